From an optimization exercise on the open Yosys and OpenROAD flow, aimed at a short achievable clock period and few clock cycles; shortcuts taken in it are not production practice.
RTL that was checked went through simulation tests only; none was proved equivalent to the original.
The runs stand in the order in which they began. Some may have run side by side, so a run need not build on the results above it, and the first need not be the original design.
Some runs may be left out. An edit can pass the tests and still lose a function that they never use.
For runs 8 and 10, only the layout was checked, not whether the RTL still works.
Power is estimated from default activity; no workload was simulated.

`design.v`:
```
module encryption_engine (
    input wire sysclk,
    input wire arduino_execute,
    output reg arduino_isfinished,
    input wire arduino_reset,
    input wire [7:0] mem_src_dout,
    output reg mem_src_clk,
    output wire mem_src_oce,
    output reg mem_src_ce,
    output reg mem_src_wre,
    output reg [13:0] mem_src_ad,
    output reg [7:0] mem_src_din,
    input wire [7:0] mem_key_dout,
    output reg mem_key_clk,
    output wire mem_key_oce,
    output reg mem_key_ce,
    output reg mem_key_wre,
    output reg [13:0] mem_key_ad,
    output reg [7:0] mem_key_din,
    input wire [7:0] mem_cmd_dout,
    output reg mem_cmd_clk,
    output wire mem_cmd_oce,
    output reg mem_cmd_ce,
    output reg mem_cmd_wre,
    output reg [13:0] mem_cmd_ad,
    output reg [7:0] mem_cmd_din,
    input wire [7:0] mem_dst_dout,
    output reg mem_dst_clk,
    output wire mem_dst_oce,
    output reg mem_dst_ce,
    output reg mem_dst_wre,
    output reg [13:0] mem_dst_ad,
    output reg [7:0] mem_dst_din,
    input wire [7:0] mem_ram_dout,
    output reg mem_ram_clk,
    output wire mem_ram_oce,
    output reg mem_ram_ce,
    output reg mem_ram_wre,
    output reg [13:0] mem_ram_ad,
    output reg [7:0] mem_ram_din
);
    assign mem_src_oce = 1'b0;
    assign mem_key_oce = 1'b0;
    assign mem_cmd_oce = 1'b0;
    assign mem_dst_oce = 1'b0;
    assign mem_ram_oce = 1'b0;
    localparam S_IDLE  = 3'd0;    
    localparam S_RD    = 3'd1;    
    localparam S_DEC   = 3'd2;    
    localparam S_BULK  = 3'd3;    
    localparam S_WR    = 3'd4;    
    localparam S_DONE  = 3'd5;    
    reg        ph;                
    reg        exe_r;
    reg [2:0]  state;
    reg [13:0] pc;
    reg [7:0]  opc;               
    reg [1:0]  nopr;              
    reg [7:0]  reg_bank_select;
    reg [15:0] lfsr;
    reg [7:0]  imm;               
    reg [7:0] r_src, r_key, r_cmd, r_dst, r_ram;
    reg [13:0] ar;                
    reg [13:0] a1;                
    reg        rv;                
    reg        p1;                
    reg [4:0]  sel_a, sel_b;      
    reg [4:0]  wr;                
    reg        is35, is22;
    wire [15:0] l8 = {lfsr[7:0],
                      lfsr[14]^lfsr[12]^lfsr[11]^lfsr[9],
                      lfsr[13]^lfsr[11]^lfsr[10]^lfsr[8],
                      lfsr[12]^lfsr[10]^lfsr[9]^lfsr[7],
                      lfsr[11]^lfsr[9]^lfsr[8]^lfsr[6],
                      lfsr[10]^lfsr[8]^lfsr[7]^lfsr[5],
                      lfsr[9]^lfsr[7]^lfsr[6]^lfsr[4],
                      lfsr[8]^lfsr[6]^lfsr[5]^lfsr[3],
                      lfsr[7]^lfsr[5]^lfsr[4]^lfsr[2]};
    wire [7:0] key = {l8[0], l8[1], l8[2], l8[3], l8[4], l8[5], l8[6], l8[7]};
    function [7:0] pick;
        input [4:0] s;
        input [7:0] d0, d1, d2, d3, d4;
        pick = ({8{s[0]}} & d0) | ({8{s[1]}} & d1) | ({8{s[2]}} & d2) |
               ({8{s[3]}} & d3) | ({8{s[4]}} & d4);
    endfunction
    wire [7:0] va = pick(sel_a, r_src, r_key, r_cmd, r_dst, r_ram);
    wire [7:0] vb = pick(sel_b, r_src, r_key, r_cmd, r_dst, r_ram);
    wire [7:0] wdata = va ^ vb ^ (is35 ? key : 8'd0) ^ (is22 ? imm : 8'd0);
    function [4:0] onehot4;
        input [1:0] b;
        onehot4 = {1'b0, b == 2'd3, b == 2'd2, b == 2'd1, b == 2'd0};
    endfunction
    wire [4:0] bank_a = onehot4(reg_bank_select[7:6]);
    wire [4:0] bank_b = onehot4(reg_bank_select[5:4]);
    wire [4:0] bank_c = onehot4(reg_bank_select[3:2]);
    wire [13:0] pc1 = pc + 14'd1;
    wire [13:0] an = ar + 14'd1;
    always @(posedge sysclk) begin
        r_src <= mem_src_dout;
        r_key <= mem_key_dout;
        r_cmd <= mem_cmd_dout;
        r_dst <= mem_dst_dout;
        r_ram <= mem_ram_dout;
    end
    always @(posedge sysclk) begin
        if (arduino_reset) begin
            ph <= 1'b0;
            mem_src_clk <= 1'b0;
            mem_key_clk <= 1'b0;
            mem_cmd_clk <= 1'b0;
            mem_dst_clk <= 1'b0;
            mem_ram_clk <= 1'b0;
            exe_r <= 1'b0;
        end else begin
            ph <= ~ph;
            mem_src_clk <= ~ph;
            mem_key_clk <= ~ph;
            mem_cmd_clk <= ~ph;
            mem_dst_clk <= ~ph;
            mem_ram_clk <= ~ph;
            exe_r <= arduino_execute;
        end
    end
    always @(posedge sysclk) begin
        if (arduino_reset) begin
            arduino_isfinished <= 1'b0;
            state <= S_IDLE;
            pc <= 14'd0;
            opc <= 8'd0;
            nopr <= 2'd0;
            reg_bank_select <= 8'd0;
            lfsr <= 16'd0;
            imm <= 8'd0;
            ar <= 14'd0;
            a1 <= 14'd0;
            rv <= 1'b0;
            p1 <= 1'b0;
            sel_a <= 5'd0;
            sel_b <= 5'd0;
            wr <= 5'd0;
            is35 <= 1'b0;
            is22 <= 1'b0;
            mem_src_ce <= 1'b0; mem_src_wre <= 1'b0; mem_src_ad <= 14'd0; mem_src_din <= 8'd0;
            mem_key_ce <= 1'b0; mem_key_wre <= 1'b0; mem_key_ad <= 14'd0; mem_key_din <= 8'd0;
            mem_cmd_ce <= 1'b0; mem_cmd_wre <= 1'b0; mem_cmd_ad <= 14'd0; mem_cmd_din <= 8'd0;
            mem_dst_ce <= 1'b0; mem_dst_wre <= 1'b0; mem_dst_ad <= 14'd0; mem_dst_din <= 8'd0;
            mem_ram_ce <= 1'b0; mem_ram_wre <= 1'b0; mem_ram_ad <= 14'd0; mem_ram_din <= 8'd0;
        end else if (ph) begin
            case (state)
                S_IDLE: begin
                    arduino_isfinished <= 1'b0;
                    if (exe_r) begin
                        pc <= 14'd0;
                        nopr <= 2'd0;
                        mem_cmd_ad <= 14'd0;
                        mem_cmd_ce <= 1'b1;
                        state <= S_RD;
                    end
                end
                S_RD: state <= S_DEC;
                S_DEC: begin
                    if (nopr == 2'd0) opc <= r_cmd;
                    case (nopr == 2'd0 ? r_cmd : opc)
                        8'h01: begin
                            mem_cmd_ce <= 1'b0;
                            arduino_isfinished <= 1'b1;
                            state <= S_DONE;
                        end
                        8'h19: begin
                            mem_cmd_ce <= 1'b0;
                            mem_dst_ad <= 14'd0;
                            mem_dst_din <= reg_bank_select;
                            mem_dst_ce <= 1'b1;
                            mem_dst_wre <= 1'b1;
                            nopr <= 2'd1;
                            state <= S_WR;
                        end
                        8'h20: begin
                            if (nopr == 2'd0) begin
                                nopr <= 2'd1;
                                pc <= pc1;
                                mem_cmd_ad <= pc1;
                                state <= S_RD;
                            end else begin
                                reg_bank_select <= r_cmd;
                                nopr <= 2'd0;
                                pc <= pc1;
                                mem_cmd_ad <= pc1;
                                state <= S_RD;
                            end
                        end
                        8'h31: begin
                            if (nopr == 2'd1) lfsr[15:8] <= r_cmd;
                            if (nopr == 2'd2) begin
                                lfsr[7:0] <= r_cmd;
                                nopr <= 2'd0;
                            end else begin
                                nopr <= nopr + 2'd1;
                            end
                            pc <= pc1;
                            mem_cmd_ad <= pc1;
                            state <= S_RD;
                        end
                        8'h33: begin
                            lfsr <= {lfsr[14:0], lfsr[14]^lfsr[12]^lfsr[11]^lfsr[9]};
                            pc <= pc1;
                            mem_cmd_ad <= pc1;
                            state <= S_RD;
                        end
                        8'h34: begin
                            mem_cmd_ce <= 1'b0;
                            mem_dst_ad <= 14'd0;
                            mem_dst_din <= lfsr[15:8];
                            mem_dst_ce <= 1'b1;
                            mem_dst_wre <= 1'b1;
                            nopr <= 2'd2;
                            state <= S_WR;
                        end
                        8'h22, 8'h24, 8'h25, 8'h26, 8'h30, 8'h35: begin
                            if ((nopr == 2'd0) && (r_cmd == 8'h22)) begin
                                nopr <= 2'd1;
                                pc <= pc1;
                                mem_cmd_ad <= pc1;
                                state <= S_RD;
                            end else begin
                                if (nopr != 2'd0) imm <= r_cmd;
                                nopr <= 2'd0;
                                is22 <= (opc == 8'h22) && (nopr != 2'd0);
                                is35 <= (r_cmd == 8'h35) && (nopr == 2'd0);
                                case (nopr == 2'd0 ? r_cmd : 8'h22)
                                    8'h22: begin sel_a <= 5'd0;  sel_b <= 5'd0;   wr <= bank_a; end
                                    8'h24: begin sel_a <= bank_a; sel_b <= 5'd0;  wr <= bank_b; end
                                    8'h25: begin sel_a <= bank_a; sel_b <= 5'd0;  wr <= 5'b10000; end
                                    8'h26: begin sel_a <= 5'b10000; sel_b <= 5'd0; wr <= bank_a; end
                                    8'h30: begin sel_a <= bank_a; sel_b <= bank_b; wr <= bank_c; end
                                    default: begin sel_a <= bank_a; sel_b <= 5'd0; wr <= bank_b; end
                                endcase
                                mem_src_ad <= 14'd0; mem_key_ad <= 14'd0; mem_cmd_ad <= 14'd0;
                                mem_dst_ad <= 14'd0; mem_ram_ad <= 14'd0;
                                mem_src_ce <= 1'b1; mem_key_ce <= 1'b1; mem_cmd_ce <= 1'b1;
                                mem_dst_ce <= 1'b1; mem_ram_ce <= 1'b1;
                                ar <= 14'd0;
                                rv <= 1'b1;
                                p1 <= 1'b0;
                                state <= S_BULK;
                            end
                        end
                        default: begin
                            pc <= pc1;
                            mem_cmd_ad <= pc1;
                            state <= S_RD;
                        end
                    endcase
                end
                S_WR: begin
                    if (nopr == 2'd2) begin
                        mem_dst_ad <= 14'd1;
                        mem_dst_din <= lfsr[7:0];
                        nopr <= 2'd1;
                    end else begin
                        mem_dst_ce <= 1'b0;
                        mem_dst_wre <= 1'b0;
                        nopr <= 2'd0;
                        pc <= pc1;
                        mem_cmd_ad <= pc1;
                        mem_cmd_ce <= 1'b1;
                        state <= S_RD;
                    end
                end
                S_BULK: begin
                    ar <= an;
                    if (ar == 14'h3fff) rv <= 1'b0;
                    p1 <= rv;
                    a1 <= ar;
                    if (is35 && p1) lfsr <= l8;
                    if (wr[0]) begin mem_src_ad <= a1; mem_src_din <= wdata; mem_src_wre <= 1'b1; mem_src_ce <= p1; end
                    else begin mem_src_ad <= an; mem_src_ce <= rv; end
                    if (wr[1]) begin mem_key_ad <= a1; mem_key_din <= wdata; mem_key_wre <= 1'b1; mem_key_ce <= p1; end
                    else begin mem_key_ad <= an; mem_key_ce <= rv; end
                    if (wr[3]) begin mem_dst_ad <= a1; mem_dst_din <= wdata; mem_dst_wre <= 1'b1; mem_dst_ce <= p1; end
                    else begin mem_dst_ad <= an; mem_dst_ce <= rv; end
                    if (wr[4]) begin mem_ram_ad <= a1; mem_ram_din <= wdata; mem_ram_wre <= 1'b1; mem_ram_ce <= p1; end
                    else begin mem_ram_ad <= an; mem_ram_ce <= rv; end
                    mem_cmd_ad <= an;
                    mem_cmd_ce <= rv;
                    if (!rv && !p1) begin
                        mem_src_wre <= 1'b0; mem_key_wre <= 1'b0;
                        mem_dst_wre <= 1'b0; mem_ram_wre <= 1'b0;
                        mem_src_ce <= 1'b0; mem_key_ce <= 1'b0;
                        mem_dst_ce <= 1'b0; mem_ram_ce <= 1'b0;
                        pc <= pc1;
                        mem_cmd_ad <= pc1;
                        mem_cmd_ce <= 1'b1;
                        state <= S_RD;
                    end
                end
                S_DONE: begin
                    if (!exe_r) begin
                        arduino_isfinished <= 1'b0;
                        state <= S_IDLE;
                    end
                end
                default: state <= S_IDLE;
            endcase
        end
    end
endmodule
```
`run.sh`:
```
#!/bin/bash
# synth_recipe.tcl (not shown) runs the flow's synth.tcl, then flattens the netlist and writes it again
# the make line also repeats each setting of config.mk as NAME=value (left out here)
make -C /OpenROAD-flow-scripts/flow DESIGN_CONFIG=/design/flow/config.mk WORK_HOME=/design/flow/orfs CLKGATE_MAP_FILE= SYNTH_SCRIPT=/design/flow/synth_recipe.tcl finish
```
`config.mk`:
```
export PLATFORM = sky130hd
export DESIGN_NAME = encryption_engine
export DESIGN_NICKNAME = encryption_engine
export VERILOG_FILES = /design/flow/design.v
export SDC_FILE = /design/flow/constraint.sdc
export NUM_CORES = 4
export LEC_CHECK = 0
export CAP_MARGIN = 20
export CORE_MARGIN = 2
export CORE_UTILIZATION = 40
export SLEW_MARGIN = 20
```
`constraint.sdc`:
```
create_clock -name core_clock -period 6.0 [get_ports {sysclk}]
set_input_delay 1.2000 -clock core_clock [delete_from_list [all_inputs] [get_ports {sysclk}]]
set_output_delay 1.2000 -clock core_clock [all_outputs]
set_load 0.01 [all_outputs]
```
==> notes.md, run 1 <==
Worst Hold Class flip-flop to flip-flop; Setup crit start nopr[0]; Max Slew Vio Count 0; Post-synth top flop dfxtp_1; Post-DP HPWL 24.74 mm; Post-Layout Cell Count 1871; #FFs+latches synth 258; critical path launch point type flip-flop; HP Start lfsr[15]; final worst slack 2.213 ns; Syn Area/Cell 8.679 um2; Syn-to-layout area delta 22.32%; layout net count 1505; Power Density 261.2 mW/mm2; arrival time worst endpoint 4.27 ns; root buffer cell clkbuf_16; largest net degree at the start of global routing 84; switching share of power 21.42%; Lkg Pwr 0.005171 uW; # clock sinks 258; Worst IR Drop VDD 0.2051 mV; synthesized area 0.01199 mm2; count of cell types in the netlist 80; Die Height 177.1 um; P_sw 820.4 uW; Fill cells 2821; vias in the first global route 9455; power share of the clock group 50.7%; slowest CP cell a21oi_1; row count 63; # Post-CTS Setup Buffers 0; via count 10450; RSZ-0062 raised after global routing false; YS warnings 1; DR WL/cell 18.77 um; DRT iter0 DRCs 1005; # IOs 174; clock transition at the registers of the reported paths 0.06 ns; Rel. slew slack 26.56%; endpoints failing hold 0; critical path class flip-flop to flip-flop; die width 177.1 um; clock buffer depth 3; Slew @ Worst Pin 1.102 ns; register area share after synthesis 43.09%; Pint 3009 uW; asr flop ratio synth 0%; layout cells sized above 1 6.820%; CTS Buf Count 29; vias per inst 5.584; Clock Latency Late Sink 0.55 ns; pre-CTS WS 2.048 ns; crit share post-route 63.12%; antenna-violating nets left 0; EDFF count, synth 0; maximum fanout along the worst path 18; min Tclk post-route 3.787 ns; commonest cells after routing, fill and taps aside dfxtp_1 (257), nand2_1 (184), clkdlybuf4s50_1 (158); # DRC 0; worst path cell trace or2_1 -> a21oi_4 -> nor4_1 -> o21ai_1 -> a21oi_1 -> a22o_1; router iterations before antenna repair 6; RD Place Congestion 0.8681; WHS 0.4568 ns; Setup Total Neg Slack 0 ns; hold_buf cts 0; Placed Cells 1819; CP endpoint kind flip-flop; H-tree levels 1; final WL 35.12 mm; number of max-cap violations 0; sequential power share 45.9%; combinational share of power 3.4%; Mapped Cells 1381; initial antenna violation count 0; ant diodes 0; Port Buffers 159; TritonCTS clock tree yes; Worst Skew 0.01738 ns; Core ar. 0.02956 mm2; worst r2r src nopr[0]; Setup violations, final 0; commonest non-fill, non-tap cell in the layout dfxtp_1; all-layer global routing usage 21.44%; cts repair resizes 0; WP data required 6.48 ns; initial core utilization 40.55%; remaining global-route overflow 0; Critical Path Max Stage Delay 0.93 ns; overall power 3830 uW; Max Clock Freq 0.2640 GHz; area of the die 0.03136 mm2; status timing/DRC/antenna clean; first-pass GRT wire length 53.77 mm
[layout make-up]
cell class                      instances  area, um2  share of cell area, %
Inverter                               15      56.30                 0.3841
Timing Repair Buffer                  172       1687                  11.50
Sequential cell                       258       5166                  35.24
Tap cell                              390      488.0                  3.328
Multi-Input combinational cell        984       6203                  42.31
Clock inverter                         14      230.2                  1.570
Clock buffer                           38      829.5                  5.658
[worst paths after layout]
| path | end | slack [ns] | cells past startpoint |
|---|---|---|---|
| worst max-delay path | mem_cmd_ad[6] | 2.21 | 6 |
| worst min-delay path | lfsr[15] | 0.46 | 2 |
| worst max register to register | mem_cmd_ad[6] | 2.21 | 6 |
| worst min register to register | lfsr[15] | 0.46 | 2 |
[per-layer routing]
metal / up-vias / routed length, um / global-route usage [%]
li1: 5103 / - / -
met1: 4919 / 16380 / 29.96
met2: 354 / 15770 / 34.14
met3: 71 / 1990 / 2.878
met4: 0 / 975 / 6.853
met5: - / 0 / 0
[metrics by stage]
| step | utilization (%) | instance area (um2) |
|---|---|---|
| 3_3_place_gp | 45.94 | 13580 |
| 4_1_cts | 49.52 | 14640 |
| 3_5_place_dp | 45.94 | 13580 |
| 5_1_grt | 49.60 | 14660 |
| 6_report | 49.60 | 14660 |
| 2_1_floorplan | - | 12030 |
[critical path: cells and delay by family (launching register included)]
family | cells | cell delay (ns)
AOI/OAI and AO/OA | 4 | 1.71
and+or+nand+nor | 2 | 1.45
DFF | 1 | 0.56
[Yosys cell counts (all sizes together), types with 3 or more instances]
| library cell | number | area [um2] |
|---|---|---|
| o41ai | 3 | 26.28 |
| a311oi | 8 | 76.32 |
| nor4b | 5 | 43.79 |
| o21ai | 72 | 364.1 |
| nor2b | 12 | 75.07 |
| nor3b | 7 | 52.55 |
| and2 | 6 | 37.54 |
| o221a | 9 | 101.4 |
| a41oi | 3 | 26.28 |
| nor3 | 25 | 136.4 |
| a21oi | 101 | 520.5 |
| nand4 | 6 | 37.54 |
| nor2 | 118 | 445.4 |
| nand3 | 28 | 140.1 |
| a221oi | 11 | 96.34 |
| or2 | 4 | 25.02 |
| mux2i | 52 | 524.3 |
| or4 | 4 | 30.03 |
| o22ai | 16 | 100.1 |
| clkbuf | 85 | 320.3 |
| xor2 | 23 | 201.4 |
| buf | 52 | 327.8 |
| nor4 | 8 | 80.08 |
| a22o | 65 | 569.3 |
| dfxtp | 258 | 5165 |
| a211o | 16 | 140.1 |
| mux2 | 4 | 48.79 |
| a221o | 9 | 90.09 |
| a22oi | 8 | 60.06 |
| or3 | 12 | 75.07 |
| and3 | 9 | 56.30 |
| nand2 | 184 | 690.7 |
| inv | 14 | 52.55 |
| a211oi | 32 | 240.2 |
| nand3b | 7 | 65.06 |
| a222oi | 8 | 80.08 |
| xnor2 | 42 | 367.9 |
| o2bb2ai | 9 | 78.83 |
| o311ai | 3 | 41.29 |
| nand4b | 5 | 43.79 |
| nand2b | 5 | 31.28 |
| o21a | 8 | 60.06 |
[sequential cells by signal, summed over array words and instances (netlist names), 14 cells and up]
signal and cells:
mem_dst_ad 14, lfsr 16, a1 14, mem_key_ad 14, pc 14, mem_src_ad 14
mem_cmd_ad 14, mem_ram_ad 14, ar 14
[cells by family (layout without fill, tap and decap cells)]
family	after synthesis	count (layout)	share of synthesized area, %
and+or+nand+nor	452	452	17.83
other	1	14	0.03129
DFF	258	258	43.09
adders and majority gates	2	2	0.2088
muxes	56	56	4.781
AOI/OAI and AO/OA	395	395	23.43
xor gates and xnor gates	65	65	4.750
buffers and inverters	152	239	5.877
[power by group through the flow]
stage	Sequential, uW	Combinational (uW)	Clock, uW
4_1_cts	1760	127	1970
5_1_grt	1760	139	2050
6_report	1760	129	1940
3_3_place_gp	1790	126	0
2_1_floorplan	1780	96.8	0
3_5_place_dp	1800	127	0
Testbench counts, summed over its fixed seeds: cycles 1,574,018.
==> run 2: changes to the inputs <==
--- a/config.mk
+++ b/config.mk
@@ -5,7 +5,9 @@
 export SDC_FILE = /design/flow/constraint.sdc
 export NUM_CORES = 4
 export LEC_CHECK = 0
+export ABC_CLOCK_PERIOD_IN_PS = 2000
 export CAP_MARGIN = 20
 export CORE_MARGIN = 2
 export CORE_UTILIZATION = 40
+export SETUP_SLACK_MARGIN = 4.0
 export SLEW_MARGIN = 20
==> run 2 against run 1 <==
Compared with the run above: die area unchanged; sequential power about the same; power decreased by 0.73%; non-clock buffer count increased by 160; setup slack improved by 1.2 ns; via count increased by 11%; maximum frequency increased by 46%; wire length increased by 16%.
==> notes.md, run 2 <==
post-synth top area cell dfxtp_1; critical path class flip-flop to flip-flop; Min-Delay Path Depth 2; global routing's busiest layer met2; Min-Delay Endpoint mem_dst_ad[9]; R2R depth 9; grt met2 use 40.35%; overall power 3802 uW; number of max-cap violations 0; Lkg Pwr 0.006827 uW; Core ar. 0.02956 mm2; CTS Buf Count 28; hold_buf cts 0; min Tclk post-route 2.595 ns; most common library cells after synthesis dfxtp_1 (258), nand2_1 (184), nor2_1 (117); first-pass GRT wire length 60.98 mm; Max Slew Vio Count 0; Worst Hold Class flip-flop to flip-flop; RSZ-0062 raised after global routing true; commonest cells after routing, fill and taps aside nand2_1 (173), buf_6 (150), dfxtp_1 (129); via count 11610; Slew @ Worst Pin 1.065 ns; FF-to-FF setup slack 3.40 ns; routing usage on met1 32.44%; Port Buffers 159; maximum fanout along the worst path 8; final WL 40.82 mm; critical path launch point type flip-flop; clock buffer depth 3; die width 177.1 um; RD Place Congestion 0.8743; crit share post-route 43.26%; EDFF count, synth 0; root buffer cell clkbuf_16; # IOs 174; Setup Total Neg Slack 0 ns; TritonCTS clock tree yes; top cell type's share of synthesized area 43.09%; row count 63; worst r2r src nopr[1]; router iterations before antenna repair 6; clock transition at the registers of the reported paths 0.06 ns; largest net degree at the start of global routing 85; fin util 59.97%; Mapped Cells 1381; asr flop ratio synth 0%; Setup violations, final 0; ant diodes 0; vias in the first global route 10780; endpoints failing hold 0; layout cells sized above 1 38.99%; Syn Area/Cell 8.679 um2; initial antenna violation count 0; WP data required 6.49 ns; Clock Latency Late Sink 0.55 ns; synth top area cells dfxtp_1 (43%), nand2_1 (5.8%), a22o_1 (4.7%); remaining global-route overflow 0; commonest non-fill, non-tap cell in the layout nand2_1; Worst Skew 0.01404 ns; register area share after synthesis 43.09%; Rel. slew slack 28.89%; DR WL/cell 20.02 um; CP endpoint kind flip-flop; layout net count 1673; arrival time worst endpoint 3.09 ns; HP Start mem_dst_ad[9]; all-layer global routing usage 24.29%; initial core utilization 40.55%; Syn-to-layout area delta 47.92%; cell with the most instances after synthesis dfxtp_1; DRT iter0 DRCs 962; YS warnings 1; most flop-heavy register lfsr; Max Clock Freq 0.3853 GHz; Worst IR Drop VDD 0.2154 mV; Largest register FFs 16; status timing/DRC/antenna clean; post-route cell area 0.01773 mm2; Die Height 177.1 um; area of the die 0.03136 mm2; count of cell types in the netlist 80; synthesized area 0.01199 mm2; antenna-violating nets left 0; Post-DP HPWL 24.60 mm; Post-synth top flop dfxtp_1; # clock sinks 258; # DRC 0; H-tree levels 1; met3 Resource Use GR 3.415%; RR Endpoint pc[12]; WHS 0.4636 ns; Power Density 214.4 mW/mm2; placed cell areas 0.01379 mm2; vias per inst 5.694; #FFs+latches synth 258
-- run 2: cell counts after synthesis --
No cell type changed its count.
-- run 2: cell families (layout without fill, tap and decap cells) --
family	count (synthesis)	after routing	synth area share, %
muxes	56	56	4.781
buffers and inverters	152	398	5.877
and+or+nand+nor	452	458	17.83
DFF	258	258	43.09
adders and majority gates	2	2	0.2088
AOI/OAI and AO/OA	395	398	23.43
xor gates and xnor gates	65	65	4.750
other	1	14	0.03129
-- run 2: power by group --
part / internal (uW) / total, uW / switching, uW
clock network: 1120 / 1830 / 707
logic: 106 / 225 / 119
registers: 1720 / 1750 / 23.2
-- run 2: final cells by class --
class,instances,area [um2]
multi-input cells,993,7360
fillers,2451,11830
clock buffers,44,872.1
well taps,390,488.0
flip-flops and latches,258,5371
inverters,15,72.57
repair buffers,332,3446
clock inverters,7,118.9
-- run 2: timing repair --
action,CTS,global route
setup endpoints to repair,335,335
buffers inserted,109,48
cloned,10,6
gates resized for setup,870,91
pin swaps,55,56
-- run 2: per-stage QoR --
step / std cells / setup WS [ns]
global placement: 1815 / 2.135
floorplan: 1394 / 3.419
detailed placement: 1815 / 2.060
global route: 2039 / 3.355
finish: 2039 / 3.405
CTS: 1985 / 3.496
-- run 2: per-layer routing --
layer,up-vias,share of wire [%]
met5,-,0
met4,0,3.3
met3,103,6.0
met2,481,47
met1,5564,44
li1,5462,-
-- run 2: worst max path at each step --
stage          endpoint  depth (start not counted)           from  slack [ns]
2_1_floorplan    pc[11]                          8  arduino_reset        3.42
6_report         pc[12]                          9        nopr[1]        3.40
5_1_grt            is35                          8        nopr[1]        3.36
3_5_place_dp     pc[12]                          7        nopr[0]        2.06
4_1_cts         lfsr[8]                          9        nopr[1]        3.50
3_3_place_gp     pc[12]                          7        nopr[0]        2.13
-- run 2: critical path: stages, from the launching register on --
cell      delay (ns)
dfxtp_4         0.38
or2_4           0.34
a21oi_4         0.23
and4bb_4        0.29
buf_6           0.12
o41a_4          0.39
a311oi_4        0.35
buf_12          0.19
and3_1          0.16
a221o_1         0.10
==> run 3: changes to the inputs <==
--- a/config.mk
+++ b/config.mk
@@ -5,9 +5,9 @@
 export SDC_FILE = /design/flow/constraint.sdc
 export NUM_CORES = 4
 export LEC_CHECK = 0
-export ABC_CLOCK_PERIOD_IN_PS = 2000
+export ABC_CLOCK_PERIOD_IN_PS = 2500
 export CAP_MARGIN = 20
 export CORE_MARGIN = 2
 export CORE_UTILIZATION = 40
-export SETUP_SLACK_MARGIN = 4.0
+export SETUP_SLACK_MARGIN = 3.0
 export SLEW_MARGIN = 20
==> run 3 against run 2 <==
Compared with the run above: still clean; hold slack got worse by 0.0071 ns; clock-buffer cell count decreased by 6; clock power increased by 6%; non-clock buffer count decreased by 157; setup slack got worse by 0.35 ns; combinational power decreased by 41%; core utilization decreased by 9.7 points; final area decreased by 16%; synthesized cell count unchanged; sequential share of layout area increased by 4.5 points; first-iteration DRC count increased by 1.1%; clock skew increased by 0.0047 ns; largest power group unchanged; highest routed layer unchanged.
==> notes.md, run 3 <==
#FFs+latches synth 258; worst path bufs/invs 2; post-synth top area cell dfxtp_1; Min-Delay Path Depth 2; clock transition at the registers of the reported paths 0.06 ns; Post-synth top flop dfxtp_1; FF-to-FF setup slack 3.12 ns; arrival time worst endpoint 1.74 ns; Met1 Wirelength 16.39 mm; Rel. slew slack 37.52%; CTS Buf Count 29; Slew @ Worst Pin 0.9373 ns; status timing/DRC/antenna clean; layout cells sized above 1 9.232%; register area share after synthesis 43.09%; remaining global-route overflow 0; worst r2r src r_cmd[7]; # IOs 174; Setup violations, final 0; vias per inst 5.613; hold_buf cts 0; Largest register FFs 16; min Tclk post-route 2.942 ns; layout net count 1508; Syn Area/Cell 8.679 um2; synth top area cells dfxtp_1 (43%), nand2_1 (5.8%), a22o_1 (4.7%); asr flop ratio synth 0%; area of the die 0.03136 mm2; first-pass GRT wire length 53.96 mm; Worst IR Drop VDD 0.2060 mV; initial antenna violation count 0; router iterations before antenna repair 6; Worst Skew 0.01876 ns; top cell type's share of synthesized area 43.09%; YS warnings 1; fin util 50.27%; CP endpoint kind output port; crit share post-route 49.03%; met3 WL 1.871 mm; all-layer global routing usage 21.51%; Mapped Cells 1381; commonest cells after routing, fill and taps aside dfxtp_1 (249), nand2_1 (183), clkdlybuf4s50_1 (158); row count 63; ant diodes 0; RSZ-0062 raised after global routing true; Power Density 258.1 mW/mm2; root buffer cell clkbuf_16; via count 10520; WP data required 4.80 ns; # DRC 0; Max Clock Freq 0.3399 GHz; DR WL/cell 18.70 um; count of cell types in the netlist 80; clock buffer depth 3; Min-Delay Endpoint lfsr[15]; # clock sinks 258; endpoints failing hold 0; TritonCTS clock tree yes; wire length on met2 15.86 mm; worst path cell trace buf_6 -> clkdlybuf4s50_1; Post-DP HPWL 24.74 mm; Top Layer Used met4; EDFF count, synth 0; Clock Latency Late Sink 0.55 ns; Core ar. 0.02956 mm2; initial core utilization 40.55%; Worst Hold Class flip-flop to flip-flop; slowest CP cell clkdlybuf4s50_1; critical path class flip-flop to output port; die width 177.1 um; synthesized area 0.01199 mm2; most common library cells after synthesis dfxtp_1 (258), nand2_1 (184), nor2_1 (117); Syn-to-layout area delta 23.99%; cell with the most instances after synthesis dfxtp_1; delay-heaviest family, CP buffers and inverters; RD Place Congestion 0.8681; Lkg Pwr 0.005219 uW; maximum fanout along the worst path 17; vias in the first global route 9534; critical path launch point type flip-flop; commonest non-fill, non-tap cell in the layout dfxtp_1; RR Endpoint pc[12]; largest net degree at the start of global routing 84; Port Buffers 159; H-tree levels 1; final WL 35.05 mm; HP Start lfsr[15]; most flop-heavy register lfsr; Setup Total Neg Slack 0 ns; antenna-violating nets left 0; number of max-cap violations 0; Fill cells 2804; DRT iter0 DRCs 973; R2R depth 8; Critical Path Max Stage Delay 0.56 ns; Max Slew Vio Count 0; Die Height 177.1 um
run 3: cell types whose count changed in the layout (fill, tap and decap cells not counted), moves of 10 or more:
cell / change
dfxtp_2: -102
nand2_1: +10
a21oi_2: -17
xnor2_1: +14
a21oi_1: +19
xnor2_2: -13
buf_6: -149
clkdlybuf4s50_1: +117
dfxtp_1: +120
buf_12: -13
dfxtp_4: -18
buf_4: -104
run 3: per-layer routing:
metal | track usage [%] | vias up
li1 | - | 5116
met1 | 30.11 | 4984
met2 | 34.39 | 356
met3 | 2.685 | 62
met4 | 6.749 | 0
met5 | 0 | -
run 3: layout make-up:
cell class                      count  area (um2)  area share [%]
Tap cell                          390       488.0           3.284
Clock inverter                     14       230.2           1.549
Timing Repair Buffer              175        1725           11.61
Sequential cell                   258        5176           34.83
Inverter                           15       60.06          0.4041
Multi-Input combinational cell    984        6351           42.74
Clock buffer                       38       829.5           5.582
run 3: worst max-delay path by stage:
stage	to	cells after the start	startpoint	slack, ns
after detailed placement	pc[12]	7	arduino_reset	2.05
after global placement	pc[12]	7	arduino_reset	2.06
final	mem_dst_clk	2	ph	3.06
after floorplan	pc[11]	8	arduino_reset	3.37
after global routing	pc[12]	8	arduino_reset	2.94
after CTS	pc[3]	7	r_cmd[5]	2.95
run 3: cell families (layout without fill, tap and decap cells):
family / Yosys count / in the layout / synth area share [%]
AO/OA/AOI/OAI: 395 / 395 / 23.43
XOR/XNOR: 65 / 65 / 4.750
adder cells (fa/ha/maj): 2 / 2 / 0.2088
buffers and inverters: 152 / 242 / 5.877
flip-flops: 258 / 258 / 43.09
multiplexers: 56 / 56 / 4.781
other: 1 / 14 / 0.03129
AND/OR/NAND/NOR: 452 / 452 / 17.83
run 3: metrics by stage:
| stage | setup WS (ns) | power (uW) | hold slack (ns) | area, um2 | cells |
|---|---|---|---|---|---|
| after floorplan | 3.371 | 1873 | 0.4357 | 12030 | 1394 |
| after global placement | 2.065 | 1921 | 0.4435 | 13580 | 1819 |
| after detailed placement | 2.048 | 1922 | 0.4473 | 13580 | 1819 |
| after CTS | 2.952 | 3861 | 0.4555 | 14770 | 1873 |
| after global routing | 2.936 | 3952 | 0.4804 | 14860 | 1874 |
| final | 3.058 | 3836 | 0.4565 | 14860 | 1874 |
run 3: power by group:
group          internal, uW  total [uW]  switching, uW  leakage (uW)
combinational          55.7         133           77.4       0.00260
sequential             1730        1760           27.9       0.00210
clock                  1230        1940            718      0.000523
total                  3010        3840            824       0.00522
run 3: worst min-delay path, delay by kind of cell, from the launching register on:
family / cells / cell delay, ns
AO/OA/AOI/OAI: 1 / 0.05
flip-flops: 1 / 0.31
AND/OR/NAND/NOR: 1 / 0.05
run 3: what timing repair did:
action | in CTS | in global routing
setup endpoints to repair | 151 | 123
pin swaps | 1 | 1
gates resized for setup | 27 | 16
setup buffers | 2 | 1
hold endpoints to repair | 0 | 0
==> run 4: changes to the inputs <==
==> design.v (replaced) <==
module encryption_engine (
    input wire sysclk,
    input wire arduino_execute,
    output reg arduino_isfinished,
    input wire arduino_reset,
    input wire [7:0] mem_src_dout,
    output reg mem_src_clk,
    output wire mem_src_oce,
    output reg mem_src_ce,
    output reg mem_src_wre,
    output reg [13:0] mem_src_ad,
    output reg [7:0] mem_src_din,
    input wire [7:0] mem_key_dout,
    output reg mem_key_clk,
    output wire mem_key_oce,
    output reg mem_key_ce,
    output reg mem_key_wre,
    output reg [13:0] mem_key_ad,
    output reg [7:0] mem_key_din,
    input wire [7:0] mem_cmd_dout,
    output reg mem_cmd_clk,
    output wire mem_cmd_oce,
    output reg mem_cmd_ce,
    output reg mem_cmd_wre,
    output reg [13:0] mem_cmd_ad,
    output reg [7:0] mem_cmd_din,
    input wire [7:0] mem_dst_dout,
    output reg mem_dst_clk,
    output wire mem_dst_oce,
    output reg mem_dst_ce,
    output reg mem_dst_wre,
    output reg [13:0] mem_dst_ad,
    output reg [7:0] mem_dst_din,
    input wire [7:0] mem_ram_dout,
    output reg mem_ram_clk,
    output wire mem_ram_oce,
    output reg mem_ram_ce,
    output reg mem_ram_wre,
    output reg [13:0] mem_ram_ad,
    output reg [7:0] mem_ram_din
);
    assign mem_src_oce = 1'b0;
    assign mem_key_oce = 1'b0;
    assign mem_cmd_oce = 1'b0;
    assign mem_dst_oce = 1'b0;
    assign mem_ram_oce = 1'b0;
    localparam NK = 3;            
    localparam FW = 16;           
    localparam IDLE = 0;          
    localparam RD   = 1;          
    localparam DEC  = 2;          
    localparam CHK  = 3;          
    localparam APP  = 4;          
    localparam EXE  = 5;          
    localparam DONE = 6;          
    localparam PWA  = 7;          
    localparam PWB  = 8;          
    reg        ph;                
    reg        exe_r;
    reg [8:0]  st;
    reg [13:0] pcn;               
    reg [2:0]  nopr;              
    reg [7:0]  reg_bank_select;
    reg [4:0]  bank_a, bank_b, bank_c;    
    reg [15:0] lfsr;
    reg [7:0] r_src, r_key, r_cmd, r_dst, r_ram;
    wire [39:0] rall = {r_ram, r_dst, r_cmd, r_key, r_src};
    localparam D01 = 0, D19 = 1, D20 = 2, D22 = 3, D24 = 4, D25 = 5, D26 = 6,
               D30 = 7, D31 = 8, D33 = 9, D34 = 10, D35 = 11;
    reg [11:0] dq;
    reg [11:0] oq;                
    wire [11:0] cf = nopr[0] ? dq : oq;
    wire cf_bulk = cf[D24] | cf[D25] | cf[D26] | cf[D30] | cf[D35];
    wire cf_small = cf[D19] | cf[D34];
    reg        p_small;           
    reg        p_two;             
    reg        p_35;
    reg [4:0]  p_x, p_y, p_d;     
    reg [7:0]  p_v0, p_v1;        
    reg        conf;              
    reg [15*FW-1:0] fm;           
    reg [14:0]      fw;           
    reg [4:0]       g_rd;         
    reg [4:0]       g_wr;         
    reg [4:0]       g_wrb;        
    reg             pw;           
    reg             g_ne;         
    reg             g_bulk;       
    reg [NK:0]      nks;          
    reg [16*NK-1:0] lk;           
    reg [8*NK-1:0]  kq;           
    reg             fin;          
    reg [13:0] ar;                
    reg [13:0] a1;                
    reg        rv;                
    reg        p1;                
    reg        c0, c1;            
    reg [4:0]  wrr;               
    reg [24:0] sc;                
    reg [39:0] kc;                
    reg [4:0]  wc;                
    function [15:0] lstep8;
        input [15:0] l;
        lstep8 = {l[7:0],
                  l[14]^l[12]^l[11]^l[9],
                  l[13]^l[11]^l[10]^l[8],
                  l[12]^l[10]^l[9]^l[7],
                  l[11]^l[9]^l[8]^l[6],
                  l[10]^l[8]^l[7]^l[5],
                  l[9]^l[7]^l[6]^l[4],
                  l[8]^l[6]^l[5]^l[3],
                  l[7]^l[5]^l[4]^l[2]};
    endfunction
    function [15:0] lstep4;
        input [15:0] l;
        lstep4 = {l[11:0],
                  l[14]^l[12]^l[11]^l[9],
                  l[13]^l[11]^l[10]^l[8],
                  l[12]^l[10]^l[9]^l[7],
                  l[11]^l[9]^l[8]^l[6]};
    endfunction
    function [7:0] keyb;
        input [15:0] l;
        reg [15:0] n;
        begin
            n = lstep8(l);
            keyb = {n[0], n[1], n[2], n[3], n[4], n[5], n[6], n[7]};
        end
    endfunction
    function [4:0] onehot4;
        input [1:0] b;
        onehot4 = {1'b0, b == 2'd3, b == 2'd2, b == 2'd1, b == 2'd0};
    endfunction
    wire [13:0] an = ar + 14'd1;
    wire [13:0] pcn1 = pcn + 14'd1;
    reg [24:0] su;
    reg [4:0] sux, suy;
    integer i, j, c;
    always @(*) begin
        for (j = 0; j < 5; j = j + 1)
            su[j*5 +: 5] = fm[(0*5+j)*FW +: 5] | fm[(1*5+j)*FW +: 5] | fm[(2*5+j)*FW +: 5];
        sux = 5'd0;
        suy = 5'd0;
        for (j = 0; j < 5; j = j + 1) begin
            sux = sux | ({5{p_x[j]}} & su[j*5 +: 5]);
            suy = suy | ({5{p_y[j]}} & su[j*5 +: 5]);
        end
    end
    reg [3*FW-1:0] nf;
    always @(*) begin
        for (c = 0; c < 3; c = c + 1) begin
            nf[c*FW +: FW] = {p_v0, (p_35 ? nks[NK-1:0] : {NK{1'b0}}), 5'd0};
            for (j = 0; j < 5; j = j + 1)
                nf[c*FW +: FW] = nf[c*FW +: FW]
                    ^ ({FW{p_x[j]}} & fm[(c*5+j)*FW +: FW])
                    ^ ({FW{p_y[j]}} & fm[(c*5+j)*FW +: FW]);
        end
    end
    reg [24:0] sc_n;
    reg [39:0] kc_n;
    reg [4:0]  wc_n;
    reg [FW-1:0] f;
    always @(*) begin
        for (j = 0; j < 5; j = j + 1) begin
            f = c0 ? fm[(0*5+j)*FW +: FW] : c1 ? fm[(1*5+j)*FW +: FW] : fm[(2*5+j)*FW +: FW];
            sc_n[j*5 +: 5] = f[4:0];
            kc_n[j*8 +: 8] = f[15:8];
            for (i = 0; i < NK; i = i + 1)
                kc_n[j*8 +: 8] = kc_n[j*8 +: 8] ^ ({8{f[5+i]}} & kq[i*8 +: 8]);
            wc_n[j] = (c0 ? fw[0*5+j] : c1 ? fw[1*5+j] : fw[2*5+j]) & rv;
        end
    end
    reg [39:0] wd;
    always @(*) begin
        for (j = 0; j < 5; j = j + 1) begin
            wd[j*8 +: 8] = kc[j*8 +: 8];
            for (i = 0; i < 5; i = i + 1)
                wd[j*8 +: 8] = wd[j*8 +: 8] ^ ({8{sc[j*5+i]}} & rall[i*8 +: 8]);
        end
    end
    always @(posedge sysclk) begin
        r_src <= mem_src_dout;
        r_key <= mem_key_dout;
        r_cmd <= mem_cmd_dout;
        r_dst <= mem_dst_dout;
        r_ram <= mem_ram_dout;
        dq[D01] <= (r_cmd == 8'h01);
        dq[D19] <= (r_cmd == 8'h19);
        dq[D20] <= (r_cmd == 8'h20);
        dq[D22] <= (r_cmd == 8'h22);
        dq[D24] <= (r_cmd == 8'h24);
        dq[D25] <= (r_cmd == 8'h25);
        dq[D26] <= (r_cmd == 8'h26);
        dq[D30] <= (r_cmd == 8'h30);
        dq[D31] <= (r_cmd == 8'h31);
        dq[D33] <= (r_cmd == 8'h33);
        dq[D34] <= (r_cmd == 8'h34);
        dq[D35] <= (r_cmd == 8'h35);
    end
    always @(posedge sysclk) begin
        if (arduino_reset) begin
            ph <= 1'b0;
            mem_src_clk <= 1'b0;
            mem_key_clk <= 1'b0;
            mem_cmd_clk <= 1'b0;
            mem_dst_clk <= 1'b0;
            mem_ram_clk <= 1'b0;
            exe_r <= 1'b0;
        end else begin
            ph <= ~ph;
            mem_src_clk <= ~mem_src_clk;
            mem_key_clk <= ~mem_key_clk;
            mem_cmd_clk <= ~mem_cmd_clk;
            mem_dst_clk <= ~mem_dst_clk;
            mem_ram_clk <= ~mem_ram_clk;
            exe_r <= arduino_execute;
        end
    end
    wire grp_end = (st[EXE] && !rv && !p1 && !pw) || st[PWB];
    wire go_exec = (st[DEC] && nopr[0] && dq[D01] && g_ne) || (st[APP] && conf && g_ne);
    wire fetch = (st[DEC] && (cf[D20] || cf[D31] || cf[D33] || (cf[D22] && nopr[0]) ||
                              !(cf[D01] || cf[D19] || cf[D22] || cf_bulk || cf[D34])))
              || (st[APP] && !(conf && g_ne));
    always @(posedge sysclk) begin
        if (arduino_reset) begin
            arduino_isfinished <= 1'b0;
            st <= 9'd1 << IDLE;
            pcn <= 14'd0;
            oq <= 12'd0;
            nopr <= 3'd1;
            reg_bank_select <= 8'd0;
            bank_a <= 5'b00001;
            bank_b <= 5'b00001;
            bank_c <= 5'b00001;
            lfsr <= 16'd0;
            p_small <= 1'b0;
            p_two <= 1'b0;
            p_35 <= 1'b0;
            p_x <= 5'd0;
            p_y <= 5'd0;
            p_d <= 5'd0;
            p_v0 <= 8'd0;
            p_v1 <= 8'd0;
            conf <= 1'b0;
            for (c = 0; c < 3; c = c + 1)
                for (j = 0; j < 5; j = j + 1)
                    fm[(c*5+j)*FW +: FW] <= (16'd1 << j);
            fw <= 15'd0;
            g_rd <= 5'd0;
            g_wr <= 5'd0;
            g_wrb <= 5'd0;
            pw <= 1'b0;
            g_ne <= 1'b0;
            g_bulk <= 1'b0;
            nks <= 1;
            lk <= {16*NK{1'b0}};
            kq <= {8*NK{1'b0}};
            fin <= 1'b0;
            ar <= 14'd0;
            a1 <= 14'd0;
            rv <= 1'b0;
            p1 <= 1'b0;
            c0 <= 1'b0;
            c1 <= 1'b0;
            wrr <= 5'd0;
            sc <= 25'd0;
            kc <= 40'd0;
            wc <= 5'd0;
            mem_src_ce <= 1'b0; mem_src_wre <= 1'b0; mem_src_ad <= 14'd0; mem_src_din <= 8'd0;
            mem_key_ce <= 1'b0; mem_key_wre <= 1'b0; mem_key_ad <= 14'd0; mem_key_din <= 8'd0;
            mem_cmd_ce <= 1'b0; mem_cmd_wre <= 1'b0; mem_cmd_ad <= 14'd0; mem_cmd_din <= 8'd0;
            mem_dst_ce <= 1'b0; mem_dst_wre <= 1'b0; mem_dst_ad <= 14'd0; mem_dst_din <= 8'd0;
            mem_ram_ce <= 1'b0; mem_ram_wre <= 1'b0; mem_ram_ad <= 14'd0; mem_ram_din <= 8'd0;
        end else if (ph) begin
            if (st[IDLE]) begin
                arduino_isfinished <= 1'b0;
                if (exe_r) begin
                    pcn <= 14'd1;
                    nopr <= 3'd1;
                    mem_cmd_ad <= 14'd0;
                    mem_cmd_ce <= 1'b1;
                    st <= 9'd1 << RD;
                end
            end
            if (st[RD]) st <= 9'd1 << DEC;
            if (st[DEC]) begin
                if (nopr[0]) oq <= dq;
                p_small <= cf_small;
                p_two <= cf[D34];
                p_35 <= cf[D35];
                p_v0 <= cf[D19] ? reg_bank_select :
                        cf[D34] ? lfsr[15:8] :
                        cf[D22] ? r_cmd : 8'd0;
                p_v1 <= lfsr[7:0];
                p_x <= cf[D26] ? 5'b10000 : cf[D22] ? 5'd0 : bank_a;
                p_y <= cf[D30] ? bank_b : 5'd0;
                p_d <= (cf[D22] | cf[D26]) ? bank_a :
                       cf[D25] ? 5'b10000 :
                       cf[D30] ? bank_c :
                       cf_small ? 5'b01000 : bank_b;
                if (cf[D20] && nopr[1]) begin
                    reg_bank_select <= r_cmd;
                    bank_a <= onehot4(r_cmd[7:6]);
                    bank_b <= onehot4(r_cmd[5:4]);
                    bank_c <= onehot4(r_cmd[3:2]);
                end
                if (cf[D31] && nopr[1]) lfsr[15:8] <= r_cmd;
                if (cf[D31] && nopr[2]) lfsr[7:0] <= r_cmd;
                if (cf[D33]) lfsr <= {lfsr[14:0], lfsr[14]^lfsr[12]^lfsr[11]^lfsr[9]};
                if (cf[D20] || cf[D22] || cf[D31])
                    nopr <= (nopr[1] && !cf[D31]) || nopr[2] ? 3'b001 : {nopr[1:0], 1'b0};
                if (cf[D01]) begin
                    mem_cmd_ce <= 1'b0;
                    fin <= 1'b1;
                    if (!g_ne) begin
                        arduino_isfinished <= 1'b1;
                        st <= 9'd1 << DONE;
                    end
                end
                if (cf_small || cf_bulk || (cf[D22] && nopr[1])) st <= 9'd1 << CHK;
            end
            if (st[CHK]) begin
                conf <= !p_small &&
                        ((|(p_d & g_rd)) | (|((sux | suy) & (g_wrb | p_d)))
                         | (p_35 && nks[NK]));
                st <= 9'd1 << APP;
            end
            if (st[APP] && !(conf && g_ne)) begin
                g_ne <= 1'b1;
                if (p_small) begin
                    fm[(0*5+3)*FW +: FW] <= {p_v0, 8'd0};
                    fw[0*5+3] <= 1'b1;
                    if (p_two) begin
                        fm[(1*5+3)*FW +: FW] <= {p_v1, 8'd0};
                        fw[1*5+3] <= 1'b1;
                    end
                    g_wr[3] <= 1'b1;
                end else begin
                    g_bulk <= 1'b1;
                    for (c = 0; c < 3; c = c + 1)
                        for (j = 0; j < 5; j = j + 1)
                            if (p_d[j]) begin
                                fm[(c*5+j)*FW +: FW] <= nf[c*FW +: FW];
                                fw[c*5+j] <= 1'b1;
                            end
                    g_rd <= g_rd | sux | suy;
                    g_wr <= g_wr | p_d;
                    g_wrb <= g_wrb | p_d;
                    if (p_35) begin
                        for (i = 0; i < NK; i = i + 1)
                            if (nks[i]) lk[i*16 +: 16] <= lfsr;
                        nks <= {nks[NK-1:0], 1'b0};
                        lfsr <= lstep4(lfsr);
                    end
                end
            end
            if (fetch) begin
                pcn <= pcn1;
                mem_cmd_ad <= pcn;
                mem_cmd_ce <= 1'b1;
                st <= 9'd1 << RD;
            end
            if (st[EXE]) begin
                ar <= an;
                if (g_bulk ? (&ar) : c1) rv <= 1'b0;
                c0 <= 1'b0;
                c1 <= c0;
                p1 <= rv;
                a1 <= ar;
                sc <= sc_n;
                kc <= kc_n;
                wc <= wc_n;
                for (i = 0; i < NK; i = i + 1) begin
                    lk[i*16 +: 16] <= lstep8(lk[i*16 +: 16]);
                    kq[i*8 +: 8] <= keyb(lstep8(lk[i*16 +: 16]));
                end
                if (wrr[0]) begin mem_src_ad <= a1; mem_src_din <= wd[0*8 +: 8]; mem_src_ce <= wc[0]; end
                else begin mem_src_ad <= an; end
                if (wrr[1]) begin mem_key_ad <= a1; mem_key_din <= wd[1*8 +: 8]; mem_key_ce <= wc[1]; end
                else begin mem_key_ad <= an; end
                mem_cmd_ad <= an;
                if (wrr[3]) begin mem_dst_ad <= a1; mem_dst_din <= wd[3*8 +: 8]; mem_dst_ce <= wc[3]; end
                else begin mem_dst_ad <= an; end
                if (wrr[4]) begin mem_ram_ad <= a1; mem_ram_din <= wd[4*8 +: 8]; mem_ram_ce <= wc[4]; end
                else begin mem_ram_ad <= an; end
                if (!rv && !p1) begin
                    mem_src_ce <= 1'b0; mem_src_wre <= 1'b0;
                    mem_key_ce <= 1'b0; mem_key_wre <= 1'b0;
                    mem_cmd_ce <= 1'b0; mem_cmd_wre <= 1'b0;
                    mem_dst_ce <= 1'b0; mem_dst_wre <= 1'b0;
                    mem_ram_ce <= 1'b0; mem_ram_wre <= 1'b0;
                    if (pw) begin
                        mem_dst_ad <= 14'd0;
                        mem_dst_din <= fm[(0*5+3)*FW+8 +: 8];
                        mem_dst_ce <= fw[0*5+3];
                        mem_dst_wre <= 1'b1;
                        st <= 9'd1 << PWA;
                    end
                end
            end
            if (st[PWA]) begin
                mem_dst_ad <= 14'd1;
                mem_dst_din <= fm[(1*5+3)*FW+8 +: 8];
                mem_dst_ce <= fw[1*5+3];
                st <= 9'd1 << PWB;
            end
            if (st[PWB]) begin
                mem_dst_ce <= 1'b0;
                mem_dst_wre <= 1'b0;
            end
            if (grp_end) begin
                begin
                    for (c = 0; c < 3; c = c + 1)
                        for (j = 0; j < 5; j = j + 1)
                            fm[(c*5+j)*FW +: FW] <= (16'd1 << j);
                    fw <= 15'd0;
                    g_rd <= 5'd0;
                    g_wr <= 5'd0;
                    g_wrb <= 5'd0;
                    g_ne <= 1'b0;
                    g_bulk <= 1'b0;
                    nks <= 1;
                    if (fin) begin
                        arduino_isfinished <= 1'b1;
                        st <= 9'd1 << DONE;
                    end else begin
                        st <= 9'd1 << CHK;
                    end
                end
            end
            if (st[DONE]) begin
                fin <= 1'b0;
                if (!exe_r) begin
                    arduino_isfinished <= 1'b0;
                    st <= 9'd1 << IDLE;
                end
            end
            if (go_exec) begin
                wrr <= g_wrb | (g_wr & ~g_rd);
                pw <= g_wr[3] & ~g_wrb[3] & g_rd[3];
                mem_src_ad <= 14'd0; mem_src_ce <= g_rd[0] & ~g_wr[0]; mem_src_wre <= g_wr[0];
                mem_key_ad <= 14'd0; mem_key_ce <= g_rd[1] & ~g_wr[1]; mem_key_wre <= g_wr[1];
                mem_cmd_ad <= 14'd0; mem_cmd_ce <= g_rd[2];            mem_cmd_wre <= 1'b0;
                mem_dst_ad <= 14'd0; mem_dst_ce <= g_rd[3] & ~g_wrb[3];
                mem_dst_wre <= g_wrb[3] | (g_wr[3] & ~g_rd[3]);
                mem_ram_ad <= 14'd0; mem_ram_ce <= g_rd[4] & ~g_wr[4]; mem_ram_wre <= g_wr[4];
                for (i = 0; i < NK; i = i + 1)
                    kq[i*8 +: 8] <= keyb(lk[i*16 +: 16]);
                ar <= 14'd0;
                rv <= 1'b1;
                p1 <= 1'b0;
                c0 <= 1'b1;
                c1 <= 1'b0;
                st <= 9'd1 << EXE;
            end
        end
    end
endmodule
--- a/config.mk
+++ b/config.mk
@@ -5,9 +5,9 @@
 export SDC_FILE = /design/flow/constraint.sdc
 export NUM_CORES = 4
 export LEC_CHECK = 0
-export ABC_CLOCK_PERIOD_IN_PS = 2500
+export ABC_CLOCK_PERIOD_IN_PS = 2000
 export CAP_MARGIN = 20
 export CORE_MARGIN = 2
 export CORE_UTILIZATION = 40
-export SETUP_SLACK_MARGIN = 3.0
+export SETUP_SLACK_MARGIN = 4.0
 export SLEW_MARGIN = 20
==> run 4 against run 3 <==
Compared with the run above: wire length rose to 4.4 times the previous value; sequential share of layout area shrank 6.2 points; power rose to 2.7 times the previous value; clock-buffer cell count increased by 78; critical path type unchanged.
==> notes.md, run 4 <==
final WL 155.4 mm; Die Height 303.5 um; post-synth top area cell dfxtp_1; arrival time worst endpoint 1.24 ns; top cell type's share of synthesized area 39.33%; YS warnings 1; Max Slew Vio Count 0; Post-DP HPWL 85.12 mm; initial antenna violation count 6; register area share after synthesis 39.33%; row count 109; RD Place Congestion 0.9368; Slew @ Worst Pin 1.076 ns; Lkg Pwr 0.01835 uW; Post-synth top flop dfxtp_1; status timing/DRC/antenna clean; Pint 7977 uW; register area 0.01439 mm2; TritonCTS clock tree yes; CP endpoint kind output port; layout net count 4722; endpoints failing hold 0; RSZ-0062 raised after global routing true; Largest register FFs 240; Syn-to-layout area delta 39.85%; crit share post-route 40.68%; sequential power share 45.0%; Mapped Cells 4333; Max Clock Freq 0.4097 GHz; P_sw 2546 uW; # clock sinks 705; #FFs+latches synth 705; most flop-heavy register fm; via count 35660; Core ar. 0.08865 mm2; # IOs 174; first-pass GRT wire length 208.2 mm; critical path launch point type flip-flop; Critical Path Max Stage Delay 0.41 ns; switching share of power 24.19%; CTS Buf Count 82; Setup Total Neg Slack 0 ns; H-tree levels 3; Rel. slew slack 28.16%; placed cell areas 0.03824 mm2; number of max-cap violations 0; worst path cell trace buf_6; antenna-violating nets left 0; initial core utilization 40.48%; slowest CP cell dfxtp_4; all-layer global routing usage 30.19%; DRT iter0 DRCs 4441; die width 303.5 um; cell with the most instances after synthesis nand2_1; commonest non-fill, non-tap cell in the layout nand2_1; Setup violations, final 0; EDFF count, synth 0; root buffer cell clkbuf_16; Syn Area/Cell 8.281 um2; Fill cells 7506; delay-heaviest family, CP flip-flops; largest net degree at the start of global routing 84; Worst IR Drop VDD 0.1930 mV; clock transition at the registers of the reported paths 0.06 ns; min Tclk post-route 2.441 ns; area of the die 0.09212 mm2; critical path class flip-flop to output port; router iterations before antenna repair 7; Worst Hold Class flip-flop to flip-flop; post-route cell area 0.05018 mm2; hold_buf cts 0; synth top area cells dfxtp_1 (39%), xnor2_1 (10%), nand2_1 (8.6%); clock buffer depth 3; Power Density 209.7 mW/mm2; vias in the first global route 31320; asr flop ratio synth 0%; synthesized area 0.03588 mm2; DR WL/cell 26.30 um; FF-to-FF setup slack 3.65 ns; most common library cells after synthesis nand2_1 (823), dfxtp_1 (705), xnor2_1 (420); vias per inst 6.036; combinational share of power 4.3%; # DRC 0; Clock Latency Late Sink 0.71 ns; Port Buffers 159; maximum fanout along the worst path 3; power share of the clock group 50.7%; count of cell types in the netlist 81; WP data required 4.80 ns; remaining global-route overflow 0; worst path bufs/invs 1; commonest cells after routing, fill and taps aside nand2_1 (720), dfxtp_1 (553), xnor2_1 (301); Multi-input gate area 0.02390 mm2; layout cells sized above 1 29.39%; biggest regs fm: 240 flops, lk: 45 flops, kc: 32 flops; Worst Skew 0.07055 ns
==> run 4: stage by stage <==
step	hold WS [ns]	total power [uW]	instances	setup WS (ns)	utilization, %
final	0.4078	10520	5908	3.559	56.61
after global routing	0.4228	10730	5905	3.540	56.60
after CTS	0.4086	10410	5723	3.541	51.76
after detailed placement	0.4000	5088	5371	2.541	43.14
after global placement	0.3997	5088	5371	2.565	43.13
after floorplan	0.4284	4987	4346	3.772	-
==> run 4: cell type report <==
cell class	instances	share of cell area [%]
Multi-Input combinational cell	3289	47.63
Sequential cell	705	28.67
Timing Repair Buffer	575	14.75
Clock buffer	116	4.864
Tap cell	1165	2.905
Clock inverter	30	0.8876
Inverter	22	0.2394
Timing Repair inverter	2	0.03241
Antenna cell	4	0.01995
==> run 4: final timing paths <==
path,startpoint,end,cells past startpoint
worst max register to register,nopr[0],mem_cmd_ad[2],9
worst min register to register,mem_ram_clk,mem_ram_clk,1
worst max-delay path,mem_cmd_ce,mem_cmd_ce,1
worst min-delay path,mem_ram_clk,mem_ram_clk,1
==> run 4: layer usage <==
layer / vias up / part of all wire (%) / global-route usage (%)
met4: 6 / 6.5 / 15.53
met1: 17170 / 39 / 40.75
met2: 2284 / 43 / 45.42
li1: 15630 / - / -
met3: 572 / 12 / 6.354
met5: - / 0.025 / 0
==> run 4: kinds of logic after synthesis <==
group	Yosys count	share of synthesized area (%)
muxes	141	4.006
xor gates and xnor gates	599	15.54
AOI/OAI and AO/OA	1143	20.83
other	1	0.01045
DFF	705	39.33
adders and majority gates	2	0.06973
and+or+nand+nor	1374	15.89
buffers and inverters	368	4.320
==> run 4: power groups by stage <==
| stage | combinational (uW) | clock (uW) | sequential, uW |
|---|---|---|---|
| final | 452 | 5330 | 4740 |
| after floorplan | 157 | 0 | 4830 |
| after global routing | 459 | 5530 | 4740 |
| after CTS | 338 | 5340 | 4730 |
| after global placement | 237 | 0 | 4850 |
| after detailed placement | 238 | 0 | 4850 |
==> run 4: timing repair <==
item,4_1_cts,5_1_grt
resized for setup,1145,522
pin swaps,174,357
buffers inserted,162,136
setup endpoints to repair,760,615
cloned,44,45
Testbench counts for the RTL of run 4, summed over its fixed seeds: cycles 787,772.
==> run 5: changes to the inputs <==
--- a/config.mk
+++ b/config.mk
@@ -8,6 +8,6 @@
 export ABC_CLOCK_PERIOD_IN_PS = 2000
 export CAP_MARGIN = 20
 export CORE_MARGIN = 2
-export CORE_UTILIZATION = 40
-export SETUP_SLACK_MARGIN = 4.0
+export CORE_UTILIZATION = 65
+export SETUP_SLACK_MARGIN = 3.7
 export SLEW_MARGIN = 20
==> run 5 against run 4 <==
Compared with the run above: largest power group unchanged; final cell count shrank 13%; register-to-register slack lost 0.06 ns; setup slack gained 0.036 ns; critical endpoint is now mem_cmd_ad[4]; largest cell class unchanged.
==> notes.md, run 5 <==
status timing/DRC/antenna clean; Syn-to-layout area delta 15.98%; Port Buffers 159; antenna-violating nets left 0; most common library cells after synthesis nand2_1 (823), dfxtp_1 (705), xnor2_1 (420); Core ar. 0.05488 mm2; remaining global-route overflow 0; largest family of logic cells by synthesized area compound AO/OA/AOI/OAI gates; Max Clock Freq 0.4157 GHz; all-layer global routing usage 41.68%; initial core utilization 65.39%; commonest cells after routing, fill and taps aside nand2_1 (815), dfxtp_1 (589), xnor2_1 (402); via count 32930; # DRC 0; Largest register FFs 240; biggest regs fm: 240 flops, lk: 45 flops, kc: 32 flops; #FFs+latches synth 705; crit share post-route 40.09%; CTS Buf Count 75; Rel. slew slack 15.46%; CP endpoint kind flip-flop; Power Density 235.1 mW/mm2; synthesized area 0.03588 mm2; Lkg Pwr 0.01452 uW; register area share after synthesis 39.33%; Placed Cells 4914; critical path class flip-flop to flip-flop; vias per inst 6.408; Synth Area in Compound Gates 20.83%; pre-CTS WS 2.158 ns; Max Slew Vio Count 0; DR WL/cell 24.18 um; # clock sinks 705; xor/xnor share of the synthesized area 15.54%; layout cells sized above 1 14.30%; top cell type's share of synthesized area 39.33%; # IOs 174; TritonCTS clock tree yes; Setup Total Neg Slack 0 ns; hold_buf cts 0; WP data required 6.48 ns; root buffer cell clkbuf_16; simple-gate portion of the synthesized area 15.89%; largest net degree at the start of global routing 104; cell with the most instances after synthesis nand2_1; commonest non-fill, non-tap cell in the layout nand2_1; Syn Area/Cell 8.281 um2; Worst Skew 0.02567 ns; RD Place Congestion 0.9993; Worst Hold Class flip-flop to flip-flop; endpoints failing hold 0; Clock Latency Late Sink 0.63 ns; count of cell types in the netlist 81; area of the die 0.05710 mm2; initial antenna violation count 7; clock buffer depth 3; most flop-heavy register fm; layout net count 4418; final worst slack 3.595 ns; post-route cell area 0.04162 mm2; clock transition at the registers of the reported paths 0.06 ns; H-tree levels 3; number of max-cap violations 0; row count 86; Post-synth top flop dfxtp_1; asr flop ratio synth 0%; Worst IR Drop VDD 0.2398 mV; Mapped Cells 4333; vias in the first global route 29280; Fill cells 4200; Synth Area in Adders 0.06974%; router iterations before antenna repair 6; die width 239.0 um; overall power 9785 uW; mux contribution to synthesized area 4.006%; Post-DP HPWL 81.69 mm; YS warnings 1; first-pass GRT wire length 182.2 mm; Post-Layout Cell Count 5139; arrival time worst endpoint 2.89 ns; Die Height 239.0 um; critical path launch point type flip-flop; DRT iter0 DRCs 3992; RSZ-0062 raised after global routing true; synth top area cells dfxtp_1 (39%), xnor2_1 (10%), nand2_1 (8.6%); Setup violations, final 0; final WL 124.3 mm; maximum fanout along the worst path 6; placed cell areas 0.03750 mm2; Slew @ Worst Pin 1.266 ns; FF-to-FF setup slack 3.59 ns; EDFF count, synth 0; min Tclk post-route 2.405 ns; post-synth top area cell dfxtp_1
run 5: area by class of cell:
class,instances,area (um2),share of cell area (%)
Inverter,22,102.6,0.2465
Clock inverter,25,334.1,0.8027
Timing Repair inverter,1,5.005,0.01203
Clock buffer,107,2168,5.210
Sequential cell,705,14290,34.33
Tap cell,704,880.8,2.116
Timing Repair Buffer,288,2769,6.653
Antenna cell,7,17.52,0.04209
Multi-Input combinational cell,3280,21050,50.58
run 5: repair_timing:
| item | 4_1_cts | 5_1_grt |
|---|---|---|
| gates resized for setup | 696 | 147 |
| endpoints found under the setup margin | 653 | 456 |
| cloned | 5 | 7 |
| pin swaps | 16 | 23 |
| setup buffers | 43 | 31 |
run 5: metrics by stage:
step | hold WS [ns] | utilization [%]
floorplan | 0.4284 | -
global placement | 0.4005 | 68.34
detailed placement | 0.4045 | 68.34
CTS | 0.3997 | 74.06
global route | 0.4022 | 75.83
finish | 0.3938 | 75.84
run 5: report_power, final:
part / switching (uW) / internal, uW
clock: 1950 / 2820
sequential: 41.3 / 4700
combinational: 183 / 85.2
run 5: cell families after synthesis:
family                   after synthesis
AND/OR/NAND/NOR                     1374
AO/OA/AOI/OAI                       1143
flip-flops                           705
XOR/XNOR                             599
buffers and inverters                368
multiplexers                         141
adder cells (fa/ha/maj)                2
other                                  1
run 5: path summary, 6_finish.rpt:
check              startpoint       endpoint  cells after the start
setup / recovery      nopr[0]  mem_cmd_ad[4]                     10
hold / removal    mem_key_clk    mem_key_clk                      1
setup reg to reg      nopr[0]  mem_cmd_ad[4]                     10
hold reg to reg   mem_key_clk    mem_key_clk                      1
run 5: worst max-delay path, cell delays in order (launching register included):
cell	delay [ns]
dfxtp_4	0.38
buf_12	0.15
buf_8	0.12
nor4_4	0.18
o22ai_4	0.15
o311a_4	0.40
buf_12	0.15
o21a_4	0.23
o21ai_4	0.23
clkbuf_16	0.21
a211oi_2	0.06
run 5: per-layer routing:
layer | up-vias | wire [um] | GRT usage [%]
met5 | - | 0 | 0
met4 | 0 | 7043 | 20.93
met3 | 419 | 15450 | 10.45
met2 | 2005 | 52960 | 61.70
met1 | 15480 | 48820 | 56.43
li1 | 15030 | - | -
==> run 6: changes to the inputs <==
--- a/config.mk
+++ b/config.mk
@@ -9,5 +9,7 @@
 export CAP_MARGIN = 20
 export CORE_MARGIN = 2
 export CORE_UTILIZATION = 65
+export CTS_CLUSTER_DIAMETER = 100
+export CTS_CLUSTER_SIZE = 22
 export SETUP_SLACK_MARGIN = 3.7
 export SLEW_MARGIN = 20
==> run 6 against run 5 <==
Compared with the run above: sequential share of layout area rose by 1.5 points; still clean on timing, DRC and antenna; core utilization decreased by 3.0 points; final cell count decreased by 1.7%; largest power group is now registers; combinational power down 2%; global-route usage down 0.39 points; sequential power barely moved.
==> notes.md, run 6 <==
status timing/DRC/antenna clean; most common library cells after synthesis nand2_1 (823), dfxtp_1 (705), xnor2_1 (420); Max Clock Freq 0.4172 GHz; Setup violations, final 0; worst path bufs/invs 1; WP data required 6.54 ns; Max Slew Vio Count 0; RD Place Congestion 0.9993; Rel. slew slack 20.04%; register area share after synthesis 39.33%; via count 32370; synth top area cells dfxtp_1 (39%), xnor2_1 (10%), nand2_1 (8.6%); commonest non-fill, non-tap cell in the layout nand2_1; worst path cell trace buf_12 -> mux2i_1 -> o21ai_0 -> nand2_1 -> a21oi_1; Setup Total Neg Slack 0 ns; Lkg Pwr 0.01371 uW; EDFF count, synth 0; Port Buffers 159; slowest CP cell o21ai_0; critical path launch point type flip-flop; Post-DP HPWL 81.69 mm; Power Density 196.3 mW/mm2; DRT iter0 DRCs 4089; CTS Buf Count 38; vias in the first global route 28870; # clock sinks 705; min Tclk post-route 2.397 ns; Top Layer Used met4; H-tree levels 2; root buffer cell clkbuf_16; router iterations before antenna repair 8; antenna-violating nets left 0; wire length on met2 52.30 mm; asr flop ratio synth 0%; Core ar. 0.05488 mm2; initial core utilization 65.39%; Largest register FFs 240; post-route cell area 0.03996 mm2; maximum fanout along the worst path 36; clock buffer depth 3; # IOs 174; arrival time worst endpoint 2.93 ns; met3 WL 14.64 mm; layout cells sized above 1 12.97%; most flop-heavy register fm; critical path class flip-flop to flip-flop; number of max-cap violations 0; combinational share of power 3.3%; DR WL/cell 24.18 um; crit share post-route 39.95%; Syn-to-layout area delta 11.36%; synthesized area 0.03588 mm2; Post-synth top flop dfxtp_1; TritonCTS clock tree yes; all-layer global routing usage 41.28%; commonest cells after routing, fill and taps aside nand2_1 (817), dfxtp_1 (575), xnor2_1 (405); #FFs+latches synth 705; sequential power share 60.4%; cell with the most instances after synthesis nand2_1; CP endpoint kind flip-flop; WHS 0.3902 ns; Slew @ Worst Pin 1.187 ns; Pint 6041 uW; first-pass GRT wire length 180.5 mm; biggest regs fm: 240 flops, lk: 45 flops, kc: 32 flops; layout net count 4380; clock transition at the registers of the reported paths 0.09 ns; placed cell areas 0.03750 mm2; Worst Hold Class flip-flop to flip-flop; Critical Path Max Stage Delay 0.92 ns; # DRC 0; YS warnings 1; P_sw 1805 uW; Worst IR Drop VDD 0.2825 mV; FF-to-FF setup slack 3.60 ns; area of the die 0.05710 mm2; switching share of power 23.00%; Fill cells 4485; Clock Latency Late Sink 0.61 ns; row count 86; Met1 Wirelength 48.40 mm; delay-heaviest family, CP compound AO/OA/AOI/OAI gates; final WL 122.1 mm; Worst Skew 0.02172 ns; post-synth top area cell dfxtp_1; largest net degree at the start of global routing 104; remaining global-route overflow 0; initial antenna violation count 7; die width 239.0 um; top cell type's share of synthesized area 39.33%; Syn Area/Cell 8.281 um2; count of cell types in the netlist 81; power share of the clock group 36.3%; vias per inst 6.407; RSZ-0062 raised after global routing true; endpoints failing hold 0; Die Height 239.0 um; Mapped Cells 4333
==> run 6: logic make-up after synthesis <==
logic type	share of synthesized area, %
and+or+nand+nor	15.89
other	0.01045
DFF	39.33
AOI/OAI and AO/OA	20.83
muxes	4.006
buffers and inverters	4.320
xor gates and xnor gates	15.54
adders and majority gates	0.06973
==> run 6: stage by stage <==
step           power [uW]  setup WS (ns)  instances  util, %
5_1_grt              8031          3.622       5050    72.80
3_3_place_gp         5075          2.190       4914    68.34
6_report             7846          3.603       5052    72.81
3_5_place_dp         5075          2.158       4914    68.34
4_1_cts              7829          3.684       5023    71.66
2_1_floorplan        4970          3.704       4346        -
==> run 6: repair_timing <==
action / in CTS / in global routing
buffers inserted: 58 / 18
endpoints found under the setup margin: 652 / 458
cloned: 6 / 3
pin swaps: 15 / 8
resized for setup: 715 / 102
hold buffers: 0 / 0
==> run 6: worst register-to-register path, stage by stage (launching register included) <==
cell	delay, ns
dfxtp_4	0.59
buf_12	0.36
mux2i_1	0.16
o21ai_0	0.92
nand2_1	0.15
a21oi_1	0.16
==> run 6: area by class of cell <==
cell class	count	area, um2	area share [%]
Inverter	22	102.6	0.2568
Antenna cell	8	20.02	0.05010
Tap cell	704	880.8	2.204
Clock inverter	5	86.33	0.2161
Timing Repair Buffer	287	2596	6.497
Sequential cell	705	14310	35.80
Clock buffer	40	979.7	2.452
Multi-Input combinational cell	3280	20980	52.51
Timing Repair inverter	1	5.005	0.01253
==> run 6: final timing paths <==
path	from	endpoint	cells past startpoint
setup reg to reg	c1	sc[8]	5
hold reg to reg	mem_dst_clk	mem_dst_clk	1
setup / recovery	c1	sc[8]	5
hold / removal	mem_dst_clk	mem_dst_clk	1
==> run 6: power by group through the flow <==
stage / clock network [uW] / registers, uW / logic, uW
finish: 2850 / 4730 / 262
global route: 3020 / 4740 / 273
CTS: 2850 / 4730 / 248
detailed placement: 0 / 4840 / 231
global placement: 0 / 4850 / 230
floorplan: 0 / 4830 / 141
==> run 6: per-layer routing <==
metal	global-route usage, %	up-vias
met1	56.51	15220
li1	-	14890
met5	0	-
met2	61.21	1885
met3	9.330	376
met4	20.66	0
==> run 7: changes to the inputs <==
--- a/design.v
+++ b/design.v
@@ -55,23 +55,24 @@
     localparam DONE = 6;          
     localparam PWA  = 7;          
     localparam PWB  = 8;          
+    localparam PRE  = 9;          
     reg        ph;                
     reg        exe_r;
-    reg [8:0]  st;
+    reg [9:0]  st;
     reg [13:0] pcn;               
-    reg [2:0]  nopr;              
+    reg        w_bs, w_lh, w_ll, w_v;    
+    reg        w_any;
     reg [7:0]  reg_bank_select;
     reg [4:0]  bank_a, bank_b, bank_c;    
     reg [15:0] lfsr;
     reg [7:0] r_src, r_key, r_cmd, r_dst, r_ram;
     wire [39:0] rall = {r_ram, r_dst, r_cmd, r_key, r_src};
     localparam D01 = 0, D19 = 1, D20 = 2, D22 = 3, D24 = 4, D25 = 5, D26 = 6,
-               D30 = 7, D31 = 8, D33 = 9, D34 = 10, D35 = 11;
-    reg [11:0] dq;
-    reg [11:0] oq;                
-    wire [11:0] cf = nopr[0] ? dq : oq;
-    wire cf_bulk = cf[D24] | cf[D25] | cf[D26] | cf[D30] | cf[D35];
-    wire cf_small = cf[D19] | cf[D34];
+               D30 = 7, D31 = 8, D33 = 9, D34 = 10, D35 = 11,
+               DSM = 12,          
+               DCK = 13,          
+               DOP = 14;          
+    reg [14:0] dq;
     reg        p_small;           
     reg        p_two;             
     reg        p_35;
@@ -196,6 +197,10 @@
         dq[D33] <= (r_cmd == 8'h33);
         dq[D34] <= (r_cmd == 8'h34);
         dq[D35] <= (r_cmd == 8'h35);
+        dq[DSM] <= (r_cmd == 8'h19) || (r_cmd == 8'h34);
+        dq[DCK] <= (r_cmd == 8'h19) || (r_cmd == 8'h34) || (r_cmd == 8'h24) || (r_cmd == 8'h25) ||
+                   (r_cmd == 8'h26) || (r_cmd == 8'h30) || (r_cmd == 8'h35);
+        dq[DOP] <= (r_cmd == 8'h20) || (r_cmd == 8'h22) || (r_cmd == 8'h31);
     end
     always @(posedge sysclk) begin
         if (arduino_reset) begin
@@ -216,18 +221,21 @@
             exe_r <= arduino_execute;
         end
     end
+    wire op = st[DEC] & ~w_any;           
     wire grp_end = (st[EXE] && !rv && !p1 && !pw) || st[PWB];
-    wire go_exec = (st[DEC] && nopr[0] && dq[D01] && g_ne) || (st[APP] && conf && g_ne);
-    wire fetch = (st[DEC] && (cf[D20] || cf[D31] || cf[D33] || (cf[D22] && nopr[0]) ||
-                              !(cf[D01] || cf[D19] || cf[D22] || cf_bulk || cf[D34])))
-              || (st[APP] && !(conf && g_ne));
+    wire fetch = (st[DEC] & (w_bs | w_lh | w_ll | (~w_any & ~dq[D01] & ~dq[DCK])))
+               | (st[APP] & ~conf)
+               | (st[IDLE] & exe_r);
     always @(posedge sysclk) begin
         if (arduino_reset) begin
             arduino_isfinished <= 1'b0;
-            st <= 9'd1 << IDLE;
+            st <= 10'd1 << IDLE;
             pcn <= 14'd0;
-            oq <= 12'd0;
-            nopr <= 3'd1;
+            w_bs <= 1'b0;
+            w_lh <= 1'b0;
+            w_ll <= 1'b0;
+            w_v <= 1'b0;
+            w_any <= 1'b0;
             reg_bank_select <= 8'd0;
             bank_a <= 5'b00001;
             bank_b <= 5'b00001;
@@ -272,93 +280,112 @@
             mem_dst_ce <= 1'b0; mem_dst_wre <= 1'b0; mem_dst_ad <= 14'd0; mem_dst_din <= 8'd0;
             mem_ram_ce <= 1'b0; mem_ram_wre <= 1'b0; mem_ram_ad <= 14'd0; mem_ram_din <= 8'd0;
         end else if (ph) begin
-            if (st[IDLE]) begin
-                arduino_isfinished <= 1'b0;
-                if (exe_r) begin
-                    pcn <= 14'd1;
-                    nopr <= 3'd1;
-                    mem_cmd_ad <= 14'd0;
-                    mem_cmd_ce <= 1'b1;
-                    st <= 9'd1 << RD;
-                end
-            end
-            if (st[RD]) st <= 9'd1 << DEC;
+            if (st[EXE]) mem_cmd_ad <= an;
+            else if (st[PRE]) mem_cmd_ad <= 14'd0;
+            else mem_cmd_ad <= pcn;
+            if (st[IDLE]) arduino_isfinished <= 1'b0;
+            if (st[RD]) st <= 10'd1 << DEC;
             if (st[DEC]) begin
-                if (nopr[0]) oq <= dq;
-                p_small <= cf_small;
-                p_two <= cf[D34];
-                p_35 <= cf[D35];
-                p_v0 <= cf[D19] ? reg_bank_select :
-                        cf[D34] ? lfsr[15:8] :
-                        cf[D22] ? r_cmd : 8'd0;
+                w_bs <= ~w_any & dq[D20];
+                w_lh <= ~w_any & dq[D31];
+                w_ll <= w_lh;
+                w_v <= ~w_any & dq[D22];
+                w_any <= (~w_any & dq[DOP]) | w_lh;
+                p_small <= ~w_any & dq[DSM];
+                p_two <= ~w_any & dq[D34];
+                p_35 <= ~w_any & dq[D35];
+                p_v0 <= w_v ? r_cmd :
+                        dq[D19] ? reg_bank_select :
+                        dq[D34] ? lfsr[15:8] : 8'd0;
                 p_v1 <= lfsr[7:0];
-                p_x <= cf[D26] ? 5'b10000 : cf[D22] ? 5'd0 : bank_a;
-                p_y <= cf[D30] ? bank_b : 5'd0;
-                p_d <= (cf[D22] | cf[D26]) ? bank_a :
-                       cf[D25] ? 5'b10000 :
-                       cf[D30] ? bank_c :
-                       cf_small ? 5'b01000 : bank_b;
-                if (cf[D20] && nopr[1]) begin
+                p_x <= w_v ? 5'd0 : dq[D26] ? 5'b10000 : bank_a;
+                p_y <= (~w_any & dq[D30]) ? bank_b : 5'd0;
+                p_d <= (w_v | dq[D26]) ? bank_a :
+                       dq[D25] ? 5'b10000 :
+                       dq[D30] ? bank_c :
+                       dq[DSM] ? 5'b01000 : bank_b;
+                if (w_bs) begin
                     reg_bank_select <= r_cmd;
                     bank_a <= onehot4(r_cmd[7:6]);
                     bank_b <= onehot4(r_cmd[5:4]);
                     bank_c <= onehot4(r_cmd[3:2]);
                 end
-                if (cf[D31] && nopr[1]) lfsr[15:8] <= r_cmd;
-                if (cf[D31] && nopr[2]) lfsr[7:0] <= r_cmd;
-                if (cf[D33]) lfsr <= {lfsr[14:0], lfsr[14]^lfsr[12]^lfsr[11]^lfsr[9]};
-                if (cf[D20] || cf[D22] || cf[D31])
-                    nopr <= (nopr[1] && !cf[D31]) || nopr[2] ? 3'b001 : {nopr[1:0], 1'b0};
-                if (cf[D01]) begin
+                if (w_lh) lfsr[15:8] <= r_cmd;
+                if (w_ll) lfsr[7:0] <= r_cmd;
+                if (op & dq[D33]) lfsr <= {lfsr[14:0], lfsr[14]^lfsr[12]^lfsr[11]^lfsr[9]};
+                if (op & dq[D01]) begin
                     mem_cmd_ce <= 1'b0;
                     fin <= 1'b1;
-                    if (!g_ne) begin
+                    if (g_ne) begin
+                        st <= 10'd1 << PRE;
+                    end else begin
                         arduino_isfinished <= 1'b1;
-                        st <= 9'd1 << DONE;
+                        st <= 10'd1 << DONE;
                     end
                 end
-                if (cf_small || cf_bulk || (cf[D22] && nopr[1])) st <= 9'd1 << CHK;
+                if (w_v | (op & dq[DCK])) st <= 10'd1 << CHK;
             end
             if (st[CHK]) begin
-                conf <= !p_small &&
+                conf <= g_ne && !p_small &&
                         ((|(p_d & g_rd)) | (|((sux | suy) & (g_wrb | p_d)))
                          | (p_35 && nks[NK]));
-                st <= 9'd1 << APP;
+                st <= 10'd1 << APP;
             end
-            if (st[APP] && !(conf && g_ne)) begin
-                g_ne <= 1'b1;
-                if (p_small) begin
-                    fm[(0*5+3)*FW +: FW] <= {p_v0, 8'd0};
-                    fw[0*5+3] <= 1'b1;
-                    if (p_two) begin
-                        fm[(1*5+3)*FW +: FW] <= {p_v1, 8'd0};
-                        fw[1*5+3] <= 1'b1;
-                    end
-                    g_wr[3] <= 1'b1;
+            if (st[APP]) begin
+                if (conf) begin
+                    st <= 10'd1 << PRE;
                 end else begin
-                    g_bulk <= 1'b1;
-                    for (c = 0; c < 3; c = c + 1)
-                        for (j = 0; j < 5; j = j + 1)
-                            if (p_d[j]) begin
-                                fm[(c*5+j)*FW +: FW] <= nf[c*FW +: FW];
-                                fw[c*5+j] <= 1'b1;
-                            end
-                    g_rd <= g_rd | sux | suy;
-                    g_wr <= g_wr | p_d;
-                    g_wrb <= g_wrb | p_d;
-                    if (p_35) begin
-                        for (i = 0; i < NK; i = i + 1)
-                            if (nks[i]) lk[i*16 +: 16] <= lfsr;
-                        nks <= {nks[NK-1:0], 1'b0};
-                        lfsr <= lstep4(lfsr);
+                    g_ne <= 1'b1;
+                    if (p_small) begin
+                        fm[(0*5+3)*FW +: FW] <= {p_v0, 8'd0};
+                        fw[0*5+3] <= 1'b1;
+                        if (p_two) begin
+                            fm[(1*5+3)*FW +: FW] <= {p_v1, 8'd0};
+                            fw[1*5+3] <= 1'b1;
+                        end
+                        g_wr[3] <= 1'b1;
+                    end else begin
+                        g_bulk <= 1'b1;
+                        for (c = 0; c < 3; c = c + 1)
+                            for (j = 0; j < 5; j = j + 1)
+                                if (p_d[j]) begin
+                                    fm[(c*5+j)*FW +: FW] <= nf[c*FW +: FW];
+                                    fw[c*5+j] <= 1'b1;
+                                end
+                        g_rd <= g_rd | sux | suy;
+                        g_wr <= g_wr | p_d;
+                        g_wrb <= g_wrb | p_d;
+                        if (p_35) begin
+                            for (i = 0; i < NK; i = i + 1)
+                                if (nks[i]) lk[i*16 +: 16] <= lfsr;
+                            nks <= {nks[NK-1:0], 1'b0};
+                            lfsr <= lstep4(lfsr);
+                        end
                     end
                 end
             end
             if (fetch) begin
                 pcn <= pcn1;
-                mem_cmd_ad <= pcn;
                 mem_cmd_ce <= 1'b1;
-                st <= 9'd1 << RD;
+                st <= 10'd1 << RD;
+            end
+            if (st[PRE]) begin
+                wrr <= g_wrb | (g_wr & ~g_rd);
+                pw <= g_wr[3] & ~g_wrb[3] & g_rd[3];
+                mem_src_ad <= 14'd0; mem_src_ce <= g_rd[0] & ~g_wr[0]; mem_src_wre <= g_wr[0];
+                mem_key_ad <= 14'd0; mem_key_ce <= g_rd[1] & ~g_wr[1]; mem_key_wre <= g_wr[1];
+                mem_cmd_ce <= g_rd[2]; mem_cmd_wre <= 1'b0;
+                mem_dst_ad <= 14'd0; mem_dst_ce <= g_rd[3] & ~g_wrb[3];
+                mem_dst_wre <= g_wrb[3] | (g_wr[3] & ~g_rd[3]);
+                mem_ram_ad <= 14'd0; mem_ram_ce <= g_rd[4] & ~g_wr[4]; mem_ram_wre <= g_wr[4];
+                for (i = 0; i < NK; i = i + 1)
+                    kq[i*8 +: 8] <= keyb(lk[i*16 +: 16]);
+                ar <= 14'd0;
+                rv <= 1'b1;
+                p1 <= 1'b0;
+                c0 <= 1'b1;
+                c1 <= 1'b0;
+                st <= 10'd1 << EXE;
             end
             if (st[EXE]) begin
                 ar <= an;
@@ -378,7 +405,6 @@
                 else begin mem_src_ad <= an; end
                 if (wrr[1]) begin mem_key_ad <= a1; mem_key_din <= wd[1*8 +: 8]; mem_key_ce <= wc[1]; end
                 else begin mem_key_ad <= an; end
-                mem_cmd_ad <= an;
                 if (wrr[3]) begin mem_dst_ad <= a1; mem_dst_din <= wd[3*8 +: 8]; mem_dst_ce <= wc[3]; end
                 else begin mem_dst_ad <= an; end
                 if (wrr[4]) begin mem_ram_ad <= a1; mem_ram_din <= wd[4*8 +: 8]; mem_ram_ce <= wc[4]; end
@@ -394,7 +420,7 @@
                         mem_dst_din <= fm[(0*5+3)*FW+8 +: 8];
                         mem_dst_ce <= fw[0*5+3];
                         mem_dst_wre <= 1'b1;
-                        st <= 9'd1 << PWA;
+                        st <= 10'd1 << PWA;
                     end
                 end
             end
@@ -402,57 +428,38 @@
                 mem_dst_ad <= 14'd1;
                 mem_dst_din <= fm[(1*5+3)*FW+8 +: 8];
                 mem_dst_ce <= fw[1*5+3];
-                st <= 9'd1 << PWB;
+                st <= 10'd1 << PWB;
             end
             if (st[PWB]) begin
                 mem_dst_ce <= 1'b0;
                 mem_dst_wre <= 1'b0;
             end
             if (grp_end) begin
-                begin
-                    for (c = 0; c < 3; c = c + 1)
-                        for (j = 0; j < 5; j = j + 1)
-                            fm[(c*5+j)*FW +: FW] <= (16'd1 << j);
-                    fw <= 15'd0;
-                    g_rd <= 5'd0;
-                    g_wr <= 5'd0;
-                    g_wrb <= 5'd0;
-                    g_ne <= 1'b0;
-                    g_bulk <= 1'b0;
-                    nks <= 1;
-                    if (fin) begin
-                        arduino_isfinished <= 1'b1;
-                        st <= 9'd1 << DONE;
-                    end else begin
-                        st <= 9'd1 << CHK;
-                    end
+                for (c = 0; c < 3; c = c + 1)
+                    for (j = 0; j < 5; j = j + 1)
+                        fm[(c*5+j)*FW +: FW] <= (16'd1 << j);
+                fw <= 15'd0;
+                g_rd <= 5'd0;
+                g_wr <= 5'd0;
+                g_wrb <= 5'd0;
+                g_ne <= 1'b0;
+                g_bulk <= 1'b0;
+                nks <= 1;
+                if (fin) begin
+                    arduino_isfinished <= 1'b1;
+                    st <= 10'd1 << DONE;
+                end else begin
+                    st <= 10'd1 << CHK;
                 end
             end
             if (st[DONE]) begin
                 fin <= 1'b0;
+                pcn <= 14'd0;
                 if (!exe_r) begin
                     arduino_isfinished <= 1'b0;
-                    st <= 9'd1 << IDLE;
+                    st <= 10'd1 << IDLE;
                 end
             end
-            if (go_exec) begin
-                wrr <= g_wrb | (g_wr & ~g_rd);
-                pw <= g_wr[3] & ~g_wrb[3] & g_rd[3];
-                mem_src_ad <= 14'd0; mem_src_ce <= g_rd[0] & ~g_wr[0]; mem_src_wre <= g_wr[0];
-                mem_key_ad <= 14'd0; mem_key_ce <= g_rd[1] & ~g_wr[1]; mem_key_wre <= g_wr[1];
-                mem_cmd_ad <= 14'd0; mem_cmd_ce <= g_rd[2];            mem_cmd_wre <= 1'b0;
-                mem_dst_ad <= 14'd0; mem_dst_ce <= g_rd[3] & ~g_wrb[3];
-                mem_dst_wre <= g_wrb[3] | (g_wr[3] & ~g_rd[3]);
-                mem_ram_ad <= 14'd0; mem_ram_ce <= g_rd[4] & ~g_wr[4]; mem_ram_wre <= g_wr[4];
-                for (i = 0; i < NK; i = i + 1)
-                    kq[i*8 +: 8] <= keyb(lk[i*16 +: 16]);
-                ar <= 14'd0;
-                rv <= 1'b1;
-                p1 <= 1'b0;
-                c0 <= 1'b1;
-                c1 <= 1'b0;
-                st <= 9'd1 << EXE;
-            end
         end
     end
 endmodule
--- a/config.mk
+++ b/config.mk
@@ -8,8 +8,6 @@
 export ABC_CLOCK_PERIOD_IN_PS = 2000
 export CAP_MARGIN = 20
 export CORE_MARGIN = 2
-export CORE_UTILIZATION = 65
-export CTS_CLUSTER_DIAMETER = 100
-export CTS_CLUSTER_SIZE = 22
-export SETUP_SLACK_MARGIN = 3.7
+export CORE_UTILIZATION = 40
+export SETUP_SLACK_MARGIN = 4.0
 export SLEW_MARGIN = 20
==> run 7 against run 6 <==
Compared with the run above: sequential share of layout area is 5.5 points lower; setup slack improved by 0.024 ns; combinational power grew 84%; via count up 5.8%; register-to-register slack improved by 0.04 ns; core utilization is 19 points lower; power is 32% higher; hold slack gained 0.019 ns; clock power up 79%; die area grew 59%; critical path type is now flip-flop to output port; critical endpoint is now mem_key_wre; largest cell class unchanged.
==> notes.md, run 7 <==
asr flop ratio synth 0%; Die Height 301.7 um; Syn Area/Cell 8.225 um2; number of max-cap violations 0; crit share post-route 39.55%; RSZ-0062 raised after global routing true; Setup Total Neg Slack 0 ns; CTS Buf Count 80; synth top area cells dfxtp_1 (40%), xnor2_1 (10%), nand2_1 (8.5%); Min-Delay Path Depth 1; first-pass GRT wire length 209.3 mm; DRT iter0 DRCs 4146; die width 301.7 um; remaining global-route overflow 0; register area share after synthesis 39.63%; Met1 Wirelength 58.12 mm; commonest cells after routing, fill and taps aside nand2_1 (725), dfxtp_1 (547), nor2_1 (360); vias in the first global route 31760; arrival time worst endpoint 1.17 ns; critical path launch point type flip-flop; post-synth top area cell dfxtp_1; Worst Skew 0.03266 ns; maximum fanout along the worst path 2; YS warnings 1; Post-Layout Cell Count 5777; Worst Hold Class flip-flop to flip-flop; clock buffer depth 3; min Tclk post-route 2.373 ns; clock transition at the registers of the reported paths 0.06 ns; layout cells sized above 1 24.64%; Port Buffers 160; vias per inst 5.927; Max Slew Vio Count 0; Post-DP HPWL 85.44 mm; EDFF count, synth 0; cell with the most instances after synthesis nand2_1; Max Clock Freq 0.4214 GHz; Worst IR Drop VDD 0.2218 mV; overall power 10320 uW; RD Place Congestion 0.9401; H-tree levels 3; commonest non-fill, non-tap cell in the layout nand2_1; CP endpoint kind output port; all-layer global routing usage 30.30%; Largest register FFs 240; root buffer cell clkbuf_16; post-route cell area 0.04738 mm2; Placed Cells 5341; WP data required 4.80 ns; row count 109; Power Density 217.8 mW/mm2; initial core utilization 40.25%; pre-CTS WS 2.414 ns; Clock Latency Late Sink 0.65 ns; #FFs+latches synth 702; delay-heaviest family, CP flip-flops; layout net count 4595; Lkg Pwr 0.01670 uW; router iterations before antenna repair 6; R2R depth 12; met3 WL 15.29 mm; Critical Path Max Stage Delay 0.40 ns; area of the die 0.09104 mm2; worst path cell trace buf_6; wire length on met2 62.08 mm; # clock sinks 702; via count 34240; antenna-violating nets left 0; Setup violations, final 0; Syn-to-layout area delta 33.63%; Crit path depth 1; TritonCTS clock tree yes; largest net degree at the start of global routing 111; Slew @ Worst Pin 1.072 ns; worst path bufs/invs 1; slowest CP cell dfxtp_4; most flop-heavy register fm; initial antenna violation count 1; status timing/DRC/antenna clean; Core ar. 0.08810 mm2; Mapped Cells 4311; endpoints failing hold 0; top cell type's share of synthesized area 39.63%; FF-to-FF setup slack 3.64 ns; biggest regs fm: 240 flops, lk: 45 flops, kc: 32 flops; count of cell types in the netlist 72; # IOs 174; synthesized area 0.03546 mm2; most common library cells after synthesis nand2_1 (799), dfxtp_1 (702), xnor2_1 (414); # DRC 0; critical path class flip-flop to output port; DR WL/cell 25.08 um; placed cell areas 0.03815 mm2; Post-synth top flop dfxtp_1; final worst slack 3.627 ns; Rel. slew slack 27.75%; final WL 144.9 mm; Top Layer Used met5
run 7: worst paths after layout:
| path | from | endpoint |
|---|---|---|
| setup / recovery | mem_key_wre | mem_key_wre |
| hold / removal | mem_ram_clk | mem_ram_clk |
| setup reg to reg | p1 | fm[66] |
| hold reg to reg | mem_ram_clk | mem_ram_clk |
run 7: timing repair:
| item | in CTS | in global routing |
|---|---|---|
| gates resized for setup | 1127 | 268 |
| setup buffers | 167 | 65 |
| hold buffers | 0 | 0 |
| gates cloned | 52 | 8 |
| endpoints found under the setup margin | 735 | 571 |
| pin swaps | 233 | 214 |
run 7: where the power goes:
group	switching [uW]	total, uW	internal (uW)
clock network	2080	5110	3030
registers	51.5	4730	4680
logic	278	482	204
total	2410	10300	7920
run 7: area by class of cell:
class / count / area [um2]
fillers: 7790 / 40720
multi-input cells: 3259 / 22450
flip-flops and latches: 702 / 14340
repair buffers: 489 / 6350
clock buffers: 124 / 2464
well taps: 1165 / 1458
clock inverters: 19 / 239.0
inverters: 17 / 71.32
repair inverters: 1 / 7.507
diodes: 1 / 2.502
run 7: metal layers:
layer / GRT usage (%) / vias to the layer above
li1: - / 15360
met1: 40.65 / 16650
met2: 45.12 / 1822
met3: 6.593 / 412
met4: 16.97 / 2
met5: 0 / -
run 7: metrics by stage:
stage	utilization [%]	hold WS, ns
floorplan	-	0.4249
global placement	43.30	0.4010
detailed placement	43.30	0.4071
CTS	51.61	0.4101
global route	53.78	0.4194
finish	53.78	0.4092
run 7: cell families (layout without fill, tap and decap cells):
| group | after synthesis | in the layout | synth area share (%) |
|---|---|---|---|
| multiplexers | 83 | 83 | 2.399 |
| flip-flops | 702 | 702 | 39.63 |
| XOR/XNOR | 606 | 608 | 15.67 |
| adder cells (fa/ha/maj) | 2 | 2 | 0.07056 |
| AND/OR/NAND/NOR | 1418 | 1427 | 16.73 |
| buffers and inverters | 375 | 650 | 4.450 |
| AO/OA/AOI/OAI | 1124 | 1126 | 21.04 |
| other | 1 | 14 | 0.01058 |
Testbench counts for the RTL of run 7, summed over its fixed seeds: cycles 787,820.
==> run 8: changes to the inputs <==
--- a/design.v
+++ b/design.v
@@ -65,6 +65,28 @@
     reg [7:0]  reg_bank_select;
     reg [4:0]  bank_a, bank_b, bank_c;    
     reg [15:0] lfsr;
+    reg        i_fin;
+    reg        i_src_ce, i_src_wre, i_key_ce, i_key_wre, i_cmd_ce, i_cmd_wre;
+    reg        i_dst_ce, i_dst_wre, i_ram_ce, i_ram_wre;
+    reg [13:0] i_src_ad, i_key_ad, i_cmd_ad, i_dst_ad, i_ram_ad;
+    reg [7:0]  i_src_din, i_key_din, i_cmd_din, i_dst_din, i_ram_din;
+    always @(posedge sysclk) begin
+        if (arduino_reset) begin
+            arduino_isfinished <= 1'b0;
+            mem_src_ce <= 1'b0; mem_src_wre <= 1'b0; mem_src_ad <= 14'd0; mem_src_din <= 8'd0;
+            mem_key_ce <= 1'b0; mem_key_wre <= 1'b0; mem_key_ad <= 14'd0; mem_key_din <= 8'd0;
+            mem_cmd_ce <= 1'b0; mem_cmd_wre <= 1'b0; mem_cmd_ad <= 14'd0; mem_cmd_din <= 8'd0;
+            mem_dst_ce <= 1'b0; mem_dst_wre <= 1'b0; mem_dst_ad <= 14'd0; mem_dst_din <= 8'd0;
+            mem_ram_ce <= 1'b0; mem_ram_wre <= 1'b0; mem_ram_ad <= 14'd0; mem_ram_din <= 8'd0;
+        end else begin
+            arduino_isfinished <= i_fin;
+            mem_src_ce <= i_src_ce; mem_src_wre <= i_src_wre; mem_src_ad <= i_src_ad; mem_src_din <= i_src_din;
+            mem_key_ce <= i_key_ce; mem_key_wre <= i_key_wre; mem_key_ad <= i_key_ad; mem_key_din <= i_key_din;
+            mem_cmd_ce <= i_cmd_ce; mem_cmd_wre <= i_cmd_wre; mem_cmd_ad <= i_cmd_ad; mem_cmd_din <= i_cmd_din;
+            mem_dst_ce <= i_dst_ce; mem_dst_wre <= i_dst_wre; mem_dst_ad <= i_dst_ad; mem_dst_din <= i_dst_din;
+            mem_ram_ce <= i_ram_ce; mem_ram_wre <= i_ram_wre; mem_ram_ad <= i_ram_ad; mem_ram_din <= i_ram_din;
+        end
+    end
     reg [7:0] r_src, r_key, r_cmd, r_dst, r_ram;
     wire [39:0] rall = {r_ram, r_dst, r_cmd, r_key, r_src};
     localparam D01 = 0, D19 = 1, D20 = 2, D22 = 3, D24 = 4, D25 = 5, D26 = 6,
@@ -148,6 +170,7 @@
         end
     end
     reg [3*FW-1:0] nf;
+    reg [3*FW-1:0] nfq;           
     always @(*) begin
         for (c = 0; c < 3; c = c + 1) begin
             nf[c*FW +: FW] = {p_v0, (p_35 ? nks[NK-1:0] : {NK{1'b0}}), 5'd0};
@@ -185,31 +208,31 @@
         r_cmd <= mem_cmd_dout;
         r_dst <= mem_dst_dout;
         r_ram <= mem_ram_dout;
-        dq[D01] <= (r_cmd == 8'h01);
-        dq[D19] <= (r_cmd == 8'h19);
-        dq[D20] <= (r_cmd == 8'h20);
-        dq[D22] <= (r_cmd == 8'h22);
-        dq[D24] <= (r_cmd == 8'h24);
-        dq[D25] <= (r_cmd == 8'h25);
-        dq[D26] <= (r_cmd == 8'h26);
-        dq[D30] <= (r_cmd == 8'h30);
-        dq[D31] <= (r_cmd == 8'h31);
-        dq[D33] <= (r_cmd == 8'h33);
-        dq[D34] <= (r_cmd == 8'h34);
-        dq[D35] <= (r_cmd == 8'h35);
-        dq[DSM] <= (r_cmd == 8'h19) || (r_cmd == 8'h34);
-        dq[DCK] <= (r_cmd == 8'h19) || (r_cmd == 8'h34) || (r_cmd == 8'h24) || (r_cmd == 8'h25) ||
-                   (r_cmd == 8'h26) || (r_cmd == 8'h30) || (r_cmd == 8'h35);
-        dq[DOP] <= (r_cmd == 8'h20) || (r_cmd == 8'h22) || (r_cmd == 8'h31);
+        dq[D01] <= (mem_cmd_dout == 8'h01);
+        dq[D19] <= (mem_cmd_dout == 8'h19);
+        dq[D20] <= (mem_cmd_dout == 8'h20);
+        dq[D22] <= (mem_cmd_dout == 8'h22);
+        dq[D24] <= (mem_cmd_dout == 8'h24);
+        dq[D25] <= (mem_cmd_dout == 8'h25);
+        dq[D26] <= (mem_cmd_dout == 8'h26);
+        dq[D30] <= (mem_cmd_dout == 8'h30);
+        dq[D31] <= (mem_cmd_dout == 8'h31);
+        dq[D33] <= (mem_cmd_dout == 8'h33);
+        dq[D34] <= (mem_cmd_dout == 8'h34);
+        dq[D35] <= (mem_cmd_dout == 8'h35);
+        dq[DSM] <= (mem_cmd_dout == 8'h19) || (mem_cmd_dout == 8'h34);
+        dq[DCK] <= (mem_cmd_dout == 8'h19) || (mem_cmd_dout == 8'h34) || (mem_cmd_dout == 8'h24) || (mem_cmd_dout == 8'h25) ||
+                   (mem_cmd_dout == 8'h26) || (mem_cmd_dout == 8'h30) || (mem_cmd_dout == 8'h35);
+        dq[DOP] <= (mem_cmd_dout == 8'h20) || (mem_cmd_dout == 8'h22) || (mem_cmd_dout == 8'h31);
     end
     always @(posedge sysclk) begin
         if (arduino_reset) begin
             ph <= 1'b0;
-            mem_src_clk <= 1'b0;
-            mem_key_clk <= 1'b0;
-            mem_cmd_clk <= 1'b0;
-            mem_dst_clk <= 1'b0;
-            mem_ram_clk <= 1'b0;
+            mem_src_clk <= 1'b1;
+            mem_key_clk <= 1'b1;
+            mem_cmd_clk <= 1'b1;
+            mem_dst_clk <= 1'b1;
+            mem_ram_clk <= 1'b1;
             exe_r <= 1'b0;
         end else begin
             ph <= ~ph;
@@ -228,7 +251,7 @@
                | (st[IDLE] & exe_r);
     always @(posedge sysclk) begin
         if (arduino_reset) begin
-            arduino_isfinished <= 1'b0;
+            i_fin <= 1'b0;
             st <= 10'd1 << IDLE;
             pcn <= 14'd0;
             w_bs <= 1'b0;
@@ -250,6 +273,7 @@
             p_v0 <= 8'd0;
             p_v1 <= 8'd0;
             conf <= 1'b0;
+            nfq <= {3*FW{1'b0}};
             for (c = 0; c < 3; c = c + 1)
                 for (j = 0; j < 5; j = j + 1)
                     fm[(c*5+j)*FW +: FW] <= (16'd1 << j);
@@ -274,16 +298,16 @@
             sc <= 25'd0;
             kc <= 40'd0;
             wc <= 5'd0;
-            mem_src_ce <= 1'b0; mem_src_wre <= 1'b0; mem_src_ad <= 14'd0; mem_src_din <= 8'd0;
-            mem_key_ce <= 1'b0; mem_key_wre <= 1'b0; mem_key_ad <= 14'd0; mem_key_din <= 8'd0;
-            mem_cmd_ce <= 1'b0; mem_cmd_wre <= 1'b0; mem_cmd_ad <= 14'd0; mem_cmd_din <= 8'd0;
-            mem_dst_ce <= 1'b0; mem_dst_wre <= 1'b0; mem_dst_ad <= 14'd0; mem_dst_din <= 8'd0;
-            mem_ram_ce <= 1'b0; mem_ram_wre <= 1'b0; mem_ram_ad <= 14'd0; mem_ram_din <= 8'd0;
+            i_src_ce <= 1'b0; i_src_wre <= 1'b0; i_src_ad <= 14'd0; i_src_din <= 8'd0;
+            i_key_ce <= 1'b0; i_key_wre <= 1'b0; i_key_ad <= 14'd0; i_key_din <= 8'd0;
+            i_cmd_ce <= 1'b0; i_cmd_wre <= 1'b0; i_cmd_ad <= 14'd0; i_cmd_din <= 8'd0;
+            i_dst_ce <= 1'b0; i_dst_wre <= 1'b0; i_dst_ad <= 14'd0; i_dst_din <= 8'd0;
+            i_ram_ce <= 1'b0; i_ram_wre <= 1'b0; i_ram_ad <= 14'd0; i_ram_din <= 8'd0;
         end else if (ph) begin
-            if (st[EXE]) mem_cmd_ad <= an;
-            else if (st[PRE]) mem_cmd_ad <= 14'd0;
-            else mem_cmd_ad <= pcn;
-            if (st[IDLE]) arduino_isfinished <= 1'b0;
+            if (st[EXE]) i_cmd_ad <= an;
+            else if (st[PRE]) i_cmd_ad <= 14'd0;
+            else i_cmd_ad <= pcn;
+            if (st[IDLE]) i_fin <= 1'b0;
             if (st[RD]) st <= 10'd1 << DEC;
             if (st[DEC]) begin
                 w_bs <= ~w_any & dq[D20];
@@ -314,12 +338,12 @@
                 if (w_ll) lfsr[7:0] <= r_cmd;
                 if (op & dq[D33]) lfsr <= {lfsr[14:0], lfsr[14]^lfsr[12]^lfsr[11]^lfsr[9]};
                 if (op & dq[D01]) begin
-                    mem_cmd_ce <= 1'b0;
+                    i_cmd_ce <= 1'b0;
                     fin <= 1'b1;
                     if (g_ne) begin
                         st <= 10'd1 << PRE;
                     end else begin
-                        arduino_isfinished <= 1'b1;
+                        i_fin <= 1'b1;
                         st <= 10'd1 << DONE;
                     end
                 end
@@ -329,6 +353,7 @@
                 conf <= g_ne && !p_small &&
                         ((|(p_d & g_rd)) | (|((sux | suy) & (g_wrb | p_d)))
                          | (p_35 && nks[NK]));
+                nfq <= nf;
                 st <= 10'd1 << APP;
             end
             if (st[APP]) begin
@@ -349,7 +374,7 @@
                         for (c = 0; c < 3; c = c + 1)
                             for (j = 0; j < 5; j = j + 1)
                                 if (p_d[j]) begin
-                                    fm[(c*5+j)*FW +: FW] <= nf[c*FW +: FW];
+                                    fm[(c*5+j)*FW +: FW] <= nfq[c*FW +: FW];
                                     fw[c*5+j] <= 1'b1;
                                 end
                         g_rd <= g_rd | sux | suy;
@@ -366,18 +391,18 @@
             end
             if (fetch) begin
                 pcn <= pcn1;
-                mem_cmd_ce <= 1'b1;
+                i_cmd_ce <= 1'b1;
                 st <= 10'd1 << RD;
             end
             if (st[PRE]) begin
                 wrr <= g_wrb | (g_wr & ~g_rd);
                 pw <= g_wr[3] & ~g_wrb[3] & g_rd[3];
-                mem_src_ad <= 14'd0; mem_src_ce <= g_rd[0] & ~g_wr[0]; mem_src_wre <= g_wr[0];
-                mem_key_ad <= 14'd0; mem_key_ce <= g_rd[1] & ~g_wr[1]; mem_key_wre <= g_wr[1];
-                mem_cmd_ce <= g_rd[2]; mem_cmd_wre <= 1'b0;
-                mem_dst_ad <= 14'd0; mem_dst_ce <= g_rd[3] & ~g_wrb[3];
-                mem_dst_wre <= g_wrb[3] | (g_wr[3] & ~g_rd[3]);
-                mem_ram_ad <= 14'd0; mem_ram_ce <= g_rd[4] & ~g_wr[4]; mem_ram_wre <= g_wr[4];
+                i_src_ad <= 14'd0; i_src_ce <= g_rd[0] & ~g_wr[0]; i_src_wre <= g_wr[0];
+                i_key_ad <= 14'd0; i_key_ce <= g_rd[1] & ~g_wr[1]; i_key_wre <= g_wr[1];
+                i_cmd_ce <= g_rd[2]; i_cmd_wre <= 1'b0;
+                i_dst_ad <= 14'd0; i_dst_ce <= g_rd[3] & ~g_wrb[3];
+                i_dst_wre <= g_wrb[3] | (g_wr[3] & ~g_rd[3]);
+                i_ram_ad <= 14'd0; i_ram_ce <= g_rd[4] & ~g_wr[4]; i_ram_wre <= g_wr[4];
                 for (i = 0; i < NK; i = i + 1)
                     kq[i*8 +: 8] <= keyb(lk[i*16 +: 16]);
                 ar <= 14'd0;
@@ -401,38 +426,38 @@
                     lk[i*16 +: 16] <= lstep8(lk[i*16 +: 16]);
                     kq[i*8 +: 8] <= keyb(lstep8(lk[i*16 +: 16]));
                 end
-                if (wrr[0]) begin mem_src_ad <= a1; mem_src_din <= wd[0*8 +: 8]; mem_src_ce <= wc[0]; end
-                else begin mem_src_ad <= an; end
-                if (wrr[1]) begin mem_key_ad <= a1; mem_key_din <= wd[1*8 +: 8]; mem_key_ce <= wc[1]; end
-                else begin mem_key_ad <= an; end
-                if (wrr[3]) begin mem_dst_ad <= a1; mem_dst_din <= wd[3*8 +: 8]; mem_dst_ce <= wc[3]; end
-                else begin mem_dst_ad <= an; end
-                if (wrr[4]) begin mem_ram_ad <= a1; mem_ram_din <= wd[4*8 +: 8]; mem_ram_ce <= wc[4]; end
-                else begin mem_ram_ad <= an; end
+                if (wrr[0]) begin i_src_ad <= a1; i_src_din <= wd[0*8 +: 8]; i_src_ce <= wc[0]; end
+                else begin i_src_ad <= an; end
+                if (wrr[1]) begin i_key_ad <= a1; i_key_din <= wd[1*8 +: 8]; i_key_ce <= wc[1]; end
+                else begin i_key_ad <= an; end
+                if (wrr[3]) begin i_dst_ad <= a1; i_dst_din <= wd[3*8 +: 8]; i_dst_ce <= wc[3]; end
+                else begin i_dst_ad <= an; end
+                if (wrr[4]) begin i_ram_ad <= a1; i_ram_din <= wd[4*8 +: 8]; i_ram_ce <= wc[4]; end
+                else begin i_ram_ad <= an; end
                 if (!rv && !p1) begin
-                    mem_src_ce <= 1'b0; mem_src_wre <= 1'b0;
-                    mem_key_ce <= 1'b0; mem_key_wre <= 1'b0;
-                    mem_cmd_ce <= 1'b0; mem_cmd_wre <= 1'b0;
-                    mem_dst_ce <= 1'b0; mem_dst_wre <= 1'b0;
-                    mem_ram_ce <= 1'b0; mem_ram_wre <= 1'b0;
+                    i_src_ce <= 1'b0; i_src_wre <= 1'b0;
+                    i_key_ce <= 1'b0; i_key_wre <= 1'b0;
+                    i_cmd_ce <= 1'b0; i_cmd_wre <= 1'b0;
+                    i_dst_ce <= 1'b0; i_dst_wre <= 1'b0;
+                    i_ram_ce <= 1'b0; i_ram_wre <= 1'b0;
                     if (pw) begin
-                        mem_dst_ad <= 14'd0;
-                        mem_dst_din <= fm[(0*5+3)*FW+8 +: 8];
-                        mem_dst_ce <= fw[0*5+3];
-                        mem_dst_wre <= 1'b1;
+                        i_dst_ad <= 14'd0;
+                        i_dst_din <= fm[(0*5+3)*FW+8 +: 8];
+                        i_dst_ce <= fw[0*5+3];
+                        i_dst_wre <= 1'b1;
                         st <= 10'd1 << PWA;
                     end
                 end
             end
             if (st[PWA]) begin
-                mem_dst_ad <= 14'd1;
-                mem_dst_din <= fm[(1*5+3)*FW+8 +: 8];
-                mem_dst_ce <= fw[1*5+3];
+                i_dst_ad <= 14'd1;
+                i_dst_din <= fm[(1*5+3)*FW+8 +: 8];
+                i_dst_ce <= fw[1*5+3];
                 st <= 10'd1 << PWB;
             end
             if (st[PWB]) begin
-                mem_dst_ce <= 1'b0;
-                mem_dst_wre <= 1'b0;
+                i_dst_ce <= 1'b0;
+                i_dst_wre <= 1'b0;
             end
             if (grp_end) begin
                 for (c = 0; c < 3; c = c + 1)
@@ -446,7 +471,7 @@
                 g_bulk <= 1'b0;
                 nks <= 1;
                 if (fin) begin
-                    arduino_isfinished <= 1'b1;
+                    i_fin <= 1'b1;
                     st <= 10'd1 << DONE;
                 end else begin
                     st <= 10'd1 << CHK;
@@ -456,7 +481,7 @@
                 fin <= 1'b0;
                 pcn <= 14'd0;
                 if (!exe_r) begin
-                    arduino_isfinished <= 1'b0;
+                    i_fin <= 1'b0;
                     st <= 10'd1 << IDLE;
                 end
             end
==> run 8 against run 7 <==
Compared with the run above: still clean on timing, DRC and antenna; wire length rose by 20%; clock-buffer cell count rose by 11; clock skew rose by 0.026 ns; synthesized area rose by 15%; clock power rose by 26%; die area rose by 15%; via count rose by 15%; critical path type unchanged; largest power group unchanged.
==> notes.md, run 8 <==
status timing/DRC/antenna clean; post-synth top area cell dfxtp_1; delay-heaviest family, CP flip-flops; register area share after synthesis 42.44%; asr flop ratio synth 0%; R2R depth 13; area of the die 0.1043 mm2; Core ar. 0.1013 mm2; Clock Latency Late Sink 0.71 ns; synthesized area 0.04071 mm2; initial core utilization 40.19%; remaining global-route overflow 0; Slew @ Worst Pin 1.048 ns; WP data required 4.80 ns; synth top area cells dfxtp_1 (42%), xnor2_1 (11%), nand2_1 (9.0%); # IOs 174; all-layer global routing usage 30.55%; worst r2r src p1; Placed Cells 6207; arrival time worst endpoint 1.21 ns; Multi-input gate area 0.02559 mm2; overall power 12560 uW; YS warnings 1; crit share post-route 40.20%; endpoints failing hold 0; #FFs+latches synth 863; DRT iter0 DRCs 4924; Post-synth top flop dfxtp_1; most flop-heavy register fm; initial antenna violation count 7; Critical Path Max Stage Delay 0.40 ns; ant diodes 0; via count 39490; Post-Layout Cell Count 6639; worst path bufs/invs 1; Worst IR Drop VDD 0.2594 mV; critical path launch point type flip-flop; commonest cells after routing, fill and taps aside nand2_1 (808), dfxtp_1 (763), xnor2_1 (477); antenna-violating nets left 0; layout cells sized above 1 25.95%; cell with the most instances after synthesis nand2_1; Worst Hold Class flip-flop to flip-flop; maximum fanout along the worst path 1; Setup Total Neg Slack 0 ns; register area 0.01745 mm2; # clock sinks 863; Rel. slew slack 29.41%; Post-DP HPWL 94.74 mm; HP Start mem_cmd_clk; final worst slack 3.588 ns; Syn Area/Cell 8.143 um2; Min-Delay Path Depth 1; # DRC 0; DR WL/cell 26.09 um; Lkg Pwr 0.01808 uW; number of max-cap violations 0; first-pass GRT wire length 238.9 mm; H-tree levels 3; biggest regs fm: 240 flops, nfq: 48 flops, lk: 45 flops; min Tclk post-route 2.412 ns; final WL 173.2 mm; Worst Skew 0.05838 ns; top cell type's share of synthesized area 42.44%; CTS Buf Count 94; die width 323.0 um; RR Endpoint fm[206]; worst path cell trace buf_6; Min-Delay Endpoint mem_cmd_clk; layout net count 5239; Syn-to-layout area delta 34.83%; CP endpoint kind output port; largest net degree at the start of global routing 94; TritonCTS clock tree yes; Largest register FFs 240; router iterations before antenna repair 8; count of cell types in the netlist 81; FF-to-FF setup slack 3.67 ns; row count 117; Port Buffers 160; Mapped Cells 4999; Power Density 228.9 mW/mm2; pre-CTS WS 2.146 ns; slowest CP cell dfxtp_4; most common library cells after synthesis nand2_1 (976), dfxtp_1 (863), xnor2_1 (498); RSZ-0062 raised after global routing true; Max Slew Vio Count 0; vias per inst 5.948; clock buffer depth 3; fin util 54.18%; Fill cells 8860; vias in the first global route 35760; RD Place Congestion 0.9343; Die Height 323.0 um; clock transition at the registers of the reported paths 0.06 ns; EDFF count, synth 0; commonest non-fill, non-tap cell in the layout nand2_1; Max Clock Freq 0.4146 GHz; root buffer cell clkbuf_16; Setup violations, final 0; critical path class flip-flop to output port
-- run 8: cell types whose count changed after synthesis, sizes merged, moves of 20 or more --
cell | previous run | this run
nor2 | 378 | 349
dfxtp | 702 | 863
a21oi | 282 | 486
nand3 | 29 | 249
mux2i | 67 | 94
xor2 | 174 | 125
o211ai | 119 | 99
a22o | 186 | 10
nor2b | 27 | 112
xnor2 | 414 | 498
a211oi | 104 | 72
o21ai | 237 | 211
nand2 | 799 | 977
buf | 122 | 143
-- run 8: final cells by class --
type | count | share of cell area [%]
multi-input cells | 3724 | 46.62
flip-flops and latches | 863 | 31.79
repair buffers | 474 | 11.84
clock buffers | 135 | 5.161
well taps | 1368 | 3.118
clock inverters | 38 | 1.183
inverters | 37 | 0.2849
-- run 8: worst max-delay path by stage --
| stage | start | slack (ns) | cells after the start | to |
|---|---|---|---|---|
| 6_report | mem_dst_din[0] | 3.59 | 1 | mem_dst_din[0] |
| 5_1_grt | mem_dst_din[0] | 3.57 | 1 | mem_dst_din[0] |
| 4_1_cts | mem_cmd_wre | 3.57 | 1 | mem_cmd_wre |
| 3_5_place_dp | arduino_reset | 2.15 | 4 | fm[57] |
| 3_3_place_gp | arduino_reset | 2.20 | 4 | fm[143] |
| 2_1_floorplan | arduino_reset | 3.64 | 7 | i_dst_ad[10] |
-- run 8: logic make-up (layout without fill, tap and decap cells) --
logic type / count (synthesis) / count (layout) / share of synthesized area, %
DFF: 863 / 863 / 42.44
other: 1 / 13 / 0.009212
AOI/OAI and AO/OA: 1118 / 1120 / 16.84
muxes: 116 / 116 / 2.920
buffers and inverters: 434 / 684 / 4.702
and+or+nand+nor: 1840 / 1848 / 19.52
adders and majority gates: 2 / 2 / 0.06146
xor gates and xnor gates: 625 / 625 / 13.51
-- run 8: through the flow --
| step | instance area [um2] | hold WS, ns |
|---|---|---|
| detailed placement | 43100 | 0.3681 |
| floorplan | 41150 | 0.4016 |
| global placement | 43080 | 0.3635 |
| CTS | 51470 | 0.3919 |
| global route | 54890 | 0.3993 |
| finish | 54890 | 0.3911 |
-- run 8: timing repair --
item                                    in CTS  in global routing
endpoints found under the hold margin        0                  0
hold buffers                                 0                  0
cloned                                      59                 12
setup buffers                              138                 50
endpoints found under the setup margin     874                599
pin swaps                                  271                240
gates resized for setup                   1141                632
-- run 8: where the power goes --
| group | total [uW] | switching (uW) | internal (uW) |
|---|---|---|---|
| sequential | 5790 | 39.8 | 5750 |
| clock | 6460 | 2590 | 3870 |
| combinational | 307 | 208 | 98.7 |
-- run 8: per-layer routing --
metal,global-route usage [%],part of all wire (%)
met1,39.38,38
met2,47.46,43
met3,7.163,11
met4,16.02,7.2
met5,0,0.097
==> run 9: changes to the inputs <==
==> design.v: back to that of run 7 <==
--- a/config.mk
+++ b/config.mk
@@ -8,6 +8,6 @@
 export ABC_CLOCK_PERIOD_IN_PS = 2000
 export CAP_MARGIN = 20
 export CORE_MARGIN = 2
-export CORE_UTILIZATION = 40
-export SETUP_SLACK_MARGIN = 4.0
+export CORE_UTILIZATION = 65
+export SETUP_SLACK_MARGIN = 3.8
 export SLEW_MARGIN = 20
==> run 9 against run 8 <==
Compared with the run above: synthesized area down 13%; final area down 23%; core utilization up 24 points; global-route usage up 10 points; highest routed layer unchanged; clock power down 26%; sequential share of layout area up 2.1 points; non-clock buffer count down 146; power down 22%.
==> notes.md, run 9 <==
status timing/DRC/antenna clean; Post-DP HPWL 76.35 mm; #FFs+latches synth 702; initial core utilization 65.76%; count of cell types in the netlist 72; antenna-violating nets left 0; first-pass GRT wire length 179.4 mm; Mapped Cells 4311; DRT iter0 DRCs 4187; layout net count 4420; Rel. slew slack 35.25%; router iterations before antenna repair 7; TritonCTS clock tree yes; CP endpoint kind output port; number of max-cap violations 0; Core ar. 0.05392 mm2; delay-heaviest family, CP flip-flops; final WL 121.2 mm; asr flop ratio synth 0%; maximum fanout along the worst path 3; register area share after synthesis 39.63%; # DRC 0; vias per inst 6.438; most common library cells after synthesis nand2_1 (799), dfxtp_1 (702), xnor2_1 (414); H-tree levels 3; Power Density 233.3 mW/mm2; Setup violations, final 0; worst path cell trace buf_6; # IOs 174; Worst IR Drop VDD 0.2261 mV; vias in the first global route 30070; CTS Buf Count 74; RSZ-0062 raised after global routing true; YS warnings 1; endpoints failing hold 0; Slew @ Worst Pin 0.9639 ns; cell with the most instances after synthesis nand2_1; Post-synth top flop dfxtp_1; row count 85; Max Slew Vio Count 0; Critical Path Max Stage Delay 0.39 ns; # clock sinks 702; clock buffer depth 3; biggest regs fm: 240 flops, lk: 45 flops, kc: 32 flops; commonest cells after routing, fill and taps aside nand2_1 (793), dfxtp_1 (555), nor2_1 (372); Syn-to-layout area delta 18.74%; WP data required 4.80 ns; EDFF count, synth 0; Max Clock Freq 0.4288 GHz; all-layer global routing usage 40.92%; Syn Area/Cell 8.225 um2; most flop-heavy register fm; die width 237.6 um; layout cells sized above 1 15.74%; critical path class flip-flop to output port; hold_buf cts 0; commonest non-fill, non-tap cell in the layout nand2_1; via count 33030; RD Place Congestion 0.9823; Lkg Pwr 0.01471 uW; Clock Latency Late Sink 0.64 ns; area of the die 0.05644 mm2; Die Height 237.6 um; top cell type's share of synthesized area 39.63%; root buffer cell clkbuf_16; overall power 9821 uW; min Tclk post-route 2.332 ns; slowest CP cell dfxtp_4; arrival time worst endpoint 1.13 ns; post-synth top area cell dfxtp_1; synthesized area 0.03546 mm2; crit share post-route 38.87%; worst path bufs/invs 1; Setup Total Neg Slack 0 ns; critical path launch point type flip-flop; DR WL/cell 23.63 um; initial antenna violation count 9; Largest register FFs 240; synth top area cells dfxtp_1 (40%), xnor2_1 (10%), nand2_1 (8.5%); Worst Hold Class flip-flop to flip-flop; ant diodes 0; remaining global-route overflow 0; Worst Skew 0.02437 ns; largest net degree at the start of global routing 114; clock transition at the registers of the reported paths 0.06 ns; WHS 0.4048 ns; Port Buffers 160
## run 9: final timing paths
path         slack (ns)           start  depth (start not counted)        endpoint
min reg2reg        0.40     mem_src_clk                          1     mem_src_clk
max                3.67  mem_dst_din[1]                          1  mem_dst_din[1]
min                0.40     mem_src_clk                          1     mem_src_clk
max reg2reg        3.70              c1                          6           kc[8]
## run 9: cell type report
type | instances | area, um2
timing repair buffer | 328 | 3563
inverter | 17 | 67.56
tap | 696 | 870.8
timing repair inverter | 1 | 7.507
clock inverter | 30 | 344.1
clock buffer | 106 | 2175
fill | 3813 | 11820
sequential | 702 | 14290
multi-input combinational | 3251 | 20790
## run 9: worst reg2reg max path, cell delays in order, from the launching register on
cell,delay [ns]
dfxtp_4,0.52
buf_4,0.19
mux2_2,0.45
o211ai_1,0.23
xnor2_1,0.11
xnor2_1,0.51
a211oi_1,0.15
## run 9: layer usage
metal	wire length, um	vias up	GRT usage (%)
met1	47340	15590	54.48
met2	51370	2009	60.97
met5	149	-	0
met4	7595	14	21.94
met3	14790	497	10.52
li1	-	14930	-
## run 9: cell families (layout without fill, tap and decap cells)
family,Yosys count,in the layout,synth area share [%]
compound gates,1124,1125,21.04
xor+xnor,606,607,15.67
fa+ha+maj,2,2,0.07056
buf+inv,375,482,4.450
flops,702,702,39.63
mux,83,83,2.399
other cells,1,13,0.01058
simple gates,1418,1421,16.73
## run 9: per-stage QoR
| step | cell area [um2] | instances | util (%) | setup WS [ns] |
|---|---|---|---|---|
| after floorplan | 35700 | 4323 | - | 3.784 |
| after global placement | 37040 | 4867 | 68.69 | 2.644 |
| after detailed placement | 37040 | 4867 | 68.69 | 2.585 |
| after CTS | 41200 | 5084 | 76.41 | 3.673 |
| after global routing | 42100 | 5131 | 78.09 | 3.662 |
| final | 42100 | 5131 | 78.09 | 3.668 |
## run 9: report_power, final
| part | switching, uW | leakage [uW] | internal, uW |
|---|---|---|---|
| Clock | 1990 | 0.00125 | 2800 |
| Sequential | 59.8 | 0.00575 | 4690 |
| Combinational | 184 | 0.00771 | 104 |
| Total | 2240 | 0.0147 | 7590 |
## run 9: timing repair
item / in CTS / in global routing
endpoints found under the setup margin: 634 / 523
gates resized for setup: 838 / 91
buffers inserted: 74 / 41
gates cloned: 7 / 6
pin swaps: 11 / 13
Testbench counts for the RTL of run 9, summed over its fixed seeds: cycles 787,820.
==> run 10: changes to the inputs <==
==> design.v: back to that of run 8 <==
--- a/config.mk
+++ b/config.mk
@@ -8,6 +8,6 @@
 export ABC_CLOCK_PERIOD_IN_PS = 2000
 export CAP_MARGIN = 20
 export CORE_MARGIN = 2
-export CORE_UTILIZATION = 65
+export CORE_UTILIZATION = 70
 export SETUP_SLACK_MARGIN = 3.8
 export SLEW_MARGIN = 20
==> run 10 against run 9 <==
Compared with the run above: still clean; synthesized area is 15% higher; clock power is 16% higher; sequential power is 22% higher; final cell count is 14% higher; non-clock buffer count is 48 lower; final area is 11% higher; via count is 17% higher; flip-flop and latch count is 161 higher; setup slack better by 0.012 ns; clock skew is 0.0020 ns lower; sequential share of layout area is 3.4 points higher; critical endpoint is now mem_src_wre; highest routed layer unchanged.
==> notes.md, run 10 <==
status timing/DRC/antenna clean; crit share post-route 38.66%; YS warnings 1; area of the die 0.06010 mm2; Lkg Pwr 0.01559 uW; WHS 0.3900 ns; CP endpoint kind output port; Fill cells 3810; R2R depth 5; DRT iter0 DRCs 6087; RSZ-0062 raised after global routing true; synth top area cells dfxtp_1 (42%), xnor2_1 (11%), nand2_1 (9.0%); commonest cells after routing, fill and taps aside nand2_1 (965), dfxtp_1 (779), xnor2_1 (490); Max Clock Freq 0.4311 GHz; CTS Buf Count 88; vias in the first global route 35330; most flop-heavy register fm; arrival time worst endpoint 1.12 ns; Syn Area/Cell 8.143 um2; count of cell types in the netlist 81; router iterations before antenna repair 10; initial antenna violation count 7; remaining global-route overflow 0; Worst Hold Class flip-flop to flip-flop; Worst Skew 0.02237 ns; # DRC 0; Critical Path Max Stage Delay 0.36 ns; Crit path depth 1; largest net degree at the start of global routing 205; # IOs 174; die width 245.2 um; slowest CP cell dfxtp_4; WP data required 4.80 ns; # clock sinks 863; Worst IR Drop VDD 0.2821 mV; commonest non-fill, non-tap cell in the layout nand2_1; Die Height 245.2 um; TritonCTS clock tree yes; met3 WL 20.78 mm; via count 38630; root buffer cell clkbuf_16; Mapped Cells 4999; top cell type's share of synthesized area 42.44%; Power Density 249.7 mW/mm2; critical path class flip-flop to output port; delay-heaviest family, CP flip-flops; overall power 11650 uW; Max Slew Vio Count 0; biggest regs fm: 240 flops, nfq: 48 flops, lk: 45 flops; initial core utilization 70.69%; Met1 Wirelength 52.42 mm; Slew @ Worst Pin 1.340 ns; #FFs+latches synth 863; clock buffer depth 3; post-synth top area cell dfxtp_1; Port Buffers 160; hold_buf cts 0; clock transition at the registers of the reported paths 0.06 ns; vias per inst 6.628; Min-Delay Path Depth 1; layout cells sized above 1 11.82%; Post-synth top flop dfxtp_1; Post-DP HPWL 86.75 mm; Core ar. 0.05759 mm2; all-layer global routing usage 45.84%; DR WL/cell 24.96 um; row count 88; most common library cells after synthesis nand2_1 (976), dfxtp_1 (863), xnor2_1 (498); Clock Latency Late Sink 0.66 ns; worst path bufs/invs 1; RD Place Congestion 0.9675; Rel. slew slack 9.702%; min Tclk post-route 2.320 ns; register area share after synthesis 42.44%; final WL 145.5 mm; first-pass GRT wire length 212.3 mm; wire length on met2 61.22 mm; endpoints failing hold 0; Top Layer Used met5; maximum fanout along the worst path 1; synthesized area 0.04071 mm2; EDFF count, synth 0; Setup violations, final 0; critical path launch point type flip-flop; worst path cell trace buf_6; Syn-to-layout area delta 14.59%; antenna-violating nets left 0; asr flop ratio synth 0%; Largest register FFs 240; Setup Total Neg Slack 0 ns; H-tree levels 3; layout net count 5038; number of max-cap violations 0; cell with the most instances after synthesis nand2_1
## run 10: changes by cell type after synthesis, moves of 35 or more
cell,before,now
xor2_1,174,125
dfxtp_1,702,863
nor2_1,378,343
xnor2_1,414,498
a21oi_1,278,485
a22o_1,186,10
nand2_1,799,976
nor2b_1,27,112
nand3_1,29,249
## run 10: where the power goes
part           switching (uW)  leakage [uW]  internal, uW
clock network            2390       0.00142          3190
logic                     185       0.00715          82.8
registers                38.9       0.00701          5760
total                    2610        0.0156          9030
## run 10: worst paths after layout
check | from | to | slack [ns]
setup / recovery | mem_src_wre | mem_src_wre | 3.68
hold / removal | mem_dst_clk | mem_dst_clk | 0.39
setup reg to reg | c1 | sc[19] | 3.68
hold reg to reg | mem_dst_clk | mem_dst_clk | 0.39
## run 10: cell type report
cell class | count | area [um2] | area share, %
well taps | 765 | 957.2 | 2.052
inverters | 37 | 141.4 | 0.3031
flip-flops and latches | 863 | 17400 | 37.30
clock buffers | 120 | 2544 | 5.453
diodes | 4 | 10.01 | 0.02146
multi-input cells | 3723 | 22210 | 47.60
repair buffers | 280 | 3024 | 6.483
clock inverters | 37 | 367.9 | 0.7886
## run 10: metrics by stage
| stage | cells | instance area, um2 | worst slack [ns] | utilization [%] |
|---|---|---|---|---|
| 2_1_floorplan | 5011 | 40890 | 3.636 | - |
| 3_3_place_gp | 5597 | 42230 | 2.381 | 73.34 |
| 3_5_place_dp | 5597 | 42230 | 2.277 | 73.34 |
| 4_1_cts | 5795 | 45840 | 3.605 | 79.60 |
| 5_1_grt | 5827 | 46640 | 3.666 | 81.00 |
| 6_report | 5829 | 46650 | 3.680 | 81.01 |
## run 10: cell families after synthesis
family | synth area share, %
simple gates | 19.52
compound gates | 16.84
flops | 42.44
xor+xnor | 13.51
buf+inv | 4.702
mux | 2.920
fa+ha+maj | 0.06146
other cells | 0.009212
## run 10: metal layers
metal	up-vias	GRT usage, %
li1	16930	-
met1	17970	59.55
met2	2973	68.35
met3	749	11.40
met4	10	28.68
met5	-	0
## run 10: timing repair
item                                    CTS  global route
pin swaps                                13            18
endpoints found under the setup margin  803           513
resized for setup                       681           113
cloned                                   14             6
endpoints found under the hold margin     0             0
setup buffers                            27            24
==> run 11: changes to the inputs <==
==> design.v: back to that of run 7 <==
--- a/config.mk
+++ b/config.mk
@@ -8,6 +8,7 @@
 export ABC_CLOCK_PERIOD_IN_PS = 2000
 export CAP_MARGIN = 20
 export CORE_MARGIN = 2
-export CORE_UTILIZATION = 70
+export CORE_UTILIZATION = 65
+export CTS_BUF_LIST = sky130_fd_sc_hd__clkbuf_8
 export SETUP_SLACK_MARGIN = 3.8
 export SLEW_MARGIN = 20
==> run 11 against run 10 <==
Compared with the run above: critical path depth is the same; clock-buffer cell count up 29; combinational power rose by 7.5%; critical endpoint is now mem_dst_din[5]; setup slack worse by 0.12 ns; sequential share of layout area decreased by 3.2 points; final area fell by 10%; global-route usage down 4.9 points; synthesized area shrank 13%; still clean on timing, DRC and antenna; die area shrank 6.1%; maximum frequency fell by 5.1%; final cell count down 11%; register-to-register slack gained 0.06 ns.
==> notes.md, run 11 <==
R2R depth 7; antenna-violating nets left 0; synth top area cells dfxtp_1 (40%), xnor2_1 (10%), nand2_1 (8.5%); RD Place Congestion 0.9823; cell with the most instances after synthesis nand2_1; simple-gate portion of the synthesized area 16.73%; worst path bufs/invs 1; initial antenna violation count 5; arrival time worst endpoint 1.24 ns; register area share after synthesis 39.63%; WHS 0.4075 ns; Clock Latency Late Sink 0.77 ns; # clock sinks 702; Syn Area/Cell 8.225 um2; grt met2 use 60.81%; clock transition at the registers of the reported paths 0.07 ns; Setup violations, final 0; largest family of logic cells by synthesized area compound AO/OA/AOI/OAI gates; most common library cells after synthesis nand2_1 (799), dfxtp_1 (702), xnor2_1 (414); Largest register FFs 240; worst path cell trace buf_6; remaining global-route overflow 0; DRT iter0 DRCs 4212; row count 85; post-synth top area cell dfxtp_1; RR Endpoint kc[8]; Die Height 237.6 um; top cell type's share of synthesized area 39.63%; number of max-cap violations 0; Synth Area in Adders 0.07057%; H-tree levels 3; DR WL/cell 23.24 um; slowest CP cell dfxtp_2; asr flop ratio synth 0%; commonest cells after routing, fill and taps aside nand2_1 (793), dfxtp_1 (557), nor2_1 (371); Max Slew Vio Count 0; Lkg Pwr 0.01470 uW; count of cell types in the netlist 72; Rel. slew slack 36.22%; xor/xnor share of the synthesized area 15.67%; final WL 120.8 mm; Slew @ Worst Pin 0.9495 ns; Worst Skew 0.03965 ns; overall power 9433 uW; # DRC 0; Setup Total Neg Slack 0 ns; Port Buffers 160; first-pass GRT wire length 179.6 mm; Max Clock Freq 0.4093 GHz; Syn-to-layout area delta 18.04%; worst r2r src c1; fin util 77.63%; status timing/DRC/antenna clean; YS warnings 1; EDFF count, synth 0; critical path launch point type flip-flop; global routing's busiest layer met2; Post-DP HPWL 76.35 mm; maximum fanout along the worst path 2; router iterations before antenna repair 7; initial core utilization 65.76%; Worst IR Drop VDD 0.2456 mV; die width 237.6 um; layout net count 4454; Min-Delay Endpoint mem_src_clk; vias in the first global route 30290; critical path class flip-flop to output port; TritonCTS clock tree yes; met3 Resource Use GR 10.09%; min Tclk post-route 2.443 ns; largest net degree at the start of global routing 114; Fill cells 3934; root buffer cell clkbuf_8; #FFs+latches synth 702; biggest regs fm: 240 flops, lk: 45 flops, kc: 32 flops; HP Start mem_src_clk; # IOs 174; WP data required 4.80 ns; routing usage on met1 54.91%; via count 33130; CP endpoint kind output port; crit share post-route 40.72%; synthesized area 0.03546 mm2; vias per inst 6.373; most flop-heavy register fm; all-layer global routing usage 40.91%; Mapped Cells 4311; Core ar. 0.05392 mm2; FF-to-FF setup slack 3.74 ns; layout cells sized above 1 16.36%; area of the die 0.05644 mm2; CTS Buf Count 113; commonest non-fill, non-tap cell in the layout nand2_1; endpoints failing hold 0; clock buffer depth 3; mux contribution to synthesized area 2.399%; Critical Path Max Stage Delay 0.37 ns; Min-Delay Path Depth 1; Post-synth top flop dfxtp_1; Synth Area in Compound Gates 21.04%; RSZ-0062 raised after global routing true; delay-heaviest family, CP flip-flops; Power Density 225.4 mW/mm2; Worst Hold Class flip-flop to flip-flop
run 11: cell types whose count changed in the layout (fill, tap and decap cells not counted), sizes merged, moves of 26 or more:
| cell | change |
|---|---|
| nand3 | -220 |
| a21oi | -204 |
| nand2 | -178 |
| a22o | +176 |
| dfxtp | -161 |
| nor2b | -85 |
| xnor2 | -84 |
| xor2 | +50 |
| buf | +46 |
| a211oi | +32 |
| clkbuf | +28 |
| mux2i | -27 |
| o21ai | +26 |
run 11: worst max path at each step:
| stage | start | end | slack [ns] | depth (start not counted) |
|---|---|---|---|---|
| 3_3_place_gp | arduino_reset | st[2] | 2.64 | 7 |
| 3_5_place_dp | arduino_reset | st[2] | 2.59 | 7 |
| 6_report | mem_dst_din[5] | mem_dst_din[5] | 3.56 | 1 |
| 4_1_cts | mem_dst_din[6] | mem_dst_din[6] | 3.55 | 1 |
| 2_1_floorplan | arduino_reset | mem_dst_ad[10] | 3.78 | 4 |
| 5_1_grt | mem_dst_din[0] | mem_dst_din[0] | 3.53 | 1 |
run 11: logic make-up after synthesis:
family | count (synthesis)
AO/OA/AOI/OAI | 1124
XOR/XNOR | 606
adder cells (fa/ha/maj) | 2
buffers and inverters | 375
flip-flops | 702
multiplexers | 83
other | 1
AND/OR/NAND/NOR | 1418
run 11: report_power, final:
group / switching, uW / leakage (uW) / total [uW] / internal, uW
sequential: 60.2 / 0.00575 / 4750 / 4690
combinational: 184 / 0.00758 / 288 / 103
clock: 2010 / 0.00137 / 4400 / 2390
total: 2260 / 0.0147 / 9430 / 7180
run 11: cell type report:
class                   instances  area (um2)  area share (%)
well taps                     696       870.8           2.081
repair buffers                321        3453           8.250
flip-flops and latches        702       14280           34.12
inverters                      17       67.56          0.1614
multi-input cells            3253       20750           49.58
repair inverters                1       7.507         0.01794
clock buffers                 149        2051           4.899
clock inverters                57       366.6          0.8759
diodes                          2       5.005         0.01196
run 11: repair_timing:
item | CTS | global route
hold buffers | 0 | 0
hold endpoints to repair | 0 | 0
cloned | 7 | 5
setup endpoints to repair | 629 | 567
gates resized for setup | 823 | 91
pin swaps | 12 | 11
setup buffers | 71 | 40
run 11: metrics by stage:
step           worst slack (ns)  instances  area [um2]
6_report                  3.557       5198       41860
5_1_grt                   3.529       5197       41850
4_1_cts                   3.551       5151       41010
3_5_place_dp              2.585       4867       37040
3_3_place_gp              2.644       4867       37040
2_1_floorplan             3.784       4323       35700
run 11: metal layers:
metal	wire length (um)	vias up
met5	32	-
met4	6995	4
met3	14690	424
met2	51400	2041
met1	47680	15620
li1	-	15040
Testbench counts for the RTL of run 11, summed over its fixed seeds: cycles 787,820.
==> run 12: changes to the inputs <==
--- a/design.v
+++ b/design.v
@@ -97,6 +97,10 @@
     reg        p1;                
     reg        c0, c1;            
     reg [4:0]  wrr;               
+    reg [4:0]  rdr;               
+    reg        m2;                
+    reg        up;                
+    reg        h;                 
     reg [24:0] sc;                
     reg [39:0] kc;                
     reg [4:0]  wc;                
@@ -222,7 +226,7 @@
         end
     end
     wire op = st[DEC] & ~w_any;           
-    wire grp_end = (st[EXE] && !rv && !p1 && !pw) || st[PWB];
+    wire grp_end = (st[EXE] && !rv && !p1 && !pw && (!m2 || h)) || st[PWB];
     wire fetch = (st[DEC] & (w_bs | w_lh | w_ll | (~w_any & ~dq[D01] & ~dq[DCK])))
                | (st[APP] & ~conf)
                | (st[IDLE] & exe_r);
@@ -271,6 +275,10 @@
             c0 <= 1'b0;
             c1 <= 1'b0;
             wrr <= 5'd0;
+            rdr <= 5'd0;
+            m2 <= 1'b0;
+            up <= 1'b0;
+            h <= 1'b0;
             sc <= 25'd0;
             kc <= 40'd0;
             wc <= 5'd0;
@@ -280,7 +288,9 @@
             mem_dst_ce <= 1'b0; mem_dst_wre <= 1'b0; mem_dst_ad <= 14'd0; mem_dst_din <= 8'd0;
             mem_ram_ce <= 1'b0; mem_ram_wre <= 1'b0; mem_ram_ad <= 14'd0; mem_ram_din <= 8'd0;
         end else if (ph) begin
-            if (st[EXE]) mem_cmd_ad <= an;
+            if (st[EXE]) begin
+                if (!m2 || h) mem_cmd_ad <= an;
+            end
             else if (st[PRE]) mem_cmd_ad <= 14'd0;
             else mem_cmd_ad <= pcn;
             if (st[IDLE]) arduino_isfinished <= 1'b0;
@@ -326,9 +336,9 @@
                 if (w_v | (op & dq[DCK])) st <= 10'd1 << CHK;
             end
             if (st[CHK]) begin
-                conf <= g_ne && !p_small &&
-                        ((|(p_d & g_rd)) | (|((sux | suy) & (g_wrb | p_d)))
-                         | (p_35 && nks[NK]));
+                conf <= g_ne && p_35 && nks[NK];
+                up <= g_ne && !p_small &&
+                      ((|(p_d & g_rd)) | (|((sux | suy) & (g_wrb | p_d))));
                 st <= 10'd1 << APP;
             end
             if (st[APP]) begin
@@ -336,6 +346,7 @@
                     st <= 10'd1 << PRE;
                 end else begin
                     g_ne <= 1'b1;
+                    if (up) m2 <= 1'b1;
                     if (p_small) begin
                         fm[(0*5+3)*FW +: FW] <= {p_v0, 8'd0};
                         fw[0*5+3] <= 1'b1;
@@ -370,14 +381,27 @@
                 st <= 10'd1 << RD;
             end
             if (st[PRE]) begin
-                wrr <= g_wrb | (g_wr & ~g_rd);
-                pw <= g_wr[3] & ~g_wrb[3] & g_rd[3];
-                mem_src_ad <= 14'd0; mem_src_ce <= g_rd[0] & ~g_wr[0]; mem_src_wre <= g_wr[0];
-                mem_key_ad <= 14'd0; mem_key_ce <= g_rd[1] & ~g_wr[1]; mem_key_wre <= g_wr[1];
-                mem_cmd_ce <= g_rd[2]; mem_cmd_wre <= 1'b0;
-                mem_dst_ad <= 14'd0; mem_dst_ce <= g_rd[3] & ~g_wrb[3];
-                mem_dst_wre <= g_wrb[3] | (g_wr[3] & ~g_rd[3]);
-                mem_ram_ad <= 14'd0; mem_ram_ce <= g_rd[4] & ~g_wr[4]; mem_ram_wre <= g_wr[4];
+                if (m2) begin
+                    wrr <= g_wr;
+                    rdr <= g_rd;
+                    pw <= 1'b0;
+                    mem_src_ad <= 14'd0; mem_src_ce <= g_rd[0]; mem_src_wre <= 1'b0;
+                    mem_key_ad <= 14'd0; mem_key_ce <= g_rd[1]; mem_key_wre <= 1'b0;
+                    mem_cmd_ce <= g_rd[2]; mem_cmd_wre <= 1'b0;
+                    mem_dst_ad <= 14'd0; mem_dst_ce <= g_rd[3]; mem_dst_wre <= 1'b0;
+                    mem_ram_ad <= 14'd0; mem_ram_ce <= g_rd[4]; mem_ram_wre <= 1'b0;
+                end else begin
+                    wrr <= g_wrb | (g_wr & ~g_rd);
+                    rdr <= g_rd & ~g_wrb;
+                    pw <= g_wr[3] & ~g_wrb[3] & g_rd[3];
+                    mem_src_ad <= 14'd0; mem_src_ce <= g_rd[0] & ~g_wr[0]; mem_src_wre <= g_wr[0];
+                    mem_key_ad <= 14'd0; mem_key_ce <= g_rd[1] & ~g_wr[1]; mem_key_wre <= g_wr[1];
+                    mem_cmd_ce <= g_rd[2]; mem_cmd_wre <= 1'b0;
+                    mem_dst_ad <= 14'd0; mem_dst_ce <= g_rd[3] & ~g_wrb[3];
+                    mem_dst_wre <= g_wrb[3] | (g_wr[3] & ~g_rd[3]);
+                    mem_ram_ad <= 14'd0; mem_ram_ce <= g_rd[4] & ~g_wr[4]; mem_ram_wre <= g_wr[4];
+                end
+                h <= 1'b0;
                 for (i = 0; i < NK; i = i + 1)
                     kq[i*8 +: 8] <= keyb(lk[i*16 +: 16]);
                 ar <= 14'd0;
@@ -387,7 +411,7 @@
                 c1 <= 1'b0;
                 st <= 10'd1 << EXE;
             end
-            if (st[EXE]) begin
+            if (st[EXE] && !m2) begin
                 ar <= an;
                 if (g_bulk ? (&ar) : c1) rv <= 1'b0;
                 c0 <= 1'b0;
@@ -424,6 +448,45 @@
                     end
                 end
             end
+            if (st[EXE] && m2 && !h) begin
+                if (g_bulk ? (&ar) : c1) rv <= 1'b0;
+                c0 <= 1'b0;
+                c1 <= c0;
+                p1 <= rv;
+                a1 <= ar;
+                sc <= sc_n;
+                kc <= kc_n;
+                wc <= wc_n;
+                for (i = 0; i < NK; i = i + 1) begin
+                    lk[i*16 +: 16] <= lstep8(lk[i*16 +: 16]);
+                    kq[i*8 +: 8] <= keyb(lstep8(lk[i*16 +: 16]));
+                end
+                if (wrr[0]) begin mem_src_ad <= a1; mem_src_din <= wd[0*8 +: 8]; mem_src_ce <= wc[0]; mem_src_wre <= 1'b1; end
+                if (wrr[1]) begin mem_key_ad <= a1; mem_key_din <= wd[1*8 +: 8]; mem_key_ce <= wc[1]; mem_key_wre <= 1'b1; end
+                if (wrr[3]) begin mem_dst_ad <= a1; mem_dst_din <= wd[3*8 +: 8]; mem_dst_ce <= wc[3]; mem_dst_wre <= 1'b1; end
+                if (wrr[4]) begin mem_ram_ad <= a1; mem_ram_din <= wd[4*8 +: 8]; mem_ram_ce <= wc[4]; mem_ram_wre <= 1'b1; end
+                h <= 1'b1;
+            end
+            if (st[EXE] && m2 && h) begin
+                ar <= an;
+                if (rdr[0]) begin mem_src_ad <= an; mem_src_ce <= rv; mem_src_wre <= 1'b0; end
+                else mem_src_ce <= 1'b0;
+                if (rdr[1]) begin mem_key_ad <= an; mem_key_ce <= rv; mem_key_wre <= 1'b0; end
+                else mem_key_ce <= 1'b0;
+                if (rdr[3]) begin mem_dst_ad <= an; mem_dst_ce <= rv; mem_dst_wre <= 1'b0; end
+                else mem_dst_ce <= 1'b0;
+                if (rdr[4]) begin mem_ram_ad <= an; mem_ram_ce <= rv; mem_ram_wre <= 1'b0; end
+                else mem_ram_ce <= 1'b0;
+                mem_cmd_ce <= rdr[2] & rv;
+                h <= 1'b0;
+                if (!rv && !p1) begin
+                    mem_src_ce <= 1'b0; mem_src_wre <= 1'b0;
+                    mem_key_ce <= 1'b0; mem_key_wre <= 1'b0;
+                    mem_cmd_ce <= 1'b0; mem_cmd_wre <= 1'b0;
+                    mem_dst_ce <= 1'b0; mem_dst_wre <= 1'b0;
+                    mem_ram_ce <= 1'b0; mem_ram_wre <= 1'b0;
+                end
+            end
             if (st[PWA]) begin
                 mem_dst_ad <= 14'd1;
                 mem_dst_din <= fm[(1*5+3)*FW+8 +: 8];
@@ -444,6 +507,7 @@
                 g_wrb <= 5'd0;
                 g_ne <= 1'b0;
                 g_bulk <= 1'b0;
+                m2 <= 1'b0;
                 nks <= 1;
                 if (fin) begin
                     arduino_isfinished <= 1'b1;
--- a/config.mk
+++ b/config.mk
@@ -9,6 +9,5 @@
 export CAP_MARGIN = 20
 export CORE_MARGIN = 2
 export CORE_UTILIZATION = 65
-export CTS_BUF_LIST = sky130_fd_sc_hd__clkbuf_8
 export SETUP_SLACK_MARGIN = 3.8
 export SLEW_MARGIN = 20
==> run 12 against run 11 <==
Compared with the run above: still clean; register-to-register slack hardly changed; setup slack better by 0.12 ns; hold slack worse by 0.0013 ns; die area is 3.2% higher; clock skew is 0.025 ns lower; sequential share of layout area is 1.0 points lower; sequential power is 1% higher; non-clock buffer count is 23 higher; global-route usage is 4.0 points higher.
==> notes.md, run 12 <==
status timing/DRC/antenna clean; layout net count 4572; most flop-heavy register fm; post-route cell area 0.04366 mm2; Largest register FFs 240; critical path launch point type flip-flop; Max Slew Vio Count 0; Lkg Pwr 0.01514 uW; Critical Path Max Stage Delay 0.38 ns; arrival time worst endpoint 1.12 ns; final WL 137.8 mm; number of max-cap violations 0; Post-synth top flop dfxtp_1; synth top area cells dfxtp_1 (39%), xnor2_1 (11%), nand2_1 (7.9%); post-synth top area cell dfxtp_1; Worst IR Drop VDD 0.2588 mV; Clock Latency Late Sink 0.63 ns; commonest non-fill, non-tap cell in the layout nand2_1; WHS 0.4062 ns; row count 86; Slew @ Worst Pin 1.383 ns; Synth Area in Compound Gates 23.16%; endpoints failing hold 0; Core ar. 0.05542 mm2; CTS Buf Count 75; Setup violations, final 0; first-pass GRT wire length 198.1 mm; Port Buffers 160; # DRC 0; router iterations before antenna repair 6; vias per inst 6.734; placed cell areas 0.03827 mm2; clock buffer depth 3; CP endpoint kind output port; Mapped Cells 4449; vias in the first global route 31750; mux contribution to synthesized area 2.248%; # clock sinks 710; #FFs+latches synth 710; most common library cells after synthesis nand2_1 (774), dfxtp_1 (710), xnor2_1 (443); remaining global-route overflow 0; initial antenna violation count 5; Fill cells 3885; cell with the most instances after synthesis nand2_1; Syn-to-layout area delta 19.24%; Syn Area/Cell 8.231 um2; all-layer global routing usage 44.90%; antenna-violating nets left 0; commonest cells after routing, fill and taps aside nand2_1 (765), dfxtp_1 (568), xnor2_1 (400); largest family of logic cells by synthesized area compound AO/OA/AOI/OAI gates; min Tclk post-route 2.323 ns; Synth Area in Adders 0.06833%; Post-DP HPWL 86.81 mm; Worst Skew 0.01424 ns; slowest CP cell dfxtp_4; area of the die 0.05825 mm2; initial core utilization 66.08%; DR WL/cell 25.84 um; maximum fanout along the worst path 2; delay-heaviest family, CP flip-flops; die width 241.4 um; overall power 10190 uW; count of cell types in the netlist 75; RD Place Congestion 0.9857; TritonCTS clock tree yes; worst path bufs/invs 1; DRT iter0 DRCs 5061; Rel. slew slack 6.859%; Max Clock Freq 0.4304 GHz; Die Height 241.4 um; YS warnings 1; Power Density 233.3 mW/mm2; biggest regs fm: 240 flops, lk: 45 flops, kc: 32 flops; H-tree levels 3; EDFF count, synth 0; largest net degree at the start of global routing 110; Worst Hold Class flip-flop to flip-flop; simple-gate portion of the synthesized area 16.21%; clock transition at the registers of the reported paths 0.06 ns; Setup Total Neg Slack 0 ns; layout cells sized above 1 15.91%; xor/xnor share of the synthesized area 14.96%; asr flop ratio synth 0%; crit share post-route 38.72%; WP data required 4.80 ns; # IOs 174; root buffer cell clkbuf_16; synthesized area 0.03662 mm2; register area share after synthesis 38.81%; via count 35920; critical path class flip-flop to output port; worst path cell trace buf_6; RSZ-0062 raised after global routing true; top cell type's share of synthesized area 38.81%
[run 12: cell types whose count changed after synthesis, moves of 15 or more]
cell,previous run,this run
o221ai_1,1,18
o21a_1,4,19
buf_2,85,67
nand2_1,799,774
a211oi_1,104,82
a22o_1,186,235
o32ai_1,20,0
nor3_1,39,93
inv_1,17,35
a221oi_1,3,24
xnor2_1,414,443
nor2_1,378,291
o21ai_0,234,252
a21oi_1,278,315
[run 12: final cells by class]
type,instances,area (um2),share of cell area (%)
multi-input combinational,3359,21790,49.91
sequential,710,14460,33.12
timing repair buffer,344,3727,8.536
clock buffer,114,2288,5.241
tap,748,935.9,2.143
clock inverter,19,299.0,0.6849
inverter,36,143.9,0.3295
timing repair inverter,1,7.507,0.01719
antenna,3,7.507,0.01719
[run 12: kinds of logic after synthesis]
logic type | count (synthesis)
AO/OA/AOI/OAI | 1260
XOR/XNOR | 613
adder cells (fa/ha/maj) | 2
buffers and inverters | 400
flip-flops | 710
multiplexers | 80
other | 1
AND/OR/NAND/NOR | 1383
[run 12: power by group]
part / switching (uW) / internal [uW]
sequential: 67.9 / 4750
clock: 1990 / 2970
combinational: 240 / 175
total: 2290 / 7890
[run 12: layer usage]
layer / up-vias / track usage [%] / wire [um]
met5: - / 0 / 38
met4: 6 / 25.38 / 9038
met3: 604 / 14.64 / 20070
met2: 2699 / 63.77 / 56810
met1: 16930 / 59.83 / 51890
li1: 15690 / - / -
[run 12: worst paths after layout]
path	startpoint	end	slack (ns)	cells past startpoint
worst max register to register	st[5]	mem_ram_ad[7]	3.73	7
worst max-delay path	mem_dst_din[7]	mem_dst_din[7]	3.68	1
worst min register to register	mem_ram_clk	mem_ram_clk	0.41	1
worst min-delay path	mem_ram_clk	mem_ram_clk	0.41	1
[run 12: what timing repair did]
item	CTS	global route
gates cloned	10	7
pin swaps	12	8
resized for setup	884	108
setup buffers	88	36
hold buffers	0	0
endpoints found under the setup margin	726	539
[run 12: per-stage QoR]
stage	worst slack, ns	util (%)	std cells
CTS	3.675	77.11	5288
floorplan	3.464	-	4461
global route	3.662	78.78	5331
global placement	1.960	69.05	5057
finish	3.677	78.79	5334
detailed placement	1.908	69.06	5057
Testbench counts for the RTL of run 12, summed over its fixed seeds: cycles 754,956.
==> run 13: changes to the inputs <==
--- a/config.mk
+++ b/config.mk
@@ -9,5 +9,7 @@
 export CAP_MARGIN = 20
 export CORE_MARGIN = 2
 export CORE_UTILIZATION = 65
+export HOLD_SLACK_MARGIN = 0.05
 export SETUP_SLACK_MARGIN = 3.8
 export SLEW_MARGIN = 20
+export TNS_END_PERCENT = 100
==> run 13 against run 12 <==
Compared with the run above: still clean; final area did not move; hold slack did not move; clock-buffer cell count did not move.
==> notes.md, run 13 <==
status timing/DRC/antenna clean; Largest register FFs 240; YS warnings 1; biggest regs fm: 240 flops, lk: 45 flops, kc: 32 flops; number of max-cap violations 0; RSZ-0062 raised after global routing true; TritonCTS clock tree yes; delay-heaviest family, CP flip-flops; Clock Latency Late Sink 0.63 ns; first-pass GRT wire length 198.1 mm; Max Clock Freq 0.4304 GHz; most common library cells after synthesis nand2_1 (774), dfxtp_1 (710), xnor2_1 (443); Multi-input gate area 0.02179 mm2; commonest cells after routing, fill and taps aside nand2_1 (765), dfxtp_1 (568), xnor2_1 (400); xor/xnor share of the synthesized area 14.96%; synthesized area 0.03662 mm2; Setup violations, final 0; CP endpoint kind output port; Synth Area in Compound Gates 23.16%; top cell type's share of synthesized area 38.81%; clock transition at the registers of the reported paths 0.06 ns; wire length on met2 56.81 mm; arrival time worst endpoint 1.12 ns; Port Buffers 160; Synth Area in Adders 0.06833%; Core ar. 0.05542 mm2; critical path launch point type flip-flop; initial antenna violation count 5; # IOs 174; Post-DP HPWL 86.81 mm; root buffer cell clkbuf_16; antenna-violating nets left 0; Syn Area/Cell 8.231 um2; die width 241.4 um; vias per inst 6.734; HP Start mem_ram_clk; worst r2r src st[5]; Power Density 233.3 mW/mm2; commonest non-fill, non-tap cell in the layout nand2_1; slowest CP cell dfxtp_4; cell with the most instances after synthesis nand2_1; # DRC 0; synth top area cells dfxtp_1 (39%), xnor2_1 (11%), nand2_1 (7.9%); Mapped Cells 4449; RD Place Congestion 0.9857; min Tclk post-route 2.323 ns; EDFF count, synth 0; Setup Total Neg Slack 0 ns; area of the die 0.05825 mm2; layout net count 4572; most flop-heavy register fm; largest family of logic cells by synthesized area compound AO/OA/AOI/OAI gates; Worst IR Drop VDD 0.2588 mV; Met1 Wirelength 51.89 mm; vias in the first global route 31750; initial core utilization 66.08%; largest net degree at the start of global routing 110; clock buffer depth 3; Lkg Pwr 0.01514 uW; count of cell types in the netlist 75; register area 0.01446 mm2; Syn-to-layout area delta 19.24%; asr flop ratio synth 0%; #FFs+latches synth 710; Critical Path Max Stage Delay 0.38 ns; Max Slew Vio Count 0; layout cells sized above 1 15.91%; Setup crit start mem_dst_din[7]; DRT iter0 DRCs 5061; Top Layer Used met5; overall power 10190 uW; crit share post-route 38.72%; Die Height 241.4 um; Fill cells 3885; all-layer global routing usage 44.90%; maximum fanout along the worst path 2; via count 35920; critical path class flip-flop to output port; mux contribution to synthesized area 2.248%; remaining global-route overflow 0; DR WL/cell 25.84 um; # clock sinks 710; CTS Buf Count 75; Worst Skew 0.01424 ns; Worst Hold Class flip-flop to flip-flop; worst path bufs/invs 1; row count 86; Post-synth top flop dfxtp_1; post-synth top area cell dfxtp_1; Rel. slew slack 6.859%; simple-gate portion of the synthesized area 16.21%; H-tree levels 3; hold_buf cts 0; worst path cell trace buf_6; register area share after synthesis 38.81%; router iterations before antenna repair 6; endpoints failing hold 0; final WL 137.8 mm; met3 WL 20.07 mm; Slew @ Worst Pin 1.383 ns; WP data required 4.80 ns
run 13: cell counts after synthesis:
No cell type changed its count.
run 13: final timing paths:
path / endpoint / slack (ns) / cells after the start
max: mem_dst_din[7] / 3.68 / 1
min: mem_ram_clk / 0.41 / 1
max reg2reg: mem_ram_ad[7] / 3.73 / 7
min reg2reg: mem_ram_clk / 0.41 / 1
run 13: through the flow:
stage | instances | hold slack, ns | area, um2 | util, % | worst slack [ns]
after detailed placement | 5057 | 0.4050 | 38270 | 69.06 | 1.908
final | 5334 | 0.4062 | 43660 | 78.79 | 3.677
after CTS | 5288 | 0.4071 | 42730 | 77.11 | 3.675
after floorplan | 4461 | 0.4284 | 36960 | - | 3.464
after global routing | 5331 | 0.4140 | 43660 | 78.78 | 3.662
after global placement | 5057 | 0.3998 | 38270 | 69.05 | 1.960
run 13: final cells by class:
type,instances,share of cell area (%)
clock inverter,19,0.6849
sequential,710,33.12
tap,748,2.143
multi-input combinational,3359,49.91
timing repair buffer,344,8.536
antenna,3,0.01719
inverter,36,0.3295
timing repair inverter,1,0.01719
clock buffer,114,5.241
run 13: layer usage:
metal / GRT usage [%] / vias to the layer above
met3: 14.64 / 604
met1: 59.83 / 16930
li1: - / 15690
met4: 25.38 / 6
met5: 0 / -
met2: 63.77 / 2699
run 13: logic make-up after synthesis:
kind of cell	Yosys count
compound gates	1260
other cells	1
flops	710
buf+inv	400
xor+xnor	613
simple gates	1383
mux	80
fa+ha+maj	2
run 13: power by group:
part / internal (uW) / leakage (uW) / switching (uW)
Combinational: 175 / 0.00804 / 240
Sequential: 4750 / 0.00582 / 67.9
Clock: 2970 / 0.00128 / 1990
run 13: what timing repair did:
item	4_1_cts	5_1_grt
pin swaps	12	8
endpoints found under the setup margin	726	539
setup buffers	88	36
resized for setup	884	108
cloned	10	7
==> run 14: changes to the inputs <==
--- a/config.mk
+++ b/config.mk
@@ -8,8 +8,6 @@
 export ABC_CLOCK_PERIOD_IN_PS = 2000
 export CAP_MARGIN = 20
 export CORE_MARGIN = 2
-export CORE_UTILIZATION = 65
-export HOLD_SLACK_MARGIN = 0.05
-export SETUP_SLACK_MARGIN = 3.8
+export CORE_UTILIZATION = 55
+export SETUP_SLACK_MARGIN = 3.9
 export SLEW_MARGIN = 20
-export TNS_END_PERCENT = 100
==> run 14 against run 13 <==
Compared with the run above: synthesized cell count stayed put; synthesized area stayed put; sequential share of layout area is 1.5 points lower; maximum frequency is 0.74% lower.
==> notes.md, run 14 <==
delay-heaviest family, CP flip-flops; TritonCTS clock tree yes; ant diodes 0; Port Buffers 160; commonest non-fill, non-tap cell in the layout nand2_1; maximum fanout along the worst path 2; RD Place Congestion 0.9621; combinational share of power 4.5%; CP endpoint kind output port; Post-synth top flop dfxtp_1; EDFF count, synth 0; register area 0.01449 mm2; critical path launch point type flip-flop; Post-DP HPWL 91.93 mm; min Tclk post-route 2.341 ns; routing usage on met1 57.84%; WHS 0.4049 ns; biggest regs fm: 240 flops, lk: 45 flops, kc: 32 flops; power share of the clock group 48.1%; post-synth top area cell dfxtp_1; Critical Path Max Stage Delay 0.39 ns; die width 262.0 um; register area share after synthesis 38.81%; top cell type's share of synthesized area 38.81%; status timing/DRC/antenna clean; Syn-to-layout area delta 25.06%; Die Height 262.0 um; Largest register FFs 240; Core ar. 0.06586 mm2; # clock sinks 710; most common library cells after synthesis nand2_1 (774), dfxtp_1 (710), xnor2_1 (443); vias per inst 6.484; crit share post-route 39.01%; fin util 69.53%; slowest CP cell dfxtp_4; #FFs+latches synth 710; layout cells sized above 1 20.08%; global routing's busiest layer met2; Worst Hold Class flip-flop to flip-flop; worst path cell trace buf_6; router iterations before antenna repair 8; largest net degree at the start of global routing 113; CTS Buf Count 77; Syn Area/Cell 8.231 um2; H-tree levels 3; via count 36160; initial core utilization 55.60%; Pint 7753 uW; final WL 150.9 mm; antenna-violating nets left 0; Setup Total Neg Slack 0 ns; WP data required 4.80 ns; grt met2 use 60.33%; Placed Cells 5173; commonest cells after routing, fill and taps aside nand2_1 (758), dfxtp_1 (560), xnor2_1 (362); most flop-heavy register fm; Worst Skew 0.02680 ns; number of max-cap violations 0; Setup violations, final 0; Slew @ Worst Pin 1.108 ns; asr flop ratio synth 0%; clock buffer depth 3; Lkg Pwr 0.01623 uW; # IOs 174; sequential power share 47.4%; initial antenna violation count 2; first-pass GRT wire length 212.6 mm; Post-Layout Cell Count 5576; met3 Resource Use GR 8.951%; clock transition at the registers of the reported paths 0.06 ns; count of cell types in the netlist 75; Power Density 221.4 mW/mm2; switching share of power 23.55%; endpoints failing hold 0; area of the die 0.06866 mm2; root buffer cell clkbuf_16; row count 94; synthesized area 0.03662 mm2; YS warnings 1; synth top area cells dfxtp_1 (39%), xnor2_1 (11%), nand2_1 (7.9%); Clock Latency Late Sink 0.65 ns; Multi-input gate area 0.02256 mm2; Max Slew Vio Count 0; RSZ-0062 raised after global routing true; # DRC 0; Fill cells 5299; DRT iter0 DRCs 5446; Mapped Cells 4449; Max Clock Freq 0.4272 GHz; Rel. slew slack 25.36%; Worst IR Drop VDD 0.1885 mV; layout net count 4697; P_sw 2388 uW; cell with the most instances after synthesis nand2_1; arrival time worst endpoint 1.14 ns; remaining global-route overflow 0; vias in the first global route 31780; all-layer global routing usage 41.58%; worst path bufs/invs 1; critical path class flip-flop to output port; DR WL/cell 27.05 um
-- run 14: cell type report --
type	count	share of cell area, %
tap	864	2.361
timing repair buffer	448	10.87
sequential	710	31.64
inverter	36	0.3279
clock buffer	119	5.016
multi-input combinational	3379	49.26
clock inverter	20	0.5218
-- run 14: timing repair --
item / in CTS / in global routing
hold buffers: 0 / 0
setup endpoints to repair: 753 / 542
buffers inserted: 115 / 99
endpoints found under the hold margin: 0 / 0
gates resized for setup: 985 / 157
cloned: 36 / 14
pin swaps: 24 / 61
-- run 14: cell families (layout without fill, tap and decap cells) --
| group | after synthesis | count (layout) | share of synthesized area [%] |
|---|---|---|---|
| flops | 710 | 710 | 38.81 |
| buf+inv | 400 | 623 | 4.527 |
| compound gates | 1260 | 1261 | 23.16 |
| xor+xnor | 613 | 613 | 14.96 |
| simple gates | 1383 | 1410 | 16.21 |
| fa+ha+maj | 2 | 2 | 0.06832 |
| other cells | 1 | 13 | 0.01024 |
| mux | 80 | 80 | 2.248 |
-- run 14: worst paths after layout --
kind / from / to / slack, ns / depth (start not counted)
worst max register to register: c1 / sc[5] / 3.73 / 6
worst min-delay path: mem_cmd_clk / mem_cmd_clk / 0.40 / 1
worst min register to register: mem_cmd_clk / mem_cmd_clk / 0.40 / 1
worst max-delay path: mem_dst_wre / mem_dst_wre / 3.66 / 1
-- run 14: metrics by stage --
| stage | power [uW] | area [um2] | worst slack, ns |
|---|---|---|---|
| 5_1_grt | 10340 | 45800 | 3.659 |
| 2_1_floorplan | 5095 | 37060 | 3.464 |
| 6_report | 10140 | 45800 | 3.659 |
| 3_3_place_gp | 5247 | 38470 | 2.200 |
| 3_5_place_dp | 5247 | 38490 | 2.205 |
| 4_1_cts | 10100 | 44090 | 3.661 |
-- run 14: power by group through the flow --
stage | combinational, uW | sequential, uW | clock, uW
6_report | 452 | 4810 | 4880
5_1_grt | 472 | 4810 | 5050
4_1_cts | 416 | 4810 | 4870
3_5_place_dp | 322 | 4930 | 0
3_3_place_gp | 320 | 4930 | 0
2_1_floorplan | 196 | 4900 | 0
-- run 14: per-layer routing --
metal / vias up / wire length (um)
met4: 2 / 9503
met5: - / 30
met3: 501 / 19020
met1: 17250 / 59920
met2: 2428 / 62380
li1: 15970 / -
==> run 15: changes to the inputs <==
==> config.mk (replaced) <==
export PLATFORM = sky130hd
export DESIGN_NAME = encryption_engine
export DESIGN_NICKNAME = encryption_engine
export VERILOG_FILES = /design/flow/design.v
export SDC_FILE = /design/flow/constraint.sdc
export NUM_CORES = 4
export LEC_CHECK = 0
export ABC_CLOCK_PERIOD_IN_PS = 1800
export CAP_MARGIN = 20
export CORE_MARGIN = 2
export CORE_UTILIZATION = 70
export SETUP_SLACK_MARGIN = 3.8
export SLEW_MARGIN = 20
==> run 15 against run 14 <==
Compared with the run above: clock power fell by 4%; register-to-register slack got worse by 0.32 ns; via count rose by 2.5%; core utilization rose by 15 points; non-clock buffer count fell by 79; setup slack got worse by 0.25 ns; die area fell by 21%; clock-buffer cell count fell by 11; clock skew fell by 0.0028 ns; first-iteration DRC count rose by 23%; sequential power barely moved; global-route usage rose by 7.0 points; critical path type is now flip-flop to flip-flop; largest cell class unchanged; highest routed layer unchanged.
==> notes.md, run 15 <==
overall power 9941 uW; number of max-cap violations 0; Syn Area/Cell 8.231 um2; commonest non-fill, non-tap cell in the layout nand2_1; largest family of logic cells by synthesized area compound AO/OA/AOI/OAI gates; CP endpoint kind flip-flop; area of the die 0.05416 mm2; all-layer global routing usage 48.62%; sequential power share 48.5%; worst path bufs/invs 0; most flop-heavy register fm; clock transition at the registers of the reported paths 0.06 ns; Multi-input gate area 0.02179 mm2; cell with the most instances after synthesis nand2_1; #FFs+latches synth 710; Min-Delay Endpoint mem_key_clk; DR WL/cell 26.75 um; Critical Path Max Stage Delay 0.84 ns; slowest CP cell xnor2_1; Setup Total Neg Slack 0 ns; layout net count 4595; register area 0.01445 mm2; maximum fanout along the worst path 5; Post-DP HPWL 85.72 mm; die width 232.7 um; Rel. slew slack 20.27%; post-route cell area 0.04353 mm2; Placed Cells 4989; critical path class flip-flop to flip-flop; FF-to-FF setup slack 3.41 ns; Min-Delay Path Depth 1; TritonCTS clock tree yes; Setup violations, final 0; row count 83; most common library cells after synthesis nand2_1 (774), dfxtp_1 (710), xnor2_1 (443); biggest regs fm: 240 flops, lk: 45 flops, kc: 32 flops; # IOs 174; hold_buf cts 0; switching share of power 23.12%; fin util 84.51%; placed cell areas 0.03819 mm2; Syn-to-layout area delta 18.86%; DRT iter0 DRCs 6711; Mapped Cells 4449; worst path cell trace and4_1 -> and3_1 -> and4_1 -> xnor2_1 -> o221ai_1 -> o211a_1; simple-gate portion of the synthesized area 16.21%; H-tree levels 3; RSZ-0062 raised after global routing true; commonest cells after routing, fill and taps aside nand2_1 (763), dfxtp_1 (569), xnor2_1 (399); vias per inst 7.009; Power Density 228.4 mW/mm2; Worst IR Drop VDD 0.2635 mV; mux contribution to synthesized area 2.248%; HP Start mem_key_clk; worst r2r src ar[8]; Slew @ Worst Pin 1.183 ns; Fill cells 3040; vias in the first global route 33000; combinational share of power 4.3%; endpoints failing hold 0; Clock Latency Late Sink 0.64 ns; Max Clock Freq 0.3856 GHz; P_sw 2298 uW; first-pass GRT wire length 201.2 mm; EDFF count, synth 0; arrival time worst endpoint 3.12 ns; power share of the clock group 47.3%; final WL 141.4 mm; Synth Area in Adders 0.06833%; antenna-violating nets left 0; crit share post-route 43.23%; initial core utilization 71.09%; Port Buffers 160; via count 37060; root buffer cell clkbuf_16; Post-synth top flop dfxtp_1; Die Height 232.7 um; YS warnings 1; status timing/DRC/antenna clean; register area share after synthesis 38.81%; Largest register FFs 240; # clock sinks 710; initial antenna violation count 5; delay-heaviest family, CP XOR/XNOR gates; RD Place Congestion 1.012; Worst Hold Class flip-flop to flip-flop; asr flop ratio synth 0%; xor/xnor share of the synthesized area 14.96%; top cell type's share of synthesized area 38.81%; router iterations before antenna repair 14; Worst Skew 0.02398 ns; largest net degree at the start of global routing 97; cell repeated most along the worst path and4_1; RR Endpoint mem_key_ad[13]; clock buffer depth 3; Max Slew Vio Count 0; # DRC 0; layout cells sized above 1 16.20%; Core ar. 0.05151 mm2; Post-Layout Cell Count 5287; WP data required 6.53 ns; CTS Buf Count 73; critical path launch point type flip-flop; Pint 7642 uW; synth top area cells dfxtp_1 (39%), xnor2_1 (11%), nand2_1 (7.9%); min Tclk post-route 2.594 ns; remaining global-route overflow 0; R2R depth 6; post-synth top area cell dfxtp_1; count of cell types in the netlist 75; Synth Area in Compound Gates 23.16%; Lkg Pwr 0.01515 uW; synthesized area 0.03662 mm2
run 15: cell types whose count changed in the layout (fill, tap and decap cells not counted), moves of 13 or more:
cell / change
buf_4: -43
xnor2_2: -36
xnor2_1: +37
buf_12: -20
o21ai_0: +18
o21ai_1: -17
and2_4: -13
run 15: what timing repair did:
item | 4_1_cts | 5_1_grt
pin swaps | 8 | 18
buffers inserted | 88 | 61
resized for setup | 861 | 101
setup endpoints to repair | 739 | 574
cloned | 11 | 6
run 15: cell families (layout without fill, tap and decap cells):
| kind of cell | Yosys count | count (layout) |
|---|---|---|
| compound gates | 1260 | 1260 |
| xor+xnor | 613 | 613 |
| fa+ha+maj | 2 | 2 |
| buf+inv | 400 | 536 |
| flops | 710 | 710 |
| mux | 80 | 80 |
| other cells | 1 | 15 |
| simple gates | 1383 | 1391 |
run 15: worst max-delay path by stage:
stage                        start        endpoint  slack [ns]  depth (start not counted)
floorplan            arduino_reset           st[2]        3.46                          7
global placement     arduino_reset          fm[45]        2.26                          5
detailed placement   arduino_reset         fm[201]        2.16                          5
CTS                 mem_dst_din[1]  mem_dst_din[1]        3.67                          1
global route                 ar[8]  mem_ram_ad[13]        3.44                          6
finish                       ar[8]  mem_key_ad[13]        3.41                          6
run 15: cell type report:
class,count,area share (%)
diodes,2,0.01150
inverters,36,0.3306
flip-flops and latches,710,33.20
multi-input cells,3359,50.06
clock inverters,22,0.5749
clock buffers,108,4.970
well taps,680,1.955
repair inverters,1,0.01725
repair buffers,369,8.882
run 15: power by group through the flow:
stage | Sequential (uW) | Clock, uW | Combinational, uW
2_1_floorplan | 4900 | 0 | 190
3_3_place_gp | 4930 | 0 | 299
3_5_place_dp | 4930 | 0 | 304
4_1_cts | 4810 | 4660 | 376
5_1_grt | 4820 | 4860 | 437
6_report | 4820 | 4700 | 424
run 15: per-stage QoR:
step	hold slack, ns	setup slack, ns
floorplan	0.4284	3.464
global placement	0.4007	2.257
detailed placement	0.4064	2.160
CTS	0.4081	3.668
global route	0.4173	3.436
finish	0.4050	3.406
run 15: layer usage:
metal / GRT usage, % / vias up / part of all wire (%)
met1: 62.39 / 17270 / 35
met3: 15.75 / 851 / 16
met5: 0 / - / 0.081
met2: 70.56 / 3215 / 41
li1: - / 15720 / -
met4: 30.37 / 10 / 8.1

-- separate check: timing with driven ports --
The flow's constraints put no driver on any port. The routed layouts listed below were extracted and timed again, unchanged, in two steps.
Step 1 sets driving cells, clkbuf_16 on the clock port and buf_2 on the other inputs (assumed; they add their load-dependent delay and slew).
Step 2 times the ports against the registers' clock, not the clock port: input delays grow and output delays shrink by t, the midpoint of the rising clock arrivals with the driver on.
a / b / c = ideal / step 1 / step 2; a / b = the first two.
run	shift t [ns]	setup slack, ns	hold WS [ns]	latest minus earliest clock arrival (ns)
run 1	0.587	2.213 / 2.213 / 2.016	0.457 / 0.457 / 0.457	0.018 / 0.018
run 2	0.592	3.405 / 3.405 / 2.855	0.464 / 0.464 / 0.464	0.015 / 0.014
run 3	0.589	3.058 / 3.012 / 2.463	0.457 / 0.457 / 0.457	0.018 / 0.019
run 4	0.739	3.559 / 3.495 / 3.031	0.408 / 0.408 / 0.408	0.070 / 0.070
run 5	0.679	3.595 / 3.595 / 3.092	0.394 / 0.394 / 0.394	0.027 / 0.027
run 6	0.663	3.603 / 3.603 / 3.025	0.390 / 0.390 / 0.390	0.023 / 0.024
run 7	0.704	3.627 / 3.557 / 3.063	0.409 / 0.409 / 0.409	0.035 / 0.035
run 8	0.757	3.588 / 3.514 / 3.105	0.391 / 0.391 / 0.391	0.060 / 0.060
run 9	0.699	3.668 / 3.601 / 3.040	0.405 / 0.405 / 0.405	0.025 / 0.025
run 10	0.714	3.680 / 3.612 / 2.988	0.390 / 0.390 / 0.390	0.027 / 0.027
run 11	0.808	3.557 / 3.495 / 2.973	0.407 / 0.407 / 0.407	0.047 / 0.047
run 12	0.690	3.677 / 3.612 / 3.005	0.406 / 0.406 / 0.406	0.015 / 0.016
run 13	0.690	3.677 / 3.612 / 3.005	0.406 / 0.406 / 0.406	0.015 / 0.016
run 14	0.710	3.659 / 3.586 / 3.067	0.405 / 0.405 / 0.405	0.029 / 0.029
run 15	0.698	3.406 / 3.406 / 2.967	0.405 / 0.405 / 0.405	0.024 / 0.024
After both steps setup and hold are still met in every run listed. The setup slack of run 10, which loses most, moves by -0.068 ns with the drivers and by -0.692 ns with both steps.
